This is an optimization exercise on Yosys and OpenROAD, whose aim is small area, not a production implementation. In this exercise RTL edits were held to simulation tests only and were not proved equivalent to the original. Order is by start time. A run may have started before the one above it ended, and the first run may already hold edits. The series may have gaps, and a smaller design here may also do less where the tests do not look. Power figures rest on the tool's default switching activity, not on a simulated workload.

**flow/config.mk**
```make
export PLATFORM = sky130hd
export DESIGN_NAME = FIR
export DESIGN_NICKNAME = FIR
export VERILOG_FILES = /design/flow/design.v
export SDC_FILE = /design/flow/constraint.sdc
export NUM_CORES = 4
export LEC_CHECK = 0
export CAP_MARGIN = 20
export CORE_MARGIN = 2
export CORE_UTILIZATION = 40
export SLEW_MARGIN = 20
```
**flow/constraint.sdc**
```tcl
create_clock -name core_clock -period 8.0 [get_ports {clk}]
set_input_delay 1.6000 -clock core_clock [delete_from_list [all_inputs] [get_ports {clk}]]
set_output_delay 1.6000 -clock core_clock [all_outputs]
set_load 0.01 [all_outputs]
```
**flow/design.v**
```verilog
module FIR
#(
parameter width_H = 5,
parameter width_W = 20,
parameter N = 32,
parameter log_N = 5,
parameter [(N+1)*(width_H+width_W)-1:0] const_num_packed = {
25'd17316,25'd19561,25'd21800,25'd24009,25'd26167,25'd28252,25'd30241,25'd32113,
25'd33849,25'd35429,25'd36836,25'd38054,25'd39071,25'd39873,25'd40453,25'd40803,
25'd40921,25'd40803,25'd40453,25'd39873,25'd39071,25'd38054,25'd36836,25'd35429,
25'd33849,25'd32113,25'd30241,25'd28252,25'd26167,25'd24009,25'd21800,25'd19561,
25'd17316}
)
(
input wire clk,
input wire rst,
input wire data_i_en,
input wire [(width_H+width_W-1):0]data_i,
output reg data_o_en,
output reg [(width_H+width_W-1):0]data_o
);
localparam W = width_H+width_W;
integer a,b;
function [(width_H+width_W-1):0]mul;
input [(width_H+width_W-1):0]mul_a;
input [(width_H+width_W-1):0]mul_b;
reg[(width_H*2+width_W*2-1):0]mul_0;
begin
mul_0=($signed(mul_a)*$signed(mul_b));
mul=(    { { width_W { mul_0[(width_H*2+width_W*2-1)]} },{mul_0} }    >>width_W );
end
endfunction
reg pipe_en[0:N];
reg [(width_H+width_W-1):0]pipe[0:N];
reg pipe_result_en[0:(log_N-1)];
reg [(width_H+width_W-1):0]pipe_result[0:(log_N-1)][0:N];
always@(posedge clk)begin
if (rst==1) begin
    for (a=0;a<(N+1);a=a+1) pipe_en[a]<=0;
    for (a=0;a<(N+1);a=a+1) pipe[a]<=0;
    for (a=0;a<(log_N);a=a+1) pipe_result_en[a]<=0;
    for (a=0;a<(log_N);a=a+1) for (b=0;b<(N+1);b=b+1) pipe_result[a][b]<=0;
    data_o_en<=0;
    data_o<=0;
end
else if (data_i_en==1) begin
    pipe_en[0]<=data_i_en;
    pipe[0]<=data_i;
    for (a=0;a<(N);a=a+1) begin
        pipe_en[a+1]<=pipe_en[a];
        pipe[a+1]<=pipe[a];
        pipe_result[0][a]<=mul(pipe[a],const_num_packed[a*W +: W]);
    end
    pipe_result_en[0]<=pipe_en[N];
    pipe_result[0][N]<=mul(pipe[N],const_num_packed[N*W +: W]);
    for (b=0;b<(log_N-1);b=b+1) begin
        pipe_result_en[b+1]<=pipe_result_en[b];
        for (a=0;a<(N/2);a=a+1) begin
            pipe_result[b+1][a]<=pipe_result[b][2*a]+pipe_result[b][2*a+1];
        end
        pipe_result[b+1][N]<=pipe_result[b][N];
    end
    data_o_en<=pipe_result_en[(log_N-1)];
    data_o<=pipe_result[(log_N-1)][0]+pipe_result[(log_N-1)][1]+pipe_result[(log_N-1)][N];
end
end
endmodule
```
**flow/run.sh**
```bash
#!/bin/bash
# synth_recipe.tcl (not shown) runs the flow's synth.tcl, then flattens the netlist and writes it again
# the make line also repeats each setting of config.mk as NAME=value (left out here)
make -C /OpenROAD-flow-scripts/flow DESIGN_CONFIG=/design/flow/config.mk WORK_HOME=/design/flow/orfs CLKGATE_MAP_FILE= SYNTH_SCRIPT=/design/flow/synth_recipe.tcl finish
```
==> flow_metrics.tcl, run 1 <==
set metrics [dict create \
    status "complete, no violations" \
    min-delay-start "pipe_result[46][21]" \
    clk_latency_ns 1.02 \
    seq_power_share 0.408 \
    cts_tree "done" \
    fp-row-count 331 \
    io_pins 54 \
    period_minus_slack_ns 7.35 \
    crit_arrival_ns 8.16 \
    wire_per_inst_um 17.3 \
    syn-cell-area_um2 325000 \
    postSynthAreaPerCell_um2 9.44 \
    r2r-start "pipe[25][8]" \
    area_growth_syn_to_layout_pct 7.87 \
    netSwitchingPower_mw 8.29 \
    setup-tns-final_ns 0 \
    intPower_mw 22.3 \
    critical-path-max-stage-delay_ns 0.71 \
    clock-root-buffer "clkbuf_16" \
    gp_congestion 0.880 \
    crit_type "reg -> reg" \
    whs_ns 0.455 \
    post-place-ws_ns 0.738 \
    register_area_um2 48700 \
    antenna_found_initial 6 \
    drive_gt1_frac 0.0306 \
    yosys_warnings 5 \
    via_count 223000 \
    grt_usage 0.194 \
    max_freq_mhz 136 \
    dieArea_um2 819000 \
    synthDistinctLibCells 107 \
    grt_max_degree 171 \
    worst_clock_skew_ns 0.0583 \
    postCtsSetupBuffers 0 \
    leakage_nw 193 \
    drc 0 \
    crit_required_ns 8.81 \
    fillCellCount 79000 \
    hold_viol 0 \
    cts_sinks 2433 \
    drtIter0Drc 9723 \
    place.port_buffers 53 \
    start_util 0.401 \
    peakVddDrop_v 0.000164 \
    worst_pin_slew_ns 1.18 \
    clkPwrFrac 0.501 \
    fp.coreArea_um2 811000 \
    final_nets 44800 \
    relSlewSlack 0.210 \
    rsz0062_at_grt "no" \
    cts_buffer_depth 4 \
    critPathMostFrequentCell "inv_1" \
    setup_ws_ns 0.650 \
    first_pass_iters 6 \
    ctsHoldBuffers 0 \
    syn_inst 34400 \
    start_kind "flip-flop" \
    die_x_um 905 \
    design_area_um2 350000 \
    critPathLaunch "pipe[25][8]" \
    overflow 0 \
    slowest_stage "o31ai_1" \
    p_comb_frac 0.091 \
    p_per_area_nw_per_um2 87.4 \
    slew_violations 0 \
    p_total_mw 30.6 \
    clk_pin_slew_ns 0.06 \
    multi_input_area_um2 242000 \
    max_cap_violations 0 \
    grt_pass1_vias 239000 \
    synth_top_flop_cell "dfxtp_1" \
    grt_pass1_wl_um 1300000 \
    synth_edf_count 0 \
    vias_per_cell 4.90 \
    r2r_slack_ns 0.65 \
    cts_resized 0 \
    seq_area_frac_synth 0.150 \
    fin_crit_sh 0.919 \
    place_area_um2 339000 \
    drtAntennaViolNets 0 \
    hold_path.class "reg -> reg" \
    h-tree-depth 5 \
    crit_family "adder cells" \
    tritoncts.num_buffers 317 \
    ys_seq_elements 2433 \
    finalSetupViolations 0 \
    place_hpwl_um 644000 \
    cp_num_buf_inv 7 \
    synthArstFlopShare 0 \
    drt_wl_total_um 786000 \
    switching_share 0.271 \
    synth_fp_nets 44800 \
    cp-end-kind "flip-flop" \
    die_h_um 905 \
    crit_fanout 7 \
]
-- cell families after synthesis --
| family | after synthesis | share of synthesized area |
|---|---|---|
| compound gates | 4214 | 0.0824 |
| mux | 1435 | 0.0443 |
| xor+xnor | 1460 | 0.0394 |
| fa+ha+maj | 10400 | 0.506 |
| buf+inv | 9163 | 0.106 |
| simple gates | 5307 | 0.0723 |
| flops | 2433 | 0.150 |
-- tightest hold or removal path: stages (launching register included) --
cell and delay (ns):
dfxtp_1 0.31, nand2_1 0.06, nand2_1 0.04
-- cell usage in the layout, fill, tap and decap left out, drive strengths merged, types with 44 or more instances in the layout --
cell type         n
fa             4587
nor3            313
inv            8511
a21o            569
o31ai           102
clkdlybuf4s50    51
nand4            79
nor2b           274
nand2          1109
o21a            150
ha             5789
nor3b            44
a211oi          192
xnor2           898
a22o             44
and3             99
nand2b          176
o211ai           65
clkbuf          431
mux2i          1428
or2              78
a21oi          1211
o21bai          100
buf             342
nand3           244
a31o             52
and2             68
a31oi           100
o21ai          1108
a21boi           79
dfxtp          2433
xor2            562
nor2           2604
or3              86
clkinv           78
-- stage by stage --
step,util,instances
2_1_floorplan,-,34400
3_3_place_gp,0.418,44900
3_5_place_dp,0.418,44900
4_1_cts,0.432,45500
5_1_grt,0.432,45500
6_report,0.432,45500
-- final cells by class --
cell class              instances  area share
well taps                   10800      0.0387
repair buffers                393     0.00990
inverters                    8494      0.0910
flip-flops and latches       2433       0.139
clock inverters               145     0.00580
diodes                          4   0.0000286
multi-input cells           22800       0.690
clock buffers                 431      0.0256
-- power by group through the flow --
stage / Combinational, mW / Sequential (mW) / Clock [mW]
2_1_floorplan: 2.06 / 12.6 / 0
3_3_place_gp: 2.74 / 12.7 / 0
3_5_place_dp: 2.80 / 12.8 / 0
4_1_cts: 2.82 / 12.5 / 15.8
5_1_grt: 3.14 / 12.5 / 16.2
6_report: 2.79 / 12.5 / 15.3
-- cells in the mapped netlist, types with 22 or more instances --
library cell / n / area share
o22ai_1: 22 / 0.00042
clkbuf_1: 556 / 0.0064
or3_1: 86 / 0.0017
a211o_1: 41 / 0.0011
a211oi_1: 189 / 0.0044
and2_1: 68 / 0.0013
nor4_1: 36 / 0.00069
a21oi_1: 1206 / 0.019
a21boi_0: 78 / 0.0018
or2_2: 76 / 0.0015
a31oi_1: 97 / 0.0019
o21bai_1: 100 / 0.0023
o21ai_1: 31 / 0.00048
nor3_1: 313 / 0.0048
nor2b_1: 274 / 0.0053
mux2i_1: 1428 / 0.044
nand2b_1: 176 / 0.0034
nor3b_1: 44 / 0.0010
and4_1: 30 / 0.00081
o31ai_1: 98 / 0.0023
a2111oi_0: 25 / 0.00067
inv_1: 8488 / 0.098
nand2_1: 1109 / 0.013
nand4_1: 79 / 0.0015
nand3b_1: 26 / 0.00060
o2111ai_1: 32 / 0.00086
dfxtp_1: 2433 / 0.15
o31a_1: 33 / 0.00089
buf_1: 112 / 0.0013
nand3_1: 244 / 0.0038
fa_1: 4587 / 0.28
o21a_1: 150 / 0.0035
a311oi_1: 26 / 0.00070
o21ai_0: 1074 / 0.017
xnor2_1: 898 / 0.024
ha_1: 5789 / 0.22
a31o_2: 49 / 0.0013
nor2_1: 2604 / 0.030
o211ai_1: 65 / 0.0015
a22o_1: 44 / 0.0012
a41oi_1: 29 / 0.00078
and3_1: 99 / 0.0019
a32o_1: 34 / 0.0010
a21o_1: 569 / 0.013
xor2_1: 562 / 0.015
-- worst paths after layout --
| check | end | cells after the start |
|---|---|---|
| min reg2reg | pipe_result[46][21] | 2 |
| max | pipe_result[25][17] | 26 |
| min | pipe_result[46][21] | 2 |
| max reg2reg | pipe_result[25][17] | 26 |
-- metal layers --
layer,GRT usage,vias up,routed length (um)
met3,0.0175,958,24900
met2,0.335,2681,375000
met1,0.261,110000,362000
met4,0.0511,0,24500
met5,0,-,0
li1,-,109000,-
-- state kept, by name (all words and copies together), names as in the netlist --
signal and count:
pipe_en 33, data_o 25, pipe 825, pipe_result_en 5, pipe_result 1544, data_o_en 1
==> run 2, diff against run 1 <==
==> flow/design.v (replaced) <==
module FIR (input wire clk, input wire rst, input wire data_i_en, input wire [24:0] data_i,
  output wire data_o_en, output reg [24:0] data_o);
reg [5:0] cnt;
assign data_o_en = (cnt == 6'd39);
always @(posedge clk) if (rst) cnt <= 6'd0; else if (data_i_en && cnt != 6'd39) cnt <= cnt + 6'd1;
reg [24:0] d1;
reg [24:0] d2;
reg [24:0] d3;
reg [24:0] d4;
reg [24:0] d5;
reg [24:0] d6;
wire signed [40:0] p0 = $signed(d6) * $signed(17'd17316);
wire signed [20:0] h0 = p0[40:20];
wire signed [40:0] p1 = $signed(d6) * $signed(17'd19561);
wire signed [20:0] h1 = p1[40:20];
wire signed [40:0] p2 = $signed(d6) * $signed(17'd21800);
wire signed [20:0] h2 = p2[40:20];
wire signed [40:0] p3 = $signed(d6) * $signed(17'd24009);
wire signed [20:0] h3 = p3[40:20];
wire signed [40:0] p4 = $signed(d6) * $signed(17'd26167);
wire signed [20:0] h4 = p4[40:20];
wire signed [40:0] p5 = $signed(d6) * $signed(17'd28252);
wire signed [20:0] h5 = p5[40:20];
wire signed [40:0] p6 = $signed(d6) * $signed(17'd30241);
wire signed [20:0] h6 = p6[40:20];
wire signed [40:0] p7 = $signed(d6) * $signed(17'd32113);
wire signed [20:0] h7 = p7[40:20];
wire signed [40:0] p8 = $signed(d6) * $signed(17'd33849);
wire signed [20:0] h8 = p8[40:20];
wire signed [40:0] p9 = $signed(d6) * $signed(17'd35429);
wire signed [20:0] h9 = p9[40:20];
wire signed [40:0] p10 = $signed(d6) * $signed(17'd36836);
wire signed [20:0] h10 = p10[40:20];
wire signed [40:0] p11 = $signed(d6) * $signed(17'd38054);
wire signed [20:0] h11 = p11[40:20];
wire signed [40:0] p12 = $signed(d6) * $signed(17'd39071);
wire signed [20:0] h12 = p12[40:20];
wire signed [40:0] p13 = $signed(d6) * $signed(17'd39873);
wire signed [20:0] h13 = p13[40:20];
wire signed [40:0] p14 = $signed(d6) * $signed(17'd40453);
wire signed [20:0] h14 = p14[40:20];
wire signed [40:0] p15 = $signed(d6) * $signed(17'd40803);
wire signed [20:0] h15 = p15[40:20];
wire signed [40:0] p16 = $signed(d6) * $signed(17'd40921);
wire signed [20:0] h16 = p16[40:20];
reg [24:0] s1;
reg [24:0] s2;
reg [24:0] s3;
reg [24:0] s4;
reg [24:0] s5;
reg [24:0] s6;
reg [24:0] s7;
reg [24:0] s8;
reg [24:0] s9;
reg [24:0] s10;
reg [24:0] s11;
reg [24:0] s12;
reg [24:0] s13;
reg [24:0] s14;
reg [24:0] s15;
reg [24:0] s16;
reg [23:0] s17;
reg [23:0] s18;
reg [23:0] s19;
reg [23:0] s20;
reg [23:0] s21;
reg [23:0] s22;
reg [23:0] s23;
reg [22:0] s24;
reg [22:0] s25;
reg [22:0] s26;
reg [22:0] s27;
reg [21:0] s28;
reg [21:0] s29;
reg [20:0] s30;
reg [20:0] s31;
reg [19:0] s32;
always @(posedge clk) if (data_i_en) begin
  d1 <= data_i;
  d2 <= d1;
  d3 <= d2;
  d4 <= d3;
  d5 <= d4;
  d6 <= d5;
  data_o <= {{4{h0[20]}},h0} + s1;
  s1 <= $signed(h1) + $signed(s2);
  s2 <= $signed(h2) + $signed(s3);
  s3 <= $signed(h3) + $signed(s4);
  s4 <= $signed(h4) + $signed(s5);
  s5 <= $signed(h5) + $signed(s6);
  s6 <= $signed(h6) + $signed(s7);
  s7 <= $signed(h7) + $signed(s8);
  s8 <= $signed(h8) + $signed(s9);
  s9 <= $signed(h9) + $signed(s10);
  s10 <= $signed(h10) + $signed(s11);
  s11 <= $signed(h11) + $signed(s12);
  s12 <= $signed(h12) + $signed(s13);
  s13 <= $signed(h13) + $signed(s14);
  s14 <= $signed(h14) + $signed(s15);
  s15 <= $signed(h15) + $signed(s16);
  s16 <= $signed(h16) + $signed({{1{s17[23]}},s17});
  s17 <= $signed(h15) + $signed(s18);
  s18 <= $signed(h14) + $signed(s19);
  s19 <= $signed(h13) + $signed(s20);
  s20 <= $signed(h12) + $signed(s21);
  s21 <= $signed(h11) + $signed(s22);
  s22 <= $signed(h10) + $signed(s23);
  s23 <= $signed(h9) + $signed({{1{s24[22]}},s24});
  s24 <= $signed(h8) + $signed(s25);
  s25 <= $signed(h7) + $signed(s26);
  s26 <= $signed(h6) + $signed(s27);
  s27 <= $signed(h5) + $signed({{1{s28[21]}},s28});
  s28 <= $signed(h4) + $signed(s29);
  s29 <= $signed(h3) + $signed({{1{s30[20]}},s30});
  s30 <= $signed(h2) + $signed(s31);
  s31 <= $signed(h1) + $signed({{1{s32[19]}},s32});
  s32 <= h0[19:0];
end
endmodule
==> run 2 against run 1 <==
Against the previous run:
- now fails the layout checks on setup timing
- final area decreased by 41%
- area after synthesis decreased by 54%
- maximum frequency decreased by 17%
- setup slack got worse by 1.5 ns
- core utilization increased by 12 points
- sequential share of layout area decreased by 0.17 points
- non-clock buffer count increased by 3897
- clock skew increased by 0.048 ns
==> flow_metrics.tcl, run 2 <==
set metrics [dict create \
    critPathLaunch "d6[9]" \
    register_area_um2 28400 \
    final_cell_mix "buf_4 (3881), inv_1 (3257), ha_1 (2213)" \
    crit_arrival_ns 9.50 \
    hold_viol 0 \
    clk_latency_ns 0.92 \
    grt_pass1_wl_um 866000 \
    drc 0 \
    crit_family "compound AO/OA/AOI/OAI gates" \
    drtAntennaViolNets 0 \
    synth_xor_area_frac 0.0614 \
    drive_gt1_frac 0.323 \
    synth_top_area_frac 0.277 \
    syn_inst 14700 \
    critical-path-max-stage-delay_ns 0.62 \
    ys_seq_elements 947 \
    status "finished with violations" \
    mostFrequentLayoutCell "buf_4" \
    fin_crit_sh 1.11 \
    grt_pass1_vias 126000 \
    finalSetupViolations 330 \
    timing.rr.end "s10[24]" \
    crit_type "reg -> reg" \
    synthSimpleGateAreaFrac 0.0703 \
    highest_layer "met5" \
    start_util 0.401 \
    r2r-start "d6[9]" \
    fp.coreArea_um2 375000 \
    synth_edf_count 941 \
    cp_num_buf_inv 6 \
    clk_pin_slew_ns 0.06 \
    synth_top_family_by_area "adder cells" \
    vias_per_cell 5.20 \
    synthAdderAreaFrac 0.489 \
    critPathMostFrequentCell "a21oi_2" \
    r2r_slack_ns -0.89 \
    setup_ws_ns -0.885 \
    via_count 126000 \
    crit_fanout 3 \
    synth_most_common_cell "inv_1" \
    slowest_stage "fa_2" \
    first_pass_iters 6 \
    syn-cell-area_um2 151000 \
    slew_violations 0 \
    start_kind "flip-flop" \
    worst_pin_slew_ns 1.09 \
    relSlewSlack 0.275 \
    clock-root-buffer "clkbuf_16" \
    wire_per_inst_um 25.2 \
    so.violations "setup timing" \
    multi_input_area_um2 120000 \
    grt_max_degree 167 \
    synth_top_flop_cell "edfxtp_1" \
    drt_wl_total_um 610000 \
    hold-path-cell-count 0 \
    period_minus_slack_ns 8.89 \
    drtIter0Drc 10600 \
    h-tree-depth 4 \
    cts_buffer_depth 4 \
    die_x_um 617 \
    cts_sinks 947 \
    seq_area_frac_synth 0.189 \
    fp-row-count 225 \
    worst_clock_skew_ns 0.106 \
    synth_fp_nets 19300 \
    grt_usage 0.316 \
    final_nets 23700 \
    io_pins 54 \
    synth_area_leaders "fa_1 (28%), ha_1 (21%), edfxtp_1 (19%)" \
    max_freq_mhz 113 \
    r2r_cells 36 \
    cts_tree "done" \
    drt-met1-wl_um 255000 \
    max_cap_violations 0 \
    rsz0062_at_grt "yes" \
    ctsHoldBuffers 0 \
    min_to "d4[21]" \
    post-place-ws_ns -1.86 \
    placed_cells 23500 \
    place_hpwl_um 516000 \
    dieArea_um2 381000 \
    fillCellCount 33000 \
    antenna_found_initial 38 \
    stdcell_count 24200 \
    area_growth_syn_to_layout_pct 37.3 \
    dr_wl_met3_um 50900 \
    synth_area_leader_cell "fa_1" \
    ys_top_cells_by_count "inv_1 (3426), ha_1 (2544), fa_1 (2084), edfxtp_1 (941), a21oi_1 (781)" \
    synthDistinctLibCells 83 \
    postSynthAreaPerCell_um2 10.3 \
    synth_compound_area_frac 0.103 \
    dr_wl_met2_um 266000 \
    min-delay-start "d3[21]" \
    yosys_warnings 1 \
    crit_required_ns 8.62 \
    hold_path.class "reg -> reg" \
    die_h_um 617 \
    whs_ns 0.398 \
    synthMuxAreaShare 0.00148 \
    tritoncts.num_buffers 135 \
    cp-end-kind "flip-flop" \
    place.port_buffers 53 \
    gp_congestion 1.06 \
    synthArstFlopShare 0 \
    overflow 0 \
]
run 2: cell types whose count changed after synthesis, sizes merged, moves of 429 or more:
cell | previous run | this run
inv | 8492 | 3426
ha | 5789 | 2544
fa | 4587 | 2084
dfxtp | 2433 | 6
nor2 | 2604 | 618
mux2i | 1428 | 20
edfxtp | 0 | 941
o21ai | 1108 | 395
nand2 | 1109 | 403
clkbuf | 556 | 37
a21oi | 1211 | 782
run 2: logic make-up after synthesis:
| kind of cell | Yosys count |
|---|---|
| adders and majority gates | 4628 |
| buffers and inverters | 3472 |
| AOI/OAI and AO/OA | 2407 |
| and+or+nand+nor | 2152 |
| xor gates and xnor gates | 1042 |
| DFF | 947 |
| muxes | 22 |
run 2: final cells by class:
cell class	count	area share
antenna	17	0.000206
clock buffer	156	0.0168
clock inverter	74	0.00406
inverter	3427	0.0627
multi-input combinational	10300	0.580
sequential	947	0.137
tap	4994	0.0302
timing repair buffer	4290	0.168
run 2: worst max-delay path by stage:
| stage | to | cells past startpoint |
|---|---|---|
| 6_report | s10[24] | 36 |
| 5_1_grt | s10[24] | 39 |
| 4_1_cts | s28[21] | 38 |
| 3_5_place_dp | s1[24] | 36 |
| 3_3_place_gp | s1[24] | 36 |
| 2_1_floorplan | s5[24] | 29 |
run 2: timing repair:
item / 4_1_cts / 5_1_grt
hold endpoints to repair: 0 / 0
gates resized for setup: 841 / 1303
setup buffers: 169 / 243
endpoints found under the setup margin: 454 / 473
cloned: 1 / 1
pin swaps: 332 / 803
run 2: stage by stage:
| step | util | area, um^2 | setup TNS (ns) |
|---|---|---|---|
| after floorplan | - | 152000 | -2045.00 |
| after global placement | 0.503 | 189000 | -251.56 |
| after detailed placement | 0.503 | 189000 | -277.55 |
| after CTS | 0.529 | 198000 | -107.56 |
| after global routing | 0.551 | 207000 | -179.38 |
| final | 0.551 | 207000 | -95.46 |
run 2: layer usage:
| metal | global-route usage | vias up |
|---|---|---|
| met5 | 0 | - |
| met2 | 0.483 | 4428 |
| met3 | 0.0633 | 1198 |
| met4 | 0.157 | 28 |
| met1 | 0.427 | 62700 |
| li1 | - | 57300 |
Power of run 2 is left out: the tool's default activity adds up to more than one toggle a clock period on the data nets, which glitch-free logic cannot reach.
==> run 3: too many edits to list; what changed since run 2 <==
flow/design.v: 119 -> 7041 lines; modules unchanged: 0
  FIR: edited, 119 -> 7026 lines, shown in part
  fa_c: new, 4 lines
  maj_c: new, 3 lines
  ha_c: new, 4 lines
  ha1_c: new, 4 lines
==> module FIR as of run 3, first 81 of 7026 lines <==
module FIR (input wire clk, input wire rst, input wire data_i_en, input wire [24:0] data_i,
  output wire data_o_en, output wire [24:0] data_o);
reg [5:0] cnt;
assign data_o_en = (cnt == 6'd39);
always @(posedge clk) if (rst) cnt <= 6'd0; else if (data_i_en && cnt != 6'd39) cnt <= cnt + 6'd1;
reg [24:0] d1;
reg [24:0] d2;
reg [24:0] d3;
reg [24:0] d4;
reg [24:0] d5;
always @(posedge clk) if (data_i_en) begin
  d1 <= {~data_i[24], data_i[23:0]};
  d2 <= d1;
  d3 <= d2;
  d4 <= d3;
  d5 <= d4;
end
reg r_c3o5k4_1;
reg r_c3o5k13_2;
reg r_c3o5k22_3;
reg r_c17o10k8_4;
reg r_c17o10k17_5;
reg r_c17o10k26_6;
reg r_c4353o2k16_7;
reg r_c4353o2k25_8;
reg r_c4353o2k34_9;
reg r_c4329o2k7_10;
reg r_c4329o2k16_11;
reg r_c4329o2k25_12;
reg r_c4329o2k34_13;
reg r_c9o12k6_14;
reg r_c9o12k15_15;
reg r_c9o12k24_16;
reg r_c1155o5k13_17;
reg r_c1155o5k22_18;
reg r_c1155o5k31_19;
reg r_c9o0k9_20;
reg r_c9o0k18_21;
reg r_c9o0k27_22;
reg r_c17399o0k9_23;
reg r_c17399o0k18_24;
reg r_c17399o0k27_25;
reg r_c17399o0k36_26;
reg r_c19561o0k9_27;
reg r_c19561o0k18_28;
reg r_c19561o0k27_29;
reg r_c19561o0k36_30;
reg r_c21o10k8_31;
reg r_c21o10k17_32;
reg r_c21o10k26_33;
reg r_c5o3k6_34;
reg r_c5o3k15_35;
reg r_c5o3k24_36;
reg r_c37o3k6_37;
reg r_c37o3k15_38;
reg r_c37o3k24_39;
reg r_c2725o3k15_40;
reg r_c2725o3k24_41;
reg r_c2725o3k33_42;
reg r_c9o6k12_43;
reg r_c9o6k21_44;
reg r_c137o6k12_45;
reg r_c137o6k21_46;
reg r_c137o6k30_47;
reg r_c32777o0k18_48;
reg r_c32777o0k27_49;
reg r_c32777o0k36_50;
reg r_c24009o0k9_51;
reg r_c24009o0k18_52;
reg r_c24009o0k27_53;
reg r_c24009o0k36_54;
reg r_c26167o0k9_55;
reg r_c26167o0k18_56;
reg r_c26167o0k27_57;
reg r_c26167o0k36_58;
reg r_c1027o5k13_59;
reg r_c1027o5k22_60;
reg r_c1027o5k31_61;
reg r_c129o2k16_62;
reg r_c129o2k25_63;
reg r_c1153o2k16_64;
==> module fa_c as of run 3 <==
module fa_c (input wire a, input wire b, input wire c, output wire s, output wire co);
assign s = a ^ b ^ c;
assign co = (a & b) | (c & (a ^ b));
endmodule
==> module maj_c as of run 3 <==
module maj_c (input wire a, input wire b, input wire c, output wire co);
assign co = (a & b) | (c & (a | b));
endmodule
==> module ha_c as of run 3 <==
module ha_c (input wire a, input wire b, output wire s, output wire co);
assign s = a ^ b;
assign co = a & b;
endmodule
==> module ha1_c as of run 3 <==
module ha1_c (input wire a, input wire b, output wire s, output wire co);
assign s = ~(a ^ b);
assign co = a | b;
endmodule
--- a/flow/config.mk
+++ b/flow/config.mk
@@ -9,3 +9,5 @@
 export CORE_MARGIN = 2
 export CORE_UTILIZATION = 40
 export SLEW_MARGIN = 20
+export SYNTH_HIERARCHICAL = 1
+export SYNTH_MINIMUM_KEEP_SIZE = 0
==> run 3 against run 2 <==
Against the previous run:
- die area shrank 49%
- wire length is 73% lower
- area after synthesis shrank 49%
- clock-buffer cell count rose by 18
- synthesized cell count down 72%
- sequential share of layout area rose by 27 points
- core utilization down 10 points
- worst hold slack gained 0.0086 ns
- clock skew fell by 0.080 ns
- now clean on timing, DRC and antenna
- setup slack improved by 2.1 ns
==> flow_metrics.tcl, run 3 <==
set metrics [dict create \
    synth_top_flop_cell "edfxtp_1" \
    slew_violations 0 \
    cts_sinks 1160 \
    cp-end-kind "flip-flop" \
    vias_per_cell 4.75 \
    stdcell_count 6923 \
    yosys_warnings 7 \
    die_h_um 443 \
    hold_path.class "reg -> reg" \
    crit_arrival_ns 7.29 \
    finalSetupViolations 0 \
    postCtsSetupBuffers 0 \
    wire_per_inst_um 24.1 \
    fin_crit_sh 0.849 \
    seq_area_frac_synth 0.452 \
    antenna_found_initial 2 \
    relSlewSlack 0.274 \
    area_growth_syn_to_layout_pct 11.5 \
    drc 0 \
    grt_max_degree 165 \
    setup-tns-final_ns 0 \
    drive_gt1_frac 0.118 \
    placed_cells 6669 \
    r2r_cells 13 \
    gp_congestion 0.857 \
    synth_edf_count 1154 \
    grt_pass1_wl_um 262000 \
    place_hpwl_um 128000 \
    setup_ws_ns 1.21 \
    synth_compound_area_frac 0.000878 \
    start_util 0.404 \
    final_nets 6301 \
    hold-path-cell-count 0 \
    synthAdderAreaFrac 0.508 \
    status "complete, no violations" \
    synthSimpleGateAreaFrac 0.00257 \
    mostFrequentLayoutCell "fa_1" \
    hold_viol 0 \
    syn_inst 4061 \
    synth_area_leaders "edfxtp_1 (45%), fa_1 (40%), ha_1 (6.8%)" \
    clk_latency_ns 0.79 \
    cts_tree "done" \
    rsz0062_at_grt "no" \
    synth_fp_nets 6063 \
    reg.largest.list "d1 x25, d2 x25, d3 x22" \
    synth_top_family_by_area "adder cells" \
    crit_type "reg -> reg" \
    final_cell_mix "fa_1 (1555), edfxtp_1 (1154), inv_1 (556)" \
    fp-row-count 160 \
    clock-root-buffer "clkbuf_16" \
    worst_clock_skew_ns 0.0267 \
    die_x_um 443 \
    ctsHoldBuffers 0 \
    fp.coreArea_um2 191000 \
    post-place-ws_ns 1.16 \
    grt_pass1_vias 40000 \
    synth_xor_area_frac 0.00672 \
    synth_area_leader_cell "edfxtp_1" \
    period_minus_slack_ns 6.79 \
    overflow 0 \
    fillCellCount 16300 \
    clk_pin_slew_ns 0.07 \
    max_cap_violations 0 \
    syn-cell-area_um2 76900 \
    max_freq_mhz 147 \
    drt_wl_total_um 167000 \
    tritoncts.num_buffers 139 \
    cts_buffer_depth 3 \
    cts_resized 0 \
    ys_seq_elements 1160 \
    crit_required_ns 8.50 \
    io_pins 54 \
    drtAntennaViolNets 0 \
    via_count 32900 \
    post-route-util 0.450 \
    crit_fanout 10 \
    place.port_buffers 53 \
    synthDistinctLibCells 31 \
    dieArea_um2 196000 \
    synthMuxAreaShare 0 \
    h-tree-depth 4 \
    postSynthAreaPerCell_um2 18.9 \
    grt_usage 0.181 \
    worst_pin_slew_ns 1.09 \
    ys_top_cells_by_count "fa_1 (1555), edfxtp_1 (1154), inv_1 (556), ha_1 (419), maj3_2 (241)" \
    start_kind "flip-flop" \
    first_pass_iters 5 \
    synth_most_common_cell "fa_1" \
    drtIter0Drc 2170 \
    synth_top_area_frac 0.450 \
    synthArstFlopShare 0 \
]
-- run 3: area by class of cell --
type	count	area (um^2)	share of cell area
diodes	2	5.00	0.0000584
flip-flops and latches	1160	34800	0.406
repair buffers	124	1150	0.0134
multi-input cells	2318	39900	0.465
inverters	556	2090	0.0243
well taps	2511	3140	0.0366
clock buffers	174	3780	0.0441
clock inverters	78	936	0.0109
-- run 3: Yosys stat by module, one instance, submodules excluded --
module	area (um^2)	flops+latches	copies in the design	cells inside
FIR	37000	1160	1	1615
ha1_c	27.5	0	58	5
fa_c	20.0	0	1555	1
ha_c	12.5	0	360	1
maj_c	11.3	0	241	1
-- run 3: worst paths after layout --
path	endpoint	slack (ns)	from
worst min register to register	d2[15]	0.41	d1[15]
worst max-delay path	r_s5b6_888	1.21	d3[9]
worst max register to register	r_s5b6_888	1.21	d3[9]
worst min-delay path	d2[15]	0.41	d1[15]
-- run 3: layer usage --
layer / GRT usage / share of wire / vias to the layer above
met5: 0 / 0.000078 / -
met4: 0.0569 / 0.031 / 2
met3: 0.0272 / 0.034 / 237
met2: 0.308 / 0.52 / 603
met1: 0.239 / 0.42 / 17900
li1: - / - / 14200
-- run 3: critical path, cell delays in order, from the launching register on --
cell,delay (ns)
edfxtp_1,0.94
fa_1,0.57
fa_1,0.44
fa_1,0.50
fa_1,0.41
fa_1,0.39
fa_1,0.41
fa_1,0.40
fa_1,0.54
inv_1,0.07
fa_1,0.41
fa_1,0.40
fa_1,0.58
fa_1,0.45
-- run 3: logic make-up after synthesis --
family                     after synthesis
adders and majority gates             2215
DFF                                   1160
buffers and inverters                  583
xor gates and xnor gates                59
and+or+nand+nor                         35
AOI/OAI and AO/OA                        9
-- run 3: through the flow --
stage | hold slack (ns) | cell area (um^2)
2_1_floorplan | 0.400 | 76900
3_3_place_gp | 0.401 | 81000
3_5_place_dp | 0.405 | 81000
4_1_cts | 0.405 | 85700
5_1_grt | 0.409 | 85700
6_report | 0.407 | 85700
Power of run 3 is not shown: the default activity estimate is doubtful for this run.
==> run 4: too many edits to list; what changed since run 3 <==
flow/design.v: 7041 -> 7011 lines; modules unchanged: 4
  FIR: edited, 7026 -> 6996 lines, shown in part
==> module FIR as of run 4, first 80 of 6996 lines <==
module FIR (input wire clk, input wire rst, input wire data_i_en, input wire [24:0] data_i,
  output wire data_o_en, output wire [24:0] data_o);
reg [5:0] cnt;
assign data_o_en = (cnt == 6'd39);
always @(posedge clk) if (rst) cnt <= 6'd0; else if (data_i_en && cnt != 6'd39) cnt <= cnt + 6'd1;
reg [24:0] d1;
reg [24:0] d2;
reg [24:0] d3;
reg [24:0] d4;
always @(posedge clk) if (data_i_en) begin
  d1 <= {~data_i[24], data_i[23:0]};
  d2 <= d1;
  d3 <= d2;
  d4 <= d3;
end
reg r_c3o5k7_1;
reg r_c3o5k17_2;
reg r_c17o10k12_3;
reg r_c17o10k22_4;
reg r_c4353o2k10_5;
reg r_c4353o2k20_6;
reg r_c4353o2k30_7;
reg r_c4329o2k10_8;
reg r_c4329o2k20_9;
reg r_c4329o2k30_10;
reg r_c9o12k10_11;
reg r_c9o12k20_12;
reg r_c1155o5k17_13;
reg r_c1155o5k27_14;
reg r_c9o0k12_15;
reg r_c9o0k22_16;
reg r_c17399o0k12_17;
reg r_c17399o0k22_18;
reg r_c17399o0k32_19;
reg r_c19561o0k12_20;
reg r_c19561o0k22_21;
reg r_c19561o0k32_22;
reg r_c21o10k12_23;
reg r_c21o10k22_24;
reg r_c5o3k9_25;
reg r_c5o3k19_26;
reg r_c37o3k9_27;
reg r_c37o3k19_28;
reg r_c37o3k29_29;
reg r_c2725o3k9_30;
reg r_c2725o3k19_31;
reg r_c2725o3k29_32;
reg r_c9o6k6_33;
reg r_c9o6k16_34;
reg r_c9o6k26_35;
reg r_c137o6k16_36;
reg r_c137o6k26_37;
reg r_c32777o0k22_38;
reg r_c32777o0k32_39;
reg r_c24009o0k12_40;
reg r_c24009o0k22_41;
reg r_c24009o0k32_42;
reg r_c26167o0k12_43;
reg r_c26167o0k22_44;
reg r_c26167o0k32_45;
reg r_c1027o5k17_46;
reg r_c1027o5k27_47;
reg r_c129o2k10_48;
reg r_c129o2k20_49;
reg r_c129o2k30_50;
reg r_c1153o2k20_51;
reg r_c1153o2k30_52;
reg r_c7063o2k10_53;
reg r_c7063o2k20_54;
reg r_c7063o2k30_55;
reg r_c5o9k3_56;
reg r_c5o9k13_57;
reg r_c5o9k23_58;
reg r_c32769o0k22_59;
reg r_c32769o0k32_60;
reg r_c30209o0k12_61;
reg r_c30209o0k22_62;
reg r_c30209o0k32_63;
reg r_c30241o0k12_64;
reg r_c30241o0k22_65;
--- a/flow/config.mk
+++ b/flow/config.mk
@@ -7,7 +7,7 @@
 export LEC_CHECK = 0
 export CAP_MARGIN = 20
 export CORE_MARGIN = 2
-export CORE_UTILIZATION = 40
+export CORE_UTILIZATION = 65
 export SLEW_MARGIN = 20
 export SYNTH_HIERARCHICAL = 1
 export SYNTH_MINIMUM_KEEP_SIZE = 0
==> run 4 against run 3 <==
Against the previous run:
- wire length fell by 3.9%
- register-to-register slack got worse by 0.40 ns
- setup slack got worse by 0.40 ns
==> flow_metrics.tcl, run 4 <==
set metrics [dict create \
    status "complete, no violations" \
    drc 0 \
    overflow 0 \
    h-tree-depth 4 \
    mostFrequentLayoutCell "fa_1" \
    synth_area_leaders "edfxtp_1 (44%), fa_1 (41%), ha_1 (6.9%)" \
    worst_clock_skew_ns 0.0380 \
    area_growth_syn_to_layout_pct 9.42 \
    syn-cell-area_um2 76100 \
    relSlewSlack 0.272 \
    synth_edf_count 1127 \
    tritoncts.num_buffers 131 \
    synth_top_family_by_area "adder cells" \
    max_freq_mhz 139 \
    place.port_buffers 53 \
    crit_required_ns 8.46 \
    synth_top_area_frac 0.445 \
    synth_xor_area_frac 0.00679 \
    postSynthAreaPerCell_um2 18.9 \
    setup-tns-final_ns 0 \
    grt_pass1_wl_um 251000 \
    fin_crit_sh 0.899 \
    clk_latency_ns 0.77 \
    die_h_um 346 \
    place_hpwl_um 124000 \
    synthArstFlopShare 0 \
    max_cap_violations 0 \
    first_pass_iters 5 \
    clk_pin_slew_ns 0.06 \
    period_minus_slack_ns 7.19 \
    rsz0062_at_grt "no" \
    slew_violations 0 \
    dieArea_um2 120000 \
    crit_fanout 9 \
    synthMuxAreaShare 0 \
    die_x_um 346 \
    antenna_found_initial 1 \
    io_pins 54 \
    crit_type "reg -> reg" \
    cts_tree "done" \
    via_count 33500 \
    grt_max_degree 176 \
    worst_pin_slew_ns 1.09 \
    fillCellCount 7317 \
    grt_pass1_vias 39800 \
    ys_top_cells_by_count "fa_1 (1555), edfxtp_1 (1127), inv_1 (551), ha_1 (419), maj3_2 (241)" \
    clock-root-buffer "clkbuf_16" \
    num_antenna_cells 0 \
    drtAntennaViolNets 0 \
    wire_per_inst_um 27.2 \
    hold_viol 0 \
    hold_path.class "reg -> reg" \
    seq_area_frac_synth 0.446 \
    synth_area_leader_cell "edfxtp_1" \
    finalSetupViolations 0 \
    syn_inst 4029 \
    postCtsSetupBuffers 0 \
    drtIter0Drc 2537 \
    drt_wl_total_um 160000 \
    synth_top_flop_cell "edfxtp_1" \
    ctsHoldBuffers 0 \
    final_nets 6269 \
    start_util 0.655 \
    synth_compound_area_frac 0.000888 \
    ys_seq_elements 1133 \
    reg.largest.list "d1 x25, d2 x25, d3 x18" \
    gp_congestion 0.874 \
    cts_sinks 1133 \
    cp-end-kind "flip-flop" \
    drive_gt1_frac 0.119 \
    yosys_warnings 7 \
    vias_per_cell 5.68 \
    crit_arrival_ns 7.65 \
    start_kind "flip-flop" \
    final_cell_mix "fa_1 (1555), edfxtp_1 (1127), inv_1 (551)" \
    fp.coreArea_um2 116000 \
    fp-row-count 125 \
    cts_resized 0 \
    synthAdderAreaFrac 0.514 \
    synthDistinctLibCells 30 \
    cts_buffer_depth 3 \
    grt_usage 0.291 \
    synthSimpleGateAreaFrac 0.00260 \
    synth_fp_nets 6031 \
    synth_most_common_cell "fa_1" \
]
-- run 4: layout make-up --
| type | instances | area (um^2) | area share |
|---|---|---|---|
| inverter | 551 | 2070 | 0.0248 |
| timing repair buffer | 132 | 1200 | 0.0145 |
| tap | 1524 | 1910 | 0.0229 |
| clock inverter | 83 | 787 | 0.00945 |
| multi-input combinational | 2318 | 39900 | 0.479 |
| clock buffer | 154 | 3470 | 0.0417 |
| sequential | 1133 | 34000 | 0.408 |
-- run 4: worst max-delay path, cell delays in order, from the launching register on --
cell	delay, ns
edfxtp_1	0.83
fa_1	0.58
fa_1	0.63
fa_1	0.53
fa_1	0.48
fa_1	0.43
fa_1	0.42
fa_1	0.41
fa_1	0.42
fa_1	0.41
fa_1	0.42
fa_1	0.42
fa_1	0.39
fa_1	0.50
-- run 4: kinds of logic after synthesis --
kind of cell | after synthesis
flops | 1133
simple gates | 35
buf+inv | 578
compound gates | 9
xor+xnor | 59
fa+ha+maj | 2215
-- run 4: metal layers --
metal  track usage  part of all wire
met5             0          0.000081
met4        0.0905             0.031
met3        0.0476             0.045
met2         0.490              0.52
met1         0.397              0.40
-- run 4: path summary, 6_finish.rpt --
path              startpoint      endpoint  slack [ns]  cells after the start
setup / recovery      d3[22]  r_s25b11_325        0.81                     13
hold / removal    r_s1b7_958    r_s0b7_984        0.41                      0
setup reg to reg      d3[22]  r_s25b11_325        0.81                     13
hold reg to reg   r_s1b7_958    r_s0b7_984        0.41                      0
-- run 4: modules after synthesis, one instance, submodules excluded --
module | flip-flops and latches | cells
ha_c | 0 | 1
maj_c | 0 | 1
fa_c | 0 | 1
ha1_c | 0 | 5
FIR | 1133 | 1583
-- run 4: through the flow --
step                utilization  hold slack (ns)  std cells  instance area (um^2)  setup WS [ns]
global placement          0.680            0.400       5658                 79000          0.896
finish                    0.717            0.412       5895                 83300          0.809
global route              0.717            0.414       5895                 83300          0.572
detailed placement        0.680            0.405       5658                 79000          0.779
floorplan                     -            0.400       4029                 76100          0.575
CTS                       0.717            0.412       5895                 83300          0.752
Power of run 4 is not shown: the default activity estimate is doubtful for this run.
## Run 5: large edit since run 4, in outline
flow/design.v: 7011 -> 6515 lines; modules unchanged: 4
  FIR: edited, 6996 -> 6500 lines, shown in part
==> module FIR as of run 5, first 84 of 6500 lines <==
module FIR (input wire clk, input wire rst, input wire data_i_en, input wire [24:0] data_i,
  output wire data_o_en, output wire [24:0] data_o);
reg [5:0] cnt;
assign data_o_en = (cnt == 6'd39);
always @(posedge clk) if (rst) cnt <= 6'd0; else if (data_i_en && cnt != 6'd39) cnt <= cnt + 6'd1;
reg [24:0] d1;
reg [24:0] d2;
reg [24:0] d3;
reg [24:0] d4;
always @(posedge clk) if (data_i_en) begin
  d1 <= {~data_i[24], data_i[23:0]};
  d2 <= d1;
  d3 <= d2;
  d4 <= d3;
end
reg r_c63o0k4_1;
reg r_c63o0k18_2;
reg r_c63o0k30_3;
reg r_dl63o1b3_4;
reg r_dl63o1b17_5;
reg r_dl63o1b29_6;
reg r_dl63o2b2_7;
reg r_dl63o2b16_8;
reg r_dl63o2b28_9;
reg r_dl63o4b0_10;
reg r_dl63o4b1_11;
reg r_dl63o4b14_12;
reg r_dl63o4b15_13;
reg r_dl63o4b26_14;
reg r_dl63o4b27_15;
reg r_c67o4k14_16;
reg r_c67o4k26_17;
reg r_dl67o5b13_18;
reg r_dl67o5b25_19;
reg r_dl67o8b10_20;
reg r_dl67o8b11_21;
reg r_dl67o8b12_22;
reg r_dl67o8b22_23;
reg r_dl67o8b23_24;
reg r_dl67o8b24_25;
reg r_c9om1k5_26;
reg r_c9om1k19_27;
reg r_dl9o0b4_28;
reg r_dl9o0b18_29;
reg r_c41o0k18_30;
reg r_c41o0k30_31;
reg r_dl41o2b2_32;
reg r_dl41o2b3_33;
reg r_dl41o2b16_34;
reg r_dl41o2b17_35;
reg r_dl41o2b28_36;
reg r_dl41o2b29_37;
reg r_c4329o2k16_38;
reg r_c4329o2k28_39;
reg r_c5om1k5_40;
reg r_c5om1k19_41;
reg r_dl5o0b4_42;
reg r_dl5o0b18_43;
reg r_dl5o1b3_44;
reg r_dl5o1b17_45;
reg r_dl5o2b2_46;
reg r_dl5o2b16_47;
reg r_dl5o3b1_48;
reg r_dl5o3b15_49;
reg r_dl5o3b27_50;
reg r_dl5o4b0_51;
reg r_dl5o4b14_52;
reg r_dl5o4b26_53;
reg r_dl5o5b13_54;
reg r_dl5o5b25_55;
reg r_dl5o6b12_56;
reg r_dl5o6b24_57;
reg r_dl5o7b11_58;
reg r_dl5o7b23_59;
reg r_dl5o9b9_60;
reg r_dl5o9b10_61;
reg r_dl5o9b21_62;
reg r_dl5o9b22_63;
reg r_dl5o10b8_64;
reg r_dl5o10b20_65;
reg r_dl5o12b6_66;
reg r_dl5o12b7_67;
reg r_dl5o12b18_68;
reg r_dl5o12b19_69;
--- a/flow/config.mk
+++ b/flow/config.mk
@@ -8,6 +8,7 @@
 export CAP_MARGIN = 20
 export CORE_MARGIN = 2
 export CORE_UTILIZATION = 65
+export CTS_BUF_LIST = sky130_fd_sc_hd__clkbuf_4 sky130_fd_sc_hd__clkbuf_8
 export SLEW_MARGIN = 20
 export SYNTH_HIERARCHICAL = 1
 export SYNTH_MINIMUM_KEEP_SIZE = 0
==> run 5 against run 4 <==
Against the previous run:
- global-route usage rose by 1.4 points
- die area fell by 5.8%
- first-iteration DRC count rose by 16%
- critical path depth is 1 higher
- area after synthesis decreased by 5.9%
- clock-buffer cell count is 105 higher
- largest cell class is now registers
- cell count is 5.0% lower
- synthesized cell count fell by 7.0%
- clock skew rose by 0.024 ns
- final area fell by 6.3%
- setup slack worse by 0.15 ns
==> flow_metrics.tcl, run 5 <==
set metrics [dict create \
    postCtsSetupBuffers 0 \
    fp.coreArea_um2 109000 \
    drive_gt1_frac 0.142 \
    crit_fanout 4 \
    hold-path-cell-count 0 \
    yosys_warnings 7 \
    postSynthAreaPerCell_um2 19.1 \
    grt_pass1_wl_um 241000 \
    finalSetupViolations 0 \
    r2r_cells 14 \
    tritoncts.num_buffers 197 \
    place.port_buffers 53 \
    final_cell_mix "fa_1 (1268), edfxtp_1 (1189), inv_1 (542)" \
    fillCellCount 6653 \
    start_kind "flip-flop" \
    multi_input_area_um2 33600 \
    place_hpwl_um 126000 \
    seq_area_frac_synth 0.500 \
    final_nets 5707 \
    via_count 32600 \
    die_x_um 336 \
    start_util 0.657 \
    clock-root-buffer "clkbuf_8" \
    cts_sinks 1195 \
    cts_tree "done" \
    dieArea_um2 113000 \
    crit_required_ns 8.59 \
    synth_fp_nets 5429 \
    first_pass_iters 7 \
    worst_pin_slew_ns 1.14 \
    reg.largest.list "d1 x25, d2 x25, d3 x22" \
    synth_top_flop_cell "edfxtp_1" \
    fin_crit_sh 0.917 \
    io_pins 54 \
    antenna_found_initial 3 \
    synth_edf_count 1189 \
    die_h_um 336 \
    drtAntennaViolNets 0 \
    relSlewSlack 0.241 \
    clk_pin_slew_ns 0.06 \
    cts_resized 0 \
    hold_viol 0 \
    gp_congestion 0.924 \
    period_minus_slack_ns 7.34 \
    synth_area_leader_cell "edfxtp_1" \
    grt_max_degree 175 \
    drtIter0Drc 2954 \
    max_cap_violations 0 \
    synth_top_area_frac 0.499 \
    cts_buffer_depth 3 \
    h-tree-depth 4 \
    syn_inst 3748 \
    synth_most_common_cell "fa_1" \
    synthDistinctLibCells 31 \
    worst_clock_skew_ns 0.0617 \
    grt_pass1_vias 37600 \
    rsz0062_at_grt "no" \
    wire_per_inst_um 28.6 \
    drc 0 \
    overflow 0 \
    ctsHoldBuffers 0 \
    register_area_um2 35800 \
    status "complete, no violations" \
    synth_area_leaders "edfxtp_1 (50%), fa_1 (35%), ha_1 (6.7%)" \
    slew_violations 0 \
    ys_seq_elements 1195 \
    max_freq_mhz 136 \
    mostFrequentLayoutCell "fa_1" \
    crit_arrival_ns 7.93 \
    grt_usage 0.305 \
    cp-end-kind "flip-flop" \
    vias_per_cell 5.82 \
    drt_wl_total_um 160000 \
    area_growth_syn_to_layout_pct 8.95 \
    syn-cell-area_um2 71600 \
    crit_type "reg -> reg" \
    setup-tns-final_ns 0 \
    ys_top_cells_by_count "fa_1 (1268), edfxtp_1 (1189), inv_1 (542), ha_1 (385), maj3_2 (231)" \
    fp-row-count 121 \
    synthArstFlopShare 0 \
    hold_path.class "reg -> reg" \
    clk_latency_ns 0.90 \
]
## run 5: cell types whose count changed after synthesis, moves of 5 or more
cell | previous run | this run
edfxtp_1 | 1127 | 1189
ha_1 | 419 | 385
maj3_2 | 241 | 231
xnor2_1 | 21 | 13
xor2_1 | 38 | 43
fa_1 | 1555 | 1268
inv_1 | 551 | 542
## run 5: path summary, 6_finish.rpt
kind          startpoint     endpoint  slack, ns
max               d3[19]  r_s2b9_1010       0.66
max reg2reg       d3[19]  r_s2b9_1010       0.66
min reg2reg  r_s1b7_1034  r_s0b7_1060       0.42
min          r_s1b7_1034  r_s0b7_1060       0.42
## run 5: layout make-up
type	instances	share of cell area
Sequential cell	1195	0.459
Multi-Input combinational cell	1985	0.430
Clock buffer	259	0.0407
Inverter	542	0.0261
Tap cell	1414	0.0227
Timing Repair Buffer	105	0.0127
Clock inverter	98	0.00840
Antenna cell	4	0.000128
## run 5: cell families after synthesis
logic type               Yosys count  share of synthesized area
adder cells (fa/ha/maj)         1884                      0.458
buffers and inverters            568                     0.0311
XOR/XNOR                          56                    0.00685
AO/OA/AOI/OAI                      9                   0.000943
AND/OR/NAND/NOR                   36                    0.00283
flip-flops                      1195                      0.500
## run 5: worst max-delay path, cell delays in order, from the launching register on
cell and delay [ns]:
edfxtp_1 0.47, fa_1 0.65, fa_1 0.50, fa_1 0.42, fa_1 0.56, fa_1 0.48, fa_1 0.41, fa_1 0.41
fa_1 0.43, fa_1 0.57, fa_1 0.46, fa_1 0.42, fa_1 0.42, fa_1 0.41, fa_1 0.45
## run 5: per-layer routing
metal / wire [um] / up-vias / global-route usage
li1: - / 13300 / -
met4: 3830 / 6 / 0.0818
met1: 67200 / 17600 / 0.452
met3: 17600 / 262 / 0.116
met5: 307 / - / 0.0196
met2: 71400 / 1377 / 0.432
## run 5: through the flow
| stage | setup slack [ns] | area (um^2) | std cells | utilization | hold slack [ns] |
|---|---|---|---|---|---|
| final | 0.664 | 78000 | 5602 | 0.716 | 0.417 |
| after detailed placement | 0.638 | 74200 | 5241 | 0.681 | 0.405 |
| after CTS | 0.616 | 78000 | 5598 | 0.716 | 0.417 |
| after floorplan | 0.650 | 71600 | 3748 | - | 0.400 |
| after global placement | 0.674 | 74200 | 5241 | 0.681 | 0.401 |
| after global routing | 0.467 | 78000 | 5601 | 0.716 | 0.420 |
## run 5: per-module statistics from Yosys, one instance, submodules excluded
module | cells inside | flip-flops and latches
fa_c | 1 | 0
ha_c | 1 | 0
ha1_c | 5 | 0
maj_c | 1 | 0
FIR | 1589 | 1195
Power of run 5 is not shown: the default activity estimate is doubtful for this run.
## Run 6: large edit since run 5, in outline
flow/design.v: 6515 -> 6063 lines; modules unchanged: 4
  FIR: edited, 6500 -> 6048 lines, shown in part
==> module FIR as of run 6, first 83 of 6048 lines <==
module FIR (input wire clk, input wire rst, input wire data_i_en, input wire [24:0] data_i,
  output wire data_o_en, output wire [24:0] data_o);
reg [5:0] cnt;
assign data_o_en = (cnt == 6'd39);
always @(posedge clk) if (rst) cnt <= 6'd0; else if (data_i_en && cnt != 6'd39) cnt <= cnt + 6'd1;
reg [24:0] d1;
reg [24:0] d2;
reg [24:0] d3;
reg [24:0] d4;
always @(posedge clk) if (data_i_en) begin
  d1 <= {~data_i[24], data_i[23:0]};
  d2 <= d1;
  d3 <= d2;
  d4 <= d3;
end
reg r_c33o9k11_1;
reg r_c33o9k22_2;
reg r_c3o3k4_3;
reg r_c3o3k17_4;
reg r_dl3o4b3_5;
reg r_dl3o4b16_6;
reg r_dl3o5b2_7;
reg r_dl3o5b15_8;
reg r_dl3o5b26_9;
reg r_c9o0k7_10;
reg r_c9o0k20_11;
reg r_c105o0k7_12;
reg r_c105o0k20_13;
reg r_c105o0k31_14;
reg r_dl105o2b5_15;
reg r_dl105o2b6_16;
reg r_dl105o2b18_17;
reg r_dl105o2b19_18;
reg r_dl105o2b29_19;
reg r_dl105o2b30_20;
reg r_c4329o2k18_21;
reg r_c4329o2k29_22;
reg r_dl3o6b1_23;
reg r_dl3o6b14_24;
reg r_dl3o6b25_25;
reg r_dl3o8b0_26;
reg r_dl3o8b12_27;
reg r_dl3o8b13_28;
reg r_dl3o8b23_29;
reg r_dl3o8b24_30;
reg r_dl3o9b11_31;
reg r_dl3o9b22_32;
reg r_dl3o10b10_33;
reg r_dl3o10b21_34;
reg r_c19o10k10_35;
reg r_c19o10k21_36;
reg r_c19561o0k20_37;
reg r_c19561o0k31_38;
reg r_dl9o2b5_39;
reg r_dl9o2b6_40;
reg r_dl9o2b18_41;
reg r_dl9o2b19_42;
reg r_dl9o3b4_43;
reg r_dl9o3b17_44;
reg r_dl9o3b28_45;
reg r_dl9o4b3_46;
reg r_dl9o4b16_47;
reg r_dl9o4b27_48;
reg r_dl9o5b2_49;
reg r_dl9o5b15_50;
reg r_dl9o5b26_51;
reg r_c25o5k15_52;
reg r_c25o5k26_53;
reg r_dl9o6b1_54;
reg r_dl9o6b14_55;
reg r_dl9o6b25_56;
reg r_c2049o0k20_57;
reg r_c2049o0k31_58;
reg r_c2625o0k7_59;
reg r_c2625o0k20_60;
reg r_c2625o0k31_61;
reg r_dl2625o1b6_62;
reg r_dl2625o1b19_63;
reg r_dl2625o1b30_64;
reg r_dl2625o3b4_65;
reg r_dl2625o3b5_66;
reg r_dl2625o3b17_67;
reg r_dl2625o3b18_68;
--- a/flow/config.mk
+++ b/flow/config.mk
@@ -9,6 +9,7 @@
 export CORE_MARGIN = 2
 export CORE_UTILIZATION = 65
 export CTS_BUF_LIST = sky130_fd_sc_hd__clkbuf_4 sky130_fd_sc_hd__clkbuf_8
+export GPL_TIMING_DRIVEN = 0
 export SLEW_MARGIN = 20
 export SYNTH_HIERARCHICAL = 1
 export SYNTH_MINIMUM_KEEP_SIZE = 0
==> run 6 against run 5 <==
Against the previous run:
- still clean
- non-clock buffer count up 8
- die area down 4.6%
- area after synthesis down 4.7%
- via count down 3.6%
- clock skew down 0.018 ns
- sequential cell count down 49
- synthesized cell count down 8.0%
- final area down 4.0%
- setup slack worse by 0.48 ns
- worst hold slack worse by 0.010 ns
- highest routed layer is now met4
==> flow_metrics.tcl, run 6 <==
set metrics [dict create \
    grt_usage 0.303 \
    clk_latency_ns 0.89 \
    slew_violations 0 \
    relSlewSlack 0.243 \
    cts_tree "done" \
    setup-tns-final_ns 0 \
    ys_seq_elements 1146 \
    worst_clock_skew_ns 0.0440 \
    wire_per_inst_um 28.9 \
    grt_pass1_wl_um 230000 \
    cts_buffer_depth 3 \
    place_hpwl_um 117000 \
    period_minus_slack_ns 7.82 \
    synth_edf_count 1140 \
    placed_cells 4902 \
    start_util 0.658 \
    max_cap_violations 0 \
    syn-cell-area_um2 68300 \
    mostFrequentLayoutCell "fa_1" \
    place.port_buffers 53 \
    via_count 31400 \
    cts_sinks 1146 \
    die_h_um 328 \
    syn_inst 3447 \
    drtIter0Drc 3281 \
    post-place-ws_ns -0.700 \
    final_nets 5333 \
    synthArstFlopShare 0 \
    start_kind "flip-flop" \
    seq_area_frac_synth 0.503 \
    whs_ns 0.407 \
    synthDistinctLibCells 34 \
    drtAntennaViolNets 0 \
    synth_most_common_cell "fa_1" \
    io_pins 54 \
    synth_top_flop_cell "edfxtp_1" \
    vias_per_cell 5.98 \
    drive_gt1_frac 0.147 \
    crit_arrival_ns 8.41 \
    synth_area_leader_cell "edfxtp_1" \
    yosys_warnings 7 \
    gp_congestion 0.947 \
    reg.largest.list "d1 x25, d2 x25, d3 x20" \
    stdcell_count 5249 \
    synth_top_area_frac 0.502 \
    tritoncts.num_buffers 187 \
    die_x_um 328 \
    crit_fanout 8 \
    h-tree-depth 4 \
    drt_wl_total_um 152000 \
    first_pass_iters 5 \
    fillCellCount 6267 \
    ys_top_cells_by_count "fa_1 (1244), edfxtp_1 (1140), inv_1 (381), ha_1 (338), maj3_2 (211)" \
    max_freq_mhz 128 \
    clk_pin_slew_ns 0.06 \
    finalSetupViolations 0 \
    synth_area_leaders "edfxtp_1 (50%), fa_1 (36%), ha_1 (6.2%)" \
    synth_fp_nets 5057 \
    status "complete, no violations" \
    rsz0062_at_grt "no" \
    fp-row-count 118 \
    postSynthAreaPerCell_um2 19.8 \
    grt_max_degree 149 \
    crit_type "reg -> reg" \
    antenna_found_initial 2 \
    cp-end-kind "flip-flop" \
    clock-root-buffer "clkbuf_8" \
    hold_path.class "reg -> reg" \
    overflow 0 \
    worst_pin_slew_ns 1.14 \
    grt_pass1_vias 35900 \
    dieArea_um2 108000 \
    hold_viol 0 \
    fp.coreArea_um2 104000 \
    drc 0 \
    crit_required_ns 8.59 \
    final_cell_mix "fa_1 (1235), edfxtp_1 (1140), inv_1 (381)" \
    setup_ws_ns 0.180 \
    area_growth_syn_to_layout_pct 9.70 \
    fin_crit_sh 0.977 \
]
==> run 6: cell count changes after synthesis, moves of 3 or more <==
cell and delta:
inv_1 -161, edfxtp_1 -49, ha_1 -47, fa_1 -24
maj3_2 -20, xnor2_1 -5, or4_1 +3
==> run 6: area by class of cell <==
| cell class | count | area, um^2 | share of cell area |
|---|---|---|---|
| multi-input combinational | 1894 | 32300 | 0.431 |
| clock buffer | 233 | 2930 | 0.0392 |
| buffer | 26 | 193 | 0.00257 |
| timing repair buffer | 87 | 1140 | 0.0152 |
| tap | 1380 | 1730 | 0.0231 |
| clock inverter | 100 | 796 | 0.0106 |
| sequential | 1146 | 34400 | 0.459 |
| antenna | 2 | 5.00 | 0.0000668 |
| inverter | 381 | 1430 | 0.0191 |
==> run 6: path summary, 6_finish.rpt <==
path / from / endpoint / slack [ns] / cells past startpoint
worst max-delay path: d3[20] / r_s2b10_955 / 0.18 / 16
worst max register to register: d3[20] / r_s2b10_955 / 0.18 / 16
worst min register to register: d1[24] / d2[24] / 0.41 / 0
worst min-delay path: d1[24] / d2[24] / 0.41 / 0
==> run 6: modules after synthesis (local to each module, per instance) <==
module,cells inside,copies in the design
FIR,1471,1
ha1_c,5,46
ha_c,1,291
fa_c,1,1244
maj_c,1,211
==> run 6: worst max-delay path: stages, from the launching register on <==
cell,delay (ns)
edfxtp_1,0.48
buf_4,0.21
buf_8,0.16
fa_2,0.37
fa_2,0.35
fa_2,0.36
fa_2,0.36
fa_1,1.04
fa_1,0.63
fa_1,0.45
fa_1,0.56
fa_1,0.47
fa_1,0.42
fa_1,0.41
fa_1,0.40
fa_1,0.40
fa_1,0.43
==> run 6: per-stage QoR <==
step | cell area [um^2] | utilization
after detailed placement | 71000 | 0.684
after global placement | 70500 | 0.679
final | 74900 | 0.721
after floorplan | 68300 | -
after global routing | 74900 | 0.721
after CTS | 74800 | 0.721
==> run 6: per-layer routing <==
| layer | vias up | wire length [um] | track usage |
|---|---|---|---|
| met5 | - | 0 | 0 |
| met1 | 17400 | 64100 | 0.468 |
| li1 | 12400 | - | - |
| met4 | 0 | 3540 | 0.0811 |
| met3 | 234 | 14100 | 0.0764 |
| met2 | 1399 | 69900 | 0.441 |
==> run 6: timing repair <==
item / 4_1_cts / 5_1_grt
gates resized for setup: 6 / 3
cloned: 0 / 0
hold endpoints to repair: 0 / 0
buffers inserted: 5 / 6
setup endpoints to repair: 33 / 11
hold buffers: 0 / 0
pin swaps: 0 / 1
==> run 6: kinds of logic (layout without fill, tap and decap cells) <==
logic type | after synthesis | in the layout | synth area share
AO/OA/AOI/OAI | 9 | 9 | 0.000990
buffers and inverters | 407 | 827 | 0.0238
other | 0 | 2 | 0
XOR/XNOR | 53 | 53 | 0.00680
AND/OR/NAND/NOR | 39 | 39 | 0.00350
adder cells (fa/ha/maj) | 1793 | 1793 | 0.462
flip-flops | 1146 | 1146 | 0.503
Power of run 6 is not shown: default switching activity piles up to over one toggle a cycle in this logic, so the estimate is an artifact.
==> run 7, diff against run 6 <==
--- a/flow/config.mk
+++ b/flow/config.mk
@@ -8,7 +8,9 @@
 export CAP_MARGIN = 20
 export CORE_MARGIN = 2
 export CORE_UTILIZATION = 65
-export CTS_BUF_LIST = sky130_fd_sc_hd__clkbuf_4 sky130_fd_sc_hd__clkbuf_8
+export CTS_BUF_LIST = sky130_fd_sc_hd__clkbuf_8 sky130_fd_sc_hd__clkbuf_16
+export CTS_CLUSTER_DIAMETER = 80
+export CTS_CLUSTER_SIZE = 20
 export GPL_TIMING_DRIVEN = 0
 export SLEW_MARGIN = 20
 export SYNTH_HIERARCHICAL = 1
==> run 7 against run 6 <==
Against the previous run:
- sequential share of layout area rose by 1.0 points
- non-clock buffer count did not move
- worst hold slack improved by 0.014 ns
- clock skew fell by 0.0096 ns
- die area did not move
- synthesized cell count did not move
- via count fell by 3.7%
- register-to-register slack barely moved
- sequential cell count did not move
- critical path type unchanged
- critical endpoint is now r_s25b10_368
==> flow_metrics.tcl, run 7 <==
set metrics [dict create \
    ctsHoldBuffers 0 \
    crit_required_ns 8.42 \
    post-place-ws_ns -0.700 \
    gp_congestion 0.947 \
    cts_buffer_depth 3 \
    yosys_warnings 7 \
    final_cell_mix "fa_1 (1235), edfxtp_1 (1140), inv_1 (383)" \
    crit_type "reg -> reg" \
    dieArea_um2 108000 \
    via_count 30300 \
    fin_crit_sh 0.978 \
    grt_usage 0.297 \
    synth_most_common_cell "fa_1" \
    worst_clock_skew_ns 0.0344 \
    synthDistinctLibCells 34 \
    crit_fanout 10 \
    tritoncts.num_buffers 71 \
    fp.coreArea_um2 104000 \
    die_h_um 328 \
    period_minus_slack_ns 7.82 \
    critPathMostFrequentCell "fa_1" \
    io_pins 54 \
    grt_pass1_vias 34600 \
    cp-end-kind "flip-flop" \
    mostFrequentLayoutCell "fa_1" \
    critical-path-max-stage-delay_ns 1.34 \
    syn-cell-area_um2 68300 \
    finalSetupViolations 0 \
    die_x_um 328 \
    drive_gt1_frac 0.103 \
    relSlewSlack 0.241 \
    status "complete, no violations" \
    synth_area_leaders "edfxtp_1 (50%), fa_1 (36%), ha_1 (6.2%)" \
    ys_top_cells_by_count "fa_1 (1244), edfxtp_1 (1140), inv_1 (381), ha_1 (338), maj3_2 (211)" \
    start_kind "flip-flop" \
    synth_top_area_frac 0.502 \
    crit_arrival_ns 8.24 \
    reg.largest.list "d1 x25, d2 x25, d3 x20" \
    cts_tree "done" \
    final_nets 5217 \
    drc 0 \
    hold_path.class "reg -> reg" \
    h-tree-depth 3 \
    antenna_found_initial 1 \
    rsz0062_at_grt "no" \
    drtAntennaViolNets 0 \
    ys_seq_elements 1146 \
    max_cap_violations 0 \
    drt_wl_total_um 150000 \
    start_util 0.658 \
    max_freq_mhz 128 \
    hold_viol 0 \
    overflow 0 \
    grt_pass1_wl_um 224000 \
    slowest_stage "fa_1" \
    syn_inst 3447 \
    synth_top_flop_cell "edfxtp_1" \
    synth_fp_nets 5057 \
    slew_violations 0 \
    cts_sinks 1146 \
    fp-row-count 118 \
    clock-root-buffer "clkbuf_16" \
    area_growth_syn_to_layout_pct 7.29 \
    wire_per_inst_um 29.9 \
    place_hpwl_um 117000 \
    first_pass_iters 8 \
    postSynthAreaPerCell_um2 19.8 \
    vias_per_cell 6.04 \
    synth_edf_count 1140 \
    crit_chain "fa_1, fa_1, fa_1, fa_1, fa_1, fa_1, fa_1, fa_1, fa_1, fa_1, fa_1, fa_1, fa_1" \
    place.port_buffers 53 \
    drtIter0Drc 2999 \
    clk_latency_ns 0.68 \
    synthArstFlopShare 0 \
    worst_pin_slew_ns 1.14 \
    clk_pin_slew_ns 0.09 \
    post-route-util 0.706 \
    grt_max_degree 149 \
    setup_ws_ns 0.179 \
    seq_area_frac_synth 0.503 \
    synth_area_leader_cell "edfxtp_1" \
]
-- run 7: worst paths after layout --
path                    from      endpoint  slack, ns  cells after the start
setup / recovery      d3[16]  r_s25b10_368       0.18                     13
hold / removal    r_s1b5_976   r_s0b5_1002       0.42                      0
setup reg to reg      d3[16]  r_s25b10_368       0.18                     13
hold reg to reg   r_s1b5_976   r_s0b5_1002       0.42                      0
-- run 7: kinds of logic after synthesis --
| family | Yosys count | share of synthesized area |
|---|---|---|
| xor+xnor | 53 | 0.00680 |
| buf+inv | 407 | 0.0238 |
| fa+ha+maj | 1793 | 0.462 |
| flops | 1146 | 0.503 |
| simple gates | 39 | 0.00350 |
| compound gates | 9 | 0.000990 |
-- run 7: metrics by stage --
| step | instances | setup TNS, ns | instance area [um^2] | hold WS [ns] |
|---|---|---|---|---|
| after global placement | 4880 | - | 70500 | 0.401 |
| after CTS | 4999 | 0 | 73200 | 0.423 |
| after detailed placement | 4902 | -8.62 | 71000 | 0.405 |
| final | 5008 | 0 | 73200 | 0.421 |
| after global routing | 5006 | 0 | 73200 | 0.427 |
| after floorplan | 3447 | 0 | 68300 | 0.400 |
-- run 7: per-module statistics from Yosys (local to each module, per instance) --
module / area [um^2] / flops+latches / cells / times used
FIR: 36100 / 1146 / 1471 / 1
fa_c: 20.0 / 0 / 1 / 1244
ha1_c: 27.5 / 0 / 5 / 46
ha_c: 12.5 / 0 / 1 / 291
maj_c: 11.3 / 0 / 1 / 211
-- run 7: layout make-up --
class | instances | area, um^2
multi-input combinational | 1894 | 32300
fill | 6403 | 30600
tap | 1380 | 1730
clock inverter | 18 | 233
antenna | 2 | 5.00
sequential | 1146 | 34400
inverter | 381 | 1430
timing repair buffer | 87 | 1140
buffer | 26 | 193
clock buffer | 74 | 1850
-- run 7: metal layers --
layer	track usage	routed length [um]	vias to the layer above
met3	0.0926	14500	202
met1	0.444	62300	16800
met4	0.0801	4130	0
li1	-	-	12100
met2	0.436	68800	1227
met5	0	0	-
-- run 7: timing repair --
| item | 4_1_cts | 5_1_grt |
|---|---|---|
| endpoints found under the setup margin | 31 | 10 |
| resized for setup | 6 | 3 |
| pin swaps | 0 | 1 |
| setup buffers | 5 | 6 |
| cloned | 0 | 0 |
-- run 7: critical path, delay by kind of cell, from the launching register on --
family	cells	cell delay (ns)
adders and majority gates	13	6.76
DFF	1	0.82
Power of run 7 is left out for the same reason.
==> run 8, diff against run 7 <==
--- a/flow/design.v
+++ b/flow/design.v
@@ -1758,16 +1758,26 @@
 wire w639 = ~d3[24];
 wire w640, w641;
 fa_c u641 (.a(d3[18]), .b(w639), .c(w638), .s(w640), .co(w641));
-wire w642, w643;
-ha1_c u643 (.a(d3[19]), .b(w641), .s(w642), .co(w643));
-wire w644, w645;
-ha1_c u645 (.a(d3[20]), .b(w643), .s(w644), .co(w645));
-wire w646, w647;
-ha1_c u647 (.a(d3[21]), .b(w645), .s(w646), .co(w647));
-wire w648, w649;
-ha1_c u649 (.a(d3[22]), .b(w647), .s(w648), .co(w649));
-wire w650, w651;
-ha1_c u651 (.a(d3[23]), .b(w649), .s(w650), .co(w651));
+wire w642;
+xnor_c u642 (.a(d3[19]), .b(w641), .s(w642));
+wire w643;
+or_c u643 (.a(d3[19]), .b(w641), .co(w643));
+wire w644;
+xnor_c u644 (.a(d3[20]), .b(w643), .s(w644));
+wire w645;
+or_c u645 (.a(d3[20]), .b(w643), .co(w645));
+wire w646;
+xnor_c u646 (.a(d3[21]), .b(w645), .s(w646));
+wire w647;
+or_c u647 (.a(d3[21]), .b(w645), .co(w647));
+wire w648;
+xnor_c u648 (.a(d3[22]), .b(w647), .s(w648));
+wire w649;
+or_c u649 (.a(d3[22]), .b(w647), .co(w649));
+wire w650;
+xnor_c u650 (.a(d3[23]), .b(w649), .s(w650));
+wire w651;
+or_c u651 (.a(d3[23]), .b(w649), .co(w651));
 wire w652 = ~(d3[24] ^ w651);
 wire w653, w654;
 ha_c u654 (.a(w569), .b(w577), .s(w653), .co(w654));
@@ -1922,14 +1932,22 @@
 wire w796 = ~w714;
 wire w797, w798;
 fa_c u798 (.a(r_dl3o10b21_34), .b(w796), .c(w795), .s(w797), .co(w798));
-wire w799, w800;
-ha1_c u800 (.a(r_dl3o9b22_32), .b(w798), .s(w799), .co(w800));
-wire w801, w802;
-ha1_c u802 (.a(r_dl3o8b23_29), .b(w800), .s(w801), .co(w802));
-wire w803, w804;
-ha1_c u804 (.a(r_dl3o8b24_30), .b(w802), .s(w803), .co(w804));
-wire w805, w806;
-ha1_c u806 (.a(r_dl3o6b25_25), .b(w804), .s(w805), .co(w806));
+wire w799;
+xnor_c u799 (.a(r_dl3o9b22_32), .b(w798), .s(w799));
+wire w800;
+or_c u800 (.a(r_dl3o9b22_32), .b(w798), .co(w800));
+wire w801;
+xnor_c u801 (.a(r_dl3o8b23_29), .b(w800), .s(w801));
+wire w802;
+or_c u802 (.a(r_dl3o8b23_29), .b(w800), .co(w802));
+wire w803;
+xnor_c u803 (.a(r_dl3o8b24_30), .b(w802), .s(w803));
+wire w804;
+or_c u804 (.a(r_dl3o8b24_30), .b(w802), .co(w804));
+wire w805;
+xnor_c u805 (.a(r_dl3o6b25_25), .b(w804), .s(w805));
+wire w806;
+or_c u806 (.a(r_dl3o6b25_25), .b(w804), .co(w806));
 wire w807 = ~(r_dl3o5b26_9 ^ w806);
 wire w808 = r_dl25o10b0_100 & w667;
 wire w809;
@@ -2062,10 +2080,14 @@
 wire w927 = ~d4[24];
 wire w928, w929;
 fa_c u929 (.a(d4[21]), .b(w927), .c(w926), .s(w928), .co(w929));
-wire w930, w931;
-ha1_c u931 (.a(d4[22]), .b(w929), .s(w930), .co(w931));
-wire w932, w933;
-ha1_c u933 (.a(d4[23]), .b(w931), .s(w932), .co(w933));
+wire w930;
+xnor_c u930 (.a(d4[22]), .b(w929), .s(w930));
+wire w931;
+or_c u931 (.a(d4[22]), .b(w929), .co(w931));
+wire w932;
+xnor_c u932 (.a(d4[23]), .b(w931), .s(w932));
+wire w933;
+or_c u933 (.a(d4[23]), .b(w931), .co(w933));
 wire w934 = ~(d4[24] ^ w933);
 wire w935 = w570 & w568;
 wire w936 = w573 & w935;
@@ -2149,16 +2171,26 @@
 wire w1006 = ~w203;
 wire w1007, w1008;
 fa_c u1008 (.a(w919), .b(w1006), .c(w1005), .s(w1007), .co(w1008));
-wire w1009, w1010;
-ha1_c u1010 (.a(w922), .b(w1008), .s(w1009), .co(w1010));
-wire w1011, w1012;
-ha1_c u1012 (.a(w925), .b(w1010), .s(w1011), .co(w1012));
-wire w1013, w1014;
-ha1_c u1014 (.a(w928), .b(w1012), .s(w1013), .co(w1014));
-wire w1015, w1016;
-ha1_c u1016 (.a(w930), .b(w1014), .s(w1015), .co(w1016));
-wire w1017, w1018;
-ha1_c u1018 (.a(w932), .b(w1016), .s(w1017), .co(w1018));
+wire w1009;
+xnor_c u1009 (.a(w922), .b(w1008), .s(w1009));
+wire w1010;
+or_c u1010 (.a(w922), .b(w1008), .co(w1010));
+wire w1011;
+xnor_c u1011 (.a(w925), .b(w1010), .s(w1011));
+wire w1012;
+or_c u1012 (.a(w925), .b(w1010), .co(w1012));
+wire w1013;
+xnor_c u1013 (.a(w928), .b(w1012), .s(w1013));
+wire w1014;
+or_c u1014 (.a(w928), .b(w1012), .co(w1014));
+wire w1015;
+xnor_c u1015 (.a(w930), .b(w1014), .s(w1015));
+wire w1016;
+or_c u1016 (.a(w930), .b(w1014), .co(w1016));
+wire w1017;
+xnor_c u1017 (.a(w932), .b(w1016), .s(w1017));
+wire w1018;
+or_c u1018 (.a(w932), .b(w1016), .co(w1018));
 wire w1019 = ~(w934 ^ w1018);
 wire w1020, w1021;
 ha_c u1021 (.a(r_dl63o7b0_125), .b(d2[9]), .s(w1020), .co(w1021));
@@ -2311,12 +2343,18 @@
 wire w1154 = ~r_dl63o1b30_84;
 wire w1155, w1156;
 fa_c u1156 (.a(w1072), .b(w1154), .c(w1153), .s(w1155), .co(w1156));
-wire w1157, w1158;
-ha1_c u1158 (.a(w1074), .b(w1156), .s(w1157), .co(w1158));
-wire w1159, w1160;
-ha1_c u1160 (.a(w1076), .b(w1158), .s(w1159), .co(w1160));
-wire w1161, w1162;
-ha1_c u1162 (.a(w1078), .b(w1160), .s(w1161), .co(w1162));
+wire w1157;
+xnor_c u1157 (.a(w1074), .b(w1156), .s(w1157));
+wire w1158;
+or_c u1158 (.a(w1074), .b(w1156), .co(w1158));
+wire w1159;
+xnor_c u1159 (.a(w1076), .b(w1158), .s(w1159));
+wire w1160;
+or_c u1160 (.a(w1076), .b(w1158), .co(w1160));
+wire w1161;
+xnor_c u1161 (.a(w1078), .b(w1160), .s(w1161));
+wire w1162;
+or_c u1162 (.a(w1078), .b(w1160), .co(w1162));
 wire w1163 = ~(w1080 ^ w1162);
 wire w1164 = d1[4] | w568;
 wire w1165;
@@ -2401,18 +2439,30 @@
 wire w1229 = ~r_dl9o3b28_45;
 wire w1230, w1231;
 fa_c u1231 (.a(w1066), .b(w1229), .c(w1228), .s(w1230), .co(w1231));
-wire w1232, w1233;
-ha1_c u1233 (.a(w1068), .b(w1231), .s(w1232), .co(w1233));
-wire w1234, w1235;
-ha1_c u1235 (.a(w1070), .b(w1233), .s(w1234), .co(w1235));
-wire w1236, w1237;
-ha1_c u1237 (.a(w1072), .b(w1235), .s(w1236), .co(w1237));
-wire w1238, w1239;
-ha1_c u1239 (.a(w1074), .b(w1237), .s(w1238), .co(w1239));
-wire w1240, w1241;
-ha1_c u1241 (.a(w1076), .b(w1239), .s(w1240), .co(w1241));
-wire w1242, w1243;
-ha1_c u1243 (.a(w1078), .b(w1241), .s(w1242), .co(w1243));
+wire w1232;
+xnor_c u1232 (.a(w1068), .b(w1231), .s(w1232));
+wire w1233;
+or_c u1233 (.a(w1068), .b(w1231), .co(w1233));
+wire w1234;
+xnor_c u1234 (.a(w1070), .b(w1233), .s(w1234));
+wire w1235;
+or_c u1235 (.a(w1070), .b(w1233), .co(w1235));
+wire w1236;
+xnor_c u1236 (.a(w1072), .b(w1235), .s(w1236));
+wire w1237;
+or_c u1237 (.a(w1072), .b(w1235), .co(w1237));
+wire w1238;
+xnor_c u1238 (.a(w1074), .b(w1237), .s(w1238));
+wire w1239;
+or_c u1239 (.a(w1074), .b(w1237), .co(w1239));
+wire w1240;
+xnor_c u1240 (.a(w1076), .b(w1239), .s(w1240));
+wire w1241;
+or_c u1241 (.a(w1076), .b(w1239), .co(w1241));
+wire w1242;
+xnor_c u1242 (.a(w1078), .b(w1241), .s(w1242));
+wire w1243;
+or_c u1243 (.a(w1078), .b(w1241), .co(w1243));
 wire w1244 = ~(w1080 ^ w1243);
 wire w1245, w1246;
 ha_c u1246 (.a(d1[0]), .b(w103), .s(w1245), .co(w1246));
@@ -3034,24 +3084,42 @@
 wire w1798 = ~w652;
 wire w1799, w1800;
 fa_c u1800 (.a(w1706), .b(w1798), .c(w1797), .s(w1799), .co(w1800));
-wire w1801, w1802;
-ha1_c u1802 (.a(w1708), .b(r_c40897o0k31_168), .s(w1801), .co(w1802));
-wire w1803, w1804;
-ha1_c u1804 (.a(w1710), .b(w1802), .s(w1803), .co(w1804));
-wire w1805, w1806;
-ha1_c u1806 (.a(w1712), .b(w1804), .s(w1805), .co(w1806));
-wire w1807, w1808;
-ha1_c u1808 (.a(w1714), .b(w1806), .s(w1807), .co(w1808));
-wire w1809, w1810;
-ha1_c u1810 (.a(w1716), .b(w1808), .s(w1809), .co(w1810));
-wire w1811, w1812;
-ha1_c u1812 (.a(w1718), .b(w1810), .s(w1811), .co(w1812));
-wire w1813, w1814;
-ha1_c u1814 (.a(w1720), .b(w1812), .s(w1813), .co(w1814));
-wire w1815, w1816;
-ha1_c u1816 (.a(w1722), .b(w1814), .s(w1815), .co(w1816));
-wire w1817, w1818;
-ha1_c u1818 (.a(w1724), .b(w1816), .s(w1817), .co(w1818));
+wire w1801;
+xnor_c u1801 (.a(w1708), .b(r_c40897o0k31_168), .s(w1801));
+wire w1802;
+or_c u1802 (.a(w1708), .b(r_c40897o0k31_168), .co(w1802));
+wire w1803;
+xnor_c u1803 (.a(w1710), .b(w1802), .s(w1803));
+wire w1804;
+or_c u1804 (.a(w1710), .b(w1802), .co(w1804));
+wire w1805;
+xnor_c u1805 (.a(w1712), .b(w1804), .s(w1805));
+wire w1806;
+or_c u1806 (.a(w1712), .b(w1804), .co(w1806));
+wire w1807;
+xnor_c u1807 (.a(w1714), .b(w1806), .s(w1807));
+wire w1808;
+or_c u1808 (.a(w1714), .b(w1806), .co(w1808));
+wire w1809;
+xnor_c u1809 (.a(w1716), .b(w1808), .s(w1809));
+wire w1810;
+or_c u1810 (.a(w1716), .b(w1808), .co(w1810));
+wire w1811;
+xnor_c u1811 (.a(w1718), .b(w1810), .s(w1811));
+wire w1812;
+or_c u1812 (.a(w1718), .b(w1810), .co(w1812));
+wire w1813;
+xnor_c u1813 (.a(w1720), .b(w1812), .s(w1813));
+wire w1814;
+or_c u1814 (.a(w1720), .b(w1812), .co(w1814));
+wire w1815;
+xnor_c u1815 (.a(w1722), .b(w1814), .s(w1815));
+wire w1816;
+or_c u1816 (.a(w1722), .b(w1814), .co(w1816));
+wire w1817;
+xnor_c u1817 (.a(w1724), .b(w1816), .s(w1817));
+wire w1818;
+or_c u1818 (.a(w1724), .b(w1816), .co(w1818));
 wire w1819 = ~(w1725 ^ w1818);
 wire w1820 = w1749 | w857;
 wire w1821;
@@ -3103,16 +3171,26 @@
 fa_c u1858 (.a(w1805), .b(w924), .c(w1856), .s(w1857), .co(w1858));
 wire w1859, w1860;
 fa_c u1860 (.a(w1807), .b(w927), .c(w1858), .s(w1859), .co(w1860));
-wire w1861, w1862;
-ha1_c u1862 (.a(w1809), .b(w1860), .s(w1861), .co(w1862));
-wire w1863, w1864;
-ha1_c u1864 (.a(w1811), .b(w1862), .s(w1863), .co(w1864));
-wire w1865, w1866;
-ha1_c u1866 (.a(w1813), .b(w1864), .s(w1865), .co(w1866));
-wire w1867, w1868;
-ha1_c u1868 (.a(w1815), .b(w1866), .s(w1867), .co(w1868));
-wire w1869, w1870;
-ha1_c u1870 (.a(w1817), .b(w1868), .s(w1869), .co(w1870));
+wire w1861;
+xnor_c u1861 (.a(w1809), .b(w1860), .s(w1861));
+wire w1862;
+or_c u1862 (.a(w1809), .b(w1860), .co(w1862));
+wire w1863;
+xnor_c u1863 (.a(w1811), .b(w1862), .s(w1863));
+wire w1864;
+or_c u1864 (.a(w1811), .b(w1862), .co(w1864));
+wire w1865;
+xnor_c u1865 (.a(w1813), .b(w1864), .s(w1865));
+wire w1866;
+or_c u1866 (.a(w1813), .b(w1864), .co(w1866));
+wire w1867;
+xnor_c u1867 (.a(w1815), .b(w1866), .s(w1867));
+wire w1868;
+or_c u1868 (.a(w1815), .b(w1866), .co(w1868));
+wire w1869;
+xnor_c u1869 (.a(w1817), .b(w1868), .s(w1869));
+wire w1870;
+or_c u1870 (.a(w1817), .b(w1868), .co(w1870));
 wire w1871 = ~(w1819 ^ w1870);
 wire w1872 = d1[0] & d1[2];
 wire w1873;
@@ -3336,20 +3414,34 @@
 wire w2055 = ~w1625;
 wire w2056, w2057;
 fa_c u2057 (.a(w1968), .b(w2055), .c(w2054), .s(w2056), .co(w2057));
-wire w2058, w2059;
-ha1_c u2059 (.a(w1970), .b(w2057), .s(w2058), .co(w2059));
-wire w2060, w2061;
-ha1_c u2061 (.a(w1972), .b(w2059), .s(w2060), .co(w2061));
-wire w2062, w2063;
-ha1_c u2063 (.a(w1974), .b(w2061), .s(w2062), .co(w2063));
-wire w2064, w2065;
-ha1_c u2065 (.a(w1976), .b(w2063), .s(w2064), .co(w2065));
-wire w2066, w2067;
-ha1_c u2067 (.a(w1978), .b(w2065), .s(w2066), .co(w2067));
-wire w2068, w2069;
-ha1_c u2069 (.a(w1980), .b(w2067), .s(w2068), .co(w2069));
-wire w2070, w2071;
-ha1_c u2071 (.a(w1982), .b(w2069), .s(w2070), .co(w2071));
+wire w2058;
+xnor_c u2058 (.a(w1970), .b(w2057), .s(w2058));
+wire w2059;
+or_c u2059 (.a(w1970), .b(w2057), .co(w2059));
+wire w2060;
+xnor_c u2060 (.a(w1972), .b(w2059), .s(w2060));
+wire w2061;
+or_c u2061 (.a(w1972), .b(w2059), .co(w2061));
+wire w2062;
+xnor_c u2062 (.a(w1974), .b(w2061), .s(w2062));
+wire w2063;
+or_c u2063 (.a(w1974), .b(w2061), .co(w2063));
+wire w2064;
+xnor_c u2064 (.a(w1976), .b(w2063), .s(w2064));
+wire w2065;
+or_c u2065 (.a(w1976), .b(w2063), .co(w2065));
+wire w2066;
+xnor_c u2066 (.a(w1978), .b(w2065), .s(w2066));
+wire w2067;
+or_c u2067 (.a(w1978), .b(w2065), .co(w2067));
+wire w2068;
+xnor_c u2068 (.a(w1980), .b(w2067), .s(w2068));
+wire w2069;
+or_c u2069 (.a(w1980), .b(w2067), .co(w2069));
+wire w2070;
+xnor_c u2070 (.a(w1982), .b(w2069), .s(w2070));
+wire w2071;
+or_c u2071 (.a(w1982), .b(w2069), .co(w2071));
 wire w2072 = ~(w1984 ^ w2071);
 wire w2073 = d1[0] & w1732;
 wire w2074;
@@ -6057,7 +6149,9 @@
 assign s = a ^ b;
 assign co = a & b;
 endmodule
-module ha1_c (input wire a, input wire b, output wire s, output wire co);
+module xnor_c (input wire a, input wire b, output wire s);
 assign s = ~(a ^ b);
+endmodule
+module or_c (input wire a, input wire b, output wire co);
 assign co = a | b;
 endmodule
--- a/flow/config.mk
+++ b/flow/config.mk
@@ -9,8 +9,8 @@
 export CORE_MARGIN = 2
 export CORE_UTILIZATION = 65
 export CTS_BUF_LIST = sky130_fd_sc_hd__clkbuf_8 sky130_fd_sc_hd__clkbuf_16
-export CTS_CLUSTER_DIAMETER = 80
-export CTS_CLUSTER_SIZE = 20
+export CTS_CLUSTER_DIAMETER = 90
+export CTS_CLUSTER_SIZE = 24
 export GPL_TIMING_DRIVEN = 0
 export SLEW_MARGIN = 20
 export SYNTH_HIERARCHICAL = 1
==> run 8 against run 7 <==
Against the previous run:
- wire length is 0.74% lower
- sequential cell count stayed put
- via count is 1.3% lower
- highest routed layer unchanged
- worst hold slack worse by 0.0038 ns
- largest cell class unchanged
- still clean on timing, DRC and antenna
- critical path type unchanged
- sequential share of layout area is 0.67 points higher
==> flow_metrics.tcl, run 8 <==
set metrics [dict create \
    grt_max_degree 161 \
    clk_latency_ns 0.72 \
    ys_seq_elements 1146 \
    synth_area_leader_cell "edfxtp_1" \
    antenna_found_initial 1 \
    cts_buffer_depth 3 \
    place_hpwl_um 117000 \
    setup_ws_ns 0.139 \
    crit_type "reg -> reg" \
    area_growth_syn_to_layout_pct 6.67 \
    design_area_um2 72200 \
    cts_tree "done" \
    ys_top_cells_by_count "fa_1 (1244), edfxtp_1 (1140), ha_1 (292), maj3_2 (211), inv_1 (197)" \
    drive_gt1_frac 0.105 \
    start_util 0.655 \
    worst_clock_skew_ns 0.0555 \
    finalSetupViolations 0 \
    top_usage_layer "met1" \
    use_met1 0.467 \
    clock-root-buffer "clkbuf_16" \
    overflow 0 \
    synth_top_area_frac 0.506 \
    post-route-util 0.699 \
    grt_pass1_vias 34100 \
    period_minus_slack_ns 7.86 \
    drc 0 \
    mostFrequentLayoutCell "fa_1" \
    synth_most_common_cell "fa_1" \
    fin_crit_sh 0.983 \
    use_met2 0.435 \
    grt_usage 0.296 \
    synth_area_leaders "edfxtp_1 (51%), fa_1 (37%), ha_1 (5.4%)" \
    final_cell_mix "fa_1 (1233), edfxtp_1 (1140), ha_1 (292)" \
    io_pins 54 \
    relSlewSlack 0.238 \
    clk_pin_slew_ns 0.10 \
    synthArstFlopShare 0 \
    hold_path.class "reg -> reg" \
    syn_inst 3309 \
    multi_input_area_um2 32400 \
    seq_area_frac_synth 0.508 \
    met3_usage 0.0664 \
    slew_violations 0 \
    max_cap_violations 0 \
    first_pass_iters 5 \
    die_h_um 327 \
    crit_arrival_ns 8.33 \
    synthDistinctLibCells 35 \
    num_antenna_cells 0 \
    hold_viol 0 \
    h-tree-depth 2 \
    post-place-ws_ns -0.723 \
    cp-end-kind "flip-flop" \
    synth_top_flop_cell "edfxtp_1" \
    syn-cell-area_um2 67700 \
    drtAntennaViolNets 0 \
    register_area_um2 34400 \
    fp-row-count 118 \
    postSynthAreaPerCell_um2 20.5 \
    hold-path-cell-count 0 \
    start_kind "flip-flop" \
    die_x_um 327 \
    place_area_um2 70300 \
    fp.coreArea_um2 103000 \
    wire_per_inst_um 30.6 \
    vias_per_cell 6.15 \
    gp_congestion 0.961 \
    cts_sinks 1146 \
    grt_pass1_wl_um 224000 \
    via_count 29900 \
    rsz0062_at_grt "no" \
    worst_pin_slew_ns 1.14 \
    crit_fanout 8 \
    drt_wl_total_um 149000 \
    drtIter0Drc 3307 \
    synth_fp_nets 4873 \
    fillCellCount 6477 \
    crit_required_ns 8.46 \
    synth_edf_count 1140 \
    final_nets 5028 \
    max_freq_mhz 127 \
    yosys_warnings 7 \
    place.port_buffers 53 \
    tritoncts.num_buffers 57 \
    r2r_cells 16 \
    status "complete, no violations" \
    dieArea_um2 107000 \
    reg.largest.list "d1 x25, d2 x25, d3 x20" \
]
[run 8: worst paths after layout]
| check | from | endpoint | slack [ns] |
|---|---|---|---|
| min reg2reg | d1[15] | d2[15] | 0.42 |
| max | d2[4] | r_c19561o0k20_37 | 0.14 |
| max reg2reg | d2[4] | r_c19561o0k20_37 | 0.14 |
| min | d1[15] | d2[15] | 0.42 |
[run 8: what timing repair did]
action	in CTS	in global routing
pin swaps	0	2
hold buffers	0	0
resized for setup	6	6
buffers inserted	6	15
endpoints found under the setup margin	40	11
[run 8: per-stage QoR]
step / hold WS (ns) / setup TNS (ns) / instances
after CTS: 0.423 / 0 / 4839
after floorplan: 0.400 / 0 / 3309
final: 0.417 / 0 / 4857
after detailed placement: 0.405 / -11.30 / 4761
after global routing: 0.431 / 0 / 4857
after global placement: 0.400 / - / 4742
[run 8: cell families after synthesis]
logic type               share of synthesized area
AO/OA/AOI/OAI                             0.000998
flip-flops                                   0.508
AND/OR/NAND/NOR                            0.00778
buffers and inverters                       0.0138
XOR/XNOR                                    0.0128
adder cells (fa/ha/maj)                      0.457
[run 8: critical path, stage by stage (launching register included)]
cell      delay (ns)
edfxtp_1        0.61
buf_6           0.26
fa_2            0.40
fa_2            0.35
fa_1            0.74
fa_1            0.55
fa_1            0.42
fa_1            0.43
fa_1            0.41
fa_1            0.41
fa_1            0.43
fa_1            0.45
fa_1            0.40
fa_1            0.45
fa_1            0.43
fa_1            0.54
maj3_2          0.39
[run 8: cell type report]
class	instances	area share
Tap cell	1380	0.0239
Clock inverter	14	0.00270
Sequential cell	1146	0.476
Clock buffer	58	0.0201
Multi-Input combinational cell	1940	0.449
Buffer	26	0.00267
Timing Repair Buffer	96	0.0154
Inverter	197	0.0102
[run 8: modules after synthesis, one instance, submodules excluded]
module	cell area, um^2	cells inside	flops+latches	times used
maj_c	11.3	1	0	211
xnor_c	8.76	1	0	46
FIR	36100	1471	1146	1
ha_c	12.5	1	0	291
fa_c	20.0	1	0	1244
or_c	6.26	1	0	46
[run 8: per-layer routing]
layer  wire (um)  vias to the layer above  part of all wire
met4        3210                        0             0.022
met1       63700                    16700              0.43
li1            -                    11800                 -
met2       68400                     1174              0.46
met3       13300                      179             0.089
met5           0                        -                 0
Power of run 8 is left out for the same reason.
==> run 9, diff against run 8 <==
--- a/flow/config.mk
+++ b/flow/config.mk
@@ -11,7 +11,6 @@
 export CTS_BUF_LIST = sky130_fd_sc_hd__clkbuf_8 sky130_fd_sc_hd__clkbuf_16
 export CTS_CLUSTER_DIAMETER = 90
 export CTS_CLUSTER_SIZE = 24
-export GPL_TIMING_DRIVEN = 0
 export SLEW_MARGIN = 20
 export SYNTH_HIERARCHICAL = 1
 export SYNTH_MINIMUM_KEEP_SIZE = 0
==> run 9 against run 8 <==
Against the previous run:
- still clean
- setup slack better by 0.18 ns
- maximum frequency grew 2.4%
- clock-buffer cell count fell by 1
==> flow_metrics.tcl, run 9 <==
set metrics [dict create \
    area_growth_syn_to_layout_pct 6.49 \
    slew_violations 0 \
    via_count 30300 \
    antenna_found_initial 5 \
    highest_layer "met5" \
    synth_top_flop_cell "edfxtp_1" \
    final_nets 5040 \
    start_util 0.655 \
    hold_path.class "reg -> reg" \
    period_minus_slack_ns 7.68 \
    synthDistinctLibCells 35 \
    hold_viol 0 \
    dr_wl_met3_um 14100 \
    synth_area_leaders "edfxtp_1 (51%), fa_1 (37%), ha_1 (5.4%)" \
    num_antenna_cells 0 \
    dr_wl_met2_um 71700 \
    mostFrequentLayoutCell "fa_1" \
    gp_congestion 0.939 \
    fillCellCount 6434 \
    min-delay-start "d1[14]" \
    place_hpwl_um 123000 \
    grt_max_degree 204 \
    ys_seq_elements 1146 \
    io_pins 54 \
    crit_type "reg -> reg" \
    cts_buffer_depth 3 \
    place.port_buffers 53 \
    grt_pass1_wl_um 232000 \
    clk_latency_ns 0.72 \
    fp-row-count 118 \
    worst_pin_slew_ns 1.26 \
    clk_pin_slew_ns 0.10 \
    max_freq_mhz 130 \
    crit_arrival_ns 8.14 \
    crit_fanout 7 \
    syn-cell-area_um2 67700 \
    r2r_cells 17 \
    ctsHoldBuffers 0 \
    dieArea_um2 107000 \
    synth_fp_nets 4873 \
    fp.coreArea_um2 103000 \
    h-tree-depth 2 \
    min_to "d2[14]" \
    worst_clock_skew_ns 0.0434 \
    cts_sinks 1146 \
    timing.rr.end "r_c40921o0k20_186" \
    ys_top_cells_by_count "fa_1 (1244), edfxtp_1 (1140), ha_1 (292), maj3_2 (211), inv_1 (197)" \
    yosys_warnings 7 \
    postCtsSetupBuffers 0 \
    r2r_slack_ns 0.32 \
    syn_inst 3309 \
    finalSetupViolations 0 \
    synth_most_common_cell "fa_1" \
    drc 0 \
    fin_crit_sh 0.960 \
    setup-tns-final_ns 0 \
    synthArstFlopShare 0 \
    relSlewSlack 0.156 \
    drt-met1-wl_um 66600 \
    die_x_um 327 \
    die_h_um 327 \
    drt_wl_total_um 156000 \
    status "complete, no violations" \
    seq_area_frac_synth 0.508 \
    synth_top_area_frac 0.506 \
    synth_edf_count 1140 \
    max_cap_violations 0 \
    vias_per_cell 6.23 \
    tritoncts.num_buffers 57 \
    synth_area_leader_cell "edfxtp_1" \
    postSynthAreaPerCell_um2 20.5 \
    r2r-start "d2[7]" \
    wire_per_inst_um 32.0 \
    drive_gt1_frac 0.105 \
    cts_resized 0 \
    reg.largest.list "d1 x25, d2 x25, d3 x20" \
    start_kind "flip-flop" \
    clock-root-buffer "clkbuf_16" \
    cp-end-kind "flip-flop" \
    grt_usage 0.309 \
    cts_tree "done" \
    hold-path-cell-count 0 \
    grt_pass1_vias 34200 \
    first_pass_iters 5 \
    overflow 0 \
    drtIter0Drc 3570 \
    rsz0062_at_grt "no" \
    crit_required_ns 8.47 \
    drtAntennaViolNets 0 \
    final_cell_mix "fa_1 (1244), edfxtp_1 (1140), ha_1 (292)" \
]
-- run 9: cell types whose count changed in the layout (fill, tap and decap cells not counted), sizes merged --
cell	change
buf	+12
bufinv	-1
clkbuf	-1
inv	+2
-- run 9: worst max-delay path, cell delays in order, from the launching register on --
cell and delay [ns]:
edfxtp_1 0.55, inv_1 0.14, fa_1 0.45, fa_1 0.40
fa_1 0.41, fa_1 0.44, fa_1 0.43, fa_1 0.43
fa_1 0.75, inv_1 0.14, fa_1 0.45, fa_1 0.42
fa_1 0.41, fa_1 0.41, fa_1 0.40, fa_1 0.41
fa_1 0.49, maj3_2 0.32
-- run 9: routing by layer --
metal / up-vias / global-route usage
met5: - / 0
met2: 1358 / 0.455
li1: 11800 / -
met1: 17000 / 0.491
met3: 174 / 0.0693
met4: 2 / 0.0628
-- run 9: through the flow --
| step | area (um^2) | std cells | util | hold WS [ns] | setup slack (ns) |
|---|---|---|---|---|---|
| finish | 72100 | 4869 | 0.697 | 0.425 | 0.322 |
| floorplan | 67700 | 3309 | - | 0.400 | 0.548 |
| CTS | 72000 | 4867 | 0.697 | 0.427 | 0.280 |
| global route | 72100 | 4869 | 0.697 | 0.429 | 0.105 |
| detailed placement | 70400 | 4795 | 0.681 | 0.405 | 0.362 |
| global placement | 70400 | 4795 | 0.681 | 0.402 | 0.442 |
-- run 9: cells by family after synthesis --
logic type,synth area share
XOR/XNOR,0.0128
buffers and inverters,0.0138
AND/OR/NAND/NOR,0.00778
flip-flops,0.508
adder cells (fa/ha/maj),0.457
AO/OA/AOI/OAI,0.000998
-- run 9: cell type report --
type | count | area [um^2] | share of cell area
clock inverters | 15 | 184 | 0.00255
clock buffers | 57 | 1430 | 0.0198
flip-flops and latches | 1146 | 34400 | 0.477
multi-input cells | 1940 | 32400 | 0.449
inverters | 197 | 739 | 0.0103
repair buffers | 134 | 1250 | 0.0173
well taps | 1380 | 1730 | 0.0240
-- run 9: how the worst max path moves through the flow --
stage / start / end / slack, ns / cells past startpoint
floorplan: d2[7] / r_c40921o0k20_186 / 0.55 / 17
global placement: d3[20] / r_s10b10_747 / 0.44 / 15
detailed placement: d3[20] / r_s10b10_747 / 0.36 / 15
CTS: d3[20] / r_s32b10_209 / 0.28 / 15
global route: d2[7] / r_c40921o0k20_186 / 0.10 / 17
finish: d2[7] / r_c40921o0k20_186 / 0.32 / 17
-- run 9: modules after synthesis (local to each module, per instance) --
module  flip-flops and latches  times used
FIR                       1146           1
fa_c                         0        1244
ha_c                         0         291
maj_c                        0         211
xnor_c                       0          46
or_c                         0          46
Power of run 9 is left out for the same reason.
==> run 10: too many edits to list; what changed since run 9 <==
flow/design.v: 6157 -> 6150 lines; modules unchanged: 5
  FIR: edited, 6140 -> 6133 lines, shown in part
==> module FIR as of run 10, first 83 of 6133 lines <==
module FIR (input wire clk, input wire rst, input wire data_i_en, input wire [24:0] data_i,
  output wire data_o_en, output wire [24:0] data_o);
reg [5:0] cnt;
assign data_o_en = (cnt == 6'd39);
always @(posedge clk) if (rst) cnt <= 6'd0; else if (data_i_en && cnt != 6'd39) cnt <= cnt + 6'd1;
wire [24:0] d0 = {~data_i[24], data_i[23:0]};
reg [24:0] d1;
reg [24:0] d2;
reg [24:0] d3;
reg [24:0] d4;
always @(posedge clk) if (data_i_en) begin
  d1 <= d0;
  d2 <= d1;
  d3 <= d2;
  d4 <= d3;
end
reg r_c33o9k11_1;
reg r_c33o9k22_2;
reg r_c3o3k4_3;
reg r_c3o3k17_4;
reg r_dl3o4b3_5;
reg r_dl3o4b16_6;
reg r_dl3o5b2_7;
reg r_dl3o5b15_8;
reg r_dl3o5b26_9;
reg r_c9o0k7_10;
reg r_c9o0k20_11;
reg r_c105o0k7_12;
reg r_c105o0k20_13;
reg r_c105o0k31_14;
reg r_dl105o2b5_15;
reg r_dl105o2b6_16;
reg r_dl105o2b18_17;
reg r_dl105o2b19_18;
reg r_dl105o2b29_19;
reg r_dl105o2b30_20;
reg r_c4329o2k18_21;
reg r_c4329o2k29_22;
reg r_dl3o6b1_23;
reg r_dl3o6b14_24;
reg r_dl3o6b25_25;
reg r_dl3o8b0_26;
reg r_dl3o8b12_27;
reg r_dl3o8b13_28;
reg r_dl3o8b23_29;
reg r_dl3o8b24_30;
reg r_dl3o9b11_31;
reg r_dl3o9b22_32;
reg r_dl3o10b10_33;
reg r_dl3o10b21_34;
reg r_c19o10k10_35;
reg r_c19o10k21_36;
reg r_c19561o0k20_37;
reg r_c19561o0k31_38;
reg r_dl9o2b5_39;
reg r_dl9o2b6_40;
reg r_dl9o2b18_41;
reg r_dl9o2b19_42;
reg r_dl9o3b4_43;
reg r_dl9o3b17_44;
reg r_dl9o3b28_45;
reg r_dl9o4b3_46;
reg r_dl9o4b16_47;
reg r_dl9o4b27_48;
reg r_dl9o5b2_49;
reg r_dl9o5b15_50;
reg r_dl9o5b26_51;
reg r_c25o5k15_52;
reg r_c25o5k26_53;
reg r_dl9o6b1_54;
reg r_dl9o6b14_55;
reg r_dl9o6b25_56;
reg r_c2049o0k20_57;
reg r_c2049o0k31_58;
reg r_c2625o0k7_59;
reg r_c2625o0k20_60;
reg r_c2625o0k31_61;
reg r_dl2625o1b6_62;
reg r_dl2625o1b19_63;
reg r_dl2625o1b30_64;
reg r_dl2625o3b4_65;
reg r_dl2625o3b5_66;
reg r_dl2625o3b17_67;
--- a/flow/config.mk
+++ b/flow/config.mk
@@ -7,7 +7,7 @@
 export LEC_CHECK = 0
 export CAP_MARGIN = 20
 export CORE_MARGIN = 2
-export CORE_UTILIZATION = 65
+export CORE_UTILIZATION = 75
 export CTS_BUF_LIST = sky130_fd_sc_hd__clkbuf_8 sky130_fd_sc_hd__clkbuf_16
 export CTS_CLUSTER_DIAMETER = 90
 export CTS_CLUSTER_SIZE = 24
==> run 10 against run 9 <==
Against the previous run:
- highest routed layer is now met4
- wire length up 1.8%
- still clean
- cell count down 4.5%
- critical path type unchanged
- core utilization up 10 points
- register-to-register slack worse by 0.03 ns
- synthesized cell count down 0.12%
- non-clock buffer count down 8
==> flow_metrics.tcl, run 10 <==
set metrics [dict create \
    die_x_um 304 \
    postCtsSetupBuffers 0 \
    die_h_um 304 \
    period_minus_slack_ns 7.71 \
    max_cap_violations 0 \
    drtAntennaViolNets 0 \
    crit_type "reg -> reg" \
    synth_top_area_frac 0.506 \
    area_growth_syn_to_layout_pct 5.94 \
    mostFrequentLayoutCell "fa_1" \
    cts_tree "done" \
    finalSetupViolations 0 \
    synth_most_common_cell "fa_1" \
    fp-row-count 110 \
    crit_required_ns 8.43 \
    setup-tns-final_ns 0 \
    synth_edf_count 1141 \
    h-tree-depth 2 \
    synth_top_flop_cell "edfxtp_1" \
    crit_arrival_ns 8.14 \
    rsz0062_at_grt "no" \
    syn_inst 3305 \
    worst_clock_skew_ns 0.0464 \
    ys_seq_elements 1147 \
    relSlewSlack 0.253 \
    ctsHoldBuffers 0 \
    vias_per_cell 6.69 \
    crit_fanout 4 \
    min-delay-start "d1[17]" \
    grt_usage 0.365 \
    io_pins 54 \
    drtIter0Drc 3930 \
    dieArea_um2 92600 \
    yosys_warnings 7 \
    synth_area_leader_cell "edfxtp_1" \
    postSynthAreaPerCell_um2 20.5 \
    status "complete, no violations" \
    start_kind "flip-flop" \
    hold_viol 0 \
    grt_max_degree 205 \
    drive_gt1_frac 0.102 \
    clk_latency_ns 0.71 \
    cts_resized 0 \
    synthDistinctLibCells 35 \
    synth_area_leaders "edfxtp_1 (51%), fa_1 (37%), ha_1 (5.3%)" \
    r2r-start "d3[20]" \
    clk_pin_slew_ns 0.10 \
    critPathLaunch "d3[20]" \
    via_count 31100 \
    slew_violations 0 \
    seq_area_frac_synth 0.508 \
    fillCellCount 4460 \
    setup_ws_ns 0.290 \
    reg.largest.list "d1 x25, d2 x25, d3 x20" \
    hold_path.class "reg -> reg" \
    start_util 0.754 \
    clock-root-buffer "clkbuf_16" \
    grt_pass1_vias 35100 \
    grt_pass1_wl_um 236000 \
    syn-cell-area_um2 67600 \
    synthArstFlopShare 0 \
    first_pass_iters 5 \
    gp_congestion 0.978 \
    fp.coreArea_um2 89700 \
    cts_buffer_depth 3 \
    ys_top_cells_by_count "fa_1 (1244), edfxtp_1 (1141), ha_1 (287), maj3_2 (211), inv_1 (197)" \
    overflow 0 \
    drc 0 \
    wire_per_inst_um 34.1 \
    final_nets 5022 \
    synth_fp_nets 4864 \
    cts_sinks 1147 \
    place.port_buffers 53 \
    cp-end-kind "flip-flop" \
    worst_pin_slew_ns 1.11 \
    post-place-ws_ns 0.303 \
    tritoncts.num_buffers 56 \
    drt_wl_total_um 158000 \
    antenna_found_initial 2 \
    max_freq_mhz 130 \
    fin_crit_sh 0.964 \
    num_antenna_cells 0 \
    final_cell_mix "fa_1 (1244), edfxtp_1 (1141), ha_1 (287)" \
    place_hpwl_um 124000 \
]
[run 10: cell types whose count changed after synthesis, sizes merged]
cell | previous run | this run
edfxtp | 1140 | 1141
ha | 292 | 287
[run 10: layout make-up]
cell class | instances | area (um^2) | share of cell area
repair buffers | 126 | 1170 | 0.0163
inverters | 197 | 739 | 0.0103
clock inverters | 11 | 119 | 0.00166
well taps | 1176 | 1470 | 0.0205
clock buffers | 58 | 1450 | 0.0203
multi-input cells | 1935 | 32300 | 0.451
flip-flops and latches | 1147 | 34400 | 0.480
[run 10: through the flow]
stage | instance area [um^2] | hold slack (ns) | instances | utilization
floorplan | 67600 | 0.400 | 3305 | -
global placement | 70100 | 0.400 | 4580 | 0.781
detailed placement | 70100 | 0.405 | 4580 | 0.781
CTS | 71600 | 0.422 | 4649 | 0.798
global route | 71700 | 0.434 | 4650 | 0.799
finish | 71700 | 0.424 | 4650 | 0.799
[run 10: modules after synthesis, one instance, submodules excluded]
| module | cells inside | flip-flops and latches |
|---|---|---|
| FIR | 1472 | 1147 |
| or_c | 1 | 0 |
| ha_c | 1 | 0 |
| fa_c | 1 | 0 |
| xnor_c | 1 | 0 |
| maj_c | 1 | 0 |
[run 10: routing by layer]
metal / vias up / track usage / part of all wire
met5: - / 0 / 0
met4: 0 / 0.0960 / 0.031
met3: 259 / 0.104 / 0.12
met2: 1903 / 0.547 / 0.47
met1: 17200 / 0.549 / 0.38
li1: 11800 / - / -
[run 10: logic make-up (layout without fill, tap and decap cells)]
group,count (synthesis),count (layout),share of synthesized area
fa+ha+maj,1742,1742,0.456
flops,1147,1147,0.508
buf+inv,223,392,0.0138
xor+xnor,99,99,0.0128
simple gates,85,85,0.00779
compound gates,9,9,0.000999
[run 10: worst paths after layout]
kind | endpoint | slack [ns] | depth (start not counted)
min reg2reg | d2[17] | 0.42 | 0
min | d2[17] | 0.42 | 0
max reg2reg | r_s20b10_492 | 0.29 | 17
max | r_s20b10_492 | 0.29 | 17
[run 10: worst max-delay path: stages, from the launching register on]
cell and delay [ns]:
edfxtp_1 0.37, inv_1 0.13, fa_1 0.44, fa_1 0.40, fa_1 0.40, fa_1 0.41, fa_1 0.82, buf_4 0.27
inv_1 0.13, fa_1 0.42, fa_1 0.39, fa_1 0.39, fa_1 0.41, fa_1 0.54, fa_1 0.49, fa_1 0.40
fa_1 0.58, fa_1 0.46
Power of run 10 is left out for the same reason.
==> run 11, diff against run 10 <==
--- a/flow/config.mk
+++ b/flow/config.mk
@@ -7,10 +7,10 @@
 export LEC_CHECK = 0
 export CAP_MARGIN = 20
 export CORE_MARGIN = 2
-export CORE_UTILIZATION = 75
+export CORE_UTILIZATION = 65
 export CTS_BUF_LIST = sky130_fd_sc_hd__clkbuf_8 sky130_fd_sc_hd__clkbuf_16
 export CTS_CLUSTER_DIAMETER = 90
-export CTS_CLUSTER_SIZE = 24
+export CTS_CLUSTER_SIZE = 28
 export SLEW_MARGIN = 20
 export SYNTH_HIERARCHICAL = 1
 export SYNTH_MINIMUM_KEEP_SIZE = 0
==> run 11 against run 10 <==
Against the previous run:
- still clean
- final area rose by 0.42%
- via count fell by 2.7%
- clock-buffer cell count fell by 7
- clock skew up 0.014 ns
- wire length decreased by 1.0%
- core utilization decreased by 10 points
- global-route usage is 5.2 points lower
- largest cell class unchanged
==> flow_metrics.tcl, run 11 <==
set metrics [dict create \
    use_met2 0.463 \
    max_freq_mhz 128 \
    placed_cells 4799 \
    io_pins 54 \
    yosys_warnings 7 \
    overflow 0 \
    clk_latency_ns 0.72 \
    start_kind "flip-flop" \
    cts_tree "done" \
    hold_path.class "reg -> reg" \
    met3_usage 0.0748 \
    synth_top_flop_cell "edfxtp_1" \
    cp-end-kind "flip-flop" \
    drc 0 \
    h-tree-depth 2 \
    fp-row-count 118 \
    postSynthAreaPerCell_um2 20.5 \
    drt_wl_total_um 157000 \
    synth_edf_count 1141 \
    fillCellCount 6494 \
    postCtsSetupBuffers 0 \
    finalSetupViolations 0 \
    setup-tns-final_ns 0 \
    gp_congestion 0.984 \
    worst_clock_skew_ns 0.0608 \
    final_nets 5030 \
    slew_violations 0 \
    use_met1 0.485 \
    ys_seq_elements 1147 \
    area_growth_syn_to_layout_pct 6.38 \
    top_usage_layer "met1" \
    synthArstFlopShare 0 \
    stdcell_count 4871 \
    drtIter0Drc 3361 \
    synth_area_leaders "edfxtp_1 (51%), fa_1 (37%), ha_1 (5.3%)" \
    syn-cell-area_um2 67600 \
    grt_max_degree 168 \
    first_pass_iters 5 \
    rsz0062_at_grt "no" \
    max_cap_violations 0 \
    synth_most_common_cell "fa_1" \
    die_h_um 327 \
    synth_area_leader_cell "edfxtp_1" \
    crit_fanout 12 \
    crit_required_ns 8.44 \
    drtAntennaViolNets 0 \
    fin_crit_sh 0.979 \
    seq_area_frac_synth 0.508 \
    syn_inst 3305 \
    crit_type "reg -> reg" \
    relSlewSlack 0.280 \
    place.port_buffers 53 \
    clk_pin_slew_ns 0.11 \
    crit_arrival_ns 8.27 \
    hold_viol 0 \
    status "complete, no violations" \
    cts_buffer_depth 3 \
    period_minus_slack_ns 7.84 \
    grt_pass1_wl_um 234000 \
    cts_sinks 1147 \
    reg.largest.list "d1 x25, d2 x25, d3 x20" \
    ctsHoldBuffers 0 \
    start_util 0.655 \
    synth_fp_nets 4864 \
    mostFrequentLayoutCell "fa_1" \
    place_hpwl_um 124000 \
    synthDistinctLibCells 35 \
    antenna_found_initial 2 \
    cts_resized 0 \
    die_x_um 327 \
    dieArea_um2 107000 \
    via_count 30300 \
    grt_usage 0.313 \
    grt_pass1_vias 34300 \
    tritoncts.num_buffers 50 \
    wire_per_inst_um 32.2 \
    worst_pin_slew_ns 1.08 \
    fp.coreArea_um2 103000 \
    ys_top_cells_by_count "fa_1 (1244), edfxtp_1 (1141), ha_1 (287), maj3_2 (211), inv_1 (197)" \
    vias_per_cell 6.22 \
    r2r_slack_ns 0.16 \
    clock-root-buffer "clkbuf_16" \
    drive_gt1_frac 0.105 \
    synth_top_area_frac 0.506 \
    final_cell_mix "fa_1 (1244), edfxtp_1 (1141), ha_1 (287)" \
]
run 11: kinds of logic after synthesis:
| logic type | share of synthesized area |
|---|---|
| AOI/OAI and AO/OA | 0.000999 |
| xor gates and xnor gates | 0.0128 |
| adders and majority gates | 0.456 |
| buffers and inverters | 0.0138 |
| DFF | 0.508 |
| and+or+nand+nor | 0.00779 |
run 11: routing by layer:
layer | vias up | wire length [um]
met5 | - | 12
met4 | 2 | 4000
met3 | 222 | 15500
met2 | 1413 | 72100
met1 | 16900 | 65300
li1 | 11800 | -
run 11: worst paths after layout:
path / start / end / cells past startpoint
max reg2reg: d3[20] / r_s24b10_393 / 15
min reg2reg: d1[21] / d2[21] / 0
min: d1[21] / d2[21] / 0
max: d3[20] / r_s24b10_393 / 15
run 11: layout make-up:
type	count	area (um^2)	area share
diodes	2	5.00	0.0000695
inverters	197	739	0.0103
clock inverters	19	240	0.00334
clock buffers	51	1280	0.0177
multi-input cells	1935	32300	0.449
well taps	1380	1730	0.0240
flip-flops and latches	1147	34400	0.478
repair buffers	140	1260	0.0176
run 11: modules after synthesis (local to each module, per instance):
| module | flops+latches | copies in the design | area, um^2 | cells |
|---|---|---|---|---|
| FIR | 1147 | 1 | 36100 | 1472 |
| or_c | 0 | 46 | 6.26 | 1 |
| fa_c | 0 | 1244 | 20.0 | 1 |
| ha_c | 0 | 286 | 12.5 | 1 |
| maj_c | 0 | 211 | 11.3 | 1 |
| xnor_c | 0 | 46 | 8.76 | 1 |
run 11: critical path, stage by stage (launching register included):
cell	delay, ns
edfxtp_1	0.42
buf_4	0.27
fa_1	0.50
fa_1	0.43
fa_1	0.44
fa_1	0.56
fa_1	0.83
fa_1	0.57
fa_1	0.48
fa_1	0.44
fa_1	0.44
fa_1	0.43
fa_1	0.43
fa_1	0.42
fa_1	0.41
fa_1	0.49
run 11: through the flow:
step                hold WS (ns)  instance area (um^2)  setup slack [ns]  utilization
finish                     0.429                 72000             0.165        0.696
global route               0.437                 72000             0.166        0.696
CTS                        0.429                 72000             0.211        0.696
detailed placement         0.405                 70400             0.250        0.682
global placement           0.400                 70400             0.235        0.682
floorplan                  0.400                 67600             0.548            -
Power of run 11 is left out for the same reason.
==> run 12, diff against run 11 <==
==> flow/config.mk (replaced) <==
export PLATFORM = sky130hd
export DESIGN_NAME = FIR
export DESIGN_NICKNAME = FIR
export VERILOG_FILES = /design/flow/design.v
export SDC_FILE = /design/flow/constraint.sdc
export NUM_CORES = 4
export LEC_CHECK = 0
export CAP_MARGIN = 20
export CORE_MARGIN = 2
export CORE_UTILIZATION = 75
export CTS_BUF_LIST = sky130_fd_sc_hd__clkbuf_4 sky130_fd_sc_hd__clkbuf_8
export CTS_CLUSTER_DIAMETER = 60
export CTS_CLUSTER_SIZE = 12
export SLEW_MARGIN = 20
export SYNTH_HIERARCHICAL = 1
export SYNTH_MINIMUM_KEEP_SIZE = 0
==> run 12 against run 11 <==
Against the previous run:
- sequential cell count unchanged
- highest routed layer is now met4
- critical path type unchanged
- still clean on timing, DRC and antenna
- global-route usage up 5.4 points
- setup slack better by 0.12 ns
- clock-buffer cell count up 70
- sequential share of layout area about the same
- cell count down 2.9%
- area after synthesis unchanged
- maximum frequency up 1.6%
- worst hold slack worse by 0.012 ns
==> flow_metrics.tcl, run 12 <==
set metrics [dict create \
    synth_top_area_frac 0.506 \
    via_count 31400 \
    place_hpwl_um 124000 \
    clock-root-buffer "clkbuf_8" \
    max_freq_mhz 130 \
    tritoncts.num_buffers 113 \
    status "complete, no violations" \
    crit_required_ns 8.57 \
    final_nets 5079 \
    fp-row-count 110 \
    period_minus_slack_ns 7.71 \
    synth_edf_count 1141 \
    postCtsSetupBuffers 0 \
    grt_usage 0.367 \
    slew_violations 0 \
    synthDistinctLibCells 35 \
    die_x_um 304 \
    seq_area_frac_synth 0.508 \
    fillCellCount 4378 \
    crit_type "reg -> reg" \
    ys_seq_elements 1147 \
    ys_top_cells_by_count "fa_1 (1244), edfxtp_1 (1141), ha_1 (287), maj3_2 (211), inv_1 (197)" \
    final_cell_mix "fa_1 (1244), edfxtp_1 (1141), ha_1 (287)" \
    drt_wl_total_um 158000 \
    post-route-util 0.802 \
    yosys_warnings 7 \
    synth_compound_area_frac 0.000999 \
    grt_pass1_wl_um 236000 \
    setup_ws_ns 0.289 \
    grt_pass1_vias 35800 \
    antenna_found_initial 5 \
    synthAdderAreaFrac 0.456 \
    post-place-ws_ns 0.303 \
    h-tree-depth 3 \
    worst_clock_skew_ns 0.0672 \
    finalSetupViolations 0 \
    cts_buffer_depth 3 \
    gp_congestion 0.978 \
    cts_tree "done" \
    io_pins 54 \
    synthSimpleGateAreaFrac 0.00779 \
    syn_inst 3305 \
    cp-end-kind "flip-flop" \
    place.port_buffers 53 \
    wire_per_inst_um 33.5 \
    fin_crit_sh 0.964 \
    cts_resized 0 \
    hold_viol 0 \
    first_pass_iters 5 \
    overflow 0 \
    synthArstFlopShare 0 \
    max_cap_violations 0 \
    cts_sinks 1147 \
    worst_pin_slew_ns 1.14 \
    crit_fanout 4 \
    vias_per_cell 6.63 \
    start_util 0.754 \
    synth_most_common_cell "fa_1" \
    postSynthAreaPerCell_um2 20.5 \
    dieArea_um2 92600 \
    area_growth_syn_to_layout_pct 6.43 \
    drtIter0Drc 3935 \
    setup-tns-final_ns 0 \
    syn-cell-area_um2 67600 \
    synth_xor_area_frac 0.0128 \
    ctsHoldBuffers 0 \
    fp.coreArea_um2 89700 \
    synth_fp_nets 4864 \
    clk_pin_slew_ns 0.08 \
    start_kind "flip-flop" \
    mostFrequentLayoutCell "fa_1" \
    drtAntennaViolNets 0 \
    rsz0062_at_grt "no" \
    clk_latency_ns 0.85 \
    reg.largest.list "d1 x25, d2 x25, d3 x20" \
    synth_top_flop_cell "edfxtp_1" \
    synth_area_leaders "edfxtp_1 (51%), fa_1 (37%), ha_1 (5.3%)" \
    drc 0 \
    die_h_um 304 \
    grt_max_degree 205 \
    synth_top_family_by_area "adder cells" \
    relSlewSlack 0.233 \
    crit_arrival_ns 8.28 \
    drive_gt1_frac 0.121 \
    synthMuxAreaShare 0 \
    hold_path.class "reg -> reg" \
    synth_area_leader_cell "edfxtp_1" \
]
-- run 12: critical path, cell delays in order (launching register included) --
cell and delay (ns):
edfxtp_1 0.35, inv_1 0.13, fa_1 0.44, fa_1 0.40, fa_1 0.39, fa_1 0.42, fa_1 0.84, buf_4 0.27
inv_1 0.13, fa_1 0.42, fa_1 0.39, fa_1 0.39, fa_1 0.41, fa_1 0.54, fa_1 0.48, fa_1 0.40
fa_1 0.58, fa_1 0.47
-- run 12: area by class of cell --
class	instances	area, um^2	share of cell area
diodes	4	10.0	0.000139
multi-input cells	1935	32300	0.449
well taps	1176	1470	0.0204
repair buffers	126	1170	0.0162
clock buffers	121	1620	0.0225
clock inverters	26	273	0.00379
flip-flops and latches	1147	34400	0.478
inverters	197	739	0.0103
-- run 12: logic make-up after synthesis --
group,after synthesis
AO/OA/AOI/OAI,9
XOR/XNOR,99
adder cells (fa/ha/maj),1742
buffers and inverters,223
AND/OR/NAND/NOR,85
flip-flops,1147
-- run 12: layer usage --
layer  vias up  share of wire  routed length (um)  track usage
met5         -              0                   0            0
met3       299           0.12               19800        0.121
li1      11900              -                   -            -
met1     17200           0.38               59800        0.540
met4         0          0.033                5220        0.107
met2      1958           0.46               73600        0.543
-- run 12: final timing paths --
path	depth (start not counted)	from	slack [ns]	endpoint
setup / recovery	17	d3[20]	0.29	r_s20b10_492
hold reg to reg	0	r_o0b22_1045	0.42	r_o1b22_1070
hold / removal	0	r_o0b22_1045	0.42	r_o1b22_1070
setup reg to reg	17	d3[20]	0.29	r_s20b10_492
-- run 12: stage by stage --
stage / hold WS, ns / instances / instance area, um^2
final: 0.417 / 4732 / 72000
after global routing: 0.426 / 4730 / 72000
after CTS: 0.420 / 4727 / 72000
after detailed placement: 0.405 / 4580 / 70100
after global placement: 0.400 / 4580 / 70100
after floorplan: 0.400 / 3305 / 67600
-- run 12: modules after synthesis (local to each module, per instance) --
module / cell area [um^2] / cells inside
or_c: 6.26 / 1
xnor_c: 8.76 / 1
ha_c: 12.5 / 1
fa_c: 20.0 / 1
maj_c: 11.3 / 1
FIR: 36100 / 1472
Power of run 12 is left out for the same reason.
==> run 13, diff against run 12 <==
--- a/flow/config.mk
+++ b/flow/config.mk
@@ -8,9 +8,9 @@
 export CAP_MARGIN = 20
 export CORE_MARGIN = 2
 export CORE_UTILIZATION = 75
-export CTS_BUF_LIST = sky130_fd_sc_hd__clkbuf_4 sky130_fd_sc_hd__clkbuf_8
-export CTS_CLUSTER_DIAMETER = 60
-export CTS_CLUSTER_SIZE = 12
+export CTS_BUF_LIST = sky130_fd_sc_hd__clkbuf_8 sky130_fd_sc_hd__clkbuf_16
+export CTS_CLUSTER_DIAMETER = 150
+export CTS_CLUSTER_SIZE = 24
 export SLEW_MARGIN = 20
 export SYNTH_HIERARCHICAL = 1
 export SYNTH_MINIMUM_KEEP_SIZE = 0
==> run 13 against run 12 <==
Against the previous run:
- still clean on timing, DRC and antenna
- maximum frequency decreased by 1.1%
- clock skew decreased by 0.029 ns
- cell count decreased by 2.0%
- via count decreased by 0.63%
- wire length decreased by 0.53%
- sequential cell count unchanged
- critical path type unchanged
- largest cell class unchanged
- highest routed layer is now met5
==> flow_metrics.tcl, run 13 <==
set metrics [dict create \
    slew_violations 0 \
    place_area_um2 70100 \
    yosys_warnings 7 \
    grt_usage 0.362 \
    cts_resized 0 \
    tritoncts.num_buffers 53 \
    first_pass_iters 5 \
    critical-path-max-stage-delay_ns 0.82 \
    design_area_um2 71500 \
    synth_top_area_frac 0.506 \
    syn_inst 3305 \
    synth_compound_area_frac 0.000999 \
    grt_pass1_wl_um 235000 \
    slowest_stage "fa_1" \
    clk_pin_slew_ns 0.09 \
    io_pins 54 \
    drive_gt1_frac 0.0988 \
    final_cell_mix "fa_1 (1244), edfxtp_1 (1141), ha_1 (287)" \
    die_h_um 304 \
    h-tree-depth 2 \
    synth_edf_count 1141 \
    r2r-start "d3[20]" \
    min-delay-start "r_o0b15_1038" \
    max_cap_violations 0 \
    cp-end-kind "flip-flop" \
    ys_top_cells_by_count "fa_1 (1244), edfxtp_1 (1141), ha_1 (287), maj3_2 (211), inv_1 (197)" \
    clock-root-buffer "clkbuf_16" \
    overflow 0 \
    drtIter0Drc 3798 \
    dieArea_um2 92600 \
    crit_type "reg -> reg" \
    finalSetupViolations 0 \
    fp-row-count 110 \
    wire_per_inst_um 34.0 \
    period_minus_slack_ns 7.80 \
    cts_sinks 1147 \
    die_x_um 304 \
    antenna_found_initial 1 \
    num_antenna_cells 0 \
    min_to "r_o1b15_1063" \
    vias_per_cell 6.72 \
    via_count 31200 \
    fin_crit_sh 0.975 \
    crit_chain "inv_1, fa_1, fa_1, fa_1, fa_1, fa_1, buf_4, inv_1, fa_1, fa_1, fa_1, fa_1, fa_1, fa_1, fa_1, fa_1, fa_1" \
    synthMuxAreaShare 0 \
    crit_arrival_ns 8.20 \
    synth_most_common_cell "fa_1" \
    cts_tree "done" \
    status "complete, no violations" \
    synthDistinctLibCells 35 \
    hold_path.class "reg -> reg" \
    synth_top_flop_cell "edfxtp_1" \
    drt_wl_total_um 158000 \
    critPathMostFrequentCell "fa_1" \
    worst_pin_slew_ns 1.19 \
    cp_num_buf_inv 3 \
    synthSimpleGateAreaFrac 0.00779 \
    drtAntennaViolNets 0 \
    mostFrequentLayoutCell "fa_1" \
    synthAdderAreaFrac 0.456 \
    postSynthAreaPerCell_um2 20.5 \
    drc 0 \
    hold_viol 0 \
    r2r_slack_ns 0.20 \
    ctsHoldBuffers 0 \
    final_nets 5018 \
    fillCellCount 4470 \
    clk_latency_ns 0.69 \
    setup-tns-final_ns 0 \
    crit_family "adder cells" \
    synth_xor_area_frac 0.0128 \
    place.port_buffers 53 \
    grt_pass1_vias 35200 \
    fp.coreArea_um2 89700 \
    reg.largest.list "d1 x25, d2 x25, d3 x20" \
    max_freq_mhz 128 \
    synth_area_leaders "edfxtp_1 (51%), fa_1 (37%), ha_1 (5.3%)" \
    start_kind "flip-flop" \
    syn-cell-area_um2 67600 \
    rsz0062_at_grt "no" \
    worst_clock_skew_ns 0.0380 \
    gp_congestion 0.978 \
    grt_max_degree 205 \
    r2r_cells 17 \
    hold-path-cell-count 0 \
    start_util 0.754 \
    crit_fanout 4 \
    postCtsSetupBuffers 0 \
    seq_area_frac_synth 0.508 \
    timing.rr.end "r_s20b10_492" \
    area_growth_syn_to_layout_pct 5.64 \
    synth_top_family_by_area "adder cells" \
    relSlewSlack 0.209 \
    synth_fp_nets 4864 \
    cts_buffer_depth 3 \
    ys_seq_elements 1147 \
    synthArstFlopShare 0 \
    crit_required_ns 8.40 \
    synth_area_leader_cell "edfxtp_1" \
    place_hpwl_um 124000 \
]
run 13: routing by layer:
metal	routed length (um)	vias to the layer above	track usage	share of wire
met4	4640	2	0.0906	0.029
met5	13	-	0	0.000083
met1	60300	17300	0.547	0.38
met2	74000	1860	0.544	0.47
met3	18500	291	0.102	0.12
li1	-	11800	-	-
run 13: area by class of cell:
class / count / area, um^2 / share of cell area
sequential: 1147 / 34400 / 0.481
multi-input combinational: 1935 / 32300 / 0.452
tap: 1176 / 1470 / 0.0206
clock buffer: 54 / 1350 / 0.0189
timing repair buffer: 125 / 1140 / 0.0159
inverter: 197 / 739 / 0.0103
clock inverter: 3 / 50.0 / 0.000700
run 13: worst reg2reg max path: stages, from the launching register on:
cell and delay (ns):
edfxtp_1 0.38, inv_1 0.14, fa_1 0.45, fa_1 0.40, fa_1 0.39, fa_1 0.41
fa_1 0.82, buf_4 0.28, inv_1 0.13, fa_1 0.42, fa_1 0.42, fa_1 0.42
fa_1 0.41, fa_1 0.54, fa_1 0.48, fa_1 0.40, fa_1 0.58, fa_1 0.46
run 13: cell families (layout without fill, tap and decap cells):
| logic type | Yosys count | count (layout) |
|---|---|---|
| buffers and inverters | 223 | 379 |
| DFF | 1147 | 1147 |
| xor gates and xnor gates | 99 | 99 |
| adders and majority gates | 1742 | 1742 |
| AOI/OAI and AO/OA | 9 | 9 |
| and+or+nand+nor | 85 | 85 |
run 13: worst max path at each step:
stage	startpoint	to	slack (ns)	cells after the start
3_3_place_gp	d3[20]	r_s24b10_393	0.41	15
4_1_cts	d3[20]	r_s20b10_492	0.24	17
3_5_place_dp	d3[20]	r_s20b10_492	0.30	17
5_1_grt	d3[20]	r_s20b10_492	0.09	16
2_1_floorplan	d2[7]	r_c40921o0k20_186	0.55	17
6_report	d3[20]	r_s20b10_492	0.20	17
run 13: per-module statistics from Yosys, one instance, submodules excluded:
module  area [um^2]  cells inside
ha_c           12.5             1
fa_c           20.0             1
FIR           36100          1472
or_c           6.26             1
xnor_c         8.76             1
maj_c          11.3             1
run 13: per-stage QoR:
stage / hold WS, ns / util / worst slack (ns) / std cells
2_1_floorplan: 0.400 / - / 0.548 / 3305
3_3_place_gp: 0.400 / 0.781 / 0.409 / 4580
3_5_place_dp: 0.405 / 0.781 / 0.303 / 4580
4_1_cts: 0.421 / 0.796 / 0.239 / 4637
5_1_grt: 0.425 / 0.796 / 0.0883 / 4637
6_report: 0.420 / 0.796 / 0.203 / 4637
Power of run 13 is left out for the same reason.
==> run 14, diff against run 13 <==
--- a/flow/config.mk
+++ b/flow/config.mk
@@ -9,7 +9,7 @@
 export CORE_MARGIN = 2
 export CORE_UTILIZATION = 75
 export CTS_BUF_LIST = sky130_fd_sc_hd__clkbuf_8 sky130_fd_sc_hd__clkbuf_16
-export CTS_CLUSTER_DIAMETER = 150
+export CTS_CLUSTER_DIAMETER = 250
 export CTS_CLUSTER_SIZE = 24
 export SLEW_MARGIN = 20
 export SYNTH_HIERARCHICAL = 1
==> run 14 against run 13 <==
Against the previous run:
- first-iteration DRC count down 1.1%
- cell count is 0.17% higher
- highest routed layer unchanged
- wire length grew 0.55%
- final area hardly changed
- largest cell class unchanged
==> flow_metrics.tcl, run 14 <==
set metrics [dict create \
    critical-path-max-stage-delay_ns 0.83 \
    synth_area_leader_cell "edfxtp_1" \
    crit_chain "inv_1, fa_1, fa_1, fa_1, fa_1, fa_1, buf_4, inv_1, fa_1, fa_1, fa_1, fa_1, fa_1, fa_1, fa_1, fa_1, fa_1" \
    ys_top_cells_by_count "fa_1 (1244), edfxtp_1 (1141), ha_1 (287), maj3_2 (211), inv_1 (197)" \
    max_cap_violations 0 \
    die_h_um 304 \
    synth_top_area_frac 0.506 \
    wire_per_inst_um 34.1 \
    worst_clock_skew_ns 0.0461 \
    grt_pass1_wl_um 237000 \
    max_freq_mhz 130 \
    synth_top_flop_cell "edfxtp_1" \
    drive_gt1_frac 0.0986 \
    hold_viol 0 \
    postCtsSetupBuffers 0 \
    clk_pin_slew_ns 0.10 \
    synth_compound_area_frac 0.000999 \
    tritoncts.num_buffers 53 \
    first_pass_iters 5 \
    area_growth_syn_to_layout_pct 5.66 \
    die_x_um 304 \
    postSynthAreaPerCell_um2 20.5 \
    synthSimpleGateAreaFrac 0.00779 \
    synth_fp_nets 4864 \
    final_nets 5018 \
    grt_max_degree 205 \
    relSlewSlack 0.254 \
    gp_congestion 0.978 \
    synthArstFlopShare 0 \
    status "complete, no violations" \
    grt_usage 0.366 \
    post-place-ws_ns 0.303 \
    mostFrequentLayoutCell "fa_1" \
    slew_violations 0 \
    drc 0 \
    cts_buffer_depth 3 \
    setup-tns-final_ns 0 \
    via_count 31200 \
    dieArea_um2 92600 \
    fin_crit_sh 0.964 \
    finalSetupViolations 0 \
    ys_seq_elements 1147 \
    drtIter0Drc 3755 \
    synth_most_common_cell "fa_1" \
    critPathMostFrequentCell "fa_1" \
    cts_resized 0 \
    num_antenna_cells 0 \
    period_minus_slack_ns 7.71 \
    post-route-util 0.796 \
    fillCellCount 4493 \
    seq_area_frac_synth 0.508 \
    crit_fanout 4 \
    final_cell_mix "fa_1 (1244), edfxtp_1 (1141), ha_1 (287)" \
    syn_inst 3305 \
    synthDistinctLibCells 35 \
    slowest_stage "fa_1" \
    multi_input_area_um2 32300 \
    crit_arrival_ns 8.13 \
    drtAntennaViolNets 0 \
    setup_ws_ns 0.290 \
    rsz0062_at_grt "no" \
    synth_xor_area_frac 0.0128 \
    fp.coreArea_um2 89700 \
    start_util 0.754 \
    syn-cell-area_um2 67600 \
    cts_tree "done" \
    hold_path.class "reg -> reg" \
    synth_top_family_by_area "adder cells" \
    yosys_warnings 7 \
    overflow 0 \
    place.port_buffers 53 \
    crit_type "reg -> reg" \
    synthAdderAreaFrac 0.456 \
    antenna_found_initial 2 \
    worst_pin_slew_ns 1.11 \
    h-tree-depth 2 \
    clk_latency_ns 0.71 \
    clock-root-buffer "clkbuf_16" \
    grt_pass1_vias 35200 \
    cp-end-kind "flip-flop" \
    cts_sinks 1147 \
    register_area_um2 34400 \
    start_kind "flip-flop" \
    io_pins 54 \
    synth_area_leaders "edfxtp_1 (51%), fa_1 (37%), ha_1 (5.3%)" \
    place_hpwl_um 124000 \
    vias_per_cell 6.71 \
    reg.largest.list "d1 x25, d2 x25, d3 x20" \
    synthMuxAreaShare 0 \
    synth_edf_count 1141 \
    fp-row-count 110 \
    ctsHoldBuffers 0 \
    crit_required_ns 8.42 \
    drt_wl_total_um 158000 \
]
==> run 14: cell types whose count changed in the layout (fill, tap and decap cells not counted), sizes merged <==
cell,delta
clkinvlp,+1
bufinv,-1
inv,+8
==> run 14: layout make-up <==
type	count	area share
Multi-Input combinational cell	1935	0.452
Tap cell	1176	0.0206
Clock buffer	54	0.0189
Sequential cell	1147	0.481
Clock inverter	11	0.000805
Inverter	197	0.0103
Timing Repair Buffer	125	0.0159
==> run 14: path summary, 6_finish.rpt <==
path              startpoint           end  slack (ns)  depth (start not counted)
setup / recovery      d3[20]  r_s20b10_492        0.29                         17
hold / removal        d1[23]        d2[23]        0.42                          0
setup reg to reg      d3[20]  r_s20b10_492        0.29                         17
hold reg to reg       d1[23]        d2[23]        0.42                          0
==> run 14: kinds of logic (layout without fill, tap and decap cells) <==
| logic type | after synthesis | count (layout) |
|---|---|---|
| adder cells (fa/ha/maj) | 1742 | 1742 |
| flip-flops | 1147 | 1147 |
| buffers and inverters | 223 | 387 |
| XOR/XNOR | 99 | 99 |
| AND/OR/NAND/NOR | 85 | 85 |
| AO/OA/AOI/OAI | 9 | 9 |
==> run 14: worst max-delay path: cells and delay by family (launching register included) <==
kind / cells / cell delay [ns]
fa+ha+maj: 14 / 6.55
buf+inv: 3 / 0.53
flops: 1 / 0.37
==> run 14: metrics by stage <==
step	std cells	hold slack, ns	instance area [um^2]
final	4645	0.424	71500
after global placement	4580	0.400	70100
after CTS	4645	0.423	71500
after global routing	4645	0.434	71500
after floorplan	3305	0.400	67600
after detailed placement	4580	0.405	70100
==> run 14: Yosys stat by module (local to each module, per instance) <==
module / cells / area [um^2]
ha_c: 1 / 12.5
or_c: 1 / 6.26
fa_c: 1 / 20.0
FIR: 1472 / 36100
maj_c: 1 / 11.3
xnor_c: 1 / 8.76
==> run 14: layer usage <==
layer	vias up	part of all wire	track usage
met4	4	0.027	0.0861
met5	-	0.00012	0
met3	252	0.12	0.103
met1	17300	0.38	0.551
met2	1921	0.47	0.553
li1	11800	-	-
Power of run 14 is left out for the same reason.
==> run 15, diff against run 14 <==
==> flow/config.mk (replaced) <==
export PLATFORM = sky130hd
export DESIGN_NAME = FIR
export DESIGN_NICKNAME = FIR
export VERILOG_FILES = /design/flow/design.v
export SDC_FILE = /design/flow/constraint.sdc
export NUM_CORES = 4
export LEC_CHECK = 0
export CAP_MARGIN = 20
export CORE_MARGIN = 2
export CORE_UTILIZATION = 70
export CTS_BUF_LIST = sky130_fd_sc_hd__clkbuf_16
export CTS_CLUSTER_DIAMETER = 150
export CTS_CLUSTER_SIZE = 26
export SLEW_MARGIN = 20
export SYNTH_HIERARCHICAL = 1
export SYNTH_MINIMUM_KEEP_SIZE = 0
==> run 15 against run 14 <==
Against the previous run:
- still clean on timing, DRC and antenna
- core utilization shrank 5.2 points
- final area grew 0.23%
- via count shrank 1.7%
- non-clock buffer count grew 8
- synthesized cell count is the same
- maximum frequency shrank 0.38%
- largest cell class unchanged
- highest routed layer is now met4
==> flow_metrics.tcl, run 15 <==
set metrics [dict create \
    crit_arrival_ns 8.17 \
    die_x_um 315 \
    io_pins 54 \
    clk_pin_slew_ns 0.11 \
    rsz0062_at_grt "no" \
    post-route-util 0.744 \
    synth_top_area_frac 0.506 \
    overflow 0 \
    cts_sinks 1147 \
    place_hpwl_um 123000 \
    fp-row-count 114 \
    worst_pin_slew_ns 1.20 \
    setup-tns-final_ns 0 \
    crit_end "r_s10b10_748" \
    die_h_um 315 \
    synth_edf_count 1141 \
    fp.coreArea_um2 96300 \
    grt_max_degree 205 \
    start_util 0.703 \
    crit_required_ns 8.43 \
    crit_type "reg -> reg" \
    mostFrequentLayoutCell "fa_1" \
    place.port_buffers 53 \
    cts_resized 0 \
    stdcell_count 4750 \
    relSlewSlack 0.202 \
    timing.rr.end "r_s10b10_748" \
    drtAntennaViolNets 0 \
    via_count 30700 \
    syn_inst 3305 \
    clock-root-buffer "clkbuf_16" \
    grt_pass1_vias 34500 \
    placed_cells 4687 \
    antenna_found_initial 3 \
    synthDistinctLibCells 35 \
    clk_latency_ns 0.69 \
    whs_ns 0.425 \
    drtIter0Drc 3663 \
    grt_pass1_wl_um 232000 \
    drc 0 \
    cts_tree "done" \
    synth_area_leaders "edfxtp_1 (51%), fa_1 (37%), ha_1 (5.3%)" \
    first_pass_iters 5 \
    gp_congestion 0.987 \
    fillCellCount 5409 \
    grt_usage 0.337 \
    postSynthAreaPerCell_um2 20.5 \
    postCtsSetupBuffers 0 \
    synth_most_common_cell "fa_1" \
    cp-end-kind "flip-flop" \
    wire_per_inst_um 32.8 \
    status "complete, no violations" \
    r2r_slack_ns 0.26 \
    reg.largest.list "d1 x25, d2 x25, d3 x20" \
    period_minus_slack_ns 7.74 \
    r2r-start "d3[20]" \
    synth_top_flop_cell "edfxtp_1" \
    max_cap_violations 0 \
    num_antenna_cells 0 \
    slew_violations 0 \
    fin_crit_sh 0.967 \
    critPathLaunch "d3[20]" \
    final_nets 5023 \
    hold_path.class "reg -> reg" \
    max_freq_mhz 129 \
    ys_seq_elements 1147 \
    hold_viol 0 \
    dieArea_um2 99100 \
    finalSetupViolations 0 \
    tritoncts.num_buffers 50 \
    final_cell_mix "fa_1 (1244), edfxtp_1 (1141), ha_1 (287)" \
    drt_wl_total_um 156000 \
    drive_gt1_frac 0.100 \
    synthArstFlopShare 0 \
    cts_buffer_depth 3 \
    area_growth_syn_to_layout_pct 5.89 \
    worst_clock_skew_ns 0.0383 \
    ctsHoldBuffers 0 \
    yosys_warnings 7 \
    ys_top_cells_by_count "fa_1 (1244), edfxtp_1 (1141), ha_1 (287), maj3_2 (211), inv_1 (197)" \
    crit_fanout 12 \
    start_kind "flip-flop" \
    h-tree-depth 2 \
    vias_per_cell 6.45 \
    syn-cell-area_um2 67600 \
    synth_area_leader_cell "edfxtp_1" \
    seq_area_frac_synth 0.508 \
    synth_fp_nets 4864 \
    r2r_cells 15 \
]
run 15: cell counts after synthesis:
Identical to the previous run, type by type.
run 15: final cells by class:
type                    count  area [um^2]  area share
inverters                 197          739      0.0103
multi-input cells        1935        32300       0.451
clock buffers              51         1280      0.0178
clock inverters            11         88.8     0.00124
repair buffers            133         1220      0.0170
well taps                1276         1600      0.0223
flip-flops and latches   1147        34400       0.480
run 15: worst min path at each step:
stage                      start           end  slack (ns)  depth (start not counted)
CTS                        d1[9]         d2[9]        0.43                          0
global placement    r_s0b22_1020  r_o0b22_1045        0.40                          0
global route        r_s0b20_1018  r_o0b20_1043        0.43                          0
floorplan                 d1[10]        d2[10]        0.40                          0
detailed placement        d1[11]        d2[11]        0.40                          0
finish                     d1[9]         d2[9]        0.43                          0
run 15: kinds of logic (layout without fill, tap and decap cells):
family                   count (synthesis)  count (layout)  share of synthesized area
AND/OR/NAND/NOR                         85              85                    0.00779
AO/OA/AOI/OAI                            9               9                   0.000999
buffers and inverters                  223             392                     0.0138
XOR/XNOR                                99              99                     0.0128
flip-flops                            1147            1147                      0.508
adder cells (fa/ha/maj)               1742            1742                      0.456
run 15: metrics by stage:
step,instance area [um^2],setup WS (ns)
after floorplan,67600,0.548
after global placement,70200,0.363
after detailed placement,70200,0.303
after CTS,71600,0.291
after global routing,71600,0.151
final,71600,0.261
run 15: worst max-delay path, stage by stage, from the launching register on:
cell and delay (ns):
edfxtp_1 0.38, buf_4 0.37, fa_1 0.55, fa_1 0.47, fa_1 0.43, fa_1 0.79, fa_1 0.57, fa_1 0.47
fa_1 0.43, fa_1 0.45, fa_1 0.43, fa_1 0.42, fa_1 0.39, fa_1 0.44, fa_1 0.42, fa_1 0.47
run 15: Yosys stat by module (local to each module, per instance):
module | times used | flops+latches | cell area, um^2
fa_c | 1244 | 0 | 20.0
maj_c | 211 | 0 | 11.3
ha_c | 286 | 0 | 12.5
FIR | 1 | 1147 | 36100
or_c | 46 | 0 | 6.26
xnor_c | 46 | 0 | 8.76
run 15: routing by layer:
layer  up-vias  wire length, um  track usage
li1      11800                -            -
met1     17000            62800        0.515
met2      1650            72200        0.500
met3       222            16800       0.0926
met4         0             3850       0.0786
met5         -                0            0
Power of run 15 is left out for the same reason.
==> run 16, diff against run 15 <==
==> flow/config.mk (replaced) <==
export PLATFORM = sky130hd
export DESIGN_NAME = FIR
export DESIGN_NICKNAME = FIR
export VERILOG_FILES = /design/flow/design.v
export SDC_FILE = /design/flow/constraint.sdc
export NUM_CORES = 4
export LEC_CHECK = 0
export CAP_MARGIN = 5
export CORE_MARGIN = 2
export CORE_UTILIZATION = 75
export CTS_BUF_LIST = sky130_fd_sc_hd__clkbuf_8 sky130_fd_sc_hd__clkbuf_16
export CTS_CLUSTER_DIAMETER = 150
export CTS_CLUSTER_SIZE = 24
export SLEW_MARGIN = 5
export SYNTH_HIERARCHICAL = 1
export SYNTH_MINIMUM_KEEP_SIZE = 0
==> run 16 against run 15 <==
Against the previous run:
- still clean
- synthesized cell count stayed put
- setup slack worse by 0.058 ns
- critical path depth is 2 higher
- core utilization is 5.2 points higher
- maximum frequency is 0.74% lower
- final area is 0.24% lower
- largest cell class unchanged
- highest routed layer is now met5
==> flow_metrics.tcl, run 16 <==
set metrics [dict create \
    status "complete, no violations" \
    grt_max_degree 205 \
    reg.largest.list "d1 x25, d2 x25, d3 x20" \
    cts_sinks 1147 \
    synthDistinctLibCells 35 \
    worst_clock_skew_ns 0.0380 \
    synth_top_area_frac 0.506 \
    fin_crit_sh 0.975 \
    mostFrequentLayoutCell "fa_1" \
    cts_resized 0 \
    yosys_warnings 7 \
    postCtsSetupBuffers 0 \
    hold_path.class "reg -> reg" \
    min_to "r_o1b15_1063" \
    fp-row-count 110 \
    crit_fanout 4 \
    cts_buffer_depth 3 \
    drtAntennaViolNets 0 \
    finalSetupViolations 0 \
    hold-path-cell-count 0 \
    synthMuxAreaShare 0 \
    synthSimpleGateAreaFrac 0.00779 \
    rsz0062_at_grt "no" \
    antenna_found_initial 1 \
    clk_pin_slew_ns 0.09 \
    dieArea_um2 92600 \
    hold_viol 0 \
    area_growth_syn_to_layout_pct 5.64 \
    clk_latency_ns 0.69 \
    via_count 31200 \
    h-tree-depth 2 \
    io_pins 54 \
    synth_area_leader_cell "edfxtp_1" \
    ys_top_cells_by_count "fa_1 (1244), edfxtp_1 (1141), ha_1 (287), maj3_2 (211), inv_1 (197)" \
    clock-root-buffer "clkbuf_16" \
    cts_tree "done" \
    wire_per_inst_um 34.0 \
    synth_top_flop_cell "edfxtp_1" \
    seq_area_frac_synth 0.508 \
    synth_top_family_by_area "adder cells" \
    top_usage_layer "met1" \
    grt_usage 0.362 \
    worst_pin_slew_ns 1.19 \
    final_nets 5018 \
    postSynthAreaPerCell_um2 20.5 \
    synth_compound_area_frac 0.000999 \
    r2r_slack_ns 0.20 \
    synth_area_leaders "edfxtp_1 (51%), fa_1 (37%), ha_1 (5.3%)" \
    relSlewSlack 0.209 \
    fp.coreArea_um2 89700 \
    slowest_stage "fa_1" \
    r2r-start "d3[20]" \
    start_util 0.754 \
    syn-cell-area_um2 67600 \
    synth_edf_count 1141 \
    ys_seq_elements 1147 \
    gp_congestion 0.978 \
    die_h_um 304 \
    use_met2 0.544 \
    period_minus_slack_ns 7.80 \
    crit_chain "inv_1, fa_1, fa_1, fa_1, fa_1, fa_1, buf_4, inv_1, fa_1, fa_1, fa_1, fa_1, fa_1, fa_1, fa_1, fa_1, fa_1" \
    slew_violations 0 \
    place_hpwl_um 124000 \
    start_kind "flip-flop" \
    max_freq_mhz 128 \
    cp-end-kind "flip-flop" \
    crit_required_ns 8.40 \
    final_cell_mix "fa_1 (1244), edfxtp_1 (1141), ha_1 (287)" \
    drt_wl_total_um 158000 \
    die_x_um 304 \
    tritoncts.num_buffers 53 \
    timing.rr.end "r_s20b10_492" \
    synth_fp_nets 4864 \
    setup-tns-final_ns 0 \
    use_met1 0.547 \
    synth_most_common_cell "fa_1" \
    crit_arrival_ns 8.20 \
    r2r_cells 17 \
    met3_usage 0.102 \
    grt_pass1_vias 35200 \
    overflow 0 \
    ctsHoldBuffers 0 \
    critPathMostFrequentCell "fa_1" \
    syn_inst 3305 \
    synthArstFlopShare 0 \
    crit_type "reg -> reg" \
    vias_per_cell 6.72 \
    drc 0 \
    min-delay-start "r_o0b15_1038" \
    drive_gt1_frac 0.0988 \
    first_pass_iters 5 \
    synthAdderAreaFrac 0.456 \
    synth_xor_area_frac 0.0128 \
    num_antenna_cells 0 \
    place.port_buffers 53 \
    critical-path-max-stage-delay_ns 0.82 \
    drtIter0Drc 3798 \
    cp_num_buf_inv 3 \
    max_cap_violations 0 \
    grt_pass1_wl_um 235000 \
    crit_family "adder cells" \
]
==> run 16: cell counts after synthesis <==
No cell type changed its count.
==> run 16: routing by layer <==
metal  share of wire  wire length (um)
met4           0.029              4640
met3            0.12             18500
met1            0.38             60300
met2            0.47             74000
met5        0.000083                13
==> run 16: cell type report <==
| type | instances | area [um^2] |
|---|---|---|
| clock buffers | 54 | 1350 |
| clock inverters | 3 | 50.0 |
| fillers | 4470 | 18300 |
| inverters | 197 | 739 |
| multi-input cells | 1935 | 32300 |
| flip-flops and latches | 1147 | 34400 |
| well taps | 1176 | 1470 |
| repair buffers | 125 | 1140 |
==> run 16: metrics by stage <==
step | instance area [um^2] | instances | hold slack (ns) | setup WS [ns] | util
after floorplan | 67600 | 3305 | 0.400 | 0.548 | -
after global placement | 70100 | 4580 | 0.400 | 0.409 | 0.781
after detailed placement | 70100 | 4580 | 0.405 | 0.303 | 0.781
after CTS | 71500 | 4637 | 0.421 | 0.239 | 0.796
after global routing | 71500 | 4637 | 0.425 | 0.0883 | 0.796
final | 71500 | 4637 | 0.420 | 0.203 | 0.796
==> run 16: Yosys stat by module (local to each module, per instance) <==
module / cell area, um^2 / flops+latches
xnor_c: 8.76 / 0
ha_c: 12.5 / 0
or_c: 6.26 / 0
maj_c: 11.3 / 0
FIR: 36100 / 1147
fa_c: 20.0 / 0
==> run 16: how the worst max path moves through the flow <==
stage | start | to | slack, ns | cells after the start
detailed placement | d3[20] | r_s20b10_492 | 0.30 | 17
global route | d3[20] | r_s20b10_492 | 0.09 | 16
finish | d3[20] | r_s20b10_492 | 0.20 | 17
CTS | d3[20] | r_s20b10_492 | 0.24 | 17
floorplan | d2[7] | r_c40921o0k20_186 | 0.55 | 17
global placement | d3[20] | r_s24b10_393 | 0.41 | 15
==> run 16: cell families after synthesis <==
logic type | count (synthesis)
AOI/OAI and AO/OA | 9
xor gates and xnor gates | 99
adders and majority gates | 1742
buffers and inverters | 223
DFF | 1147
and+or+nand+nor | 85
==> run 16: worst reg2reg max path, delay by kind of cell, from the launching register on <==
family / cells / cell delay (ns)
adder cells (fa/ha/maj): 14 / 6.60
buffers and inverters: 3 / 0.55
flip-flops: 1 / 0.38
Power of run 16 is left out for the same reason.
==> run 17, diff against run 16 <==
--- a/flow/config.mk
+++ b/flow/config.mk
@@ -5,12 +5,12 @@
 export SDC_FILE = /design/flow/constraint.sdc
 export NUM_CORES = 4
 export LEC_CHECK = 0
-export CAP_MARGIN = 5
+export CAP_MARGIN = 10
 export CORE_MARGIN = 2
 export CORE_UTILIZATION = 75
 export CTS_BUF_LIST = sky130_fd_sc_hd__clkbuf_8 sky130_fd_sc_hd__clkbuf_16
 export CTS_CLUSTER_DIAMETER = 150
 export CTS_CLUSTER_SIZE = 24
-export SLEW_MARGIN = 5
+export SLEW_MARGIN = 10
 export SYNTH_HIERARCHICAL = 1
 export SYNTH_MINIMUM_KEEP_SIZE = 0
==> run 17 against run 16 <==
Against the previous run:
- core utilization stayed put
- worst hold slack did not move
- highest routed layer unchanged
- die area unchanged
- largest cell class unchanged
- setup slack unchanged
- global-route usage unchanged
- critical path depth unchanged
- still clean on timing, DRC and antenna
- non-clock buffer count unchanged
- final area unchanged
- sequential cell count did not move
- synthesized cell count did not move
- register-to-register slack is essentially flat
- clock skew unchanged
- critical endpoint unchanged
==> flow_metrics.tcl, run 17 <==
set metrics [dict create \
    cp-end-kind "flip-flop" \
    synth_area_leader_cell "edfxtp_1" \
    hold_path.class "reg -> reg" \
    ys_seq_elements 1147 \
    cts_sinks 1147 \
    mostFrequentLayoutCell "fa_1" \
    grt_usage 0.362 \
    drtAntennaViolNets 0 \
    postSynthAreaPerCell_um2 20.5 \
    clock-root-buffer "clkbuf_16" \
    slew_violations 0 \
    drt_wl_total_um 158000 \
    synthArstFlopShare 0 \
    postCtsSetupBuffers 0 \
    post-route-util 0.796 \
    cts_tree "done" \
    rsz0062_at_grt "no" \
    antenna_found_initial 1 \
    dr_wl_met2_um 74000 \
    highest_layer "met5" \
    reg.largest.list "d1 x25, d2 x25, d3 x20" \
    max_freq_mhz 128 \
    status "complete, no violations" \
    drt-met1-wl_um 60300 \
    start_util 0.754 \
    crit_arrival_ns 8.20 \
    hold_viol 0 \
    place.port_buffers 53 \
    placed_cells 4580 \
    synth_top_flop_cell "edfxtp_1" \
    crit_required_ns 8.40 \
    fin_crit_sh 0.975 \
    area_growth_syn_to_layout_pct 5.64 \
    multi_input_area_um2 32300 \
    synthDistinctLibCells 35 \
    dieArea_um2 92600 \
    clk_pin_slew_ns 0.09 \
    drive_gt1_frac 0.0988 \
    seq_area_frac_synth 0.508 \
    final_cell_mix "fa_1 (1244), edfxtp_1 (1141), ha_1 (287)" \
    place_area_um2 70100 \
    gp_congestion 0.978 \
    first_pass_iters 5 \
    fillCellCount 4470 \
    tritoncts.num_buffers 53 \
    synth_fp_nets 4864 \
    place_hpwl_um 124000 \
    worst_clock_skew_ns 0.0380 \
    h-tree-depth 2 \
    design_area_um2 71500 \
    synth_area_leaders "edfxtp_1 (51%), fa_1 (37%), ha_1 (5.3%)" \
    fp.coreArea_um2 89700 \
    drc 0 \
    ctsHoldBuffers 0 \
    dr_wl_met3_um 18500 \
    grt_max_degree 205 \
    synth_edf_count 1141 \
    synth_top_area_frac 0.506 \
    cts_buffer_depth 3 \
    cts_resized 0 \
    io_pins 54 \
    grt_pass1_wl_um 235000 \
    max_cap_violations 0 \
    relSlewSlack 0.209 \
    syn_inst 3305 \
    crit_type "reg -> reg" \
    register_area_um2 34400 \
    syn-cell-area_um2 67600 \
    num_antenna_cells 0 \
    die_x_um 304 \
    ys_top_cells_by_count "fa_1 (1244), edfxtp_1 (1141), ha_1 (287), maj3_2 (211), inv_1 (197)" \
    die_h_um 304 \
    start_kind "flip-flop" \
    clk_latency_ns 0.69 \
    period_minus_slack_ns 7.80 \
    via_count 31200 \
    worst_pin_slew_ns 1.19 \
    drtIter0Drc 3798 \
    finalSetupViolations 0 \
    final_nets 5018 \
    overflow 0 \
    yosys_warnings 7 \
    setup-tns-final_ns 0 \
    synth_most_common_cell "fa_1" \
    vias_per_cell 6.72 \
    grt_pass1_vias 35200 \
    stdcell_count 4637 \
    crit_fanout 4 \
    fp-row-count 110 \
    wire_per_inst_um 34.0 \
]
-- run 17: cell counts in the layout (fill, tap and decap cells not counted) --
Identical to the previous run, type by type.
-- run 17: worst max-delay path, cell delays in order, from the launching register on --
cell	delay, ns
edfxtp_1	0.38
inv_1	0.14
fa_1	0.44
fa_1	0.40
fa_1	0.39
fa_1	0.41
fa_1	0.82
buf_4	0.27
inv_1	0.13
fa_1	0.42
fa_1	0.42
fa_1	0.42
fa_1	0.41
fa_1	0.54
fa_1	0.48
fa_1	0.40
fa_1	0.58
fa_1	0.46
-- run 17: cells by family (layout without fill, tap and decap cells) --
family	after synthesis	count (layout)	share of synthesized area
flip-flops	1147	1147	0.508
buffers and inverters	223	379	0.0138
adder cells (fa/ha/maj)	1742	1742	0.456
XOR/XNOR	99	99	0.0128
AO/OA/AOI/OAI	9	9	0.000999
AND/OR/NAND/NOR	85	85	0.00779
-- run 17: per-stage QoR --
stage	setup slack, ns	hold WS (ns)
after floorplan	0.548	0.400
after global placement	0.409	0.400
after detailed placement	0.303	0.405
after CTS	0.239	0.421
after global routing	0.0883	0.425
final	0.203	0.420
-- run 17: layout make-up --
class	instances	share of cell area
multi-input combinational	1935	0.452
sequential	1147	0.481
clock inverter	3	0.000700
timing repair buffer	125	0.0159
clock buffer	54	0.0189
tap	1176	0.0206
inverter	197	0.0103
-- run 17: final timing paths --
kind,cells past startpoint,from,endpoint,slack [ns]
worst max-delay path,17,d3[20],r_s20b10_492,0.20
worst min-delay path,0,r_o0b15_1038,r_o1b15_1063,0.42
worst max register to register,17,d3[20],r_s20b10_492,0.20
worst min register to register,0,r_o0b15_1038,r_o1b15_1063,0.42
-- run 17: Yosys stat by module (local to each module, per instance) --
module	cell area (um^2)	copies in the design	cells inside
FIR	36100	1	1472
fa_c	20.0	1244	1
ha_c	12.5	286	1
maj_c	11.3	211	1
or_c	6.26	46	1
xnor_c	8.76	46	1
-- run 17: per-layer routing --
layer  vias to the layer above  GRT usage
met5                         -          0
met3                       291      0.102
met4                         2     0.0906
met2                      1860      0.544
met1                     17300      0.547
li1                      11800          -
Power of run 17 is left out for the same reason.

afterwards: timing with drivers on the ports:
In the flow no input, the clock included, has a driving cell. The finished layouts below were timed again as built, in two steps. Step 1: set_driving_cell puts a clkbuf_16 on clk and a buf_2 on each other input, an assumption about the parent block. Step 2, shift: input delay + t, output delay - t, t = (earliest + latest rising clock arrival at the registers) / 2. This alone moves slack from input paths to output paths. Slacks: ideal / step 1 / step 2; pairs: ideal / step 1.
run | t, ns | setup WS [ns] | slew at the worst register clock pin (ns)
run 1 | 1.115 | 0.650 / 0.650 / 0.650 | 0.07 / 0.07
run 2 | 0.968 | -0.885 / -0.885 / -0.885 | 0.07 / 0.07
run 3 | 0.851 | 1.205 / 1.205 / 1.205 | 0.07 / 0.07
run 4 | 0.820 | 0.809 / 0.809 / 0.809 | 0.06 / 0.06
run 5 | 0.940 | 0.664 / 0.664 / 0.664 | 0.09 / 0.09
run 6 | 0.930 | 0.180 / 0.180 / 0.180 | 0.08 / 0.08
run 7 | 0.732 | 0.179 / 0.179 / 0.179 | 0.09 / 0.09
run 8 | 0.764 | 0.139 / 0.139 / 0.139 | 0.10 / 0.10
run 9 | 0.779 | 0.322 / 0.322 / 0.322 | 0.11 / 0.11
run 10 | 0.756 | 0.290 / 0.290 / 0.290 | 0.11 / 0.11
run 11 | 0.766 | 0.165 / 0.165 / 0.165 | 0.12 / 0.12
run 12 | 0.887 | 0.289 / 0.289 / 0.289 | 0.10 / 0.10
run 13 | 0.734 | 0.203 / 0.203 / 0.203 | 0.11 / 0.11
run 14 | 0.758 | 0.290 / 0.290 / 0.290 | 0.12 / 0.12
run 15 | 0.748 | 0.261 / 0.261 / 0.261 | 0.12 / 0.12
run 16 | 0.734 | 0.203 / 0.203 / 0.203 | 0.11 / 0.11
run 17 | 0.734 | 0.203 / 0.203 / 0.203 | 0.11 / 0.11
